Context: an optimization exercise on an open-source flow, tuned for a short achievable clock period and few clock cycles. The choices shown serve that exercise and are no tape-out recipe. In this exercise RTL edits were held to simulation tests only and were not proved equivalent to the original. Runs are listed by start time; runs that overlapped did not see each other's results, and the first one shown may already differ from the original design. The series may have gaps, and a smaller design here may also do less where the tests do not look.

==> design/flow/design.v <==
`timescale 1ns / 1ps
module Risc_16_bit(
 input clk,
 input rst,
 output [15:0] imem_addr,
 input  [15:0] imem_data,
 output        dmem_we,
 output [2:0]  dmem_addr,
 output [15:0] dmem_wdata
);
 wire jump,bne,beq,mem_read,mem_write,alu_src,reg_dst,mem_to_reg,reg_write;
 wire[1:0] alu_op;
 wire [3:0] opcode;
 Datapath_Unit DU
 (
  .clk(clk),
  .rst(rst),
  .imem_addr(imem_addr),
  .imem_data(imem_data),
  .trace_we(dmem_we),
  .trace_addr(dmem_addr),
  .trace_wdata(dmem_wdata),
  .jump(jump),
  .beq(beq),
  .mem_read(mem_read),
  .mem_write(mem_write),
  .alu_src(alu_src),
  .reg_dst(reg_dst),
  .mem_to_reg(mem_to_reg),
  .reg_write(reg_write),
  .bne(bne),
  .alu_op(alu_op),
  .opcode(opcode)
 );
 Control_Unit control
 (
  .opcode(opcode),
  .reg_dst(reg_dst),
  .mem_to_reg(mem_to_reg),
  .alu_op(alu_op),
  .jump(jump),
  .bne(bne),
  .beq(beq),
  .mem_read(mem_read),
  .mem_write(mem_write),
  .alu_src(alu_src),
  .reg_write(reg_write)
 );
endmodule
`timescale 1ns / 1ps
module Datapath_Unit(
 input clk,
 input rst,
 output [15:0] imem_addr,
 input  [15:0] imem_data,
 output trace_we,
 output [2:0] trace_addr,
 output [15:0] trace_wdata,
 input jump,beq,mem_read,mem_write,alu_src,reg_dst,mem_to_reg,reg_write,bne,
 input[1:0] alu_op,
 output[3:0] opcode
);
 reg  [15:0] pc_current;
 wire [15:0] pc_next,pc2;
 wire [15:0] instr;
 wire [2:0] reg_write_dest;
 wire [15:0] reg_write_data;
 wire [2:0] reg_read_addr_1;
 wire [15:0] reg_read_data_1;
 wire [2:0] reg_read_addr_2;
 wire [15:0] reg_read_data_2;
 wire [15:0] ext_im,read_data2;
 wire [2:0] ALU_Control;
 wire [15:0] ALU_out;
 wire zero_flag;
 wire [15:0] PC_j, PC_beq, PC_2beq,PC_2bne,PC_bne;
 wire beq_control;
 wire bne_control;
 wire [12:0] jump_shift;
 wire [15:0] mem_read_data;
 always @(posedge clk)
 begin 
   if (rst)
     pc_current <= 16'd0;
   else
     pc_current <= pc_next;
 end
 assign pc2 = pc_current + 16'd2;
 assign imem_addr = pc_current;
 assign instr = imem_data;
 assign jump_shift = {instr[11:0],1'b0};
 assign reg_write_dest = (reg_dst==1'b1) ? instr[5:3] :instr[8:6];
 assign reg_read_addr_1 = instr[11:9];
 assign reg_read_addr_2 = instr[8:6];
 GPRs reg_file
 (
  .clk(clk),
  .rst(rst),
  .reg_write_en(reg_write),
  .reg_write_dest(reg_write_dest),
  .reg_write_data(reg_write_data),
  .reg_read_addr_1(reg_read_addr_1),
  .reg_read_data_1(reg_read_data_1),
  .reg_read_addr_2(reg_read_addr_2),
  .reg_read_data_2(reg_read_data_2)
 );
 assign ext_im = {{10{instr[5]}},instr[5:0]};  
 alu_control ALU_Control_unit(.ALUOp(alu_op),.Opcode(instr[15:12]),.ALU_Cnt(ALU_Control));
 assign read_data2 = (alu_src==1'b1) ? ext_im : reg_read_data_2;
 ALU alu_unit(.a(reg_read_data_1),.b(read_data2),.alu_control(ALU_Control),.result(ALU_out),.zero(zero_flag));
 assign PC_beq = pc2 + {ext_im[14:0],1'b0};
 assign PC_bne = pc2 + {ext_im[14:0],1'b0};
 assign beq_control = beq & zero_flag;
 assign bne_control = bne & (~zero_flag);
 assign PC_2beq = (beq_control==1'b1) ? PC_beq : pc2;
 assign PC_2bne = (bne_control==1'b1) ? PC_bne : PC_2beq;
 assign PC_j = {pc2[15:13],jump_shift};
 assign pc_next = (jump == 1'b1) ? PC_j :  PC_2bne;
  Data_Memory dm
   (
    .clk(clk),
    .rst(rst),
    .trace_we(trace_we),
    .trace_addr(trace_addr),
    .trace_wdata(trace_wdata),
    .mem_access_addr(ALU_out),
    .mem_write_data(reg_read_data_2),
    .mem_write_en(mem_write),
    .mem_read(mem_read),
    .mem_read_data(mem_read_data)
   );
 assign reg_write_data = (mem_to_reg == 1'b1)?  mem_read_data: ALU_out;
 assign opcode = instr[15:12];
endmodule
`timescale 1ns / 1ps
module Control_Unit(
      input[3:0] opcode,
      output reg[1:0] alu_op,
      output reg jump,beq,bne,mem_read,mem_write,alu_src,reg_dst,mem_to_reg,reg_write    
    );
always @(*)
begin
 case(opcode) 
 4'b0000:  
   begin
    reg_dst = 1'b0;
    alu_src = 1'b1;
    mem_to_reg = 1'b1;
    reg_write = 1'b1;
    mem_read = 1'b1;
    mem_write = 1'b0;
    beq = 1'b0;
    bne = 1'b0;
    alu_op = 2'b00;
    jump = 1'b0;   
   end
 4'b0001: 
   begin
    reg_dst = 1'b0;
    alu_src = 1'b1;
    mem_to_reg = 1'b0;
    reg_write = 1'b0;
    mem_read = 1'b0;
    mem_write = 1'b1;
    beq = 1'b0;
    bne = 1'b0;
    alu_op = 2'b00;
    jump = 1'b0;   
   end
 4'b0010:  
   begin
    reg_dst = 1'b1;
    alu_src = 1'b0;
    mem_to_reg = 1'b0;
    reg_write = 1'b1;
    mem_read = 1'b0;
    mem_write = 1'b0;
    beq = 1'b0;
    bne = 1'b0;
    alu_op = 2'b10;
    jump = 1'b0;   
   end
 4'b0011:  
   begin
    reg_dst = 1'b1;
    alu_src = 1'b0;
    mem_to_reg = 1'b0;
    reg_write = 1'b1;
    mem_read = 1'b0;
    mem_write = 1'b0;
    beq = 1'b0;
    bne = 1'b0;
    alu_op = 2'b10;
    jump = 1'b0;   
   end
 4'b0100:  
   begin
    reg_dst = 1'b1;
    alu_src = 1'b0;
    mem_to_reg = 1'b0;
    reg_write = 1'b1;
    mem_read = 1'b0;
    mem_write = 1'b0;
    beq = 1'b0;
    bne = 1'b0;
    alu_op = 2'b10;
    jump = 1'b0;   
   end
 4'b0101:  
   begin
    reg_dst = 1'b1;
    alu_src = 1'b0;
    mem_to_reg = 1'b0;
    reg_write = 1'b1;
    mem_read = 1'b0;
    mem_write = 1'b0;
    beq = 1'b0;
    bne = 1'b0;
    alu_op = 2'b10;
    jump = 1'b0;   
   end
 4'b0110:  
   begin
    reg_dst = 1'b1;
    alu_src = 1'b0;
    mem_to_reg = 1'b0;
    reg_write = 1'b1;
    mem_read = 1'b0;
    mem_write = 1'b0;
    beq = 1'b0;
    bne = 1'b0;
    alu_op = 2'b10;
    jump = 1'b0;   
   end
 4'b0111:  
   begin
    reg_dst = 1'b1;
    alu_src = 1'b0;
    mem_to_reg = 1'b0;
    reg_write = 1'b1;
    mem_read = 1'b0;
    mem_write = 1'b0;
    beq = 1'b0;
    bne = 1'b0;
    alu_op = 2'b10;
    jump = 1'b0;   
   end
 4'b1000:  
   begin
    reg_dst = 1'b1;
    alu_src = 1'b0;
    mem_to_reg = 1'b0;
    reg_write = 1'b1;
    mem_read = 1'b0;
    mem_write = 1'b0;
    beq = 1'b0;
    bne = 1'b0;
    alu_op = 2'b10;
    jump = 1'b0;   
   end
 4'b1001:  
   begin
    reg_dst = 1'b1;
    alu_src = 1'b0;
    mem_to_reg = 1'b0;
    reg_write = 1'b1;
    mem_read = 1'b0;
    mem_write = 1'b0;
    beq = 1'b0;
    bne = 1'b0;
    alu_op = 2'b10;
    jump = 1'b0;   
   end
 4'b1011: 
   begin
    reg_dst = 1'b0;
    alu_src = 1'b0;
    mem_to_reg = 1'b0;
    reg_write = 1'b0;
    mem_read = 1'b0;
    mem_write = 1'b0;
    beq = 1'b1;
    bne = 1'b0;
    alu_op = 2'b01;
    jump = 1'b0;   
   end
 4'b1100:
   begin
    reg_dst = 1'b0;
    alu_src = 1'b0;
    mem_to_reg = 1'b0;
    reg_write = 1'b0;
    mem_read = 1'b0;
    mem_write = 1'b0;
    beq = 1'b0;
    bne = 1'b1;
    alu_op = 2'b01;
    jump = 1'b0;   
   end
 4'b1101: 
   begin
    reg_dst = 1'b0;
    alu_src = 1'b0;
    mem_to_reg = 1'b0;
    reg_write = 1'b0;
    mem_read = 1'b0;
    mem_write = 1'b0;
    beq = 1'b0;
    bne = 1'b0;
    alu_op = 2'b00;
    jump = 1'b1;   
   end   
 default: begin
    reg_dst = 1'b1;
    alu_src = 1'b0;
    mem_to_reg = 1'b0;
    reg_write = 1'b1;
    mem_read = 1'b0;
    mem_write = 1'b0;
    beq = 1'b0;
    bne = 1'b0;
    alu_op = 2'b00;
    jump = 1'b0; 
   end
 endcase
 end
endmodule
`timescale 1ns / 1ps
module alu_control(
    input [1:0] ALUOp,
    input [3:0] Opcode,
    output reg [2:0] ALU_Cnt
);
always @(*) begin
    case(ALUOp)
        2'b00: ALU_Cnt = 3'b000;  
        2'b01: ALU_Cnt = 3'b001;  
        2'b10: begin  
            case(Opcode)
                4'b0010: ALU_Cnt = 3'b000;  
                4'b0011: ALU_Cnt = 3'b001;  
                4'b0100: ALU_Cnt = 3'b010;  
                4'b0101: ALU_Cnt = 3'b011;  
                4'b0110: ALU_Cnt = 3'b100;  
                4'b0111: ALU_Cnt = 3'b101;  
                4'b1000: ALU_Cnt = 3'b110;  
                4'b1001: ALU_Cnt = 3'b111;  
                default: ALU_Cnt = 3'b000;
            endcase
        end
        default: ALU_Cnt = 3'b000;
    endcase
end
endmodule
module ALU(
 input  [15:0] a,  
 input  [15:0] b,  
 input  [2:0] alu_control, 
 output reg [15:0] result,  
 output zero
    );
always @(*)
begin 
 case(alu_control)
 3'b000: result = a + b; 
 3'b001: result = a - b; 
 3'b010: result = ~a;
 3'b011: result = a<<b;
 3'b100: result = a>>b;
 3'b101: result = a & b;
 3'b110: result = a | b; 
 3'b111: begin if (a<b) result = 16'd1;
    else result = 16'd0;
    end
 default:result = a + b; 
 endcase
end
assign zero = (result==16'd0) ? 1'b1: 1'b0;
endmodule
`timescale 1ns / 1ps
module GPRs(
 input    clk,
 input    rst,
 input    reg_write_en,
 input  [2:0] reg_write_dest,
 input  [15:0] reg_write_data,
 input  [2:0] reg_read_addr_1,
 output  [15:0] reg_read_data_1,
 input  [2:0] reg_read_addr_2,
 output  [15:0] reg_read_data_2
);
 reg [15:0] reg_array [7:0];
 integer i;
 always @ (posedge clk ) begin
   if (rst) begin
    for(i=0;i<8;i=i+1)
     reg_array[i] <= 16'd0;
   end
   else if(reg_write_en) begin
    reg_array[reg_write_dest] <= reg_write_data;
   end
 end
 assign reg_read_data_1 = reg_array[reg_read_addr_1];
 assign reg_read_data_2 = reg_array[reg_read_addr_2];
endmodule
`timescale 1ns / 1ps
module Data_Memory(
 input clk,
 input rst,
 output reg        trace_we,
 output reg [2:0]  trace_addr,
 output reg [15:0] trace_wdata,
 input [15:0]   mem_access_addr,
 input [15:0]   mem_write_data,
 input     mem_write_en,
 input mem_read,
 output [15:0]   mem_read_data
);
reg [16 - 1:0] memory [8 - 1:0];
wire [2:0] ram_addr=mem_access_addr[2:0];
integer i;
 always @(posedge clk) begin
  if (rst) begin
   for (i = 0; i < 8; i = i + 1)
    memory[i] <= 16'd0;
  end
  else if (mem_write_en)
   memory[ram_addr] <= mem_write_data;
 end
 always @(posedge clk) begin
  if (rst) begin
   trace_we    <= 1'b0;
   trace_addr  <= 3'd0;
   trace_wdata <= 16'd0;
  end
  else begin
   trace_we    <= mem_write_en;
   trace_addr  <= ram_addr;
   trace_wdata <= mem_write_data;
  end
 end
 assign mem_read_data = (mem_read==1'b1) ? memory[ram_addr]: 16'd0; 
endmodule
==> design/flow/run.sh <==
#!/bin/bash
# synth_recipe.tcl (not shown) runs the flow's synth.tcl, then flattens the netlist and writes it again
# the make line also repeats each setting of config.mk as NAME=value (left out here)
make -C /OpenROAD-flow-scripts/flow DESIGN_CONFIG=/design/flow/config.mk WORK_HOME=/design/flow/orfs CLKGATE_MAP_FILE= SYNTH_SCRIPT=/design/flow/synth_recipe.tcl finish
==> design/flow/config.mk <==
export PLATFORM = sky130hd
export DESIGN_NAME = Risc_16_bit
export DESIGN_NICKNAME = Risc_16_bit
export VERILOG_FILES = /design/flow/design.v
export SDC_FILE = /design/flow/constraint.sdc
export NUM_CORES = 4
export LEC_CHECK = 0
export CAP_MARGIN = 20
export CORE_MARGIN = 2
export CORE_UTILIZATION = 40
export SLEW_MARGIN = 20
==> design/flow/constraint.sdc <==
create_clock -name core_clock -period 6.4 [get_ports {clk}]
set_input_delay 1.2800 -clock core_clock [delete_from_list [all_inputs] [get_ports {clk}]]
set_output_delay 1.2800 -clock core_clock [all_outputs]
set_load 0.01 [all_outputs]
==> flow_metrics.tcl, run 1 <==
set metrics [dict create \
    core-area_mm2 0.0479 \
    fmax_ghz 0.161 \
    min_period_ns 6.21 \
    synthCells 1856 \
    ios 54 \
    fill_cells 4341 \
    ys.flop_type "edfxtp_1" \
    post_cts.repair.setup_buffers 0 \
    ant_nets 0 \
    worst_pin_slew_ns 1.11 \
    syn_area_mm2 0.0195 \
    hold_start "DU.pc_current[14]$_SDFF_PP0_" \
    avgViaCountPerCell 5.90 \
    cp-end-kind "flip-flop" \
    initial_core_util_pct 40.7 \
    htree_levels 2 \
    synth-edff-count 256 \
    drt_iter0_drc 1552 \
    crit_start "imem_data[10]" \
    row_count 80 \
    yosysSeqAreaShare_pct 43.0 \
    finalInstanceArea_mm2 0.0238 \
    fin_skew_ns 0.0168 \
    cts_made_buffers 34 \
    rsz0062_at_grt "false" \
    ys_warn_count 6 \
    setup_viol 0 \
    cts-root-buf "clkbuf_16" \
    grt_remaining_overflow 0 \
    final_layout_size_suffix_gt1_share_pct 22.5 \
    grt_pass1_vias 15900 \
    antenna_cells 0 \
    vias 16300 \
    postPlaceCellArea_mm2 0.0226 \
    cp.arrival_ns 6.66 \
    drv_slew 0 \
    dp_hpwl_um 51800 \
    critPathMaxFanout 14 \
    fin_setup_tns_ns 0 \
    timing.final.crit_share_pct 97.0 \
    hold_path.class "flip-flop to flip-flop" \
    gp_congestion 0.989 \
    fin_ws_ns 0.191 \
    die_h_um 225 \
    synthArstFlopShare_pct 0 \
    wl_per_cell_um 24.6 \
    dr.pass1.iters 7 \
    grt_use_total_pct 27.0 \
    avgSynthCellArea_um2 10.5 \
    cts_tree "done" \
    syn_to_final_growth_pct 21.7 \
    post-place-ws_ns -0.308 \
    start_kind "input pin" \
    crit_type "input pin to flip-flop" \
    synth_cell_types 100 \
    antenna_found_initial 0 \
    dieArea_mm2 0.0506 \
    drc 0 \
    report.final.hold_viol_count 0 \
    maxCapViolCount 0 \
    nets 2211 \
    grt_pass1_wl_um 102000 \
    required_ns 6.85 \
    rr_startpoint "DU.reg_file.reg_array[4][0]$_SDFFCE_PN0P_" \
    cts_buffer_depth 3 \
    portBuffers 52 \
    outcome "finished clean" \
    clk_pin_slew_ns 0.06 \
    seq_area_mm2 0.00839 \
    yosys.area.top_type_share_pct 39.4 \
    ys_ff_latch 291 \
    timing.hold.ws_ns 0.651 \
    cts_sinks 291 \
    multi_input_area_mm2 0.0103 \
    maxSlewHeadroom_pct 25.8 \
    synth_area_leaders "edfxtp_1 39%, mux2i_1 11%, nor2_1 5.5%, ha_1 4.2%, mux4_2 4.0%" \
    drt-total-wl_um 68100 \
    die_x_um 225 \
    grt_max_degree 55 \
    clock_latency_ns 0.54 \
    reg2reg_slack_ns 1.26 \
    yosys.area.top_type "edfxtp_1" \
]
[Yosys cell counts, types with 16 or more instances]
cell,n
dfxtp_1,35
nand2b_1,24
o21ai_0,31
nand3_1,32
buf_4,17
edfxtp_1,256
clkbuf_1,50
mux4_2,35
o21ai_1,16
buf_2,25
a21oi_1,48
mux2i_1,206
inv_1,49
nor2_1,285
nor2b_1,76
and2_1,25
nand2_1,119
mux2_2,29
a21o_1,16
a22oi_1,19
nor3_1,33
ha_1,65
o22ai_1,22
xnor2_1,31
[flip-flops by register name (all words and copies together), names as in the netlist]
signal,cells
DU.dm.memory,128
DU.reg_file.reg_array,128
DU.dm.trace_wdata,16
DU.pc_current,15
DU.dm.trace_addr,3
DU.dm.trace_we,1
[critical path: stages]
cell and delay [ns]:
clkdlybuf4s50_1 0.51, buf_12 0.16, mux4_2 0.53, mux2i_4 0.20, ha_1 0.20, inv_1 0.06
fa_1 0.46, a211oi_1 0.34, o21ai_0 0.25, buf_4 0.20, a31oi_1 0.26, xnor2_1 0.15
a21oi_1 0.08, nor2_1 0.20, o2111a_1 0.27, o22ai_1 0.12, nor4_1 0.25, and4_4 0.35
mux2i_4 0.27, buf_12 0.16, nand3_1 0.09, a311oi_2 0.25
[timing repair]
| action | in CTS | in global routing |
|---|---|---|
| hold buffers | 0 | 0 |
| setup endpoints to repair | 0 | 14 |
| resized for setup | 0 | 4 |
| endpoints found under the hold margin | 0 | 0 |
[layout by cell type, fill, tap and decap left out, drive strengths merged, types with 10 or more instances in the layout]
master	synthesis	routed
a21o	16	16
a21oi	52	52
a22oi	20	20
a311oi	10	10
a31oi	13	13
and2	27	27
and3	14	14
buf	61	295
clkbuf	50	45
clkdlybuf4s50	0	49
dfxtp	35	35
edfxtp	256	256
ha	65	65
inv	58	59
mux2	33	33
mux2i	214	214
mux4	35	35
nand2	119	119
nand2b	24	24
nand3	32	32
nand4	12	12
nor2	288	288
nor2b	76	76
nor3	34	34
nor4	13	13
o211ai	10	10
o21ai	47	47
o21bai	14	14
o22ai	22	22
o31ai	11	11
or2	14	14
or3	11	11
or4	10	10
xnor2	31	31
xor2	13	13
[per-stage QoR]
stage          cells  util, %
6_report        2762     49.5
5_1_grt         2762     49.5
4_1_cts         2762     49.5
3_5_place_dp    2704     47.2
3_3_place_gp    2704     47.2
2_1_floorplan   1856        -
[path summary, 6_finish.rpt]
path,endpoint,cells after the start
worst min register to register,DU.pc_current[14]$_SDFF_PP0_,3
worst max-delay path,DU.pc_current[12]$_SDFF_PP0_,22
worst max register to register,DU.pc_current[12]$_SDFF_PP0_,20
worst min-delay path,DU.pc_current[14]$_SDFF_PP0_,3
[cell type report]
class	instances	share of cell area, %
clock buffers	45	3.88
clock inverters	13	0.674
inverters	58	0.948
multi-input cells	1396	43.5
flip-flops and latches	291	35.3
well taps	615	3.24
repair buffers	344	12.4
[kinds of logic (layout without fill, tap and decap cells)]
group,count (synthesis),in the layout,share of synthesized area [%]
and+or+nand+nor,698,698,17.4
AOI/OAI and AO/OA,303,303,11.6
DFF,291,291,43.0
muxes,282,282,17.3
buffers and inverters,169,460,4.26
adders and majority gates,68,68,4.47
xor gates and xnor gates,44,44,1.97
other,1,1,0.0192
[metal layers]
layer | vias to the layer above | part of all wire, % | global-route usage (%)
li1 | 7406 | - | -
met1 | 8120 | 44 | 38.4
met2 | 631 | 45 | 42.1
met3 | 139 | 6.5 | 3.69
met4 | 0 | 3.8 | 10.0
met5 | - | 0 | 0
Testbench counts, summed over its fixed seeds: cycles 24,079.
Power of run 1 is not shown: the default activity estimate is doubtful for this run.
==> run 2: changes to the inputs <==
==> design/flow/design.v (replaced) <==
`timescale 1ns / 1ps
module Risc_16_bit(
 input clk,
 input rst,
 output [15:0] imem_addr,
 input  [15:0] imem_data,
 output reg        dmem_we,
 output reg [2:0]  dmem_addr,
 output reg [15:0] dmem_wdata
);
 reg [7:0]  pc;
 reg [15:0] rf  [0:7];
 reg [15:0] mem [0:7];
 reg [7:0] e_ra, e_rb;         
 reg [7:0] e_wen;              
 reg       e_add, e_sub, e_not, e_sll, e_srl, e_and, e_or, e_slt, e_lw;
 reg       e_sw, e_beq, e_bne, e_pred;
 reg [5:0] e_imm;
 reg [7:0] e_alt;              
 assign imem_addr = {7'd0, pc, 1'b0};
 wire [15:0] ins = imem_data;
 wire [3:0]  op  = ins[15:12];
 wire f_j   = (op == 4'b1101);
 wire f_beq = (op == 4'b1011);
 wire f_bne = (op == 4'b1100);
 wire f_lw  = (op == 4'b0000);
 wire f_sw  = (op == 4'b0001);
 wire f_rtype = !(f_j | f_beq | f_bne | f_lw | f_sw);
 wire f_pred = f_bne | (f_beq & ins[5]);
 wire [7:0] pc1   = pc + 8'd1;
 wire [7:0] f_tgt = pc1 + {{2{ins[5]}}, ins[5:0]};
 wire [15:0] a, b;
 wire eq = (a == b);
 wire e_taken = (e_beq & eq) | (e_bne & ~eq);
 wire e_mis = (e_beq | e_bne) & (e_taken != e_pred);
 wire [7:0] pc_next = e_mis ? e_alt :
                      f_j   ? ins[7:0] :
                      f_pred ? f_tgt : pc1;
 function [7:0] onehot(input [2:0] x);
  onehot = 8'd1 << x;
 endfunction
 always @(posedge clk) begin
  if (rst) begin
   pc <= 8'd0;
   e_ra <= 8'd0; e_rb <= 8'd0; e_wen <= 8'd0;
   {e_add, e_sub, e_not, e_sll, e_srl, e_and, e_or, e_slt, e_lw} <= 9'd0;
   {e_sw, e_beq, e_bne, e_pred} <= 4'd0;
   e_imm <= 6'd0; e_alt <= 8'd0;
  end else begin
   pc <= pc_next;
   e_ra <= onehot(ins[11:9]);
   e_rb <= onehot(ins[8:6]);
   e_imm <= ins[5:0];
   e_alt <= f_pred ? pc1 : f_tgt;
   e_pred <= f_pred;
   if (e_mis) begin
    e_wen <= 8'd0;
    {e_add, e_sub, e_not, e_sll, e_srl, e_and, e_or, e_slt, e_lw} <= 9'd0;
    {e_sw, e_beq, e_bne} <= 3'd0;
   end else begin
    e_wen <= f_lw ? onehot(ins[8:6]) : f_rtype ? onehot(ins[5:3]) : 8'd0;
    e_add <= (op == 4'b0010) | (op == 4'b1010) | (op == 4'b1110) | (op == 4'b1111);
    e_sub <= (op == 4'b0011);
    e_not <= (op == 4'b0100);
    e_sll <= (op == 4'b0101);
    e_srl <= (op == 4'b0110);
    e_and <= (op == 4'b0111);
    e_or  <= (op == 4'b1000);
    e_slt <= (op == 4'b1001);
    e_lw  <= f_lw;
    e_sw  <= f_sw;
    e_beq <= f_beq;
    e_bne <= f_bne;
   end
  end
 end
 reg [15:0] ra, rb;
 integer i;
 always @(*) begin
  ra = 16'd0; rb = 16'd0;
  for (i = 0; i < 8; i = i + 1) begin
   ra = ra | ({16{e_ra[i]}} & rf[i]);
   rb = rb | ({16{e_rb[i]}} & rf[i]);
  end
 end
 assign a = ra;
 assign b = rb;
 wire [15:0] sum  = a + b;
 wire [16:0] dif  = {1'b0, a} - {1'b0, b};
 wire        big  = |b[15:4];
 wire [15:0] shl  = big ? 16'd0 : (a << b[3:0]);
 wire [15:0] shr  = big ? 16'd0 : (a >> b[3:0]);
 wire [2:0]  ma   = a[2:0] + e_imm[2:0];
 wire [15:0] ld   = mem[ma];
 wire [15:0] res =
   ({16{e_add}} & sum) |
   ({16{e_sub}} & dif[15:0]) |
   ({16{e_not}} & ~a) |
   ({16{e_sll}} & shl) |
   ({16{e_srl}} & shr) |
   ({16{e_and}} & (a & b)) |
   ({16{e_or}}  & (a | b)) |
   ({16{e_slt}} & {15'd0, dif[16]}) |
   ({16{e_lw}}  & ld);
 always @(posedge clk) begin
  if (rst) begin
   for (i = 0; i < 8; i = i + 1) begin
    rf[i]  <= 16'd0;
    mem[i] <= 16'd0;
   end
   dmem_we <= 1'b0;
   dmem_addr <= 3'd0;
   dmem_wdata <= 16'd0;
  end else begin
   for (i = 0; i < 8; i = i + 1)
    if (e_wen[i]) rf[i] <= res;
   if (e_sw) mem[ma] <= b;
   dmem_we <= e_sw;
   dmem_addr <= ma;
   dmem_wdata <= b;
  end
 end
endmodule
--- a/design/flow/config.mk
+++ b/design/flow/config.mk
@@ -6,6 +6,8 @@
 export NUM_CORES = 4
 export LEC_CHECK = 0
+export ABC_CLOCK_PERIOD_IN_PS = 2000
 export CAP_MARGIN = 20
 export CORE_MARGIN = 2
 export CORE_UTILIZATION = 40
+export SETUP_SLACK_MARGIN = 4.0
 export SLEW_MARGIN = 20
==> flow_metrics.tcl, run 2 <==
set metrics [dict create \
    drv_slew 0 \
    grt_remaining_overflow 0 \
    fmax_ghz 0.275 \
    dp_hpwl_um 41200 \
    dr.pass1.iters 8 \
    maxCapViolCount 0 \
    fin_skew_ns 0.0193 \
    r2r_cells 14 \
    synth_fa_ha_area_share_pct 4.07 \
    cp.arrival_ns 4.01 \
    start_kind "flip-flop" \
    syn_area_mm2 0.0182 \
    maxSlewHeadroom_pct 29.9 \
    synthSimpleGateAreaFrac_pct 16.1 \
    fin_setup_tns_ns 0 \
    drc 0 \
    clock_latency_ns 0.55 \
    row_count 78 \
    fin_util_pct 56.0 \
    cts_buffer_depth 3 \
    hold_path.class "flip-flop to flip-flop" \
    crit_buf_inv 3 \
    dieArea_mm2 0.0473 \
    drt-total-wl_um 71400 \
    rsz0062_at_grt "true" \
    synth_common_cells "346 x nor2_1, 204 x dfxtp_1, 129 x a22oi_1, 128 x edfxtp_1, 109 x clkbuf_1" \
    slowest_stage "fa_2" \
    min_period_ns 3.64 \
    synth_top_family_by_area "compound AO/OA/AOI/OAI gates" \
    ys.flop_type "dfxtp_1" \
    yosys.area.top_type "dfxtp_1" \
    path_delay_family "compound AO/OA/AOI/OAI gates" \
    timing.hold.ws_ns 0.466 \
    die_h_um 218 \
    synth_compound_area_share_pct 20.6 \
    core-area_mm2 0.0452 \
    htree_levels 2 \
    rr_startpoint "e_rb[2]$_SDFF_PP0_" \
    synthArstFlopShare_pct 0 \
    avgSynthCellArea_um2 9.74 \
    reg2reg_slack_ns 2.76 \
    avgViaCountPerCell 6.36 \
    yosys.area.top_type_share_pct 22.4 \
    met1_usage_pct 39.7 \
    initial_core_util_pct 40.4 \
    synth_area_leaders "dfxtp_1 22%, edfxtp_1 21%, nor2_1 7.1%, a22oi_1 5.3%, mux2i_1 4.9%" \
    portBuffers 45 \
    wl_per_cell_um 26.5 \
    timing.final.crit_share_pct 56.9 \
    final_layout_size_suffix_gt1_share_pct 37.3 \
    syn_to_final_growth_pct 38.7 \
    ant_nets 0 \
    antenna_cells 0 \
    cp-end-kind "flip-flop" \
    synth.area.mux_share_pct 8.54 \
    outcome "finished clean" \
    gp_congestion 0.963 \
    critPathCapture "rf[7][12]$_SDFFE_PP0P_" \
    grt_max_degree 111 \
    vias 17100 \
    cts_tree "done" \
    reg.largest.list "mem: 128 flops, rf: 128 flops, dmem_wdata: 16 flops" \
    synth_xor_area_share_pct 1.73 \
    ios 54 \
    ys_warn_count 2 \
    drt_iter0_drc 2157 \
    gr-max-usage-layer "met2" \
    report.final.hold_viol_count 0 \
    die_x_um 218 \
    crit_start "e_rb[2]$_SDFF_PP0_" \
    cp_num_cells 14 \
    synthCells 1874 \
    layout_commonest_cell "nor2_1" \
    yosysSeqAreaShare_pct 43.4 \
    cts_sinks 332 \
    required_ns 6.77 \
    ys_ff_latch 332 \
    synth_most_common_cell "nor2_1" \
    clk_pin_slew_ns 0.06 \
    antenna_found_initial 0 \
    cts_made_buffers 39 \
    use_met3_pct 5.13 \
    grt_pass1_vias 16400 \
    rr_endpoint "rf[7][12]$_SDFFE_PP0P_" \
    crit_chain "buf_6 > a22oi_2 > and4_4 > buf_4 > fa_2 > o21bai_4 > o2111ai_4 > a211o_4 > a21oi_4 > mux2i_1 > a311o_1 > a2111oi_4 > buf_6 > a211oi_1" \
    cts-root-buf "clkbuf_16" \
    crit_path_frequent_cell "buf_6" \
    grt.met2_usage_pct 44.1 \
    synth_cell_types 94 \
    grt_pass1_wl_um 104000 \
    synth-edff-count 128 \
    crit_type "flip-flop to flip-flop" \
    max_stage_delay_ns 0.44 \
    grt_use_total_pct 28.9 \
    setup_viol 0 \
    nets 2141 \
    worst_pin_slew_ns 1.05 \
    critPathMaxFanout 9 \
    layout_common_cells "249 x nor2_1, 180 x dfxtp_1, 138 x buf_4" \
]
[run 2: routing by layer]
metal  part of all wire (%)  vias to the layer above
li1                       -                     7379
met1                     40                     8387
met2                     45                     1164
met3                     11                      211
met4                    4.7                        0
met5                      0                        -
[run 2: cells by family (layout without fill, tap and decap cells)]
logic type,Yosys count,in the layout
DFF,332,332
xor gates and xnor gates,31,31
other,1,8
AOI/OAI and AO/OA,486,486
and+or+nand+nor,620,629
muxes,123,123
adders and majority gates,57,57
buffers and inverters,224,431
[run 2: area by class of cell]
type	count	area [um^2]
Clock buffer	59	1150
Clock inverter	13	139
Fill cell	3707	19900
Inverter	60	250
Multi-Input combinational cell	1334	11800
Sequential cell	332	8000
Tap cell	600	751
Timing Repair Buffer	299	3200
[run 2: metrics by stage]
stage | setup slack, ns | std cells | area (um^2)
floorplan | 2.67 | 1881 | 19300
global placement | 1.54 | 2398 | 19600
detailed placement | 1.43 | 2398 | 19600
CTS | 2.79 | 2661 | 24000
global route | 2.65 | 2697 | 25300
finish | 2.76 | 2697 | 25300
[run 2: worst reg2reg max path: stages, from the launching register on]
cell	delay, ns
dfxtp_4	0.36
buf_6	0.15
a22oi_2	0.11
and4_4	0.27
buf_4	0.17
fa_2	0.44
o21bai_4	0.19
o2111ai_4	0.17
a211o_4	0.39
a21oi_4	0.21
mux2i_1	0.09
a311o_1	0.32
a2111oi_4	0.30
buf_6	0.20
a211oi_1	0.09
[run 2: worst min-delay path by stage]
stage	from	to	slack (ns)	cells past startpoint
floorplan	e_alt[7]$_SDFF_PP0_	pc[7]$_SDFF_PP0_	0.44	2
global placement	e_alt[3]$_SDFF_PP0_	pc[3]$_SDFF_PP0_	0.45	2
detailed placement	e_alt[6]$_SDFF_PP0_	pc[6]$_SDFF_PP0_	0.46	2
CTS	e_alt[3]$_SDFF_PP0_	pc[3]$_SDFF_PP0_	0.47	2
global route	e_alt[0]$_SDFF_PP0_	pc[0]$_SDFF_PP0_	0.50	2
finish	e_alt[3]$_SDFF_PP0_	pc[3]$_SDFF_PP0_	0.47	2
[run 2: repair_timing]
item / in CTS / in global routing
pin swaps: 75 / 55
endpoints found under the setup margin: 455 / 435
gates cloned: 17 / 1
endpoints found under the hold margin: 0 / 0
buffers inserted: 174 / 35
gates resized for setup: 418 / 251
hold buffers: 0 / 0
Testbench counts for the RTL of run 2, summed over its fixed seeds: cycles 25,148.
Power of run 2 is not shown: the default activity estimate is doubtful for this run.
==> run 3: changes to the inputs <==
==> design/flow/design.v (replaced) <==
`timescale 1ns / 1ps
module Risc_16_bit(
 input clk,
 input rst,
 output [15:0] imem_addr,
 input  [15:0] imem_data,
 output        dmem_we,
 output [2:0]  dmem_addr,
 output [15:0] dmem_wdata
);
 reg [7:0]  pc;
 reg [15:0] rf  [0:7];
 reg [15:0] mem [0:7];
 reg [15:0] e_a, e_b;          
 reg [2:0]  e_dst;             
 reg        e_we;              
 reg        e_add, e_sub, e_not, e_sll, e_srl, e_and, e_or, e_slt, e_lw;
 reg        e_sw, e_beq, e_bne, e_pred;
 reg [2:0]  e_imm;             
 reg [7:0]  e_alt;             
 assign imem_addr = {7'd0, pc, 1'b0};
 wire [15:0] ins = imem_data;
 wire [3:0]  op  = ins[15:12];
 wire f_j   = (op == 4'b1101);
 wire f_beq = (op == 4'b1011);
 wire f_bne = (op == 4'b1100);
 wire f_lw  = (op == 4'b0000);
 wire f_sw  = (op == 4'b0001);
 wire f_rtype = !(f_j | f_beq | f_bne | f_lw | f_sw);
 wire f_pred = f_bne | (f_beq & ins[5]);
 wire [7:0] pc1   = pc + 8'd1;
 wire [7:0] f_tgt = pc1 + {{2{ins[5]}}, ins[5:0]};
 wire eq = (e_a == e_b);
 wire e_taken = (e_beq & eq) | (e_bne & ~eq);
 wire e_mis = (e_beq | e_bne) & (e_taken != e_pred);
 wire [7:0] pc_next = e_mis ? e_alt :
                      f_j   ? ins[7:0] :
                      f_pred ? f_tgt : pc1;
 wire [15:0] res;
 wire fwd_a = e_we & (e_dst == ins[11:9]);
 wire fwd_b = e_we & (e_dst == ins[8:6]);
 wire [15:0] f_a = fwd_a ? res : rf[ins[11:9]];
 wire [15:0] f_b = fwd_b ? res : rf[ins[8:6]];
 always @(posedge clk) begin
  if (rst) begin
   pc <= 8'd0;
   e_a <= 16'd0; e_b <= 16'd0;
   e_dst <= 3'd0; e_we <= 1'b0;
   {e_add, e_sub, e_not, e_sll, e_srl, e_and, e_or, e_slt, e_lw} <= 9'd0;
   {e_sw, e_beq, e_bne, e_pred} <= 4'd0;
   e_imm <= 3'd0; e_alt <= 8'd0;
  end else begin
   pc <= pc_next;
   e_a <= f_a;
   e_b <= f_b;
   e_imm <= ins[2:0];
   e_alt <= f_pred ? pc1 : f_tgt;
   e_pred <= f_pred;
   e_dst <= f_lw ? ins[8:6] : ins[5:3];
   if (e_mis) begin
    e_we <= 1'b0;
    {e_add, e_sub, e_not, e_sll, e_srl, e_and, e_or, e_slt, e_lw} <= 9'd0;
    {e_sw, e_beq, e_bne} <= 3'd0;
   end else begin
    e_we  <= f_lw | f_rtype;
    e_add <= (op == 4'b0010) | (op == 4'b1010) | (op == 4'b1110) | (op == 4'b1111);
    e_sub <= (op == 4'b0011);
    e_not <= (op == 4'b0100);
    e_sll <= (op == 4'b0101);
    e_srl <= (op == 4'b0110);
    e_and <= (op == 4'b0111);
    e_or  <= (op == 4'b1000);
    e_slt <= (op == 4'b1001);
    e_lw  <= f_lw;
    e_sw  <= f_sw;
    e_beq <= f_beq;
    e_bne <= f_bne;
   end
  end
 end
 wire [15:0] a = e_a;
 wire [15:0] b = e_b;
 wire [15:0] sum  = a + b;
 wire [16:0] dif  = {1'b0, a} - {1'b0, b};
 wire        big  = |b[15:4];
 wire [15:0] shl  = big ? 16'd0 : (a << b[3:0]);
 wire [15:0] shr  = big ? 16'd0 : (a >> b[3:0]);
 wire [2:0]  ma   = a[2:0] + e_imm;
 wire [15:0] ld   = mem[ma];
 assign res =
   ({16{e_add}} & sum) |
   ({16{e_sub}} & dif[15:0]) |
   ({16{e_not}} & ~a) |
   ({16{e_sll}} & shl) |
   ({16{e_srl}} & shr) |
   ({16{e_and}} & (a & b)) |
   ({16{e_or}}  & (a | b)) |
   ({16{e_slt}} & {15'd0, dif[16]}) |
   ({16{e_lw}}  & ld);
 assign dmem_we    = e_sw;
 assign dmem_addr  = ma;
 assign dmem_wdata = b;
 integer i;
 always @(posedge clk) begin
  if (rst) begin
   for (i = 0; i < 8; i = i + 1) begin
    rf[i]  <= 16'd0;
    mem[i] <= 16'd0;
   end
  end else begin
   if (e_we) rf[e_dst] <= res;
   if (e_sw) mem[ma] <= b;
  end
 end
endmodule
==> flow_metrics.tcl, run 3 <==
set metrics [dict create \
    vias 16200 \
    cp.arrival_ns 2.00 \
    fmax_ghz 0.305 \
    hold_buffers 0 \
    finalInstanceArea_mm2 0.0261 \
    final_layout_size_suffix_gt1_share_pct 40.5 \
    nets 1998 \
    cts_made_buffers 38 \
    grt_remaining_overflow 0 \
    clock_latency_ns 0.58 \
    cts_tree "done" \
    synth_most_common_cell "edfxtp_1" \
    drc 0 \
    required_ns 5.12 \
    start_kind "flip-flop" \
    layout_common_cells "256 x edfxtp_1, 179 x nor2_1, 143 x buf_4" \
    post-place-ws_ns 2.09 \
    crit_chain "ha_4 > fa_2 > inv_4 > xnor2_4 > bufinv_16 > buf_6" \
    ys.flop_type "edfxtp_1" \
    avgViaCountPerCell 6.32 \
    dr.pass1.iters 5 \
    fill_cells 3881 \
    core-area_mm2 0.0474 \
    hold_path.class "flip-flop to flip-flop" \
    gp_congestion 0.926 \
    synth_area_leaders "edfxtp_1 40%, mux4_2 13%, dfxtp_1 7.1%, nor2_1 3.9%, ha_1 3.8%" \
    fin_skew_ns 0.0234 \
    clk_pin_slew_ns 0.06 \
    syn_area_mm2 0.0191 \
    timing.final.crit_share_pct 51.2 \
    rr_startpoint "e_a[0]$_SDFF_PP0_" \
    crit_type "flip-flop to output port" \
    avgSynthCellArea_um2 11.2 \
    dieArea_mm2 0.0495 \
    path_delay_family "adder cells" \
    initial_core_util_pct 40.3 \
    crit_start "e_a[0]$_SDFF_PP0_" \
    reg2reg_slack_ns 3.15 \
    row_count 80 \
    synthCells 1705 \
    drt-total-wl_um 69600 \
    synth-edff-count 256 \
    yosys.area.top_type_share_pct 40.2 \
    die_x_um 223 \
    syn_to_final_growth_pct 36.4 \
    antenna_cells 0 \
    maxCapViolCount 0 \
    htree_levels 2 \
    drv_slew 0 \
    wl_per_cell_um 27.2 \
    grt_pass1_wl_um 101000 \
    cts-root-buf "clkbuf_16" \
    ys_warn_count 1 \
    cts_sinks 324 \
    cts_buffer_depth 3 \
    synthArstFlopShare_pct 0 \
    ys_ff_latch 324 \
    fin_ws_ns 3.12 \
    yosys.area.top_type "edfxtp_1" \
    portBuffers 45 \
    crit_buf_inv 3 \
    reg.largest.list "mem: 128 flops, rf: 128 flops" \
    ant_nets 0 \
    critPathMaxFanout 2 \
    synth_common_cells "256 x edfxtp_1, 200 x nor2_1, 122 x nand2_1, 110 x nor3_1, 108 x mux4_2" \
    ios 54 \
    postPlaceCellArea_mm2 0.0205 \
    antenna_found_initial 0 \
    cp-end-kind "output port" \
    grt_use_total_pct 27.0 \
    yosysSeqAreaShare_pct 47.4 \
    maxSlewHeadroom_pct 36.6 \
    max_stage_delay_ns 0.38 \
    slowest_stage "fa_2" \
    hold_start "e_alt[5]$_SDFF_PP0_" \
    rsz0062_at_grt "true" \
    report.final.hold_viol_count 0 \
    fin_util_pct 54.9 \
    synth_cell_types 85 \
    outcome "finished clean" \
    grt_max_degree 57 \
    dp_hpwl_um 37800 \
    layout_commonest_cell "edfxtp_1" \
    setup_viol 0 \
    die_h_um 223 \
    drt_iter0_drc 1810 \
    grt_pass1_vias 15800 \
    min_period_ns 3.28 \
    worst_pin_slew_ns 0.944 \
    fin_setup_tns_ns 0 \
]
-- run 3: cell types whose count changed in the layout (fill, tap and decap cells not counted), moves of 22 or more --
cell	delta
edfxtp_1	+128
nor3_1	+62
nor4_1	+22
nand2_1	+25
nor2_4	-57
mux2i_1	-53
a211oi_2	-35
mux4_2	+83
nor2_1	-70
nor2b_1	+34
a22oi_2	-28
dfxtp_1	-152
a22oi_1	-102
-- run 3: layer usage --
layer	part of all wire (%)	global-route usage, %	wire (um)	vias to the layer above
li1	-	-	-	6920
met1	38	33.8	26300	8094
met2	49	45.6	34000	956
met3	8.5	4.51	5930	211
met4	4.9	12.7	3390	0
met5	0	0	0	-
-- run 3: final cells by class --
type                    count  area [um^2]  area share (%)
well taps                 615          769            2.95
flip-flops and latches    324         9180            35.2
inverters                  66          440            1.69
clock inverters            21          239           0.917
clock buffers              47         1000            3.86
repair inverters            4         37.5           0.144
multi-input cells        1183        11200            42.8
repair buffers            301         3220            12.4
-- run 3: kinds of logic after synthesis --
| kind of cell | after synthesis | share of synthesized area [%] |
|---|---|---|
| adder cells (fa/ha/maj) | 62 | 4.22 |
| flip-flops | 324 | 47.4 |
| XOR/XNOR | 27 | 1.32 |
| AO/OA/AOI/OAI | 336 | 13.0 |
| multiplexers | 148 | 14.9 |
| AND/OR/NAND/NOR | 588 | 14.5 |
| other | 1 | 0.0196 |
| buffers and inverters | 219 | 4.73 |
-- run 3: worst reg2reg max path, cell delays in order, from the launching register on --
cell	delay (ns)
dfxtp_4	0.36
ha_4	0.15
fa_2	0.38
inv_4	0.10
xnor2_4	0.13
bufinv_16	0.20
buf_6	0.12
buf_8	0.12
buf_6	0.12
buf_12	0.13
mux4_2	0.30
nand2_2	0.11
nand2_4	0.06
a2111oi_4	0.44
buf_4	0.23
nor2_1	0.04
-- run 3: final timing paths --
check	cells past startpoint	endpoint
hold reg to reg	2	pc[5]$_SDFF_PP0_
setup reg to reg	15	rf[7][3]$_SDFFCE_PN0P_
setup / recovery	6	dmem_addr[2]
hold / removal	2	pc[5]$_SDFF_PP0_
-- run 3: metrics by stage --
stage / hold slack, ns / std cells
final: 0.431 / 2561
after global routing: 0.464 / 2561
after CTS: 0.427 / 2490
after detailed placement: 0.430 / 2236
after global placement: 0.426 / 2236
after floorplan: 0.417 / 1712
-- run 3: what timing repair did --
action                     CTS  global route
cloned                      18            12
pin swaps                   63            49
buffers inserted           168            59
resized for setup          416           171
setup endpoints to repair  589           471
Testbench counts for the RTL of run 3, summed over its fixed seeds: cycles 24,956.
Power of run 3 is not shown: the default activity estimate is doubtful for this run.
==> run 4: changes to the inputs <==
==> design/flow/design.v (replaced) <==
`timescale 1ns / 1ps
module Risc_16_bit(
 input clk,
 input rst,
 output [15:0] imem_addr,
 input  [15:0] imem_data,
 output        dmem_we,
 output [2:0]  dmem_addr,
 output [15:0] dmem_wdata
);
 integer i;
 reg [7:0]  pc;
 reg [15:0] rf  [0:7];
 reg [15:0] mem [0:7];
 reg [15:0] e_a, e_b;          
 reg [15:0] e_m [0:7];         
 reg [2:0]  e_dst;             
 reg        e_we;              
 reg        e_add, e_sub, e_not, e_sll, e_srl, e_and, e_or, e_slt, e_lw;
 reg        e_sw, e_beq, e_bne, e_pred;
 reg [2:0]  e_imm;             
 reg [7:0]  e_alt;             
 reg [15:0] w_res;
 reg [2:0]  w_dst;
 reg        w_we;
 assign imem_addr = {7'd0, pc, 1'b0};
 wire [15:0] ins = imem_data;
 wire [3:0]  op  = ins[15:12];
 wire [2:0]  rs  = ins[11:9];
 wire [2:0]  rt  = ins[8:6];
 wire f_j   = (op == 4'b1101);
 wire f_beq = (op == 4'b1011);
 wire f_bne = (op == 4'b1100);
 wire f_lw  = (op == 4'b0000);
 wire f_sw  = (op == 4'b0001);
 wire f_rtype = !(f_j | f_beq | f_bne | f_lw | f_sw);
 wire f_pred = f_bne | (f_beq & ins[5]);
 wire [7:0] pc1   = pc + 8'd1;
 wire [5:0] t_lo;
 wire       t_c;
 ks_add #(6) tadd (.x(pc1[5:0]), .y(ins[5:0]), .ci(1'b0), .s(t_lo), .co(t_c));
 wire [1:0] h0 = pc1[7:6];
 wire [1:0] hp = pc1[7:6] + 2'd1;
 wire [1:0] hm = pc1[7:6] - 2'd1;
 wire [1:0] t_hi = ins[5] ? (t_c ? h0 : hm) : (t_c ? hp : h0);
 wire [7:0] f_tgt = {t_hi, t_lo};
 wire eq = (e_a == e_b);
 wire e_taken = (e_beq & eq) | (e_bne & ~eq);
 wire e_mis = (e_beq | e_bne) & (e_taken != e_pred);
 wire s_j   = ~e_mis & f_j;
 wire s_tgt = ~e_mis & ~f_j & f_pred;
 wire s_seq = ~e_mis & ~f_j & ~f_pred;
 wire [7:0] pc_next = ({8{e_mis}} & e_alt) | ({8{s_j}} & ins[7:0]) |
                      ({8{s_tgt}} & f_tgt) | ({8{s_seq}} & pc1);
 wire [15:0] res;
 wire fe_a = e_we & (e_dst == rs);
 wire fe_b = e_we & (e_dst == rt);
 wire fw_a = w_we & (w_dst == rs);
 wire fw_b = w_we & (w_dst == rt);
 wire [15:0] f_a = fe_a ? res : fw_a ? w_res : rf[rs];
 wire [15:0] f_b = fe_b ? res : fw_b ? w_res : rf[rt];
 wire [2:0]  ma = e_a[2:0] + e_imm;
 reg  [15:0] mem_nx [0:7];
 always @(*)
  for (i = 0; i < 8; i = i + 1)
   mem_nx[i] = (e_sw && ma == i) ? e_b : mem[i];
 always @(posedge clk) begin
  if (rst) begin
   pc <= 8'd0;
   e_we <= 1'b0;
   {e_add, e_sub, e_not, e_sll, e_srl, e_and, e_or, e_slt, e_lw} <= 9'd0;
   {e_sw, e_beq, e_bne} <= 3'd0;
   w_we <= 1'b0;
  end else begin
   pc <= pc_next;
   w_we <= e_we;
   if (e_mis) begin
    e_we <= 1'b0;
    {e_add, e_sub, e_not, e_sll, e_srl, e_and, e_or, e_slt, e_lw} <= 9'd0;
    {e_sw, e_beq, e_bne} <= 3'd0;
   end else begin
    e_we  <= f_lw | f_rtype;
    e_add <= (op == 4'b0010) | (op == 4'b1010) | (op == 4'b1110) | (op == 4'b1111);
    e_sub <= (op == 4'b0011);
    e_not <= (op == 4'b0100);
    e_sll <= (op == 4'b0101);
    e_srl <= (op == 4'b0110);
    e_and <= (op == 4'b0111);
    e_or  <= (op == 4'b1000);
    e_slt <= (op == 4'b1001);
    e_lw  <= f_lw;
    e_sw  <= f_sw;
    e_beq <= f_beq;
    e_bne <= f_bne;
   end
  end
 end
 always @(posedge clk) begin
  e_a <= f_a;
  e_b <= f_b;
  for (i = 0; i < 8; i = i + 1)
   e_m[i] <= mem_nx[(i + ins[2:0]) & 7];
  e_imm <= ins[2:0];
  e_alt <= f_pred ? pc1 : f_tgt;
  e_pred <= f_pred;
  e_dst <= f_lw ? rt : ins[5:3];
  w_res <= res;
  w_dst <= e_dst;
 end
 wire [15:0] a = e_a;
 wire [15:0] b = e_b;
 wire [15:0] sum, dif;
 wire        sco, dco;
 ks_add #(16) add_u (.x(a), .y(b),  .ci(1'b0), .s(sum), .co(sco));
 ks_add #(16) sub_u (.x(a), .y(~b), .ci(1'b1), .s(dif), .co(dco));
 wire        lt   = ~dco;             
 wire        big  = |b[15:4];
 wire [15:0] sh1  = {16{~big}} & (16'd1 << b[3:0]);
 reg  [15:0] shl, shr;
 integer k, j;
 always @(*) begin
  for (j = 0; j < 16; j = j + 1) begin
   shl[j] = 1'b0;
   shr[j] = 1'b0;
   for (k = 0; k < 16; k = k + 1) begin
    if (k <= j)     shl[j] = shl[j] | (sh1[k] & a[j-k]);
    if (j + k < 16) shr[j] = shr[j] | (sh1[k] & a[j+k]);
   end
  end
 end
 wire [15:0] ld = e_m[a[2:0]];
 assign res =
   ({16{e_add}} & sum) |
   ({16{e_sub}} & dif) |
   ({16{e_not}} & ~a) |
   ({16{e_sll}} & shl) |
   ({16{e_srl}} & shr) |
   ({16{e_and}} & (a & b)) |
   ({16{e_or}}  & (a | b)) |
   ({16{e_slt}} & {15'd0, lt}) |
   ({16{e_lw}}  & ld);
 assign dmem_we    = e_sw;
 assign dmem_addr  = ma;
 assign dmem_wdata = b;
 always @(posedge clk) begin
  if (rst) begin
   for (i = 0; i < 8; i = i + 1) begin
    rf[i]  <= 16'd0;
    mem[i] <= 16'd0;
   end
  end else begin
   if (w_we) rf[w_dst] <= w_res;
   for (i = 0; i < 8; i = i + 1)
    mem[i] <= mem_nx[i];
  end
 end
endmodule
`timescale 1ns / 1ps
module ks_add #(parameter W = 16) (
 input  [W-1:0] x,
 input  [W-1:0] y,
 input          ci,
 output [W-1:0] s,
 output         co
);
 localparam N = W + 1;
 localparam L = (N <= 2) ? 1 : (N <= 4) ? 2 : (N <= 8) ? 3 : (N <= 16) ? 4 : (N <= 32) ? 5 : 6;
 wire [N-1:0] g [0:L];
 wire [N-1:0] p [0:L];
 assign g[0] = {x & y, ci};
 assign p[0] = {x ^ y, 1'b0};
 genvar l, i;
 generate
  for (l = 0; l < L; l = l + 1) begin : lv
   for (i = 0; i < N; i = i + 1) begin : bt
    if (i >= (1 << l)) begin : m
     assign g[l+1][i] = g[l][i] | (p[l][i] & g[l][i-(1<<l)]);
     assign p[l+1][i] = p[l][i] & p[l][i-(1<<l)];
    end else begin : c
     assign g[l+1][i] = g[l][i];
     assign p[l+1][i] = p[l][i];
    end
   end
  end
 endgenerate
 assign s  = p[0][N-1:1] ^ g[L][N-2:0];
 assign co = g[L][N-1];
endmodule
==> flow_metrics.tcl, run 4 <==
set metrics [dict create \
    outcome "finished clean" \
    synth_most_common_cell "nor2_1" \
    portBuffers 45 \
    yosysSeqAreaShare_pct 34.2 \
    grt.met2_usage_pct 57.2 \
    met1_usage_pct 47.8 \
    gp_congestion 1.05 \
    cts_made_buffers 54 \
    die_h_um 284 \
    antenna_found_initial 7 \
    cp-end-kind "flip-flop" \
    cts-root-buf "clkbuf_16" \
    vias 35800 \
    nets 4149 \
    maxSlewHeadroom_pct 13.3 \
    reg.largest.list "e_m: 128 flops, mem: 128 flops, rf: 128 flops" \
    fin_util_pct 61.3 \
    start_kind "flip-flop" \
    synth_area_leaders "dfxtp_1 22%, edfxtp_1 12%, mux4_2 6.8%, mux2i_1 5.7%, nor2_1 4.7%" \
    cts_buffer_depth 3 \
    ys_warn_count 6 \
    hold_path.class "flip-flop to flip-flop" \
    ant_nets 0 \
    fmax_ghz 0.292 \
    required_ns 6.87 \
    synthArstFlopShare_pct 0 \
    grt_use_total_pct 38.7 \
    yosys.area.top_type "dfxtp_1" \
    timing.hold.ws_ns 0.400 \
    grt_remaining_overflow 0 \
    avgViaCountPerCell 6.95 \
    crit_type "flip-flop to flip-flop" \
    ios 54 \
    drt_iter0_drc 6583 \
    ys_ff_latch 472 \
    fin_skew_ns 0.0424 \
    min_period_ns 3.42 \
    setup_viol 0 \
    use_met3_pct 14.2 \
    drv_slew 0 \
    synthCells 3518 \
    cp.arrival_ns 3.89 \
    gr-max-usage-layer "met2" \
    avgSynthCellArea_um2 8.93 \
    die_x_um 284 \
    syn_area_mm2 0.0314 \
    layout_common_cells "405 x buf_4, 311 x dfxtp_1, 308 x nor2_1" \
    report.final.hold_viol_count 0 \
    rsz0062_at_grt "true" \
    yosys.area.top_type_share_pct 21.9 \
    cts_tree "done" \
    grt_pass1_wl_um 232000 \
    final_layout_size_suffix_gt1_share_pct 44.4 \
    fin_setup_tns_ns 0 \
    ys.flop_type "dfxtp_1" \
    htree_levels 2 \
    dr.pass1.iters 22 \
    dp_hpwl_um 91000 \
    core-area_mm2 0.0776 \
    clk_pin_slew_ns 0.06 \
    dieArea_mm2 0.0808 \
    cts_sinks 472 \
    drc 0 \
    row_count 102 \
    synth_cell_types 98 \
    maxCapViolCount 0 \
    initial_core_util_pct 40.5 \
    wl_per_cell_um 33.0 \
    timing.final.crit_share_pct 53.5 \
    clock_latency_ns 0.66 \
    critPathMaxFanout 3 \
    grt_max_degree 81 \
    drt-total-wl_um 170000 \
    syn_to_final_growth_pct 51.4 \
    layout_commonest_cell "buf_4" \
    worst_pin_slew_ns 1.30 \
    grt_pass1_vias 33000 \
    synth-edff-count 128 \
    synth_common_cells "394 x nor2_1, 344 x dfxtp_1, 249 x clkbuf_1, 233 x nand2_1, 232 x a21oi_1" \
]
==> run 4: logic make-up after synthesis <==
logic type      synth area share (%)
simple gates                    17.0
compound gates                  23.0
other cells                   0.0119
mux                             16.2
xor+xnor                        1.25
flops                           34.2
fa+ha+maj                       2.78
buf+inv                         5.56
==> run 4: per-stage QoR <==
stage	area [um^2]	setup slack (ns)	cells
after detailed placement	33700	1.62	4370
after floorplan	33800	3.24	3525
after global routing	47600	2.91	5148
after CTS	43400	3.05	4922
after global placement	33700	1.72	4370
final	47600	2.98	5149
==> run 4: area by class of cell <==
class                           instances  area (um^2)
Antenna cell                            1         2.50
Multi-Input combinational cell       2648        24100
Fill cell                            6068        30000
Inverter                               81          470
Tap cell                             1040         1300
Clock buffer                           72         1560
Sequential cell                       472        10800
Timing Repair Buffer                  806         8970
Clock inverter                         29          289
==> run 4: routing by layer <==
layer | vias to the layer above | wire [um]
li1 | 14500 | -
met1 | 17100 | 58700
met2 | 3175 | 70000
met4 | 8 | 15200
met5 | - | 93
met3 | 1090 | 26000
==> run 4: final timing paths <==
path | startpoint | to | slack, ns | cells after the start
min | e_dst[2]$_DFF_P_ | w_dst[2]$_DFF_P_ | 0.40 | 0
min reg2reg | e_dst[2]$_DFF_P_ | w_dst[2]$_DFF_P_ | 0.40 | 0
max | e_a[0]$_DFF_P_ | e_b[14]$_DFF_P_ | 2.98 | 15
max reg2reg | e_a[0]$_DFF_P_ | e_b[14]$_DFF_P_ | 2.98 | 15
==> run 4: critical path: stages, from the launching register on <==
cell      delay (ns)
dfxtp_4         0.40
buf_6           0.15
buf_6           0.13
buf_12          0.14
buf_16          0.13
ha_4            0.17
fa_2            0.40
a211oi_2        0.28
o211ai_1        0.23
buf_4           0.21
buf_6           0.11
a21oi_4         0.11
a21oi_2         0.08
and2_4          0.17
o32ai_4         0.34
a41oi_2         0.17
==> run 4: repair_timing <==
item / CTS / global route
setup endpoints to repair: 522 / 370
resized for setup: 872 / 519
cloned: 34 / 8
hold buffers: 0 / 0
buffers inserted: 417 / 218
pin swaps: 159 / 254
Testbench counts for the RTL of run 4, summed over its fixed seeds: cycles 24,956.
Power of run 4 is not shown: the default activity estimate is doubtful for this run.
==> run 5: changes to the inputs <==
--- a/design/flow/design.v
+++ b/design/flow/design.v
@@ -14,4 +14,10 @@
  reg [15:0] mem [0:7];
  reg [15:0] e_a, e_b;          
+ reg [15:0] e_as;              
+ reg [15:0] e_bs;              
+ reg [15:0] e_nb;              
+ reg        e_ci;              
+ reg [2:0]  e_al;              
+ reg [15:0] e_bw;              
  reg [15:0] e_m [0:7];         
  reg [2:0]  e_dst;             
@@ -36,4 +42,8 @@
  wire f_rtype = !(f_j | f_beq | f_bne | f_lw | f_sw);
  wire f_pred = f_bne | (f_beq & ins[5]);
+ wire f_sll = (op == 4'b0101);
+ wire f_srl = (op == 4'b0110);
+ wire f_sub = (op == 4'b0011);
+ wire f_slt = (op == 4'b1001);
  wire [7:0] pc1   = pc + 8'd1;
  wire [5:0] t_lo;
@@ -60,9 +70,17 @@
  wire [15:0] f_a = fe_a ? res : fw_a ? w_res : rf[rs];
  wire [15:0] f_b = fe_b ? res : fw_b ? w_res : rf[rt];
- wire [2:0]  ma = e_a[2:0] + e_imm;
+ wire [2:0]  ma = e_al + e_imm;
  reg  [15:0] mem_nx [0:7];
  always @(*)
   for (i = 0; i < 8; i = i + 1)
-   mem_nx[i] = (e_sw && ma == i) ? e_b : mem[i];
+   mem_nx[i] = (e_sw && ma == i) ? e_bw : mem[i];
+ reg  [15:0] m_rot [0:7];
+ integer v, u;
+ always @(*)
+  for (v = 0; v < 8; v = v + 1) begin
+   m_rot[v] = 16'd0;
+   for (u = 0; u < 8; u = u + 1)
+    m_rot[v] = m_rot[v] | ({16{ins[2:0] == u}} & mem_nx[(v + u) % 8]);
+  end
  always @(posedge clk) begin
   if (rst) begin
@@ -82,11 +100,11 @@
     e_we  <= f_lw | f_rtype;
     e_add <= (op == 4'b0010) | (op == 4'b1010) | (op == 4'b1110) | (op == 4'b1111);
-    e_sub <= (op == 4'b0011);
+    e_sub <= f_sub;
     e_not <= (op == 4'b0100);
-    e_sll <= (op == 4'b0101);
-    e_srl <= (op == 4'b0110);
+    e_sll <= f_sll;
+    e_srl <= f_srl;
     e_and <= (op == 4'b0111);
     e_or  <= (op == 4'b1000);
-    e_slt <= (op == 4'b1001);
+    e_slt <= f_slt;
     e_lw  <= f_lw;
     e_sw  <= f_sw;
@@ -99,6 +117,12 @@
   e_a <= f_a;
   e_b <= f_b;
+  e_as <= (f_sll | f_srl) ? f_a : 16'd0;
+  e_bs <= (f_sll | f_srl) ? f_b : 16'd0;
+  e_nb <= (f_sub | f_slt) ? ~f_b : 16'd0;
+  e_ci <= f_sub | f_slt;
+  e_al <= (f_lw | f_sw) ? f_a[2:0] : 3'd0;
+  e_bw <= f_sw ? f_b : 16'd0;
   for (i = 0; i < 8; i = i + 1)
-   e_m[i] <= mem_nx[(i + ins[2:0]) & 7];
+   e_m[i] <= m_rot[i];
   e_imm <= ins[2:0];
   e_alt <= f_pred ? pc1 : f_tgt;
@@ -113,8 +137,8 @@
  wire        sco, dco;
  ks_add #(16) add_u (.x(a), .y(b),  .ci(1'b0), .s(sum), .co(sco));
- ks_add #(16) sub_u (.x(a), .y(~b), .ci(1'b1), .s(dif), .co(dco));
+ ks_add #(16) sub_u (.x(a), .y(e_nb), .ci(e_ci), .s(dif), .co(dco));
  wire        lt   = ~dco;             
- wire        big  = |b[15:4];
- wire [15:0] sh1  = {16{~big}} & (16'd1 << b[3:0]);
+ wire        big  = |e_bs[15:4];
+ wire [15:0] sh1  = {16{~big}} & (16'd1 << e_bs[3:0]);
  reg  [15:0] shl, shr;
  integer k, j;
@@ -124,10 +148,10 @@
    shr[j] = 1'b0;
    for (k = 0; k < 16; k = k + 1) begin
-    if (k <= j)     shl[j] = shl[j] | (sh1[k] & a[j-k]);
-    if (j + k < 16) shr[j] = shr[j] | (sh1[k] & a[j+k]);
-   end
-  end
- end
- wire [15:0] ld = e_m[a[2:0]];
+    if (k <= j)     shl[j] = shl[j] | (sh1[k] & e_as[j-k]);
+    if (j + k < 16) shr[j] = shr[j] | (sh1[k] & e_as[j+k]);
+   end
+  end
+ end
+ wire [15:0] ld = e_m[e_al];
  assign res =
    ({16{e_add}} & sum) |
@@ -142,5 +166,5 @@
  assign dmem_we    = e_sw;
  assign dmem_addr  = ma;
- assign dmem_wdata = b;
+ assign dmem_wdata = e_bw;
  always @(posedge clk) begin
   if (rst) begin
==> flow_metrics.tcl, run 5 <==
set metrics [dict create \
    crit_type "flip-flop to output port" \
    yosys.area.top_type_share_pct 27.0 \
    ys_warn_count 7 \
    dp_hpwl_um 66400 \
    synth_fa_ha_area_share_pct 2.56 \
    clock_latency_ns 0.65 \
    hold_path.class "flip-flop to flip-flop" \
    row_count 101 \
    gp_congestion 0.922 \
    cts-root-buf "clkbuf_16" \
    rr_startpoint "e_al[0]$_SDFF_PN0_" \
    vias 32500 \
    ys.flop_type "dfxtp_1" \
    hold_start "e_dst[2]$_DFF_P_" \
    grt_use_total_pct 30.0 \
    synth_xor_area_share_pct 1.46 \
    synth_common_cells "530 x o22ai_1, 506 x nor2_1, 412 x dfxtp_1, 242 x clkbuf_1, 228 x nand2_1" \
    outcome "finished clean" \
    drt-total-wl_um 130000 \
    cp-end-kind "output port" \
    slowest_stage "dfxtp_4" \
    yosys.area.top_type "dfxtp_1" \
    crit_chain "ha_4 > fa_2 > xor2_4 > inv_4 > buf_6" \
    min_period_ns 3.20 \
    synthCells 3433 \
    dieArea_mm2 0.0786 \
    hold_buffers 0 \
    timing.final.crit_share_pct 49.9 \
    ys_ff_latch 540 \
    ios 54 \
    start_kind "flip-flop" \
    avgSynthCellArea_um2 8.89 \
    initial_core_util_pct 40.3 \
    worst_pin_slew_ns 1.26 \
    cp.arrival_ns 1.92 \
    fill_cells 5957 \
    syn_to_final_growth_pct 44.4 \
    rr_endpoint "e_m[4][13]$_DFF_P_" \
    report.final.hold_viol_count 0 \
    final_layout_size_suffix_gt1_share_pct 34.9 \
    path_delay_family "adder cells" \
    crit_buf_inv 2 \
    fmax_ghz 0.313 \
    core-area_mm2 0.0757 \
    wl_per_cell_um 27.1 \
    dr.pass1.iters 13 \
    fin_skew_ns 0.0306 \
    hold_depth 0 \
    r2r_cells 16 \
    avgViaCountPerCell 6.76 \
    reg.largest.list "e_m: 128 flops, mem: 128 flops, rf: 128 flops" \
    synthSimpleGateAreaFrac_pct 18.4 \
    maxCapViolCount 0 \
    antenna_found_initial 1 \
    required_ns 5.12 \
    cts_made_buffers 56 \
    drc 0 \
    grt_pass1_wl_um 183000 \
    holdPathEnd "w_dst[2]$_DFF_P_" \
    synth_compound_area_share_pct 20.5 \
    synth_top_family_by_area "compound AO/OA/AOI/OAI gates" \
    synth.area.mux_share_pct 12.4 \
    critPathMaxFanout 3 \
    portBuffers 45 \
    grt_max_degree 129 \
    reg2reg_slack_ns 3.29 \
    maxSlewHeadroom_pct 15.9 \
    htree_levels 2 \
    synth_area_leaders "dfxtp_1 27%, edfxtp_1 13%, o22ai_1 11%, nor2_1 6.2%, mux2i_1 5.6%" \
    cts_buffer_depth 3 \
    cts_tree "done" \
    die_x_um 280 \
    synth-edff-count 128 \
    max_stage_delay_ns 0.37 \
    nets 3865 \
    cts_sinks 540 \
    layout_common_cells "480 x nor2_1, 455 x o22ai_1, 351 x dfxtp_1" \
    fin_setup_tns_ns 0 \
    ant_nets 0 \
    syn_area_mm2 0.0305 \
    rsz0062_at_grt "true" \
    synth_cell_types 86 \
    drv_slew 0 \
    yosysSeqAreaShare_pct 39.6 \
    synth_most_common_cell "o22ai_1" \
    grt_remaining_overflow 0 \
    setup_viol 0 \
    drt_iter0_drc 4592 \
    layout_commonest_cell "nor2_1" \
    synthArstFlopShare_pct 0 \
    clk_pin_slew_ns 0.06 \
    grt_pass1_vias 28700 \
    die_h_um 280 \
]
## run 5: cells by family (layout without fill, tap and decap cells)
logic type,after synthesis,count (layout)
DFF,540,540
and+or+nand+nor,1184,1194
buffers and inverters,381,678
other,1,9
adders and majority gates,60,60
xor gates and xnor gates,51,51
muxes,271,356
AOI/OAI and AO/OA,945,945
## run 5: worst reg2reg max path, cell delays in order, from the launching register on
cell and delay, ns:
dfxtp_4 0.37, ha_4 0.16, fa_2 0.37, xor2_4 0.21, buf_4 0.15, buf_6 0.09, buf_6 0.11, nand2_4 0.07
nor2_4 0.17, buf_12 0.15, buf_16 0.14, buf_12 0.12, buf_4 0.11, mux2i_4 0.32, o22ai_1 0.12, nor2_1 0.19
nand2_1 0.14
## run 5: worst max path at each step
stage	startpoint	end	slack, ns	cells past startpoint
after global placement	e_al[0]$_SDFF_PN0_	e_nb[2]$_SDFF_PN0_	2.15	8
final	e_al[0]$_SDFF_PN0_	dmem_addr[2]	3.20	5
after global routing	e_al[0]$_SDFF_PN0_	dmem_addr[2]	3.18	5
after floorplan	imem_data[0]	pc[7]$_SDFF_PP0_	3.24	10
after detailed placement	e_al[0]$_SDFF_PN0_	e_nb[2]$_SDFF_PN0_	2.13	8
after CTS	e_al[0]$_SDFF_PN0_	dmem_addr[2]	3.19	5
## run 5: timing repair
| item | CTS | global route |
|---|---|---|
| hold endpoints to repair | 0 | 0 |
| gates resized for setup | 777 | 341 |
| buffers inserted | 255 | 124 |
| setup endpoints to repair | 511 | 423 |
| pin swaps | 141 | 306 |
| gates cloned | 55 | 48 |
## run 5: area by class of cell
type / instances / area [um^2] / share of cell area, %
sequential: 540 / 12300 / 27.8
multi-input combinational: 2614 / 22900 / 51.9
clock inverter: 17 / 224 / 0.508
antenna: 1 / 2.50 / 0.00567
clock buffer: 86 / 1700 / 3.85
inverter: 80 / 325 / 0.738
timing repair buffer: 495 / 5490 / 12.5
tap: 978 / 1220 / 2.77
## run 5: routing by layer
metal	up-vias	track usage [%]	routed length, um
met5	-	0	17
met4	2	9.53	7160
met3	662	6.06	15200
met2	2563	47.7	58400
met1	15500	40.9	49500
li1	13800	-	-
## run 5: metrics by stage
| step | hold WS (ns) | worst slack, ns | cells | util [%] | area [um^2] |
|---|---|---|---|---|---|
| after floorplan | 0.375 | 3.24 | 3440 | - | 32300 |
| after global placement | 0.395 | 2.15 | 4225 | 43.3 | 32800 |
| after detailed placement | 0.395 | 2.13 | 4225 | 43.3 | 32800 |
| after CTS | 0.403 | 3.19 | 4638 | 53.4 | 40400 |
| after global routing | 0.407 | 3.18 | 4810 | 58.3 | 44100 |
| final | 0.400 | 3.20 | 4811 | 58.3 | 44100 |
Testbench counts for the RTL of run 5, summed over its fixed seeds: cycles 24,956.
Power of run 5 is not shown: the default activity estimate is doubtful for this run.
==> run 6: changes to the inputs <==
--- a/design/flow/design.v
+++ b/design/flow/design.v
@@ -5,7 +5,7 @@
  output [15:0] imem_addr,
  input  [15:0] imem_data,
- output        dmem_we,
- output [2:0]  dmem_addr,
- output [15:0] dmem_wdata
+ output reg        dmem_we,
+ output reg [2:0]  dmem_addr,
+ output reg [15:0] dmem_wdata
 );
  integer i;
@@ -20,5 +20,5 @@
  reg [2:0]  e_al;              
  reg [15:0] e_bw;              
- reg [15:0] e_m [0:7];         
+ reg [2:0]  e_tw [0:7];        
  reg [2:0]  e_dst;             
  reg        e_we;              
@@ -71,16 +71,8 @@
  wire [15:0] f_b = fe_b ? res : fw_b ? w_res : rf[rt];
  wire [2:0]  ma = e_al + e_imm;
- reg  [15:0] mem_nx [0:7];
+ reg  [7:0]  msel;
  always @(*)
   for (i = 0; i < 8; i = i + 1)
-   mem_nx[i] = (e_sw && ma == i) ? e_bw : mem[i];
- reg  [15:0] m_rot [0:7];
- integer v, u;
- always @(*)
-  for (v = 0; v < 8; v = v + 1) begin
-   m_rot[v] = 16'd0;
-   for (u = 0; u < 8; u = u + 1)
-    m_rot[v] = m_rot[v] | ({16{ins[2:0] == u}} & mem_nx[(v + u) % 8]);
-  end
+   msel[i] = (e_al == e_tw[i]);
  always @(posedge clk) begin
   if (rst) begin
@@ -115,4 +107,6 @@
  end
  always @(posedge clk) begin
+  dmem_addr  <= ma;
+  dmem_wdata <= e_bw;
   e_a <= f_a;
   e_b <= f_b;
@@ -124,5 +118,5 @@
   e_bw <= f_sw ? f_b : 16'd0;
   for (i = 0; i < 8; i = i + 1)
-   e_m[i] <= m_rot[i];
+   e_tw[i] <= i[2:0] - ins[2:0];
   e_imm <= ins[2:0];
   e_alt <= f_pred ? pc1 : f_tgt;
@@ -153,5 +147,10 @@
   end
  end
- wire [15:0] ld = e_m[e_al];
+ reg  [15:0] ld;
+ always @(*) begin
+  ld = 16'd0;
+  for (i = 0; i < 8; i = i + 1)
+   ld = ld | ({16{msel[i]}} & mem[i]);
+ end
  assign res =
    ({16{e_add}} & sum) |
@@ -164,7 +163,4 @@
    ({16{e_slt}} & {15'd0, lt}) |
    ({16{e_lw}}  & ld);
- assign dmem_we    = e_sw;
- assign dmem_addr  = ma;
- assign dmem_wdata = e_bw;
  always @(posedge clk) begin
   if (rst) begin
@@ -173,8 +169,10 @@
     mem[i] <= 16'd0;
    end
+   dmem_we <= 1'b0;
   end else begin
+   dmem_we <= e_sw;
    if (w_we) rf[w_dst] <= w_res;
    for (i = 0; i < 8; i = i + 1)
-    mem[i] <= mem_nx[i];
+    if (e_sw & msel[i]) mem[i] <= e_bw;
   end
  end
==> design/flow/flow/run.sh (new file) <==
#!/bin/bash
# The standard layout, with one synthesis change: no full/half adder cells
# (ADDER_MAP_FILE empty), so that ABC maps the adders as plain logic.
set -euo pipefail
bash standard.sh ADDER_MAP_FILE= finish > standard.log 2>&1
==> design/flow/standard.sh (new file) <==
#!/bin/bash
# synth_recipe.tcl (not shown) runs the flow's synth.tcl, then flattens the netlist and writes it again
# the make line also repeats each setting of config.mk as NAME=value (left out here)
make -C /OpenROAD-flow-scripts/flow DESIGN_CONFIG=/design/flow/config.mk WORK_HOME=/design/flow/orfs CLKGATE_MAP_FILE= SYNTH_SCRIPT=/design/flow/synth_recipe.tcl "${@:-finish}"
removed: design/flow/run.sh
==> flow_metrics.tcl, run 6 <==
set metrics [dict create \
    outcome "finished clean" \
    yosys.area.top_type_share_pct 27.3 \
    final_layout_size_suffix_gt1_share_pct 31.0 \
    placed_cells 3115 \
    synthCells 2502 \
    cts-root-buf "clkbuf_16" \
    row_count 88 \
    reg.largest.list "mem: 128 flops, rf: 128 flops" \
    antenna_cells 0 \
    setup_viol 0 \
    multi_input_area_mm2 0.0138 \
    synth_area_leaders "dfxtp_1 27%, edfxtp_1 17%, mux4_2 6.2%, a21oi_1 4.3%, nand2_1 4.1%" \
    fill_cells 5048 \
    cts_tree "done" \
    rsz0062_at_grt "true" \
    fmax_ghz 0.344 \
    grt_remaining_overflow 0 \
    fin_skew_ns 0.0233 \
    layout_commonest_cell "dfxtp_1" \
    dr.pass1.iters 8 \
    start_kind "flip-flop" \
    yosys.area.top_type "dfxtp_1" \
    htree_levels 2 \
    required_ns 6.83 \
    synthArstFlopShare_pct 0 \
    cts_made_buffers 45 \
    grt_max_degree 94 \
    gp_congestion 0.928 \
    synth_most_common_cell "dfxtp_1" \
    die_x_um 244 \
    synth_common_cells "315 x dfxtp_1, 250 x nand2_1, 198 x a21oi_1, 183 x clkbuf_1, 176 x nand3_1" \
    cp.arrival_ns 3.34 \
    maxCapViolCount 0 \
    drv_slew 0 \
    ant_nets 0 \
    timing.final.crit_share_pct 45.4 \
    timing.hold.ws_ns 0.405 \
    grt_pass1_vias 20000 \
    cp-end-kind "flip-flop" \
    dp_hpwl_um 50200 \
    grt_pass1_wl_um 123000 \
    layout_common_cells "256 x dfxtp_1, 241 x nand2_1, 185 x buf_4" \
    wl_per_cell_um 24.2 \
    clock_latency_ns 0.58 \
    avgViaCountPerCell 6.10 \
    synth-edff-count 128 \
    vias 20900 \
    drc 0 \
    initial_core_util_pct 40.3 \
    worst_pin_slew_ns 1.06 \
    avgSynthCellArea_um2 9.23 \
    yosysSeqAreaShare_pct 43.9 \
    stdcell_count 3426 \
    hold_buffers 0 \
    ios 54 \
    syn_area_mm2 0.0231 \
    report.final.hold_viol_count 0 \
    seq_area_mm2 0.0103 \
    antenna_found_initial 0 \
    cts_sinks 443 \
    cts_buffer_depth 3 \
    dieArea_mm2 0.0597 \
    maxSlewHeadroom_pct 29.1 \
    ys.flop_type "dfxtp_1" \
    ys_warn_count 5 \
    drt_iter0_drc 1945 \
    core-area_mm2 0.0574 \
    die_h_um 244 \
    syn_to_final_growth_pct 29.0 \
    grt_use_total_pct 26.6 \
    critPathMaxFanout 11 \
    clk_pin_slew_ns 0.07 \
    synth_cell_types 87 \
    crit_type "flip-flop to flip-flop" \
    drt-total-wl_um 83000 \
    portBuffers 45 \
    ys_ff_latch 443 \
    fin_setup_tns_ns 0 \
    hold_path.class "flip-flop to flip-flop" \
    min_period_ns 2.91 \
    nets 2642 \
]
## run 6: cell types whose count changed after synthesis, moves of 64 or more
cell / previous run / this run
o22ai_1: 530 / 10
nor2_1: 506 / 161
mux2i_1: 171 / 48
a21oi_1: 80 / 198
dfxtp_1: 412 / 315
nand3_1: 106 / 176
a22oi_1: 27 / 91
## run 6: routing by layer
layer  part of all wire, %  routed length, um  GRT usage, %  vias to the layer above
met5                     0                  0             0                        -
met4                   4.5               3760          11.5                        0
met3                   8.4               6960          4.47                      239
met2                    47              38900          43.1                     1109
met1                    40              33400          35.2                    10200
li1                      -                  -             -                     9312
## run 6: logic make-up (layout without fill, tap and decap cells)
family	Yosys count	after routing	share of synthesized area (%)
and+or+nand+nor	938	941	20.4
xor gates and xnor gates	106	106	4.02
AOI/OAI and AO/OA	569	569	16.6
DFF	443	443	43.9
buffers and inverters	300	449	5.23
other	1	8	0.0162
adders and majority gates	14	14	0.612
muxes	131	131	9.25
## run 6: critical path, cell delays in order (launching register included)
cell     delay, ns
dfxtp_4       0.40
xnor2_2       0.16
and3_4        0.23
buf_6         0.17
a22oi_2       0.13
nand4_1       0.18
a221o_1       0.41
a221o_1       0.29
a221o_1       0.37
a21o_1        0.25
nor2b_1       0.15
## run 6: final timing paths
kind	from	endpoint	slack [ns]	cells past startpoint
max	e_al[1]$_SDFF_PN0_	e_bw[5]$_SDFF_PN0_	3.49	10
min	e_dst[0]$_DFF_P_	w_dst[0]$_DFF_P_	0.40	0
max reg2reg	e_al[1]$_SDFF_PN0_	e_bw[5]$_SDFF_PN0_	3.49	10
min reg2reg	e_dst[0]$_DFF_P_	w_dst[0]$_DFF_P_	0.40	0
## run 6: area by class of cell
cell class                 count  share of cell area (%)
inverter                      53                   0.676
sequential                   443                    34.5
clock inverter                22                   0.646
multi-input combinational   1769                    46.1
clock buffer                  62                    4.51
timing repair buffer         312                    10.3
tap                          765                    3.21
## run 6: metrics by stage
stage / instance area, um^2 / utilization (%) / setup WS (ns)
2_1_floorplan: 23600 / - / 3.24
3_3_place_gp: 24000 / 41.9 / 2.23
3_5_place_dp: 24000 / 41.9 / 2.22
4_1_cts: 28700 / 50.0 / 3.55
5_1_grt: 29800 / 52.0 / 3.45
6_report: 29800 / 52.0 / 3.49
## run 6: timing repair
| item | 4_1_cts | 5_1_grt |
|---|---|---|
| gates resized for setup | 545 | 152 |
| pin swaps | 133 | 112 |
| setup endpoints to repair | 465 | 219 |
| setup buffers | 158 | 55 |
| gates cloned | 8 | 6 |
Testbench counts for the RTL of run 6, summed over its fixed seeds: cycles 25,148.
Power of run 6 is not shown: the default activity estimate is doubtful for this run.
==> run 7: changes to the inputs <==
--- a/design/flow/design.v
+++ b/design/flow/design.v
@@ -19,5 +19,4 @@
  reg        e_ci;              
  reg [2:0]  e_al;              
- reg [15:0] e_bw;              
  reg [2:0]  e_tw [0:7];        
  reg [2:0]  e_dst;             
@@ -108,5 +107,5 @@
  always @(posedge clk) begin
   dmem_addr  <= ma;
-  dmem_wdata <= e_bw;
+  dmem_wdata <= e_b;
   e_a <= f_a;
   e_b <= f_b;
@@ -116,5 +115,4 @@
   e_ci <= f_sub | f_slt;
   e_al <= (f_lw | f_sw) ? f_a[2:0] : 3'd0;
-  e_bw <= f_sw ? f_b : 16'd0;
   for (i = 0; i < 8; i = i + 1)
    e_tw[i] <= i[2:0] - ins[2:0];
@@ -135,32 +133,45 @@
  wire        big  = |e_bs[15:4];
  wire [15:0] sh1  = {16{~big}} & (16'd1 << e_bs[3:0]);
- reg  [15:0] shl, shr;
- integer k, j;
- always @(*) begin
-  for (j = 0; j < 16; j = j + 1) begin
-   shl[j] = 1'b0;
-   shr[j] = 1'b0;
-   for (k = 0; k < 16; k = k + 1) begin
-    if (k <= j)     shl[j] = shl[j] | (sh1[k] & e_as[j-k]);
-    if (j + k < 16) shr[j] = shr[j] | (sh1[k] & e_as[j+k]);
-   end
-  end
- end
- reg  [15:0] ld;
- always @(*) begin
-  ld = 16'd0;
-  for (i = 0; i < 8; i = i + 1)
-   ld = ld | ({16{msel[i]}} & mem[i]);
- end
- assign res =
-   ({16{e_add}} & sum) |
-   ({16{e_sub}} & dif) |
-   ({16{e_not}} & ~a) |
-   ({16{e_sll}} & shl) |
-   ({16{e_srl}} & shr) |
-   ({16{e_and}} & (a & b)) |
-   ({16{e_or}}  & (a | b)) |
-   ({16{e_slt}} & {15'd0, lt}) |
-   ({16{e_lw}}  & ld);
+ wire [15:0] shl, shr, ld;
+ genvar gj, gk;
+ generate
+  for (gj = 0; gj < 16; gj = gj + 1) begin : shb
+   wire [15:0] tl, tr;
+   for (gk = 0; gk < 16; gk = gk + 1) begin : t
+    if (gk <= gj) begin : l
+     assign tl[gk] = sh1[gk] & e_as[gj-gk];
+    end else begin : lz
+     assign tl[gk] = 1'b0;
+    end
+    if (gj + gk < 16) begin : r
+     assign tr[gk] = sh1[gk] & e_as[gj+gk];
+    end else begin : rz
+     assign tr[gk] = 1'b0;
+    end
+   end
+   assign shl[gj] = |tl;
+   assign shr[gj] = |tr;
+  end
+  for (gj = 0; gj < 16; gj = gj + 1) begin : ldb
+   wire [7:0] tm;
+   for (gk = 0; gk < 8; gk = gk + 1) begin : t
+    assign tm[gk] = msel[gk] & mem[gk][gj];
+   end
+   assign ld[gj] = |tm;
+  end
+  for (gj = 0; gj < 16; gj = gj + 1) begin : rb
+   wire [8:0] tr;
+   assign tr[0] = e_add & sum[gj];
+   assign tr[1] = e_sub & dif[gj];
+   assign tr[2] = e_not & ~a[gj];
+   assign tr[3] = e_sll & shl[gj];
+   assign tr[4] = e_srl & shr[gj];
+   assign tr[5] = e_and & a[gj] & b[gj];
+   assign tr[6] = e_or & (a[gj] | b[gj]);
+   assign tr[7] = (gj == 0) ? (e_slt & lt) : 1'b0;
+   assign tr[8] = e_lw & ld[gj];
+   assign res[gj] = |tr;
+  end
+ endgenerate
  always @(posedge clk) begin
   if (rst) begin
@@ -174,5 +185,5 @@
    if (w_we) rf[w_dst] <= w_res;
    for (i = 0; i < 8; i = i + 1)
-    if (e_sw & msel[i]) mem[i] <= e_bw;
+    if (e_sw & msel[i]) mem[i] <= e_b;
   end
  end
==> flow_metrics.tcl, run 7 <==
set metrics [dict create \
    synth_common_cells "299 x dfxtp_1, 231 x nand2_1, 194 x a21oi_1, 171 x nand3_1, 165 x clkbuf_1" \
    dp_hpwl_um 51700 \
    crit_type "flip-flop to flip-flop" \
    grt_use_total_pct 27.4 \
    grt_max_degree 98 \
    holdPathEnd "w_dst[2]$_DFF_P_" \
    die_x_um 245 \
    grt_pass1_vias 20700 \
    syn_area_mm2 0.0233 \
    min_period_ns 3.14 \
    yosys.area.top_type_share_pct 25.7 \
    dr.pass1.iters 7 \
    nets 2656 \
    drv_slew 0 \
    hold_start "e_dst[2]$_DFF_P_" \
    start_kind "flip-flop" \
    fin_skew_ns 0.0388 \
    core-area_mm2 0.0576 \
    cts_made_buffers 47 \
    synthArstFlopShare_pct 0 \
    yosys.area.top_type "dfxtp_1" \
    hold_buffers 0 \
    max_stage_delay_ns 0.54 \
    synth_area_leaders "dfxtp_1 26%, edfxtp_1 17%, mux4_2 6.3%, a21oi_1 4.2%, and2_1 4.1%" \
    syn_to_final_growth_pct 26.7 \
    final_layout_size_suffix_gt1_share_pct 28.6 \
    dieArea_mm2 0.0602 \
    cts-root-buf "clkbuf_16" \
    layout_common_cells "241 x dfxtp_1, 215 x nand2_1, 177 x a21oi_1" \
    outcome "finished clean" \
    htree_levels 2 \
    maxCapViolCount 0 \
    layout_commonest_cell "dfxtp_1" \
    wl_per_cell_um 24.6 \
    rr_startpoint "e_bs[0]$_SDFF_PN0_" \
    fin_setup_tns_ns 0 \
    timing.final.crit_share_pct 49.0 \
    critPathMaxFanout 27 \
    crit_chain "buf_4 > or2_2 > nor4_4 > buf_6 > and2_1 > a22oi_2 > nand3_2 > a2111o_1 > a221oi_4 > inv_1 > buf_4" \
    cp.arrival_ns 3.64 \
    clk_pin_slew_ns 0.07 \
    synth_most_common_cell "dfxtp_1" \
    synth_cell_types 95 \
    synth-edff-count 128 \
    reg2reg_slack_ns 3.26 \
    setup_viol 0 \
    ant_nets 0 \
    avgViaCountPerCell 6.20 \
    slowest_stage "a2111o_1" \
    hold_depth 0 \
    ys.flop_type "dfxtp_1" \
    maxSlewHeadroom_pct 30.9 \
    gp_congestion 0.961 \
    worst_pin_slew_ns 1.04 \
    initial_core_util_pct 40.5 \
    drc 0 \
    r2r_cells 11 \
    cts_buffer_depth 3 \
    cts_tree "done" \
    fmax_ghz 0.319 \
    report.final.hold_viol_count 0 \
    ios 54 \
    rsz0062_at_grt "true" \
    synthCells 2534 \
    drt-total-wl_um 84700 \
    cp-end-kind "flip-flop" \
    fill_cells 5086 \
    rr_endpoint "w_res[8]$_DFF_P_" \
    reg.largest.list "mem: 128 flops, rf: 128 flops" \
    crit_buf_inv 4 \
    antenna_found_initial 0 \
    grt_remaining_overflow 0 \
    portBuffers 45 \
    cts_sinks 427 \
    row_count 88 \
    vias 21300 \
    ys_warn_count 5 \
    crit_path_frequent_cell "buf_4" \
    die_h_um 245 \
    hold_path.class "flip-flop to flip-flop" \
    path_delay_family "compound AO/OA/AOI/OAI gates" \
    grt_pass1_wl_um 127000 \
    yosysSeqAreaShare_pct 42.2 \
    required_ns 6.90 \
    clock_latency_ns 0.61 \
    ys_ff_latch 427 \
    avgSynthCellArea_um2 9.19 \
    antenna_cells 0 \
    drt_iter0_drc 2814 \
]
run 7: changes by cell type after synthesis, moves of 14 or more:
cell | previous run | this run
dfxtp_1 | 315 | 299
o211ai_1 | 6 | 26
clkbuf_1 | 183 | 165
mux2i_1 | 48 | 69
a211oi_1 | 34 | 15
nand2_1 | 250 | 231
o21ai_0 | 51 | 65
run 7: worst register-to-register path, delay by kind of cell (launching register included):
| kind | cells | cell delay (ns) |
|---|---|---|
| buffers and inverters | 4 | 0.59 |
| flip-flops | 1 | 0.38 |
| AND/OR/NAND/NOR | 4 | 0.69 |
| AO/OA/AOI/OAI | 3 | 1.40 |
run 7: worst max path at each step:
stage / from / to / slack [ns] / cells past startpoint
after global placement: imem_data[10] / e_as[3]$_SDFF_PN0_ / 2.40 / 8
after CTS: e_bs[10]$_SDFF_PN0_ / e_nb[10]$_SDFF_PN0_ / 3.41 / 10
after global routing: e_bs[9]$_SDFF_PN0_ / e_a[8]$_DFF_P_ / 3.14 / 12
after detailed placement: imem_data[0] / e_alt[7]$_DFF_P_ / 2.35 / 9
after floorplan: imem_data[2] / pc[5]$_SDFF_PP0_ / 3.25 / 9
final: e_bs[0]$_SDFF_PN0_ / w_res[8]$_DFF_P_ / 3.26 / 11
run 7: final cells by class:
type,instances,area [um^2],area share (%)
clock buffer,65,1350,4.56
clock inverter,22,218,0.737
inverter,61,235,0.797
multi-input combinational,1820,14000,47.5
sequential,427,10000,33.9
tap,765,957,3.24
timing repair buffer,281,2740,9.27
run 7: timing repair:
item                                    CTS  global route
gates cloned                              8             3
setup buffers                           135            40
resized for setup                       483           128
pin swaps                                96            86
endpoints found under the setup margin  421           145
run 7: per-layer routing:
metal  vias up  share of wire, %  global-route usage, %
li1       9531                 -                      -
met1     10300                39                   34.1
met2      1169                47                   45.3
met3       315               8.5                   5.63
met4         0               4.8                   12.9
met5         -                 0                      0
run 7: logic make-up (layout without fill, tap and decap cells):
group | count (synthesis) | after routing | share of synthesized area (%)
mux | 151 | 151 | 10.1
buf+inv | 297 | 429 | 5.18
simple gates | 928 | 931 | 20.3
fa+ha+maj | 9 | 9 | 0.392
flops | 427 | 427 | 42.2
xor+xnor | 109 | 109 | 4.10
compound gates | 612 | 612 | 17.7
other cells | 1 | 8 | 0.0161
run 7: per-stage QoR:
| stage | utilization (%) | instance area, um^2 | cells | setup slack (ns) | hold slack (ns) |
|---|---|---|---|---|---|
| global placement | 42.5 | 24500 | 3168 | 2.40 | 0.393 |
| global route | 51.3 | 29500 | 3441 | 3.14 | 0.423 |
| floorplan | - | 24000 | 2541 | 3.25 | 0.329 |
| detailed placement | 42.5 | 24500 | 3168 | 2.35 | 0.400 |
| finish | 51.3 | 29500 | 3441 | 3.26 | 0.402 |
| CTS | 49.7 | 28600 | 3398 | 3.41 | 0.404 |
Testbench counts for the RTL of run 7, summed over its fixed seeds: cycles 25,148.
Power of run 7 is not shown: the default activity estimate is doubtful for this run.
==> run 8: changes to the inputs <==
--- a/design/flow/design.v
+++ b/design/flow/design.v
@@ -46,12 +46,18 @@
  wire f_slt = (op == 4'b1001);
  wire [7:0] pc1   = pc + 8'd1;
- wire [5:0] t_lo;
- wire       t_c;
- ks_add #(6) tadd (.x(pc1[5:0]), .y(ins[5:0]), .ci(1'b0), .s(t_lo), .co(t_c));
- wire [1:0] h0 = pc1[7:6];
- wire [1:0] hp = pc1[7:6] + 2'd1;
- wire [1:0] hm = pc1[7:6] - 2'd1;
- wire [1:0] t_hi = ins[5] ? (t_c ? h0 : hm) : (t_c ? hp : h0);
- wire [7:0] f_tgt = {t_hi, t_lo};
+ reg [3:0] lo_k [0:7];         
+ reg [4:0] h0_k [0:7];         
+ reg [4:0] h1_k [0:7];         
+ integer q;
+ always @(*)
+  for (q = 0; q < 8; q = q + 1) begin
+   lo_k[q] = {1'b0, pc1[2:0]} + q[3:0];
+   h0_k[q] = pc1[7:3] + {{2{q[2]}}, q[2:0]};
+   h1_k[q] = pc1[7:3] + {{2{q[2]}}, q[2:0]} + 5'd1;
+  end
+ wire [3:0] t_lo = lo_k[ins[2:0]];
+ wire [4:0] t_h0 = h0_k[ins[5:3]];
+ wire [4:0] t_h1 = h1_k[ins[5:3]];
+ wire [7:0] f_tgt = {t_lo[3] ? t_h1 : t_h0, t_lo[2:0]};
  wire eq = (e_a == e_b);
  wire e_taken = (e_beq & eq) | (e_bne & ~eq);
@@ -132,5 +138,7 @@
  wire        lt   = ~dco;             
  wire        big  = |e_bs[15:4];
- wire [15:0] sh1  = {16{~big}} & (16'd1 << e_bs[3:0]);
+ wire [15:0] sh1  = 16'd1 << e_bs[3:0];
+ wire        sll_ok = e_sll & ~big;
+ wire        srl_ok = e_srl & ~big;
  wire [15:0] shl, shr, ld;
  genvar gj, gk;
@@ -165,6 +173,6 @@
    assign tr[1] = e_sub & dif[gj];
    assign tr[2] = e_not & ~a[gj];
-   assign tr[3] = e_sll & shl[gj];
-   assign tr[4] = e_srl & shr[gj];
+   assign tr[3] = sll_ok & shl[gj];
+   assign tr[4] = srl_ok & shr[gj];
    assign tr[5] = e_and & a[gj] & b[gj];
    assign tr[6] = e_or & (a[gj] | b[gj]);
--- a/design/flow/config.mk
+++ b/design/flow/config.mk
@@ -9,5 +9,6 @@
 export CAP_MARGIN = 20
 export CORE_MARGIN = 2
-export CORE_UTILIZATION = 40
+export CORE_UTILIZATION = 60
+export PLACE_DENSITY = 0.75
 export SETUP_SLACK_MARGIN = 4.0
 export SLEW_MARGIN = 20
==> flow_metrics.tcl, run 8 <==
set metrics [dict create \
    synth_common_cells "299 x dfxtp_1, 253 x nand2_1, 221 x a21oi_1, 182 x clkbuf_1, 160 x nand3_1" \
    grt_pass1_vias 21900 \
    synth_most_common_cell "dfxtp_1" \
    antenna_found_initial 2 \
    layout_commonest_cell "dfxtp_1" \
    drt-total-wl_um 93700 \
    avgSynthCellArea_um2 9.13 \
    drc 0 \
    ant_nets 0 \
    layout_common_cells "239 x dfxtp_1, 236 x nand2_1, 201 x buf_4" \
    cts_tree "done" \
    ios 54 \
    cts_buffer_depth 3 \
    cts_sinks 427 \
    row_count 72 \
    timing.final.crit_share_pct 46.6 \
    cts-root-buf "clkbuf_16" \
    crit_start "e_bs[0]$_SDFF_PN0_" \
    dieArea_mm2 0.0413 \
    cts_made_buffers 44 \
    ys_warn_count 7 \
    initial_core_util_pct 61.2 \
    rsz0062_at_grt "true" \
    yosysSeqAreaShare_pct 41.3 \
    crit_type "flip-flop to flip-flop" \
    nets 2757 \
    grt_pass1_wl_um 133000 \
    outcome "finished clean" \
    synthArstFlopShare_pct 0 \
    ys_ff_latch 427 \
    clk_pin_slew_ns 0.07 \
    dp_hpwl_um 49100 \
    clock_latency_ns 0.62 \
    die_h_um 203 \
    grt_use_total_pct 42.2 \
    hold_depth 2 \
    setup_viol 0 \
    dr.pass1.iters 12 \
    yosys.area.top_type_share_pct 25.1 \
    vias 23400 \
    min_period_ns 2.98 \
    htree_levels 2 \
    rr_startpoint "e_bs[0]$_SDFF_PN0_" \
    final_layout_size_suffix_gt1_share_pct 33.7 \
    fin_setup_tns_ns 0 \
    avgViaCountPerCell 7.11 \
    grt_max_degree 98 \
    drv_slew 0 \
    die_x_um 203 \
    maxSlewHeadroom_pct 34.9 \
    fin_util_pct 79.8 \
    syn_to_final_growth_pct 30.4 \
    synth_area_leaders "dfxtp_1 25%, edfxtp_1 16%, mux4_2 6.3%, a21oi_1 4.6%, and2_1 4.0%" \
    gp_congestion 1.02 \
    synth_cell_types 98 \
    synthCells 2607 \
    reg.largest.list "mem: 128 flops, rf: 128 flops" \
    synth-edff-count 128 \
    reg2reg_slack_ns 3.42 \
    portBuffers 45 \
    fmax_ghz 0.335 \
    syn_area_mm2 0.0238 \
    grt_remaining_overflow 0 \
    start_kind "flip-flop" \
    cp.arrival_ns 3.49 \
    fin_skew_ns 0.0232 \
    maxCapViolCount 0 \
    critPathMaxFanout 7 \
    wl_per_cell_um 28.5 \
    cp-end-kind "flip-flop" \
    ys.flop_type "dfxtp_1" \
    hold_start "e_alt[1]$_DFF_P_" \
    drt_iter0_drc 3397 \
    hold_path.class "flip-flop to flip-flop" \
    report.final.hold_viol_count 0 \
    r2r_cells 9 \
    yosys.area.top_type "dfxtp_1" \
    worst_pin_slew_ns 0.974 \
    core-area_mm2 0.0389 \
    required_ns 6.90 \
]
==> run 8: through the flow <==
stage	worst slack (ns)	instance area [um^2]	hold WS, ns	cells
final	3.42	31000	0.452	3291
after global routing	3.42	31000	0.457	3290
after CTS	3.61	29300	0.426	3207
after detailed placement	2.20	24200	0.384	2946
after global placement	2.29	24200	0.389	2946
after floorplan	3.23	24300	0.326	2614
==> run 8: per-layer routing <==
metal  vias up  GRT usage [%]  wire length (um)
met5         -              0               281
li1       9815              -                 -
met4         8           26.6              8100
met1     11100           50.9             31700
met2      1871           67.1             41600
met3       575           11.8             12100
==> run 8: kinds of logic after synthesis <==
family                   share of synthesized area (%)
AO/OA/AOI/OAI                                     18.5
XOR/XNOR                                          3.86
adder cells (fa/ha/maj)                          0.384
buffers and inverters                             5.52
flip-flops                                        41.3
multiplexers                                      11.0
other                                           0.0158
AND/OR/NAND/NOR                                   19.4
==> run 8: critical path, stage by stage, from the launching register on <==
cell      delay [ns]
dfxtp_4         0.41
buf_12          0.15
buf_4           0.14
mux2i_2         0.59
o32ai_2         0.34
a311oi_2        0.39
o221ai_2        0.17
a21oi_2         0.26
inv_2           0.13
mux2_2          0.30
==> run 8: path summary, 6_finish.rpt <==
check,endpoint
hold / removal,pc[1]$_SDFF_PP0_
setup / recovery,e_a[10]$_DFF_P_
hold reg to reg,pc[1]$_SDFF_PP0_
setup reg to reg,e_a[10]$_DFF_P_
==> run 8: layout make-up <==
type / count / area, um^2
inverters: 54 / 223
fillers: 2336 / 7880
clock inverters: 20 / 282
diodes: 1 / 2.50
repair buffers: 340 / 3650
multi-input cells: 1872 / 15000
flip-flops and latches: 427 / 10000
well taps: 518 / 648
clock buffers: 59 / 1240
==> run 8: timing repair <==
item | in CTS | in global routing
gates resized for setup | 641 | 207
cloned | 18 | 7
setup buffers | 164 | 76
hold buffers | 0 | 0
pin swaps | 128 | 97
setup endpoints to repair | 401 | 138
Testbench counts for the RTL of run 8, summed over its fixed seeds: cycles 25,148.
Power of run 8 is not shown: the default activity estimate is doubtful for this run.
==> run 9: changes to the inputs <==
==> design/flow/design.v: back to that of run 6 <==
==> flow_metrics.tcl, run 9 <==
set metrics [dict create \
    max_stage_delay_ns 0.48 \
    start_kind "flip-flop" \
    cts_made_buffers 45 \
    maxCapViolCount 0 \
    post-place-ws_ns 2.25 \
    vias 23200 \
    grt_remaining_overflow 0 \
    fin_skew_ns 0.0269 \
    ys_warn_count 5 \
    seq_area_mm2 0.0103 \
    hold_start "e_dst[0]$_DFF_P_" \
    placed_cells 2853 \
    nets 2672 \
    multi_input_area_mm2 0.0138 \
    worst_pin_slew_ns 1.13 \
    cts_sinks 443 \
    stdcell_count 3202 \
    cts-root-buf "clkbuf_16" \
    ios 54 \
    cp-end-kind "flip-flop" \
    r2r_cells 10 \
    cts_buffer_depth 3 \
    timing.final.crit_share_pct 48.1 \
    dieArea_mm2 0.0401 \
    fin_ws_ns 3.32 \
    dr.pass1.iters 10 \
    ys.flop_type "dfxtp_1" \
    initial_core_util_pct 61.2 \
    drt_iter0_drc 3982 \
    rsz0062_at_grt "true" \
    synth_area_leaders "dfxtp_1 27%, edfxtp_1 17%, mux4_2 6.2%, a21oi_1 4.3%, nand2_1 4.1%" \
    min_period_ns 3.08 \
    htree_levels 2 \
    setup_viol 0 \
    fin_setup_tns_ns 0 \
    crit_path_frequent_cell "a221o_1" \
    antenna_found_initial 1 \
    cts_tree "done" \
    crit_chain "xnor2_1 > and3_4 > buf_12 > a22oi_2 > nand4_1 > a221o_1 > a221o_1 > a221o_1 > a21o_1 > nor2b_1" \
    grt.met2_usage_pct 66.1 \
    layout_common_cells "261 x dfxtp_1, 241 x nand2_1, 185 x buf_4" \
    grt_use_total_pct 42.7 \
    yosys.area.top_type "dfxtp_1" \
    outcome "finished clean" \
    yosys.area.top_type_share_pct 27.3 \
    fin_util_pct 79.5 \
    cp.arrival_ns 3.51 \
    reg.largest.list "mem: 128 flops, rf: 128 flops" \
    ys_ff_latch 443 \
    synth-edff-count 128 \
    syn_to_final_growth_pct 29.9 \
    yosysSeqAreaShare_pct 43.9 \
    synthArstFlopShare_pct 0 \
    avgViaCountPerCell 7.24 \
    syn_area_mm2 0.0231 \
    hold_path.class "flip-flop to flip-flop" \
    core-area_mm2 0.0378 \
    hold_buffers 0 \
    critPathMaxFanout 17 \
    fill_cells 2080 \
    report.final.hold_viol_count 0 \
    rr_endpoint "e_bs[5]$_SDFF_PN0_" \
    crit_type "flip-flop to flip-flop" \
    hold_depth 0 \
    synth_cell_types 87 \
    wl_per_cell_um 29.0 \
    avgSynthCellArea_um2 9.23 \
    holdPathEnd "w_dst[0]$_DFF_P_" \
    rr_startpoint "e_al[2]$_SDFF_PN0_" \
    clk_pin_slew_ns 0.06 \
    die_x_um 200 \
    fmax_ghz 0.325 \
    grt_max_degree 87 \
    grt_pass1_vias 21900 \
    layout_commonest_cell "dfxtp_1" \
    portBuffers 45 \
    drv_slew 0 \
    slowest_stage "dfxtp_4" \
    gp_congestion 0.997 \
    drt-total-wl_um 93000 \
    ant_nets 0 \
    synthCells 2502 \
    grt_pass1_wl_um 132000 \
    synth_most_common_cell "dfxtp_1" \
    gr-max-usage-layer "met2" \
    die_h_um 200 \
    reg2reg_slack_ns 3.32 \
    maxSlewHeadroom_pct 24.3 \
    required_ns 6.84 \
    final_layout_size_suffix_gt1_share_pct 32.8 \
    drc 0 \
    met1_usage_pct 53.5 \
    use_met3_pct 12.0 \
    dp_hpwl_um 48300 \
    clock_latency_ns 0.59 \
    synth_common_cells "315 x dfxtp_1, 250 x nand2_1, 198 x a21oi_1, 183 x clkbuf_1, 176 x nand3_1" \
    row_count 71 \
]
## run 9: changes by cell type in the layout (fill, tap and decap cells not counted), sizes merged, moves of 10 or more
cell / before / now
a21oi: 222 / 201
o22ai: 24 / 10
mux2: 29 / 19
a211oi: 18 / 34
o211ai: 33 / 6
dfxtp: 299 / 315
o21ai: 95 / 54
mux2i: 78 / 48
a22oi: 71 / 91
nand3: 160 / 176
a311oi: 12 / 1
nor2: 131 / 162
## run 9: stage by stage
stage | hold WS [ns] | cell area [um^2]
floorplan | 0.329 | 23600
global placement | 0.385 | 23700
detailed placement | 0.394 | 23700
CTS | 0.427 | 28900
global route | 0.434 | 30000
finish | 0.439 | 30000
## run 9: routing by layer
layer	routed length [um]	vias to the layer above
met5	0	-
met2	40900	2146
met1	31800	11000
met4	7080	0
met3	13100	621
li1	-	9396
## run 9: logic make-up (layout without fill, tap and decap cells)
logic type	Yosys count	after routing	share of synthesized area, %
AO/OA/AOI/OAI	569	569	16.6
XOR/XNOR	106	106	4.02
adder cells (fa/ha/maj)	14	14	0.612
buffers and inverters	300	475	5.23
flip-flops	443	443	43.9
multiplexers	131	131	9.25
other	1	9	0.0162
AND/OR/NAND/NOR	938	944	20.4
## run 9: final cells by class
type / instances / area share, %
inverters: 53 / 0.671
well taps: 511 / 2.13
clock inverters: 17 / 0.742
diodes: 1 / 0.00834
repair buffers: 339 / 11.6
flip-flops and latches: 443 / 34.3
clock buffers: 66 / 4.50
multi-input cells: 1772 / 46.1
## run 9: worst max path at each step
stage / start / end
CTS: e_al[2]$_SDFF_PN0_ / e_bs[5]$_SDFF_PN0_
global route: e_bs[8]$_SDFF_PN0_ / e_as[15]$_SDFF_PN0_
detailed placement: imem_data[1] / pc[6]$_SDFF_PP0_
global placement: imem_data[8] / e_nb[4]$_SDFF_PN0_
finish: e_al[2]$_SDFF_PN0_ / e_bs[5]$_SDFF_PN0_
floorplan: imem_data[0] / pc[6]$_SDFF_PP0_
## run 9: repair_timing
action	CTS	global route
endpoints found under the setup margin	481	252
buffers inserted	180	67
gates resized for setup	617	135
pin swaps	148	113
cloned	13	5
## run 9: critical path: cells and delay by family, from the launching register on
family / cells / cell delay [ns]
flip-flops: 1 / 0.48
XOR/XNOR: 1 / 0.12
AO/OA/AOI/OAI: 5 / 1.61
AND/OR/NAND/NOR: 3 / 0.53
buffers and inverters: 1 / 0.16
Testbench counts for the RTL of run 9, summed over its fixed seeds: cycles 25,148.
Power of run 9 is not shown: the default activity estimate is doubtful for this run.
==> run 10: changes to the inputs <==
--- a/design/flow/design.v
+++ b/design/flow/design.v
@@ -5,7 +5,7 @@
  output [15:0] imem_addr,
  input  [15:0] imem_data,
- output reg        dmem_we,
- output reg [2:0]  dmem_addr,
- output reg [15:0] dmem_wdata
+ output        dmem_we,
+ output [2:0]  dmem_addr,
+ output [15:0] dmem_wdata
 );
  integer i;
@@ -19,5 +19,4 @@
  reg        e_ci;              
  reg [2:0]  e_al;              
- reg [15:0] e_bw;              
  reg [2:0]  e_tw [0:7];        
  reg [2:0]  e_dst;             
@@ -25,4 +24,9 @@
  reg        e_add, e_sub, e_not, e_sll, e_srl, e_and, e_or, e_slt, e_lw;
  reg        e_sw, e_beq, e_bne, e_pred;
+ reg        e_early;           
+ reg [2:0]  e_pa;
+ reg        r_pend;
+ reg [2:0]  r_addr;
+ reg [15:0] r_data;
  reg [2:0]  e_imm;             
  reg [7:0]  e_alt;             
@@ -41,5 +45,6 @@
  wire f_sw  = (op == 4'b0001);
  wire f_rtype = !(f_j | f_beq | f_bne | f_lw | f_sw);
- wire f_pred = f_bne | (f_beq & ins[5]);
+ wire f_same = (rs == rt);
+ wire f_pred = (f_bne & ~f_same) | (f_beq & (f_same | ins[5]));
  wire f_sll = (op == 4'b0101);
  wire f_srl = (op == 4'b0110);
@@ -47,12 +52,18 @@
  wire f_slt = (op == 4'b1001);
  wire [7:0] pc1   = pc + 8'd1;
- wire [5:0] t_lo;
- wire       t_c;
- ks_add #(6) tadd (.x(pc1[5:0]), .y(ins[5:0]), .ci(1'b0), .s(t_lo), .co(t_c));
- wire [1:0] h0 = pc1[7:6];
- wire [1:0] hp = pc1[7:6] + 2'd1;
- wire [1:0] hm = pc1[7:6] - 2'd1;
- wire [1:0] t_hi = ins[5] ? (t_c ? h0 : hm) : (t_c ? hp : h0);
- wire [7:0] f_tgt = {t_hi, t_lo};
+ reg [3:0] lo_k [0:7];         
+ reg [4:0] h0_k [0:7];         
+ reg [4:0] h1_k [0:7];         
+ integer q;
+ always @(*)
+  for (q = 0; q < 8; q = q + 1) begin
+   lo_k[q] = {1'b0, pc1[2:0]} + q[3:0];
+   h0_k[q] = pc1[7:3] + {{2{q[2]}}, q[2:0]};
+   h1_k[q] = pc1[7:3] + {{2{q[2]}}, q[2:0]} + 5'd1;
+  end
+ wire [3:0] t_lo = lo_k[ins[2:0]];
+ wire [4:0] t_h0 = h0_k[ins[5:3]];
+ wire [4:0] t_h1 = h1_k[ins[5:3]];
+ wire [7:0] f_tgt = {t_lo[3] ? t_h1 : t_h0, t_lo[2:0]};
  wire eq = (e_a == e_b);
  wire e_taken = (e_beq & eq) | (e_bne & ~eq);
@@ -68,5 +79,6 @@
  wire fw_a = w_we & (w_dst == rs);
  wire fw_b = w_we & (w_dst == rt);
- wire [15:0] f_a = fe_a ? res : fw_a ? w_res : rf[rs];
+ wire [15:0] o_a = fw_a ? w_res : rf[rs];    
+ wire [15:0] f_a = fe_a ? res : o_a;
  wire [15:0] f_b = fe_b ? res : fw_b ? w_res : rf[rt];
  wire [2:0]  ma = e_al + e_imm;
@@ -107,6 +119,8 @@
  end
  always @(posedge clk) begin
-  dmem_addr  <= ma;
-  dmem_wdata <= e_bw;
+  e_early <= ~fe_a;
+  e_pa <= o_a[2:0] + ins[2:0];
+  r_addr <= ma;
+  r_data <= e_b;
   e_a <= f_a;
   e_b <= f_b;
@@ -116,5 +130,4 @@
   e_ci <= f_sub | f_slt;
   e_al <= (f_lw | f_sw) ? f_a[2:0] : 3'd0;
-  e_bw <= f_sw ? f_b : 16'd0;
   for (i = 0; i < 8; i = i + 1)
    e_tw[i] <= i[2:0] - ins[2:0];
@@ -126,4 +139,7 @@
   w_dst <= e_dst;
  end
+ assign dmem_we    = r_pend | (e_sw & e_early);
+ assign dmem_addr  = r_pend ? r_addr : e_pa;
+ assign dmem_wdata = r_pend ? r_data : e_b;
  wire [15:0] a = e_a;
  wire [15:0] b = e_b;
@@ -134,33 +150,48 @@
  wire        lt   = ~dco;             
  wire        big  = |e_bs[15:4];
- wire [15:0] sh1  = {16{~big}} & (16'd1 << e_bs[3:0]);
- reg  [15:0] shl, shr;
- integer k, j;
- always @(*) begin
-  for (j = 0; j < 16; j = j + 1) begin
-   shl[j] = 1'b0;
-   shr[j] = 1'b0;
-   for (k = 0; k < 16; k = k + 1) begin
-    if (k <= j)     shl[j] = shl[j] | (sh1[k] & e_as[j-k]);
-    if (j + k < 16) shr[j] = shr[j] | (sh1[k] & e_as[j+k]);
-   end
-  end
- end
- reg  [15:0] ld;
- always @(*) begin
-  ld = 16'd0;
-  for (i = 0; i < 8; i = i + 1)
-   ld = ld | ({16{msel[i]}} & mem[i]);
- end
- assign res =
-   ({16{e_add}} & sum) |
-   ({16{e_sub}} & dif) |
-   ({16{e_not}} & ~a) |
-   ({16{e_sll}} & shl) |
-   ({16{e_srl}} & shr) |
-   ({16{e_and}} & (a & b)) |
-   ({16{e_or}}  & (a | b)) |
-   ({16{e_slt}} & {15'd0, lt}) |
-   ({16{e_lw}}  & ld);
+ wire [15:0] sh1  = 16'd1 << e_bs[3:0];
+ wire        sll_ok = e_sll & ~big;
+ wire        srl_ok = e_srl & ~big;
+ wire [15:0] shl, shr, ld;
+ genvar gj, gk;
+ generate
+  for (gj = 0; gj < 16; gj = gj + 1) begin : shb
+   wire [15:0] tl, tr;
+   for (gk = 0; gk < 16; gk = gk + 1) begin : t
+    if (gk <= gj) begin : l
+     assign tl[gk] = sh1[gk] & e_as[gj-gk];
+    end else begin : lz
+     assign tl[gk] = 1'b0;
+    end
+    if (gj + gk < 16) begin : r
+     assign tr[gk] = sh1[gk] & e_as[gj+gk];
+    end else begin : rz
+     assign tr[gk] = 1'b0;
+    end
+   end
+   assign shl[gj] = |tl;
+   assign shr[gj] = |tr;
+  end
+  for (gj = 0; gj < 16; gj = gj + 1) begin : ldb
+   wire [7:0] tm;
+   for (gk = 0; gk < 8; gk = gk + 1) begin : t
+    assign tm[gk] = msel[gk] & mem[gk][gj];
+   end
+   assign ld[gj] = |tm;
+  end
+  for (gj = 0; gj < 16; gj = gj + 1) begin : rb
+   wire [8:0] tr;
+   assign tr[0] = e_add & sum[gj];
+   assign tr[1] = e_sub & dif[gj];
+   assign tr[2] = e_not & ~a[gj];
+   assign tr[3] = sll_ok & shl[gj];
+   assign tr[4] = srl_ok & shr[gj];
+   assign tr[5] = e_and & a[gj] & b[gj];
+   assign tr[6] = e_or & (a[gj] | b[gj]);
+   assign tr[7] = (gj == 0) ? (e_slt & lt) : 1'b0;
+   assign tr[8] = e_lw & ld[gj];
+   assign res[gj] = |tr;
+  end
+ endgenerate
  always @(posedge clk) begin
   if (rst) begin
@@ -169,10 +200,10 @@
     mem[i] <= 16'd0;
    end
-   dmem_we <= 1'b0;
+   r_pend <= 1'b0;
   end else begin
-   dmem_we <= e_sw;
+   r_pend <= e_sw & ~(e_early & ~r_pend);
    if (w_we) rf[w_dst] <= w_res;
    for (i = 0; i < 8; i = i + 1)
-    if (e_sw & msel[i]) mem[i] <= e_bw;
+    if (e_sw & msel[i]) mem[i] <= e_b;
   end
  end
--- a/design/flow/config.mk
+++ b/design/flow/config.mk
@@ -9,6 +9,5 @@
 export CAP_MARGIN = 20
 export CORE_MARGIN = 2
-export CORE_UTILIZATION = 60
-export PLACE_DENSITY = 0.75
+export CORE_UTILIZATION = 40
 export SETUP_SLACK_MARGIN = 4.0
 export SLEW_MARGIN = 20
==> flow_metrics.tcl, run 10 <==
set metrics [dict create \
    crit_type "flip-flop to output port" \
    route.met2.wl_um 43800 \
    yosys.area.top_type_share_pct 24.9 \
    drv_slew 0 \
    reg2reg_slack_ns 3.53 \
    ys_ff_latch 431 \
    cts_tree "done" \
    worst_pin_slew_ns 0.955 \
    dp_hpwl_um 53000 \
    maxSlewHeadroom_pct 36.3 \
    report.final.hold_viol_count 0 \
    drc 0 \
    crit_chain "buf_12 > mux2_4 > buf_6" \
    route.met3.wl_um 8630 \
    grt_max_degree 89 \
    ys_warn_count 7 \
    yosysSeqAreaShare_pct 40.7 \
    clk_pin_slew_ns 0.06 \
    fin_skew_ns 0.0323 \
    die_h_um 251 \
    hold_path.class "flip-flop to flip-flop" \
    gp_congestion 0.966 \
    htree_levels 2 \
    avgSynthCellArea_um2 9.13 \
    grt_pass1_vias 22400 \
    synth-edff-count 128 \
    fmax_ghz 0.341 \
    antenna_found_initial 1 \
    critPathMaxFanout 7 \
    syn_area_mm2 0.0243 \
    cts_sinks 431 \
    drt_iter0_drc 2471 \
    slowest_stage "dfxtp_4" \
    wl_per_cell_um 25.2 \
    ios 54 \
    grt_pass1_wl_um 138000 \
    top_layer_used "met5" \
    cts-root-buf "clkbuf_16" \
    initial_core_util_pct 40.4 \
    synth_common_cells "303 x dfxtp_1, 240 x nand2_1, 224 x nor2_1, 218 x a21oi_1, 150 x clkbuf_1" \
    clock_latency_ns 0.62 \
    synth_area_leaders "dfxtp_1 25%, edfxtp_1 16%, mux4_2 6.6%, a21oi_1 4.5%, and2_1 3.8%" \
    portBuffers 45 \
    synthCells 2663 \
    grt_remaining_overflow 0 \
    yosys.area.top_type "dfxtp_1" \
    synthArstFlopShare_pct 0 \
    wl_met1_um 34800 \
    min_period_ns 2.93 \
    grt_use_total_pct 28.6 \
    layout_common_cells "251 x dfxtp_1, 212 x nand2_1, 209 x nor2_1" \
    syn_to_final_growth_pct 34.4 \
    outcome "finished clean" \
    drt-total-wl_um 92400 \
    row_count 90 \
    timing.final.crit_share_pct 45.8 \
    die_x_um 251 \
    ys.flop_type "dfxtp_1" \
    dieArea_mm2 0.0628 \
    synth_cell_types 97 \
    dr.pass1.iters 6 \
    cts_buffer_depth 3 \
    setup_viol 0 \
    ant_nets 0 \
    nets 2860 \
    layout_commonest_cell "dfxtp_1" \
    cp-end-kind "output port" \
    reg.largest.list "mem: 128 flops, rf: 128 flops" \
    maxCapViolCount 0 \
    synth_most_common_cell "dfxtp_1" \
    avgViaCountPerCell 6.20 \
    start_kind "flip-flop" \
    cp.arrival_ns 1.65 \
    rsz0062_at_grt "true" \
    final_layout_size_suffix_gt1_share_pct 33.3 \
    max_stage_delay_ns 0.39 \
    core-area_mm2 0.0602 \
    vias 22700 \
    fin_setup_tns_ns 0 \
    cts_made_buffers 47 \
    hold_buffers 0 \
    required_ns 5.12 \
]
==> run 10: changes by cell type in the layout (fill, tap and decap cells not counted), moves of 17 or more <==
cell | before | now
buf_6 | 68 | 97
o21ai_0 | 32 | 64
o211ai_1 | 6 | 30
nor2_1 | 128 | 209
nand2_1 | 241 | 212
nand3_1 | 169 | 115
buf_4 | 185 | 168
a21oi_1 | 179 | 198
mux2i_1 | 45 | 68
==> run 10: kinds of logic (layout without fill, tap and decap cells) <==
family / after synthesis / count (layout) / share of synthesized area (%)
AND/OR/NAND/NOR: 933 / 933 / 19.1
AO/OA/AOI/OAI: 686 / 686 / 19.0
flip-flops: 431 / 431 / 40.7
buffers and inverters: 307 / 516 / 5.29
multiplexers: 177 / 177 / 11.1
XOR/XNOR: 117 / 117 / 4.35
adder cells (fa/ha/maj): 11 / 11 / 0.453
other: 1 / 9 / 0.0154
==> run 10: cell type report <==
type                       instances  area (um^2)
inverter                          60          302
clock inverter                    22          229
clock buffer                      64         1420
fill                            5093        27600
timing repair inverter             1         6.26
sequential                       431        10100
timing repair buffer             369         4350
antenna                            1         2.50
multi-input combinational       1932        15300
tap                              782          978
==> run 10: repair_timing <==
item                                    CTS  global route
buffers inserted                        214            47
gates resized for setup                 767           136
cloned                                   20             1
endpoints found under the setup margin  435           176
pin swaps                               151            85
==> run 10: worst paths after layout <==
kind / start / endpoint / depth (start not counted)
hold reg to reg: e_dst[2]$_DFF_P_ / w_dst[2]$_DFF_P_ / 0
hold / removal: e_dst[2]$_DFF_P_ / w_dst[2]$_DFF_P_ / 0
setup reg to reg: e_al[1]$_SDFF_PN0_ / e_as[9]$_SDFF_PN0_ / 12
setup / recovery: r_pend$_SDFF_PP0_ / dmem_wdata[15] / 3
==> run 10: metal layers <==
| layer | vias up | global-route usage (%) |
|---|---|---|
| met4 | 2 | 14.2 |
| met1 | 11000 | 35.4 |
| met3 | 331 | 5.82 |
| li1 | 10100 | - |
| met5 | - | 0 |
| met2 | 1264 | 47.5 |
==> run 10: worst max-delay path: cells and delay by family (launching register included) <==
family	cells	cell delay, ns
DFF	1	0.39
muxes	1	0.35
buffers and inverters	2	0.29
==> run 10: stage by stage <==
stage / setup WS, ns / hold slack (ns) / std cells / util, % / instance area, um^2
2_1_floorplan: 3.21 / 0.326 / 2670 / - / 24900
3_3_place_gp: 2.03 / 0.385 / 3293 / 42.0 / 25300
3_5_place_dp: 1.94 / 0.388 / 3293 / 42.0 / 25300
4_1_cts: 3.45 / 0.392 / 3613 / 52.6 / 31700
5_1_grt: 3.44 / 0.399 / 3661 / 54.3 / 32700
6_report: 3.47 / 0.391 / 3662 / 54.3 / 32700
Testbench counts for the RTL of run 10, summed over its fixed seeds: cycles 24,801.
Power of run 10 is not shown: the default activity estimate is doubtful for this run.
==> run 11: changes to the inputs <==
--- a/design/flow/design.v
+++ b/design/flow/design.v
@@ -80,6 +80,9 @@
  wire fw_b = w_we & (w_dst == rt);
  wire [15:0] o_a = fw_a ? w_res : rf[rs];    
- wire [15:0] f_a = fe_a ? res : o_a;
- wire [15:0] f_b = fe_b ? res : fw_b ? w_res : rf[rt];
+ wire [15:0] o_b = fw_b ? w_res : rf[rt];
+ wire f_sh  = f_sll | f_srl;
+ wire f_mem = f_lw | f_sw;
+ wire [15:0] n_a, n_b, n_as, n_bs, n_nb;
+ wire [2:0]  n_al;
  wire [2:0]  ma = e_al + e_imm;
  reg  [7:0]  msel;
@@ -123,11 +126,11 @@
   r_addr <= ma;
   r_data <= e_b;
-  e_a <= f_a;
-  e_b <= f_b;
-  e_as <= (f_sll | f_srl) ? f_a : 16'd0;
-  e_bs <= (f_sll | f_srl) ? f_b : 16'd0;
-  e_nb <= (f_sub | f_slt) ? ~f_b : 16'd0;
+  e_a <= n_a;
+  e_b <= n_b;
+  e_as <= n_as;
+  e_bs <= n_bs;
+  e_nb <= n_nb;
   e_ci <= f_sub | f_slt;
-  e_al <= (f_lw | f_sw) ? f_a[2:0] : 3'd0;
+  e_al <= n_al;
   for (i = 0; i < 8; i = i + 1)
    e_tw[i] <= i[2:0] - ins[2:0];
@@ -153,4 +156,15 @@
  wire        sll_ok = e_sll & ~big;
  wire        srl_ok = e_srl & ~big;
+ wire [8:0] usel = {e_lw, e_slt, e_or, e_and, srl_ok, sll_ok, e_not, e_sub, e_add};
+ wire [8:0] s_a  = usel & {9{fe_a}};
+ wire [8:0] s_b  = usel & {9{fe_b}};
+ wire [8:0] s_as = usel & {9{fe_a & f_sh}};
+ wire [8:0] s_bs = usel & {9{fe_b & f_sh}};
+ wire [8:0] s_al = usel & {9{fe_a & f_mem}};
+ wire nf_a  = ~fe_a;
+ wire nf_b  = ~fe_b;
+ wire nf_as = ~fe_a & f_sh;
+ wire nf_bs = ~fe_b & f_sh;
+ wire nf_al = ~fe_a & f_mem;
  wire [15:0] shl, shr, ld;
  genvar gj, gk;
@@ -181,15 +195,25 @@
   end
   for (gj = 0; gj < 16; gj = gj + 1) begin : rb
-   wire [8:0] tr;
-   assign tr[0] = e_add & sum[gj];
-   assign tr[1] = e_sub & dif[gj];
-   assign tr[2] = e_not & ~a[gj];
-   assign tr[3] = sll_ok & shl[gj];
-   assign tr[4] = srl_ok & shr[gj];
-   assign tr[5] = e_and & a[gj] & b[gj];
-   assign tr[6] = e_or & (a[gj] | b[gj]);
-   assign tr[7] = (gj == 0) ? (e_slt & lt) : 1'b0;
-   assign tr[8] = e_lw & ld[gj];
-   assign res[gj] = |tr;
+   wire [8:0] u;
+   assign u[0] = sum[gj];
+   assign u[1] = dif[gj];
+   assign u[2] = ~a[gj];
+   assign u[3] = shl[gj];
+   assign u[4] = shr[gj];
+   assign u[5] = a[gj] & b[gj];
+   assign u[6] = a[gj] | b[gj];
+   assign u[7] = (gj == 0) ? lt : 1'b0;
+   assign u[8] = ld[gj];
+   assign res[gj] = |(u & usel);
+   fwd_sel fa  (.u(u), .s(s_a),  .n(nf_a),  .o(o_a[gj]), .y(n_a[gj]));
+   fwd_sel fb  (.u(u), .s(s_b),  .n(nf_b),  .o(o_b[gj]), .y(n_b[gj]));
+   fwd_sel fas (.u(u), .s(s_as), .n(nf_as), .o(o_a[gj]), .y(n_as[gj]));
+   fwd_sel fbs (.u(u), .s(s_bs), .n(nf_bs), .o(o_b[gj]), .y(n_bs[gj]));
+   wire nb_n;
+   fwd_sel fnb (.u(u), .s(s_b),  .n(nf_b),  .o(o_b[gj]), .y(nb_n));
+   assign n_nb[gj] = ~nb_n;
+   if (gj < 3) begin : al
+    fwd_sel fal (.u(u), .s(s_al), .n(nf_al), .o(o_a[gj]), .y(n_al[gj]));
+   end
   end
  endgenerate
@@ -208,4 +232,14 @@
   end
  end
+endmodule
+`timescale 1ns / 1ps
+module fwd_sel(
+ input  [8:0] u,
+ input  [8:0] s,
+ input        n,
+ input        o,
+ output       y
+);
+ assign y = |{u & s, n & o};
 endmodule
 `timescale 1ns / 1ps
==> flow_metrics.tcl, run 11 <==
set metrics [dict create \
    synthCells 2629 \
    hold_buffers 0 \
    grt_max_degree 83 \
    syn_to_final_growth_pct 33.7 \
    rr_startpoint "e_al[0]$_DFF_P_" \
    setup_viol 0 \
    worst_pin_slew_ns 0.885 \
    rsz0062_at_grt "true" \
    nets 2817 \
    cts_sinks 431 \
    synth_most_common_cell "dfxtp_1" \
    crit_type "flip-flop to output port" \
    required_ns 5.12 \
    avgSynthCellArea_um2 9.12 \
    critPathCapture "dmem_wdata[8]" \
    drt_iter0_drc 2373 \
    r2r_cells 12 \
    row_count 89 \
    cts_tree "done" \
    htree_levels 2 \
    ios 54 \
    maxSlewHeadroom_pct 40.9 \
    crit_start "r_pend$_SDFF_PP0_" \
    outcome "finished clean" \
    drt-total-wl_um 89900 \
    avgViaCountPerCell 6.11 \
    start_kind "flip-flop" \
    timing.final.crit_share_pct 46.5 \
    cts_buffer_depth 3 \
    min_period_ns 2.97 \
    critPathMaxFanout 6 \
    maxCapViolCount 0 \
    wl_per_cell_um 24.9 \
    antenna_found_initial 0 \
    dieArea_mm2 0.0619 \
    die_h_um 249 \
    vias 22000 \
    reg2reg_slack_ns 3.56 \
    grt_pass1_wl_um 131000 \
    grt_remaining_overflow 0 \
    ys.flop_type "dfxtp_1" \
    ant_nets 0 \
    yosys.area.top_type_share_pct 25.3 \
    ys_ff_latch 431 \
    grt_pass1_vias 21000 \
    drc 0 \
    reg.largest.list "mem: 128 flops, rf: 128 flops" \
    layout_common_cells "246 x dfxtp_1, 217 x nor2_1, 210 x a21oi_1, 210 x nand2_1, 172 x buf_4" \
    clk_pin_slew_ns 0.06 \
    core-area_mm2 0.0591 \
    synth_area_leaders "dfxtp_1 25%, edfxtp_1 16%, mux4_2 6.5%, a21oi_1 4.9%, nor2_1 3.8%" \
    layout_commonest_cell "dfxtp_1" \
    gp_congestion 0.977 \
    fin_setup_tns_ns 0 \
    ys_warn_count 7 \
    grt_use_total_pct 27.4 \
    synthArstFlopShare_pct 0 \
    syn_area_mm2 0.0240 \
    synth-edff-count 128 \
    fmax_ghz 0.336 \
    final_layout_size_suffix_gt1_share_pct 33.0 \
    multi_input_area_mm2 0.0149 \
    dr.pass1.iters 6 \
    cts-root-buf "clkbuf_16" \
    drv_slew 0 \
    cp-end-kind "output port" \
    clock_latency_ns 0.62 \
    cts_made_buffers 47 \
    fin_skew_ns 0.0523 \
    cp.arrival_ns 1.69 \
    synth_common_cells "303 x dfxtp_1, 240 x nor2_1, 235 x a21oi_1, 230 x nand2_1, 162 x clkbuf_1" \
    yosys.area.top_type "dfxtp_1" \
    dp_hpwl_um 53100 \
    yosysSeqAreaShare_pct 41.3 \
    portBuffers 45 \
    fill_cells 4996 \
    seq_area_mm2 0.0101 \
    report.final.hold_viol_count 0 \
    rr_endpoint "e_as[13]$_DFF_P_" \
    initial_core_util_pct 40.5 \
    synth_cell_types 89 \
    hold_path.class "flip-flop to flip-flop" \
    die_x_um 249 \
]
[run 11: layout make-up]
class / instances / area share [%]
clock buffer: 68 / 4.45
antenna: 1 / 0.00781
tap: 773 / 3.02
clock inverter: 19 / 0.902
timing repair buffer: 350 / 12.7
multi-input combinational: 1909 / 46.5
timing repair inverter: 3 / 0.0781
inverter: 57 / 0.867
sequential: 431 / 31.5
[run 11: what timing repair did]
item                                    4_1_cts  5_1_grt
gates resized for setup                     640      221
cloned                                       16        7
pin swaps                                   133       99
endpoints found under the setup margin      433      217
setup buffers                               162       88
[run 11: cell families (layout without fill, tap and decap cells)]
logic type,after synthesis,in the layout,share of synthesized area (%)
AOI/OAI and AO/OA,674,674,18.6
buffers and inverters,296,497,5.14
DFF,431,431,41.3
other,1,9,0.0156
xor gates and xnor gates,117,117,4.37
and+or+nand+nor,922,922,18.9
muxes,178,178,11.2
adders and majority gates,10,10,0.423
[run 11: worst min path at each step]
stage | start | endpoint | slack, ns | cells after the start
floorplan | e_b[12]$_DFF_P_ | r_data[12]$_DFF_P_ | 0.33 | 0
global placement | e_dst[2]$_DFF_P_ | w_dst[2]$_DFF_P_ | 0.40 | 0
detailed placement | e_dst[2]$_DFF_P_ | w_dst[2]$_DFF_P_ | 0.41 | 0
CTS | e_b[3]$_DFF_P_ | r_data[3]$_DFF_P_ | 0.43 | 0
global route | e_b[3]$_DFF_P_ | r_data[3]$_DFF_P_ | 0.44 | 0
finish | e_b[10]$_DFF_P_ | r_data[10]$_DFF_P_ | 0.43 | 0
[run 11: stage by stage]
stage                     util, %  hold slack (ns)  setup slack [ns]  area (um^2)  instances
after floorplan                 -            0.329              3.41        24500       2636
after global placement       42.2            0.399              2.31        24900       3250
after detailed placement     42.2            0.414              2.25        24900       3250
after CTS                    51.1            0.430              3.38        30200       3515
after global routing         54.2            0.435              3.38        32000       3610
final                        54.2            0.432              3.43        32000       3611
[run 11: worst max-delay path: stages, from the launching register on]
cell     delay (ns)
dfxtp_4        0.40
buf_12         0.12
buf_12         0.14
mux2_4         0.31
buf_6          0.12
[run 11: layer usage]
metal  track usage, %  share of wire [%]  vias to the layer above
met4             13.2                5.3                        0
li1                 -                  -                     9883
met5                0                  0                        -
met1             35.0                 39                    10700
met3             4.61                8.4                      268
met2             45.0                 47                     1172
Testbench counts for the RTL of run 11, summed over its fixed seeds: cycles 24,801.
Power of run 11 is not shown: the default activity estimate is doubtful for this run.
==> run 12: changes to the inputs <==
--- a/design/flow/design.v
+++ b/design/flow/design.v
@@ -15,19 +15,19 @@
  reg [15:0] e_a, e_b;          
  reg [15:0] e_as;              
- reg [15:0] e_bs;              
  reg [15:0] e_nb;              
  reg        e_ci;              
+ reg [15:0] e_sh;              
+ reg [7:0]  e_ms;              
+ reg [2:0]  e_ma;              
+ reg        e_early;           
  reg [2:0]  e_al;              
- reg [2:0]  e_tw [0:7];        
+ reg [2:0]  e_imm;             
+ reg        r_pend;
+ reg [2:0]  r_addr;
+ reg [15:0] r_data;
  reg [2:0]  e_dst;             
  reg        e_we;              
  reg        e_add, e_sub, e_not, e_sll, e_srl, e_and, e_or, e_slt, e_lw;
  reg        e_sw, e_beq, e_bne, e_pred;
- reg        e_early;           
- reg [2:0]  e_pa;
- reg        r_pend;
- reg [2:0]  r_addr;
- reg [15:0] r_data;
- reg [2:0]  e_imm;             
  reg [7:0]  e_alt;             
  reg [15:0] w_res;
@@ -51,4 +51,6 @@
  wire f_sub = (op == 4'b0011);
  wire f_slt = (op == 4'b1001);
+ wire f_sh  = f_sll | f_srl;
+ wire f_mem = f_lw | f_sw;
  wire [7:0] pc1   = pc + 8'd1;
  reg [3:0] lo_k [0:7];         
@@ -69,9 +71,4 @@
  wire e_taken = (e_beq & eq) | (e_bne & ~eq);
  wire e_mis = (e_beq | e_bne) & (e_taken != e_pred);
- wire s_j   = ~e_mis & f_j;
- wire s_tgt = ~e_mis & ~f_j & f_pred;
- wire s_seq = ~e_mis & ~f_j & ~f_pred;
- wire [7:0] pc_next = ({8{e_mis}} & e_alt) | ({8{s_j}} & ins[7:0]) |
-                      ({8{s_tgt}} & f_tgt) | ({8{s_seq}} & pc1);
  wire [15:0] res;
  wire fe_a = e_we & (e_dst == rs);
@@ -81,13 +78,16 @@
  wire [15:0] o_a = fw_a ? w_res : rf[rs];    
  wire [15:0] o_b = fw_b ? w_res : rf[rt];
- wire f_sh  = f_sll | f_srl;
- wire f_mem = f_lw | f_sw;
- wire [15:0] n_a, n_b, n_as, n_bs, n_nb;
- wire [2:0]  n_al;
- wire [2:0]  ma = e_al + e_imm;
- reg  [7:0]  msel;
- always @(*)
-  for (i = 0; i < 8; i = i + 1)
-   msel[i] = (e_al == e_tw[i]);
+ wire [15:0] f_a = fe_a ? res : o_a;
+ wire [15:0] f_b = fe_b ? res : o_b;
+ wire f_hold = (f_sh & fe_b) | (f_lw & fe_a);
+ wire s_hold = ~e_mis & f_hold;
+ wire s_j    = ~e_mis & ~f_hold & f_j;
+ wire s_tgt  = ~e_mis & ~f_hold & ~f_j & f_pred;
+ wire s_seq  = ~e_mis & ~f_hold & ~f_j & ~f_pred;
+ wire [7:0] pc_next = ({8{e_mis}} & e_alt) | ({8{s_hold}} & pc) |
+                      ({8{s_j}} & ins[7:0]) | ({8{s_tgt}} & f_tgt) |
+                      ({8{s_seq}} & pc1);
+ wire [2:0] f_ma = o_a[2:0] + ins[2:0];
+ wire       f_big = |o_b[15:4];
  always @(posedge clk) begin
   if (rst) begin
@@ -100,5 +100,5 @@
    pc <= pc_next;
    w_we <= e_we;
-   if (e_mis) begin
+   if (e_mis | f_hold) begin
     e_we <= 1'b0;
     {e_add, e_sub, e_not, e_sll, e_srl, e_and, e_or, e_slt, e_lw} <= 9'd0;
@@ -122,18 +122,19 @@
  end
  always @(posedge clk) begin
+  e_a <= f_a;
+  e_b <= f_b;
+  e_as <= f_sh ? f_a : 16'd0;
+  e_nb <= (f_sub | f_slt) ? ~f_b : 16'd0;
+  e_ci <= f_sub | f_slt;
+  for (i = 0; i < 16; i = i + 1)
+   e_sh[i] <= f_sh & ~f_big & (o_b[3:0] == i);
+  for (i = 0; i < 8; i = i + 1)
+   e_ms[i] <= f_mem & (f_ma == i);
+  e_ma <= f_ma;
   e_early <= ~fe_a;
-  e_pa <= o_a[2:0] + ins[2:0];
+  e_al <= f_sw ? f_a[2:0] : 3'd0;
+  e_imm <= ins[2:0];
   r_addr <= ma;
   r_data <= e_b;
-  e_a <= n_a;
-  e_b <= n_b;
-  e_as <= n_as;
-  e_bs <= n_bs;
-  e_nb <= n_nb;
-  e_ci <= f_sub | f_slt;
-  e_al <= n_al;
-  for (i = 0; i < 8; i = i + 1)
-   e_tw[i] <= i[2:0] - ins[2:0];
-  e_imm <= ins[2:0];
   e_alt <= f_pred ? pc1 : f_tgt;
   e_pred <= f_pred;
@@ -142,6 +143,8 @@
   w_dst <= e_dst;
  end
+ wire [2:0] ma = e_early ? e_ma : e_al + e_imm;
+ wire [7:0] wsel = e_early ? e_ms : (8'd1 << ma);
  assign dmem_we    = r_pend | (e_sw & e_early);
- assign dmem_addr  = r_pend ? r_addr : e_pa;
+ assign dmem_addr  = r_pend ? r_addr : e_ma;
  assign dmem_wdata = r_pend ? r_data : e_b;
  wire [15:0] a = e_a;
@@ -152,19 +155,4 @@
  ks_add #(16) sub_u (.x(a), .y(e_nb), .ci(e_ci), .s(dif), .co(dco));
  wire        lt   = ~dco;             
- wire        big  = |e_bs[15:4];
- wire [15:0] sh1  = 16'd1 << e_bs[3:0];
- wire        sll_ok = e_sll & ~big;
- wire        srl_ok = e_srl & ~big;
- wire [8:0] usel = {e_lw, e_slt, e_or, e_and, srl_ok, sll_ok, e_not, e_sub, e_add};
- wire [8:0] s_a  = usel & {9{fe_a}};
- wire [8:0] s_b  = usel & {9{fe_b}};
- wire [8:0] s_as = usel & {9{fe_a & f_sh}};
- wire [8:0] s_bs = usel & {9{fe_b & f_sh}};
- wire [8:0] s_al = usel & {9{fe_a & f_mem}};
- wire nf_a  = ~fe_a;
- wire nf_b  = ~fe_b;
- wire nf_as = ~fe_a & f_sh;
- wire nf_bs = ~fe_b & f_sh;
- wire nf_al = ~fe_a & f_mem;
  wire [15:0] shl, shr, ld;
  genvar gj, gk;
@@ -174,10 +162,10 @@
    for (gk = 0; gk < 16; gk = gk + 1) begin : t
     if (gk <= gj) begin : l
-     assign tl[gk] = sh1[gk] & e_as[gj-gk];
+     assign tl[gk] = e_sh[gk] & e_as[gj-gk];
     end else begin : lz
      assign tl[gk] = 1'b0;
     end
     if (gj + gk < 16) begin : r
-     assign tr[gk] = sh1[gk] & e_as[gj+gk];
+     assign tr[gk] = e_sh[gk] & e_as[gj+gk];
     end else begin : rz
      assign tr[gk] = 1'b0;
@@ -190,30 +178,20 @@
    wire [7:0] tm;
    for (gk = 0; gk < 8; gk = gk + 1) begin : t
-    assign tm[gk] = msel[gk] & mem[gk][gj];
+    assign tm[gk] = e_ms[gk] & mem[gk][gj];
    end
    assign ld[gj] = |tm;
   end
   for (gj = 0; gj < 16; gj = gj + 1) begin : rb
-   wire [8:0] u;
-   assign u[0] = sum[gj];
-   assign u[1] = dif[gj];
-   assign u[2] = ~a[gj];
-   assign u[3] = shl[gj];
-   assign u[4] = shr[gj];
-   assign u[5] = a[gj] & b[gj];
-   assign u[6] = a[gj] | b[gj];
-   assign u[7] = (gj == 0) ? lt : 1'b0;
-   assign u[8] = ld[gj];
-   assign res[gj] = |(u & usel);
-   fwd_sel fa  (.u(u), .s(s_a),  .n(nf_a),  .o(o_a[gj]), .y(n_a[gj]));
-   fwd_sel fb  (.u(u), .s(s_b),  .n(nf_b),  .o(o_b[gj]), .y(n_b[gj]));
-   fwd_sel fas (.u(u), .s(s_as), .n(nf_as), .o(o_a[gj]), .y(n_as[gj]));
-   fwd_sel fbs (.u(u), .s(s_bs), .n(nf_bs), .o(o_b[gj]), .y(n_bs[gj]));
-   wire nb_n;
-   fwd_sel fnb (.u(u), .s(s_b),  .n(nf_b),  .o(o_b[gj]), .y(nb_n));
-   assign n_nb[gj] = ~nb_n;
-   if (gj < 3) begin : al
-    fwd_sel fal (.u(u), .s(s_al), .n(nf_al), .o(o_a[gj]), .y(n_al[gj]));
-   end
+   wire [8:0] tr;
+   assign tr[0] = e_add & sum[gj];
+   assign tr[1] = e_sub & dif[gj];
+   assign tr[2] = e_not & ~a[gj];
+   assign tr[3] = e_sll & shl[gj];
+   assign tr[4] = e_srl & shr[gj];
+   assign tr[5] = e_and & a[gj] & b[gj];
+   assign tr[6] = e_or & (a[gj] | b[gj]);
+   assign tr[7] = (gj == 0) ? (e_slt & lt) : 1'b0;
+   assign tr[8] = e_lw & ld[gj];
+   assign res[gj] = |tr;
   end
  endgenerate
@@ -229,17 +207,7 @@
    if (w_we) rf[w_dst] <= w_res;
    for (i = 0; i < 8; i = i + 1)
-    if (e_sw & msel[i]) mem[i] <= e_b;
+    if (e_sw & wsel[i]) mem[i] <= e_b;
   end
  end
-endmodule
-`timescale 1ns / 1ps
-module fwd_sel(
- input  [8:0] u,
- input  [8:0] s,
- input        n,
- input        o,
- output       y
-);
- assign y = |{u & s, n & o};
 endmodule
 `timescale 1ns / 1ps
==> flow_metrics.tcl, run 12 <==
set metrics [dict create \
    outcome "finished clean" \
    synthCells 2400 \
    finalInstanceArea_mm2 0.0296 \
    crit_chain "buf_12 > buf_6 > mux2_4 > buf_6" \
    synth.area.mux_share_pct 13.9 \
    postPlaceCellArea_mm2 0.0239 \
    fmax_ghz 0.343 \
    maxCapViolCount 0 \
    antenna_cells 0 \
    ios 54 \
    critPathMaxFanout 8 \
    layout_common_cells "243 x nor2_1, 242 x dfxtp_1, 182 x nand2_1" \
    yosys.area.top_type_share_pct 26.4 \
    vias 20200 \
    yosysSeqAreaShare_pct 43.3 \
    rsz0062_at_grt "true" \
    fill_cells 4864 \
    fin_setup_tns_ns 0 \
    synth_common_cells "300 x dfxtp_1, 274 x nor2_1, 199 x nand2_1, 181 x clkbuf_1, 154 x mux2i_1" \
    max_stage_delay_ns 0.37 \
    hold_buffers 0 \
    start_kind "flip-flop" \
    reg.largest.list "mem: 128 flops, rf: 128 flops" \
    slowest_stage "dfxtp_4" \
    avgSynthCellArea_um2 9.47 \
    yosys.area.top_type "dfxtp_1" \
    cts_buffer_depth 3 \
    grt_use_total_pct 26.6 \
    gp_congestion 0.962 \
    antenna_found_initial 0 \
    dieArea_mm2 0.0588 \
    fin_ws_ns 3.48 \
    dp_hpwl_um 48300 \
    synth_area_leaders "dfxtp_1 26%, edfxtp_1 17%, mux2i_1 6.8%, mux4_2 6.4%, nor2_1 4.5%" \
    layout_commonest_cell "nor2_1" \
    initial_core_util_pct 40.4 \
    clk_pin_slew_ns 0.06 \
    grt_pass1_vias 19500 \
    worst_pin_slew_ns 0.963 \
    syn_area_mm2 0.0227 \
    stdcell_count 3337 \
    portBuffers 45 \
    grt_pass1_wl_um 122000 \
    ys_warn_count 6 \
    synth_xor_area_share_pct 3.85 \
    fin_skew_ns 0.0313 \
    cts_sinks 428 \
    die_h_um 242 \
    synth_fa_ha_area_share_pct 0.578 \
    post-place-ws_ns 1.96 \
    row_count 87 \
    cts-root-buf "clkbuf_16" \
    htree_levels 2 \
    report.final.hold_viol_count 0 \
    drc 0 \
    cp-end-kind "output port" \
    synthSimpleGateAreaFrac_pct 17.4 \
    avgViaCountPerCell 6.07 \
    cts_made_buffers 48 \
    min_period_ns 2.92 \
    synth_cell_types 89 \
    synth_compound_area_share_pct 16.2 \
    maxSlewHeadroom_pct 35.7 \
    drt_iter0_drc 2264 \
    crit_path_frequent_cell "buf_6" \
    grt_max_degree 105 \
    crit_type "flip-flop to output port" \
    synth_top_family_by_area "simple AND/OR/NAND/NOR gates" \
    grt_remaining_overflow 0 \
    synth_most_common_cell "dfxtp_1" \
    final_layout_size_suffix_gt1_share_pct 31.7 \
    hold_path.class "flip-flop to flip-flop" \
    synth-edff-count 128 \
    drt-total-wl_um 81400 \
    ys.flop_type "dfxtp_1" \
    ys_ff_latch 428 \
    placed_cells 3026 \
    wl_per_cell_um 24.4 \
    nets 2564 \
    setup_viol 0 \
    synthArstFlopShare_pct 0 \
    required_ns 5.12 \
    clock_latency_ns 0.61 \
    timing.final.crit_share_pct 45.6 \
    dr.pass1.iters 10 \
    core-area_mm2 0.0563 \
    cts_tree "done" \
    syn_to_final_growth_pct 30.3 \
    ant_nets 0 \
    drv_slew 0 \
    die_x_um 242 \
    cp.arrival_ns 1.64 \
]
run 12: cell types whose count changed in the layout (fill, tap and decap cells not counted), moves of 17 or more:
cell      before  now
a22oi_1       45  127
nand2b_1      27   10
nand2_1      210  182
o21ai_2       10   35
nand3_1      104   33
mux2i_1       64  137
buf_12        46   17
nand4_1       18   52
a22oi_2       37    0
nor2b_1       22    5
a21oi_1      210   69
nor2_1       217  243
run 12: cells by family after synthesis:
logic type | after synthesis
muxes | 233
and+or+nand+nor | 821
adders and majority gates | 13
AOI/OAI and AO/OA | 536
buffers and inverters | 269
xor gates and xnor gates | 99
other | 1
DFF | 428
run 12: final timing paths:
| kind | from | to | slack, ns | depth (start not counted) |
|---|---|---|---|---|
| worst min-delay path | e_dst[0]$_DFF_P_ | w_dst[0]$_DFF_P_ | 0.40 | 0 |
| worst min register to register | e_dst[0]$_DFF_P_ | w_dst[0]$_DFF_P_ | 0.40 | 0 |
| worst max-delay path | r_pend$_SDFF_PP0_ | dmem_wdata[11] | 3.48 | 4 |
| worst max register to register | e_a[0]$_DFF_P_ | e_as[8]$_SDFF_PP0_ | 3.58 | 11 |
run 12: stage by stage:
| step | utilization [%] | hold slack, ns |
|---|---|---|
| after floorplan | - | 0.326 |
| after global placement | 42.4 | 0.401 |
| after detailed placement | 42.4 | 0.395 |
| after CTS | 50.3 | 0.399 |
| after global routing | 52.6 | 0.403 |
| final | 52.6 | 0.398 |
run 12: timing repair:
action,CTS,global route
gates resized for setup,554,189
pin swaps,107,87
cloned,12,5
buffers inserted,157,52
endpoints found under the setup margin,282,305
run 12: per-layer routing:
metal	wire length [um]	GRT usage (%)
met5	0	0
met4	3300	10.1
met3	6630	3.92
met2	38600	43.4
met1	33000	35.8
run 12: cell type report:
| cell class | instances | area (um^2) | area share [%] |
|---|---|---|---|
| Multi-Input combinational cell | 1712 | 13700 | 46.2 |
| Tap cell | 756 | 946 | 3.19 |
| Inverter | 47 | 216 | 0.731 |
| Clock buffer | 66 | 1360 | 4.58 |
| Clock inverter | 19 | 203 | 0.684 |
| Sequential cell | 428 | 10000 | 33.8 |
| Timing Repair Buffer | 309 | 3200 | 10.8 |
run 12: critical path, delay by kind of cell, from the launching register on:
| family | cells | cell delay (ns) |
|---|---|---|
| multiplexers | 1 | 0.29 |
| buffers and inverters | 3 | 0.38 |
| flip-flops | 1 | 0.37 |
Testbench counts for the RTL of run 12, summed over its fixed seeds: cycles 25,148.
Power of run 12 is not shown: the default activity estimate is doubtful for this run.
==> run 13: changes to the inputs <==
--- a/design/flow/design.v
+++ b/design/flow/design.v
@@ -12,22 +12,23 @@
  reg [7:0]  pc;
  reg [15:0] rf  [0:7];
+ reg [15:0] rf_sh [0:7];       
  reg [15:0] mem [0:7];
  reg [15:0] e_a, e_b;          
  reg [15:0] e_as;              
+ reg [15:0] e_sh;              
  reg [15:0] e_nb;              
  reg        e_ci;              
- reg [15:0] e_sh;              
- reg [7:0]  e_ms;              
- reg [2:0]  e_ma;              
- reg        e_early;           
  reg [2:0]  e_al;              
- reg [2:0]  e_imm;             
- reg        r_pend;
- reg [2:0]  r_addr;
- reg [15:0] r_data;
+ reg [2:0]  e_tw [0:7];        
  reg [2:0]  e_dst;             
  reg        e_we;              
  reg        e_add, e_sub, e_not, e_sll, e_srl, e_and, e_or, e_slt, e_lw;
  reg        e_sw, e_beq, e_bne, e_pred;
+ reg        e_early;           
+ reg [2:0]  e_pa;
+ reg        r_pend;
+ reg [2:0]  r_addr;
+ reg [15:0] r_data;
+ reg [2:0]  e_imm;             
  reg [7:0]  e_alt;             
  reg [15:0] w_res;
@@ -51,6 +52,4 @@
  wire f_sub = (op == 4'b0011);
  wire f_slt = (op == 4'b1001);
- wire f_sh  = f_sll | f_srl;
- wire f_mem = f_lw | f_sw;
  wire [7:0] pc1   = pc + 8'd1;
  reg [3:0] lo_k [0:7];         
@@ -77,8 +76,12 @@
  wire fw_b = w_we & (w_dst == rt);
  wire [15:0] o_a = fw_a ? w_res : rf[rs];    
- wire [15:0] o_b = fw_b ? w_res : rf[rt];
  wire [15:0] f_a = fe_a ? res : o_a;
- wire [15:0] f_b = fe_b ? res : o_b;
- wire f_hold = (f_sh & fe_b) | (f_lw & fe_a);
+ wire [15:0] f_b = fe_b ? res : fw_b ? w_res : rf[rt];
+ reg  [15:0] w_sh;
+ always @(*)
+  for (i = 0; i < 16; i = i + 1)
+   w_sh[i] = ~|w_res[15:4] & (w_res[3:0] == i);
+ wire [15:0] o_sh = fw_b ? w_sh : rf_sh[rt];
+ wire f_hold = (f_sll | f_srl) & fe_b;
  wire s_hold = ~e_mis & f_hold;
  wire s_j    = ~e_mis & ~f_hold & f_j;
@@ -88,6 +91,9 @@
                       ({8{s_j}} & ins[7:0]) | ({8{s_tgt}} & f_tgt) |
                       ({8{s_seq}} & pc1);
- wire [2:0] f_ma = o_a[2:0] + ins[2:0];
- wire       f_big = |o_b[15:4];
+ wire [2:0]  ma = e_al + e_imm;
+ reg  [7:0]  msel;
+ always @(*)
+  for (i = 0; i < 8; i = i + 1)
+   msel[i] = (e_al == e_tw[i]);
  always @(posedge clk) begin
   if (rst) begin
@@ -122,19 +128,18 @@
  end
  always @(posedge clk) begin
+  e_early <= ~fe_a;
+  e_pa <= o_a[2:0] + ins[2:0];
+  r_addr <= ma;
+  r_data <= e_b;
   e_a <= f_a;
   e_b <= f_b;
-  e_as <= f_sh ? f_a : 16'd0;
+  e_as <= (f_sll | f_srl) ? f_a : 16'd0;
+  e_sh <= (f_sll | f_srl) ? o_sh : 16'd0;
   e_nb <= (f_sub | f_slt) ? ~f_b : 16'd0;
   e_ci <= f_sub | f_slt;
-  for (i = 0; i < 16; i = i + 1)
-   e_sh[i] <= f_sh & ~f_big & (o_b[3:0] == i);
+  e_al <= (f_lw | f_sw) ? f_a[2:0] : 3'd0;
   for (i = 0; i < 8; i = i + 1)
-   e_ms[i] <= f_mem & (f_ma == i);
-  e_ma <= f_ma;
-  e_early <= ~fe_a;
-  e_al <= f_sw ? f_a[2:0] : 3'd0;
+   e_tw[i] <= i[2:0] - ins[2:0];
   e_imm <= ins[2:0];
-  r_addr <= ma;
-  r_data <= e_b;
   e_alt <= f_pred ? pc1 : f_tgt;
   e_pred <= f_pred;
@@ -143,8 +148,6 @@
   w_dst <= e_dst;
  end
- wire [2:0] ma = e_early ? e_ma : e_al + e_imm;
- wire [7:0] wsel = e_early ? e_ms : (8'd1 << ma);
  assign dmem_we    = r_pend | (e_sw & e_early);
- assign dmem_addr  = r_pend ? r_addr : e_ma;
+ assign dmem_addr  = r_pend ? r_addr : e_pa;
  assign dmem_wdata = r_pend ? r_data : e_b;
  wire [15:0] a = e_a;
@@ -155,4 +158,7 @@
  ks_add #(16) sub_u (.x(a), .y(e_nb), .ci(e_ci), .s(dif), .co(dco));
  wire        lt   = ~dco;             
+ wire [15:0] sh1  = e_sh;
+ wire        sll_ok = e_sll;
+ wire        srl_ok = e_srl;
  wire [15:0] shl, shr, ld;
  genvar gj, gk;
@@ -162,10 +168,10 @@
    for (gk = 0; gk < 16; gk = gk + 1) begin : t
     if (gk <= gj) begin : l
-     assign tl[gk] = e_sh[gk] & e_as[gj-gk];
+     assign tl[gk] = sh1[gk] & e_as[gj-gk];
     end else begin : lz
      assign tl[gk] = 1'b0;
     end
     if (gj + gk < 16) begin : r
-     assign tr[gk] = e_sh[gk] & e_as[gj+gk];
+     assign tr[gk] = sh1[gk] & e_as[gj+gk];
     end else begin : rz
      assign tr[gk] = 1'b0;
@@ -178,5 +184,5 @@
    wire [7:0] tm;
    for (gk = 0; gk < 8; gk = gk + 1) begin : t
-    assign tm[gk] = e_ms[gk] & mem[gk][gj];
+    assign tm[gk] = msel[gk] & mem[gk][gj];
    end
    assign ld[gj] = |tm;
@@ -187,6 +193,6 @@
    assign tr[1] = e_sub & dif[gj];
    assign tr[2] = e_not & ~a[gj];
-   assign tr[3] = e_sll & shl[gj];
-   assign tr[4] = e_srl & shr[gj];
+   assign tr[3] = sll_ok & shl[gj];
+   assign tr[4] = srl_ok & shr[gj];
    assign tr[5] = e_and & a[gj] & b[gj];
    assign tr[6] = e_or & (a[gj] | b[gj]);
@@ -200,4 +206,5 @@
    for (i = 0; i < 8; i = i + 1) begin
     rf[i]  <= 16'd0;
+    rf_sh[i] <= 16'd1;
     mem[i] <= 16'd0;
    end
@@ -205,7 +212,10 @@
   end else begin
    r_pend <= e_sw & ~(e_early & ~r_pend);
-   if (w_we) rf[w_dst] <= w_res;
+   if (w_we) begin
+    rf[w_dst] <= w_res;
+    rf_sh[w_dst] <= w_sh;
+   end
    for (i = 0; i < 8; i = i + 1)
-    if (e_sw & wsel[i]) mem[i] <= e_b;
+    if (e_sw & msel[i]) mem[i] <= e_b;
   end
  end
==> flow_metrics.tcl, run 13 <==
set metrics [dict create \
    timing.final.crit_share_pct 48.2 \
    ys_ff_latch 559 \
    rsz0062_at_grt "true" \
    synth-edff-count 256 \
    hold_path.class "flip-flop to flip-flop" \
    ys.flop_type "dfxtp_1" \
    maxCapViolCount 0 \
    grt_use_total_pct 28.0 \
    ys_warn_count 7 \
    antenna_cells 0 \
    yosys.area.top_type "edfxtp_1" \
    cts_buffer_depth 3 \
    avgSynthCellArea_um2 9.83 \
    syn_to_final_growth_pct 32.0 \
    outcome "finished clean" \
    report.final.hold_viol_count 0 \
    dr.pass1.iters 9 \
    layout_common_cells "277 x nand2_1, 256 x edfxtp_1, 241 x nor2_1" \
    path_delay_family "flip-flops" \
    portBuffers 45 \
    fill_cells 6064 \
    synthArstFlopShare_pct 0 \
    rr_endpoint "e_alt[7]$_DFF_P_" \
    fmax_ghz 0.324 \
    hold_start "e_dst[2]$_DFF_P_" \
    start_kind "flip-flop" \
    grt_max_degree 109 \
    cts-root-buf "clkbuf_16" \
    crit_chain "buf_16 > buf_6 > mux2_4 > buf_6" \
    grt_pass1_vias 24600 \
    grt_remaining_overflow 0 \
    cts_made_buffers 61 \
    yosysSeqAreaShare_pct 47.7 \
    setup_viol 0 \
    cp.arrival_ns 1.81 \
    htree_levels 2 \
    wl_per_cell_um 26.5 \
    die_x_um 272 \
    die_h_um 272 \
    maxSlewHeadroom_pct 32.3 \
    final_layout_size_suffix_gt1_share_pct 33.9 \
    cts_tree "done" \
    yosys.area.top_type_share_pct 26.7 \
    min_period_ns 3.09 \
    drv_slew 0 \
    clk_pin_slew_ns 0.06 \
    crit_buf_inv 3 \
    cp-end-kind "output port" \
    synth_cell_types 95 \
    ios 54 \
    max_stage_delay_ns 0.44 \
    synthCells 2932 \
    syn_area_mm2 0.0288 \
    synth_common_cells "323 x nand2_1, 303 x dfxtp_1, 262 x nor2_1, 256 x edfxtp_1, 229 x clkbuf_1" \
    nets 3081 \
    crit_path_frequent_cell "buf_6" \
    avgViaCountPerCell 6.31 \
    drc 0 \
    fin_skew_ns 0.0349 \
    multi_input_area_mm2 0.0165 \
    grt_pass1_wl_um 159000 \
    reg.largest.list "mem: 128 flops, rf: 128 flops, rf_sh: 128 flops" \
    required_ns 5.12 \
    hold_buffers 0 \
    fin_setup_tns_ns 0 \
    gp_congestion 0.970 \
    ant_nets 0 \
    slowest_stage "dfxtp_4" \
    holdPathEnd "w_dst[2]$_DFF_P_" \
    drt-total-wl_um 108000 \
    synth_area_leaders "edfxtp_1 27%, dfxtp_1 21%, mux4_2 7.5%, nand2_1 4.2%, nor2_1 3.4%" \
    crit_type "flip-flop to output port" \
    cts_sinks 559 \
    worst_pin_slew_ns 1.02 \
    row_count 98 \
    initial_core_util_pct 40.4 \
    drt_iter0_drc 3204 \
    antenna_found_initial 1 \
    core-area_mm2 0.0714 \
    reg2reg_slack_ns 3.67 \
    dp_hpwl_um 58200 \
    clock_latency_ns 0.67 \
    hold_depth 0 \
    layout_commonest_cell "nand2_1" \
    seq_area_mm2 0.0140 \
    synth_most_common_cell "nand2_1" \
    dieArea_mm2 0.0742 \
    r2r_cells 12 \
    vias 25700 \
    rr_startpoint "pc[0]$_SDFF_PP0_" \
    critPathMaxFanout 5 \
]
run 13: area by class of cell:
type / count / share of cell area (%)
tap: 950 / 3.13
clock inverter: 24 / 0.875
timing repair buffer: 350 / 10.5
sequential: 559 / 36.8
inverter: 45 / 0.606
multi-input combinational: 2045 / 43.4
timing repair inverter: 1 / 0.0230
clock buffer: 91 / 4.68
run 13: worst register-to-register path, cell delays in order, from the launching register on:
cell and delay, ns:
dfxtp_2 0.34, buf_12 0.13, buf_4 0.17, nand3_4 0.12, xor2_4 0.23, or3_4 0.40, a31oi_4 0.20, o41a_1 0.31
buf_4 0.16, nand2_2 0.06, xnor2_2 0.21, and4_1 0.23, nor3_2 0.06
run 13: logic make-up (layout without fill, tap and decap cells):
family	Yosys count	in the layout	share of synthesized area, %
AOI/OAI and AO/OA	658	658	15.7
buffers and inverters	349	511	4.89
xor gates and xnor gates	116	116	3.53
other	1	8	0.0130
and+or+nand+nor	1066	1080	17.5
adders and majority gates	9	9	0.326
DFF	559	559	47.7
muxes	174	174	10.3
run 13: stage by stage:
| stage | worst slack (ns) | hold slack [ns] | utilization [%] | area (um^2) | std cells |
|---|---|---|---|---|---|
| after floorplan | 3.34 | 0.329 | - | 30000 | 2939 |
| after global placement | 2.16 | 0.387 | 42.3 | 30200 | 3673 |
| after detailed placement | 2.03 | 0.383 | 42.3 | 30200 | 3674 |
| after CTS | 3.30 | 0.393 | 51.2 | 36500 | 3984 |
| after global routing | 3.27 | 0.408 | 53.3 | 38000 | 4065 |
| final | 3.31 | 0.393 | 53.3 | 38000 | 4065 |
run 13: worst max path at each step:
stage                 startpoint          endpoint  slack (ns)  depth (start not counted)
4_1_cts        r_pend$_SDFF_PP0_    dmem_wdata[12]        3.30                          4
5_1_grt        r_pend$_SDFF_PP0_    dmem_wdata[12]        3.27                          4
3_5_place_dp        imem_data[3]  pc[7]$_SDFF_PP0_        2.03                         10
6_report       r_pend$_SDFF_PP0_    dmem_wdata[12]        3.31                          4
3_3_place_gp        imem_data[3]  pc[7]$_SDFF_PP0_        2.16                         10
2_1_floorplan       imem_data[4]  pc[7]$_SDFF_PP0_        3.34                          9
run 13: timing repair:
item,4_1_cts,5_1_grt
setup endpoints to repair,694,331
setup buffers,161,78
pin swaps,138,107
gates cloned,34,3
gates resized for setup,701,197
run 13: per-layer routing:
metal | track usage (%) | wire (um)
met1 | 36.4 | 42100
met2 | 45.2 | 50500
met3 | 4.95 | 9770
met4 | 13.4 | 5510
met5 | 0 | 20
Testbench counts for the RTL of run 13, summed over its fixed seeds: cycles 24,993.
Power of run 13 is not shown: the default activity estimate is doubtful for this run.
==> run 14: changes to the inputs <==
--- a/design/flow/design.v
+++ b/design/flow/design.v
@@ -15,5 +15,6 @@
  reg [15:0] mem [0:7];
  reg [15:0] e_a, e_b;          
- reg [15:0] e_as;              
+ reg [15:0] e_asl, e_asr;      
+ reg [15:0] e_bw;              
  reg [15:0] e_sh;              
  reg [15:0] e_nb;              
@@ -108,21 +109,20 @@
    if (e_mis | f_hold) begin
     e_we <= 1'b0;
-    {e_add, e_sub, e_not, e_sll, e_srl, e_and, e_or, e_slt, e_lw} <= 9'd0;
     {e_sw, e_beq, e_bne} <= 3'd0;
    end else begin
     e_we  <= f_lw | f_rtype;
-    e_add <= (op == 4'b0010) | (op == 4'b1010) | (op == 4'b1110) | (op == 4'b1111);
-    e_sub <= f_sub;
-    e_not <= (op == 4'b0100);
-    e_sll <= f_sll;
-    e_srl <= f_srl;
-    e_and <= (op == 4'b0111);
-    e_or  <= (op == 4'b1000);
-    e_slt <= f_slt;
-    e_lw  <= f_lw;
     e_sw  <= f_sw;
     e_beq <= f_beq;
     e_bne <= f_bne;
    end
+   e_add <= (op == 4'b0010) | (op == 4'b1010) | (op == 4'b1110) | (op == 4'b1111);
+   e_sub <= f_sub;
+   e_not <= (op == 4'b0100);
+   e_sll <= f_sll;
+   e_srl <= f_srl;
+   e_and <= (op == 4'b0111);
+   e_or  <= (op == 4'b1000);
+   e_slt <= f_slt;
+   e_lw  <= f_lw;
   end
  end
@@ -131,8 +131,10 @@
   e_pa <= o_a[2:0] + ins[2:0];
   r_addr <= ma;
-  r_data <= e_b;
+  r_data <= e_bw;
   e_a <= f_a;
   e_b <= f_b;
-  e_as <= (f_sll | f_srl) ? f_a : 16'd0;
+  e_asl <= f_sll ? f_a : 16'd0;
+  e_asr <= f_srl ? f_a : 16'd0;
+  e_bw <= f_sw ? f_b : 16'd0;
   e_sh <= (f_sll | f_srl) ? o_sh : 16'd0;
   e_nb <= (f_sub | f_slt) ? ~f_b : 16'd0;
@@ -150,5 +152,5 @@
  assign dmem_we    = r_pend | (e_sw & e_early);
  assign dmem_addr  = r_pend ? r_addr : e_pa;
- assign dmem_wdata = r_pend ? r_data : e_b;
+ assign dmem_wdata = r_pend ? r_data : e_bw;
  wire [15:0] a = e_a;
  wire [15:0] b = e_b;
@@ -168,10 +170,10 @@
    for (gk = 0; gk < 16; gk = gk + 1) begin : t
     if (gk <= gj) begin : l
-     assign tl[gk] = sh1[gk] & e_as[gj-gk];
+     assign tl[gk] = sh1[gk] & e_asl[gj-gk];
     end else begin : lz
      assign tl[gk] = 1'b0;
     end
     if (gj + gk < 16) begin : r
-     assign tr[gk] = sh1[gk] & e_as[gj+gk];
+     assign tr[gk] = sh1[gk] & e_asr[gj+gk];
     end else begin : rz
      assign tr[gk] = 1'b0;
@@ -217,5 +219,5 @@
    end
    for (i = 0; i < 8; i = i + 1)
-    if (e_sw & msel[i]) mem[i] <= e_b;
+    if (e_sw & msel[i]) mem[i] <= e_bw;
   end
  end
==> flow_metrics.tcl, run 14 <==
set metrics [dict create \
    outcome "finished clean" \
    dr.pass1.iters 11 \
    timing.final.crit_share_pct 45.8 \
    ios 54 \
    die_x_um 278 \
    ys.flop_type "dfxtp_1" \
    reg.largest.list "mem: 128 flops, rf: 128 flops, rf_sh: 128 flops" \
    yosys.area.top_type_share_pct 25.6 \
    cts_made_buffers 67 \
    synth_top_family_by_area "compound AO/OA/AOI/OAI gates" \
    critPathCapture "dmem_wdata[2]" \
    cts_sinks 591 \
    gp_congestion 0.900 \
    die_h_um 278 \
    final_layout_size_suffix_gt1_share_pct 31.3 \
    portBuffers 45 \
    required_ns 5.12 \
    yosysSeqAreaShare_pct 47.9 \
    syn_area_mm2 0.0300 \
    crit_start "r_pend$_SDFF_PP0_" \
    crit_type "flip-flop to output port" \
    setup_viol 0 \
    ys_ff_latch 591 \
    grt_max_degree 93 \
    synth.area.mux_share_pct 9.77 \
    grt.met2_usage_pct 43.8 \
    clk_pin_slew_ns 0.06 \
    avgViaCountPerCell 6.20 \
    dp_hpwl_um 60900 \
    synth_common_cells "400 x nand2_1, 335 x dfxtp_1, 264 x nor2_1, 256 x edfxtp_1, 248 x clkbuf_1" \
    met1_usage_pct 33.7 \
    fin_setup_tns_ns 0 \
    synthArstFlopShare_pct 0 \
    yosys.area.top_type "edfxtp_1" \
    cp-end-kind "output port" \
    vias 26000 \
    grt_pass1_wl_um 157000 \
    drv_slew 0 \
    drt-total-wl_um 105000 \
    synthSimpleGateAreaFrac_pct 16.7 \
    core-area_mm2 0.0744 \
    max_stage_delay_ns 0.40 \
    fmax_ghz 0.341 \
    report.final.hold_viol_count 0 \
    hold_buffers 0 \
    layout_common_cells "381 x nand2_1, 268 x dfxtp_1, 256 x edfxtp_1" \
    worst_pin_slew_ns 1.02 \
    maxCapViolCount 0 \
    layout_commonest_cell "nand2_1" \
    placed_cells 3792 \
    wl_per_cell_um 25.2 \
    synth_xor_area_share_pct 3.34 \
    crit_chain "buf_12 > mux2_4 > buf_6" \
    grt_use_total_pct 26.4 \
    drt_iter0_drc 2993 \
    min_period_ns 2.93 \
    synth_most_common_cell "nand2_1" \
    synth-edff-count 256 \
    grt_remaining_overflow 0 \
    htree_levels 3 \
    ys_warn_count 7 \
    avgSynthCellArea_um2 9.86 \
    ant_nets 0 \
    initial_core_util_pct 40.4 \
    maxSlewHeadroom_pct 32.0 \
    hold_path.class "flip-flop to flip-flop" \
    use_met3_pct 4.05 \
    nets 3186 \
    syn_to_final_growth_pct 29.4 \
    start_kind "flip-flop" \
    dieArea_mm2 0.0773 \
    clock_latency_ns 0.62 \
    rsz0062_at_grt "true" \
    rr_endpoint "e_al[0]$_SDFF_PN0_" \
    fin_skew_ns 0.0268 \
    gr-max-usage-layer "met2" \
    critPathMaxFanout 8 \
    rr_startpoint "e_al[0]$_SDFF_PN0_" \
    synthCells 3046 \
    slowest_stage "dfxtp_4" \
    cp.arrival_ns 1.65 \
    cts_tree "done" \
    reg2reg_slack_ns 3.60 \
    stdcell_count 4188 \
    synth_fa_ha_area_share_pct 0.491 \
    antenna_found_initial 2 \
    synth_compound_area_share_pct 16.9 \
    drc 0 \
    cts_buffer_depth 3 \
    r2r_cells 12 \
    synth_area_leaders "edfxtp_1 26%, dfxtp_1 22%, mux4_2 7.2%, nand2_1 5.0%, a21oi_1 3.3%" \
    grt_pass1_vias 25500 \
    synth_cell_types 88 \
    row_count 100 \
    cts-root-buf "clkbuf_16" \
    hold_start "e_dst[0]$_DFF_P_" \
]
-- run 14: cell count changes after synthesis, moves of 24 or more --
cell and change:
a221oi_1 +27, nand2_1 +77, nand3_1 -104, dfxtp_1 +32
a22o_1 +28, and2_1 +24
-- run 14: worst min path at each step --
stage,endpoint,cells after the start
2_1_floorplan,r_data[0]$_DFF_P_,0
3_3_place_gp,w_dst[2]$_DFF_P_,0
3_5_place_dp,w_dst[2]$_DFF_P_,0
4_1_cts,w_dst[2]$_DFF_P_,0
5_1_grt,w_dst[2]$_DFF_P_,0
6_report,w_dst[0]$_DFF_P_,0
-- run 14: layer usage --
layer  routed length (um)  vias to the layer above
met2                51000                     1316
met1                41400                    12900
li1                     -                    11400
met3                 7880                      318
met5                    0                        -
met4                 5060                        0
-- run 14: stage by stage --
stage / util (%) / hold slack, ns / instance area (um^2) / setup WS, ns
after floorplan: - / 0.329 / 31000 / 3.38
after global placement: 41.8 / 0.401 / 31100 / 1.75
after detailed placement: 41.8 / 0.389 / 31100 / 1.81
after CTS: 50.4 / 0.426 / 37500 / 3.46
after global routing: 52.2 / 0.444 / 38900 / 3.45
final: 52.2 / 0.426 / 38900 / 3.47
-- run 14: final cells by class --
class / instances / area (um^2)
multi-input combinational: 2111 / 16700
tap: 969 / 1210
fill: 6363 / 35600
inverter: 49 / 203
clock buffer: 92 / 1910
clock inverter: 26 / 293
timing repair buffer: 348 / 3980
antenna: 2 / 5.00
sequential: 591 / 14600
-- run 14: repair_timing --
| action | in CTS | in global routing |
|---|---|---|
| hold endpoints to repair | 0 | 0 |
| gates resized for setup | 670 | 176 |
| buffers inserted | 181 | 66 |
| cloned | 25 | 4 |
| pin swaps | 133 | 100 |
| endpoints found under the setup margin | 721 | 380 |
-- run 14: worst max-delay path: cells and delay by family (launching register included) --
| kind | cells | cell delay (ns) |
|---|---|---|
| buffers and inverters | 2 | 0.30 |
| flip-flops | 1 | 0.40 |
| multiplexers | 1 | 0.34 |
-- run 14: cells by family (layout without fill, tap and decap cells) --
kind of cell,count (synthesis),count (layout)
simple gates,1068,1083
flops,591,591
other cells,1,10
compound gates,725,725
mux,170,170
xor+xnor,111,111
buf+inv,366,515
fa+ha+maj,14,14
Testbench counts for the RTL of run 14, summed over its fixed seeds: cycles 24,993.
Power of run 14 is not shown: the default activity estimate is doubtful for this run.
==> run 15: changes to the inputs <==
--- a/design/flow/design.v
+++ b/design/flow/design.v
@@ -12,10 +12,9 @@
  reg [7:0]  pc;
  reg [15:0] rf  [0:7];
- reg [15:0] rf_sh [0:7];       
  reg [15:0] mem [0:7];
  reg [15:0] e_a, e_b;          
  reg [15:0] e_asl, e_asr;      
  reg [15:0] e_bw;              
- reg [15:0] e_sh;              
+ reg [15:0] e_bs;              
  reg [15:0] e_nb;              
  reg        e_ci;              
@@ -32,5 +31,5 @@
  reg [15:0] r_data;
  reg [2:0]  e_imm;             
- reg [7:0]  e_alt;             
+ reg [7:0]  e_pc1, e_tgt;      
  reg [15:0] w_res;
  reg [2:0]  w_dst;
@@ -71,4 +70,10 @@
  wire e_taken = (e_beq & eq) | (e_bne & ~eq);
  wire e_mis = (e_beq | e_bne) & (e_taken != e_pred);
+ wire [7:0] e_alt = e_pred ? e_pc1 : e_tgt;    
+ wire s_j   = ~e_mis & f_j;
+ wire s_tgt = ~e_mis & ~f_j & f_pred;
+ wire s_seq = ~e_mis & ~f_j & ~f_pred;
+ wire [7:0] pc_next = ({8{e_mis}} & e_alt) | ({8{s_j}} & ins[7:0]) |
+                      ({8{s_tgt}} & f_tgt) | ({8{s_seq}} & pc1);
  wire [15:0] res;
  wire fe_a = e_we & (e_dst == rs);
@@ -79,17 +84,4 @@
  wire [15:0] f_a = fe_a ? res : o_a;
  wire [15:0] f_b = fe_b ? res : fw_b ? w_res : rf[rt];
- reg  [15:0] w_sh;
- always @(*)
-  for (i = 0; i < 16; i = i + 1)
-   w_sh[i] = ~|w_res[15:4] & (w_res[3:0] == i);
- wire [15:0] o_sh = fw_b ? w_sh : rf_sh[rt];
- wire f_hold = (f_sll | f_srl) & fe_b;
- wire s_hold = ~e_mis & f_hold;
- wire s_j    = ~e_mis & ~f_hold & f_j;
- wire s_tgt  = ~e_mis & ~f_hold & ~f_j & f_pred;
- wire s_seq  = ~e_mis & ~f_hold & ~f_j & ~f_pred;
- wire [7:0] pc_next = ({8{e_mis}} & e_alt) | ({8{s_hold}} & pc) |
-                      ({8{s_j}} & ins[7:0]) | ({8{s_tgt}} & f_tgt) |
-                      ({8{s_seq}} & pc1);
  wire [2:0]  ma = e_al + e_imm;
  reg  [7:0]  msel;
@@ -107,5 +99,5 @@
    pc <= pc_next;
    w_we <= e_we;
-   if (e_mis | f_hold) begin
+   if (e_mis) begin
     e_we <= 1'b0;
     {e_sw, e_beq, e_bne} <= 3'd0;
@@ -137,5 +129,5 @@
   e_asr <= f_srl ? f_a : 16'd0;
   e_bw <= f_sw ? f_b : 16'd0;
-  e_sh <= (f_sll | f_srl) ? o_sh : 16'd0;
+  e_bs <= (f_sll | f_srl) ? f_b : 16'd0;
   e_nb <= (f_sub | f_slt) ? ~f_b : 16'd0;
   e_ci <= f_sub | f_slt;
@@ -144,5 +136,6 @@
    e_tw[i] <= i[2:0] - ins[2:0];
   e_imm <= ins[2:0];
-  e_alt <= f_pred ? pc1 : f_tgt;
+  e_pc1 <= pc1;
+  e_tgt <= f_tgt;
   e_pred <= f_pred;
   e_dst <= f_lw ? rt : ins[5:3];
@@ -160,7 +153,8 @@
  ks_add #(16) sub_u (.x(a), .y(e_nb), .ci(e_ci), .s(dif), .co(dco));
  wire        lt   = ~dco;             
- wire [15:0] sh1  = e_sh;
- wire        sll_ok = e_sll;
- wire        srl_ok = e_srl;
+ wire        big  = |e_bs[15:4];
+ wire [15:0] sh1  = 16'd1 << e_bs[3:0];
+ wire        sll_ok = e_sll & ~big;
+ wire        srl_ok = e_srl & ~big;
  wire [15:0] shl, shr, ld;
  genvar gj, gk;
@@ -208,5 +202,4 @@
    for (i = 0; i < 8; i = i + 1) begin
     rf[i]  <= 16'd0;
-    rf_sh[i] <= 16'd1;
     mem[i] <= 16'd0;
    end
@@ -214,8 +207,5 @@
   end else begin
    r_pend <= e_sw & ~(e_early & ~r_pend);
-   if (w_we) begin
-    rf[w_dst] <= w_res;
-    rf_sh[w_dst] <= w_sh;
-   end
+   if (w_we) rf[w_dst] <= w_res;
    for (i = 0; i < 8; i = i + 1)
     if (e_sw & msel[i]) mem[i] <= e_bw;
==> flow_metrics.tcl, run 15 <==
set metrics [dict create \
    antenna_found_initial 1 \
    cts_made_buffers 49 \
    hold_start "e_dst[0]$_DFF_P_" \
    antenna_cells 0 \
    min_period_ns 3.00 \
    syn_area_mm2 0.0249 \
    avgViaCountPerCell 6.18 \
    dieArea_mm2 0.0643 \
    row_count 91 \
    synthCells 2695 \
    drt-total-wl_um 94800 \
    cts_tree "done" \
    dr.pass1.iters 6 \
    drv_slew 0 \
    max_stage_delay_ns 0.69 \
    r2r_cells 10 \
    synth_area_leaders "dfxtp_1 28%, edfxtp_1 15%, mux4_2 6.2%, a21oi_1 4.4%, nand2_1 4.2%" \
    yosys.area.top_type_share_pct 27.6 \
    reg.largest.list "mem: 128 flops, rf: 128 flops" \
    layout_common_cells "281 x dfxtp_1, 263 x nand2_1, 195 x buf_4" \
    initial_core_util_pct 40.4 \
    report.final.hold_viol_count 0 \
    vias 23300 \
    ys_warn_count 7 \
    synth-edff-count 128 \
    timing.final.crit_share_pct 46.9 \
    clk_pin_slew_ns 0.06 \
    die_h_um 253 \
    ys_ff_latch 471 \
    reg2reg_slack_ns 3.40 \
    rsz0062_at_grt "true" \
    crit_chain "buf_12 > bufbuf_16 > and3_4 > a21oi_1 > o21bai_1 > a222oi_1 > o211ai_1 > a221o_2 > a21oi_4 > inv_1" \
    gp_congestion 0.970 \
    grt_use_total_pct 28.5 \
    hold_depth 0 \
    grt_max_degree 114 \
    cts-root-buf "clkbuf_16" \
    slowest_stage "a222oi_1" \
    clock_latency_ns 0.62 \
    dp_hpwl_um 54900 \
    rr_startpoint "e_bs[1]$_SDFF_PN0_" \
    avgSynthCellArea_um2 9.24 \
    final_layout_size_suffix_gt1_share_pct 34.7 \
    ios 54 \
    synthArstFlopShare_pct 0 \
    nets 2911 \
    syn_to_final_growth_pct 36.6 \
    grt_pass1_vias 21900 \
    portBuffers 45 \
    htree_levels 2 \
    grt_remaining_overflow 0 \
    drt_iter0_drc 3028 \
    rr_endpoint "e_a[6]$_DFF_P_" \
    layout_commonest_cell "dfxtp_1" \
    grt_pass1_wl_um 139000 \
    ant_nets 0 \
    cp.arrival_ns 3.49 \
    synth_most_common_cell "dfxtp_1" \
    cts_sinks 471 \
    maxCapViolCount 0 \
    cts_buffer_depth 3 \
    wl_per_cell_um 25.2 \
    synth_common_cells "343 x dfxtp_1, 281 x nand2_1, 217 x a21oi_1, 165 x clkbuf_1, 162 x nor2_1" \
    yosys.area.top_type "dfxtp_1" \
    cp-end-kind "flip-flop" \
    critPathMaxFanout 10 \
    drc 0 \
    maxSlewHeadroom_pct 33.4 \
    synth_cell_types 89 \
    crit_type "flip-flop to flip-flop" \
    required_ns 6.89 \
    holdPathEnd "w_dst[0]$_DFF_P_" \
    ys.flop_type "dfxtp_1" \
    fin_setup_tns_ns 0 \
    start_kind "flip-flop" \
    fin_skew_ns 0.0420 \
    core-area_mm2 0.0616 \
    yosysSeqAreaShare_pct 43.0 \
    setup_viol 0 \
    fmax_ghz 0.333 \
    die_x_um 253 \
    worst_pin_slew_ns 0.998 \
    hold_path.class "flip-flop to flip-flop" \
    outcome "finished clean" \
]
run 15: worst max-delay path, delay by kind of cell (launching register included):
family                 cells  cell delay [ns]
and+or+nand+nor            1             0.16
DFF                        1             0.38
AOI/OAI and AO/OA          6             1.88
buffers and inverters      3             0.47
run 15: worst max-delay path by stage:
stage	depth (start not counted)	to	slack [ns]	start
2_1_floorplan	9	pc[7]$_SDFF_PP0_	3.37	imem_data[4]
3_3_place_gp	9	pc[7]$_SDFF_PP0_	2.16	imem_data[5]
3_5_place_dp	9	pc[7]$_SDFF_PP0_	2.14	imem_data[5]
4_1_cts	4	dmem_wdata[13]	3.43	r_pend$_SDFF_PP0_
5_1_grt	4	dmem_wdata[13]	3.40	r_pend$_SDFF_PP0_
6_report	10	e_a[6]$_DFF_P_	3.40	e_bs[1]$_SDFF_PN0_
run 15: cell type report:
| cell class | instances | area (um^2) |
|---|---|---|
| Multi-Input combinational cell | 1909 | 15400 |
| Inverter | 78 | 365 |
| Sequential cell | 471 | 10900 |
| Timing Repair Buffer | 384 | 4630 |
| Clock buffer | 73 | 1470 |
| Fill cell | 5154 | 27600 |
| Clock inverter | 14 | 233 |
| Tap cell | 837 | 1050 |
run 15: per-layer routing:
layer  GRT usage [%]  part of all wire [%]
met4            12.3                   5.2
met5               0                     0
met2            45.4                    46
met1            38.8                    39
met3            3.54                   9.5
run 15: kinds of logic (layout without fill, tap and decap cells):
family,after synthesis,in the layout,synth area share (%)
mux,171,171,10.5
flops,471,471,43.0
xor+xnor,120,120,4.22
compound gates,697,697,19.1
other cells,1,8,0.0151
simple gates,904,904,17.5
fa+ha+maj,9,9,0.367
buf+inv,322,549,5.23
run 15: through the flow:
step,cells,util (%),hold WS [ns],setup WS [ns],instance area (um^2)
after floorplan,2702,-,0.329,3.37,25600
final,3766,55.2,0.429,3.40,34000
after global placement,3381,42.3,0.414,2.16,26000
after detailed placement,3381,42.3,0.416,2.14,26000
after CTS,3680,52.4,0.430,3.43,32300
after global routing,3766,55.2,0.433,3.40,34000
run 15: repair_timing:
action | 4_1_cts | 5_1_grt
setup endpoints to repair | 381 | 310
hold buffers | 0 | 0
buffers inserted | 189 | 83
cloned | 23 | 3
pin swaps | 119 | 132
gates resized for setup | 694 | 226
Testbench counts for the RTL of run 15, summed over its fixed seeds: cycles 24,801.
Power of run 15 is not shown: the default activity estimate is doubtful for this run.
==> run 16: changes to the inputs <==
--- a/design/flow/design.v
+++ b/design/flow/design.v
@@ -12,9 +12,10 @@
  reg [7:0]  pc;
  reg [15:0] rf  [0:7];
+ reg [15:0] rf_sh [0:7];       
  reg [15:0] mem [0:7];
  reg [15:0] e_a, e_b;          
  reg [15:0] e_asl, e_asr;      
  reg [15:0] e_bw;              
- reg [15:0] e_bs;              
+ reg [15:0] e_sh;              
  reg [15:0] e_nb;              
  reg        e_ci;              
@@ -71,9 +72,4 @@
  wire e_mis = (e_beq | e_bne) & (e_taken != e_pred);
  wire [7:0] e_alt = e_pred ? e_pc1 : e_tgt;    
- wire s_j   = ~e_mis & f_j;
- wire s_tgt = ~e_mis & ~f_j & f_pred;
- wire s_seq = ~e_mis & ~f_j & ~f_pred;
- wire [7:0] pc_next = ({8{e_mis}} & e_alt) | ({8{s_j}} & ins[7:0]) |
-                      ({8{s_tgt}} & f_tgt) | ({8{s_seq}} & pc1);
  wire [15:0] res;
  wire fe_a = e_we & (e_dst == rs);
@@ -84,4 +80,17 @@
  wire [15:0] f_a = fe_a ? res : o_a;
  wire [15:0] f_b = fe_b ? res : fw_b ? w_res : rf[rt];
+ reg  [15:0] w_sh;
+ always @(*)
+  for (i = 0; i < 16; i = i + 1)
+   w_sh[i] = ~|w_res[15:4] & (w_res[3:0] == i);
+ wire [15:0] o_sh = fw_b ? w_sh : rf_sh[rt];
+ wire f_hold = (f_sll | f_srl) & fe_b;
+ wire s_hold = ~e_mis & f_hold;
+ wire s_j    = ~e_mis & ~f_hold & f_j;
+ wire s_tgt  = ~e_mis & ~f_hold & ~f_j & f_pred;
+ wire s_seq  = ~e_mis & ~f_hold & ~f_j & ~f_pred;
+ wire [7:0] pc_next = ({8{e_mis}} & e_alt) | ({8{s_hold}} & pc) |
+                      ({8{s_j}} & ins[7:0]) | ({8{s_tgt}} & f_tgt) |
+                      ({8{s_seq}} & pc1);
  wire [2:0]  ma = e_al + e_imm;
  reg  [7:0]  msel;
@@ -99,5 +108,5 @@
    pc <= pc_next;
    w_we <= e_we;
-   if (e_mis) begin
+   if (e_mis | f_hold) begin
     e_we <= 1'b0;
     {e_sw, e_beq, e_bne} <= 3'd0;
@@ -129,5 +138,5 @@
   e_asr <= f_srl ? f_a : 16'd0;
   e_bw <= f_sw ? f_b : 16'd0;
-  e_bs <= (f_sll | f_srl) ? f_b : 16'd0;
+  e_sh <= (f_sll | f_srl) ? o_sh : 16'd0;
   e_nb <= (f_sub | f_slt) ? ~f_b : 16'd0;
   e_ci <= f_sub | f_slt;
@@ -153,8 +162,7 @@
  ks_add #(16) sub_u (.x(a), .y(e_nb), .ci(e_ci), .s(dif), .co(dco));
  wire        lt   = ~dco;             
- wire        big  = |e_bs[15:4];
- wire [15:0] sh1  = 16'd1 << e_bs[3:0];
- wire        sll_ok = e_sll & ~big;
- wire        srl_ok = e_srl & ~big;
+ wire [15:0] sh1  = e_sh;
+ wire        sll_ok = e_sll;
+ wire        srl_ok = e_srl;
  wire [15:0] shl, shr, ld;
  genvar gj, gk;
@@ -202,4 +210,5 @@
    for (i = 0; i < 8; i = i + 1) begin
     rf[i]  <= 16'd0;
+    rf_sh[i] <= 16'd1;
     mem[i] <= 16'd0;
    end
@@ -207,5 +216,8 @@
   end else begin
    r_pend <= e_sw & ~(e_early & ~r_pend);
-   if (w_we) rf[w_dst] <= w_res;
+   if (w_we) begin
+    rf[w_dst] <= w_res;
+    rf_sh[w_dst] <= w_sh;
+   end
    for (i = 0; i < 8; i = i + 1)
     if (e_sw & msel[i]) mem[i] <= e_bw;
==> flow_metrics.tcl, run 16 <==
set metrics [dict create \
    gr-max-usage-layer "met2" \
    cp.arrival_ns 1.77 \
    required_ns 5.12 \
    row_count 100 \
    crit_chain "buf_12 > buf_16 > mux2_4 > buf_6" \
    layout_commonest_cell "dfxtp_1" \
    die_x_um 279 \
    crit_start "r_pend$_SDFF_PP0_" \
    ys_ff_latch 599 \
    ys.flop_type "dfxtp_1" \
    grt_remaining_overflow 0 \
    r2r_cells 11 \
    hold_buffers 0 \
    grt_max_degree 72 \
    cts-root-buf "clkbuf_16" \
    hold_depth 0 \
    dieArea_mm2 0.0776 \
    min_period_ns 3.05 \
    avgSynthCellArea_um2 10.0 \
    critPathMaxFanout 5 \
    rsz0062_at_grt "true" \
    drt_iter0_drc 3686 \
    met1_usage_pct 36.3 \
    dp_hpwl_um 59600 \
    nets 3147 \
    layout_common_cells "276 x dfxtp_1, 256 x edfxtp_1, 241 x nor2_1" \
    yosys.area.top_type_share_pct 25.5 \
    synth_area_leaders "edfxtp_1 25%, dfxtp_1 23%, mux4_2 7.2%, a21oi_1 3.4%, nand2_1 3.3%" \
    maxSlewHeadroom_pct 32.4 \
    ys_warn_count 7 \
    use_met3_pct 5.28 \
    cts_tree "done" \
    drv_slew 0 \
    synthCells 3014 \
    gp_congestion 0.961 \
    grt_pass1_wl_um 164000 \
    critPathCapture "dmem_wdata[13]" \
    worst_pin_slew_ns 1.01 \
    vias 26600 \
    portBuffers 45 \
    hold_start "e_dst[1]$_DFF_P_" \
    synth_most_common_cell "dfxtp_1" \
    ios 54 \
    die_h_um 279 \
    drt-total-wl_um 112000 \
    yosys.area.top_type "edfxtp_1" \
    syn_to_final_growth_pct 30.5 \
    ant_nets 0 \
    rr_startpoint "e_al[2]$_SDFF_PN0_" \
    report.final.hold_viol_count 0 \
    timing.final.crit_share_pct 47.7 \
    drc 0 \
    wl_per_cell_um 27.0 \
    outcome "finished clean" \
    avgViaCountPerCell 6.42 \
    post-place-ws_ns 1.73 \
    rr_endpoint "e_nb[5]$_SDFF_PN0_" \
    start_kind "flip-flop" \
    fin_skew_ns 0.0568 \
    reg2reg_slack_ns 3.46 \
    setup_viol 0 \
    maxCapViolCount 0 \
    cts_sinks 599 \
    yosysSeqAreaShare_pct 48.2 \
    htree_levels 3 \
    hold_path.class "flip-flop to flip-flop" \
    core-area_mm2 0.0746 \
    fmax_ghz 0.328 \
    antenna_found_initial 3 \
    cts_made_buffers 67 \
    synthArstFlopShare_pct 0 \
    cp-end-kind "output port" \
    clock_latency_ns 0.65 \
    dr.pass1.iters 8 \
    grt_pass1_vias 25600 \
    clk_pin_slew_ns 0.06 \
    grt.met2_usage_pct 43.9 \
    initial_core_util_pct 40.5 \
    final_layout_size_suffix_gt1_share_pct 32.0 \
    slowest_stage "dfxtp_4" \
    synth_common_cells "343 x dfxtp_1, 269 x nand2_1, 264 x nor2_1, 256 x edfxtp_1, 241 x clkbuf_1" \
    synth_cell_types 90 \
    max_stage_delay_ns 0.44 \
    reg.largest.list "mem: 128 flops, rf: 128 flops, rf_sh: 128 flops" \
    fin_setup_tns_ns 0 \
    cts_buffer_depth 3 \
    synth-edff-count 256 \
    fin_ws_ns 3.35 \
    syn_area_mm2 0.0302 \
    grt_use_total_pct 27.7 \
    crit_type "flip-flop to output port" \
]
==> run 16: changes by cell type in the layout (fill, tap and decap cells not counted), moves of 28 or more <==
cell / change
edfxtp_1: +128
buf_4: -32
nand2_1: -28
and3_1: +94
and2_1: -97
nor2_1: +108
a22oi_1: +60
==> run 16: cell families after synthesis <==
group                      synth area share, %
DFF                                       48.2
and+or+nand+nor                           16.3
AOI/OAI and AO/OA                         16.0
muxes                                     10.4
buffers and inverters                     4.99
other                                   0.0124
xor gates and xnor gates                  3.54
adders and majority gates                0.444
==> run 16: worst min-delay path by stage <==
stage                              to  slack [ns]
detailed placement   w_dst[1]$_DFF_P_        0.38
CTS                  w_dst[1]$_DFF_P_        0.39
global route         w_dst[1]$_DFF_P_        0.40
floorplan           r_data[0]$_DFF_P_        0.33
finish               w_dst[1]$_DFF_P_        0.39
global placement     w_dst[1]$_DFF_P_        0.39
==> run 16: worst max-delay path: cells and delay by family, from the launching register on <==
family   cells  cell delay (ns)
flops        1             0.44
mux          1             0.31
buf+inv      3             0.38
==> run 16: metrics by stage <==
step / util [%] / std cells / area, um^2 / hold WS, ns
after detailed placement: 42.0 / 3756 / 31400 / 0.383
after CTS: 50.9 / 4070 / 38000 / 0.387
after floorplan: - / 3021 / 31200 / 0.329
after global routing: 52.8 / 4150 / 39400 / 0.398
after global placement: 42.0 / 3756 / 31400 / 0.389
final: 52.8 / 4150 / 39400 / 0.391
==> run 16: timing repair <==
action / CTS / global route
setup endpoints to repair: 799 / 340
gates cloned: 31 / 4
pin swaps: 131 / 86
buffers inserted: 164 / 74
gates resized for setup: 689 / 162
==> run 16: routing by layer <==
layer | vias up | wire (um)
met5 | - | 10
met4 | 2 | 6310
met3 | 381 | 11100
met2 | 1705 | 51400
met1 | 13100 | 43300
li1 | 11400 | -
==> run 16: final cells by class <==
type	instances	area, um^2
Fill cell	6227	35200
Clock buffer	85	1800
Sequential cell	599	14700
Antenna cell	2	5.00
Clock inverter	34	489
Multi-Input combinational cell	2058	16800
Inverter	62	277
Tap cell	969	1210
Timing Repair Buffer	340	4020
Timing Repair inverter	1	16.3
Testbench counts for the RTL of run 16, summed over its fixed seeds: cycles 24,993.
Power of run 16 is not shown: the default activity estimate is doubtful for this run.
==> run 17: changes to the inputs <==
--- a/design/flow/design.v
+++ b/design/flow/design.v
@@ -32,5 +32,5 @@
  reg [15:0] r_data;
  reg [2:0]  e_imm;             
- reg [7:0]  e_pc1, e_tgt;      
+ reg [7:0]  e_alt;             
  reg [15:0] w_res;
  reg [2:0]  w_dst;
@@ -71,5 +71,4 @@
  wire e_taken = (e_beq & eq) | (e_bne & ~eq);
  wire e_mis = (e_beq | e_bne) & (e_taken != e_pred);
- wire [7:0] e_alt = e_pred ? e_pc1 : e_tgt;    
  wire [15:0] res;
  wire fe_a = e_we & (e_dst == rs);
@@ -145,6 +144,5 @@
    e_tw[i] <= i[2:0] - ins[2:0];
   e_imm <= ins[2:0];
-  e_pc1 <= pc1;
-  e_tgt <= f_tgt;
+  e_alt <= f_pred ? pc1 : f_tgt;
   e_pred <= f_pred;
   e_dst <= f_lw ? rt : ins[5:3];
--- a/design/flow/config.mk
+++ b/design/flow/config.mk
@@ -9,5 +9,5 @@
 export CAP_MARGIN = 20
 export CORE_MARGIN = 2
-export CORE_UTILIZATION = 40
+export CORE_UTILIZATION = 30
 export SETUP_SLACK_MARGIN = 4.0
 export SLEW_MARGIN = 20
==> flow_metrics.tcl, run 17 <==
set metrics [dict create \
    timing.final.crit_share_pct 46.7 \
    syn_area_mm2 0.0300 \
    top_layer_used "met5" \
    avgViaCountPerCell 5.68 \
    clock_latency_ns 0.67 \
    gp_congestion 0.881 \
    drv_slew 0 \
    cp.arrival_ns 1.71 \
    grt_pass1_wl_um 152000 \
    synthCells 3046 \
    drt_iter0_drc 3217 \
    htree_levels 2 \
    max_stage_delay_ns 0.42 \
    ys_ff_latch 591 \
    maxCapViolCount 0 \
    dieArea_mm2 0.103 \
    row_count 116 \
    yosys.area.top_type_share_pct 25.6 \
    synth_cell_types 88 \
    grt_pass1_vias 23700 \
    report.final.hold_viol_count 0 \
    ys.flop_type "dfxtp_1" \
    drt-total-wl_um 103000 \
    yosys.area.top_type "edfxtp_1" \
    fmax_ghz 0.335 \
    r2r_cells 12 \
    antenna_found_initial 4 \
    fin_setup_tns_ns 0 \
    layout_common_cells "382 x nand2_1, 265 x dfxtp_1, 256 x edfxtp_1" \
    cts_tree "done" \
    hold_start "e_dst[2]$_DFF_P_" \
    fin_skew_ns 0.0402 \
    rr_endpoint "e_bw[14]$_SDFF_PN0_" \
    ys_warn_count 7 \
    avgSynthCellArea_um2 9.86 \
    cts_buffer_depth 3 \
    nets 3157 \
    grt_remaining_overflow 0 \
    final_layout_size_suffix_gt1_share_pct 30.9 \
    crit_chain "buf_16 > mux2_4 > buf_6" \
    rsz0062_at_grt "true" \
    slowest_stage "dfxtp_4" \
    die_x_um 320 \
    cts_sinks 591 \
    clk_pin_slew_ns 0.07 \
    synth_common_cells "400 x nand2_1, 335 x dfxtp_1, 264 x nor2_1, 256 x edfxtp_1, 248 x clkbuf_1" \
    synth_most_common_cell "nand2_1" \
    worst_pin_slew_ns 1.05 \
    min_period_ns 2.99 \
    crit_start "r_pend$_SDFF_PP0_" \
    ios 54 \
    maxSlewHeadroom_pct 30.1 \
    start_kind "flip-flop" \
    hold_depth 0 \
    wl_per_cell_um 23.0 \
    hold_buffers 0 \
    portBuffers 45 \
    core-area_mm2 0.0997 \
    reg2reg_slack_ns 3.58 \
    vias 25500 \
    holdPathEnd "w_dst[2]$_DFF_P_" \
    drc 0 \
    route.met3.wl_um 9760 \
    cts_made_buffers 57 \
    ant_nets 0 \
    cp-end-kind "output port" \
    route.met2.wl_um 47600 \
    synth_area_leaders "edfxtp_1 26%, dfxtp_1 22%, mux4_2 7.2%, nand2_1 5.0%, a21oi_1 3.3%" \
    synthArstFlopShare_pct 0 \
    required_ns 5.12 \
    outcome "finished clean" \
    dp_hpwl_um 58100 \
    wl_met1_um 42700 \
    yosysSeqAreaShare_pct 47.9 \
    critPathMaxFanout 6 \
    hold_path.class "flip-flop to flip-flop" \
    die_h_um 320 \
    crit_type "flip-flop to output port" \
    dr.pass1.iters 10 \
    layout_commonest_cell "nand2_1" \
    reg.largest.list "mem: 128 flops, rf: 128 flops, rf_sh: 128 flops" \
    initial_core_util_pct 30.1 \
    rr_startpoint "e_al[0]$_SDFF_PN0_" \
    synth-edff-count 256 \
    syn_to_final_growth_pct 29.0 \
    cts-root-buf "clkbuf_16" \
    setup_viol 0 \
    grt_use_total_pct 19.1 \
    grt_max_degree 78 \
]
run 17: cell count changes after synthesis, moves of 13 or more:
cell / change
and2_1: +23
mux2_2: -16
nand2_1: +131
nor2b_1: +15
o21ai_0: +24
nand4_1: +17
nand3_1: -129
a211oi_1: +35
and3_1: -13
run 17: cell families (layout without fill, tap and decap cells):
logic type	Yosys count	count (layout)	synth area share [%]
simple gates	1068	1078	16.7
compound gates	725	725	16.9
flops	591	591	47.9
buf+inv	366	487	4.90
mux	170	170	9.77
xor+xnor	111	111	3.34
fa+ha+maj	14	14	0.491
other cells	1	9	0.0125
run 17: metrics by stage:
| step | hold WS (ns) | area [um^2] | setup slack, ns | util, % | instances |
|---|---|---|---|---|---|
| 3_5_place_dp | 0.404 | 31600 | 1.87 | 31.7 | 4125 |
| 3_3_place_gp | 0.414 | 31600 | 1.95 | 31.7 | 4125 |
| 5_1_grt | 0.429 | 38800 | 3.38 | 38.9 | 4482 |
| 2_1_floorplan | 0.329 | 31000 | 3.38 | - | 3053 |
| 6_report | 0.412 | 38800 | 3.41 | 38.9 | 4483 |
| 4_1_cts | 0.419 | 37400 | 3.37 | 37.5 | 4416 |
run 17: how the worst max path moves through the flow:
stage,end,cells past startpoint
floorplan,pc[7]$_SDFF_PP0_,10
global placement,pc[7]$_SDFF_PP0_,10
detailed placement,pc[7]$_SDFF_PP0_,10
CTS,dmem_wdata[9],3
global route,dmem_wdata[9],3
finish,dmem_wdata[8],3
run 17: layer usage:
layer | track usage (%) | vias to the layer above
li1 | - | 11300
met1 | 26.2 | 12600
met2 | 30.5 | 1281
met3 | 3.91 | 223
met4 | 5.50 | 4
met5 | 0 | -
run 17: final cells by class:
type,instances,area (um^2)
diodes,1,2.50
inverters,49,205
fillers,9410,60900
repair buffers,334,3840
clock buffers,82,1600
flip-flops and latches,591,14600
clock inverters,22,290
multi-input cells,2106,16600
well taps,1298,1620
run 17: what timing repair did:
action                                  CTS  global route
gates resized for setup                 667           180
gates cloned                             24             2
pin swaps                               126           120
endpoints found under the setup margin  694           370
setup buffers                           163            64
run 17: worst max-delay path, delay by kind of cell (launching register included):
kind	cells	cell delay, ns
buffers and inverters	2	0.29
multiplexers	1	0.34
flip-flops	1	0.42
Testbench counts for the RTL of run 17, summed over its fixed seeds: cycles 24,993.
Power of run 17 is not shown: the default activity estimate is doubtful for this run.
==> run 18: changes to the inputs <==
==> design/flow/design.v: back to that of run 10 <==
--- a/design/flow/config.mk
+++ b/design/flow/config.mk
@@ -9,5 +9,5 @@
 export CAP_MARGIN = 20
 export CORE_MARGIN = 2
-export CORE_UTILIZATION = 30
-export SETUP_SLACK_MARGIN = 4.0
+export CORE_UTILIZATION = 40
+export SETUP_SLACK_MARGIN = 3.7
 export SLEW_MARGIN = 20
==> flow_metrics.tcl, run 18 <==
set metrics [dict create \
    initial_core_util_pct 40.4 \
    cp.arrival_ns 1.61 \
    gp_congestion 0.971 \
    clock_latency_ns 0.62 \
    synth_most_common_cell "dfxtp_1" \
    worst_pin_slew_ns 1.15 \
    htree_levels 2 \
    nets 2775 \
    yosysSeqAreaShare_pct 40.7 \
    dieArea_mm2 0.0628 \
    outcome "finished clean" \
    path_delay_family "flip-flops" \
    gr-max-usage-layer "met2" \
    yosys.area.top_type_share_pct 24.9 \
    post-place-ws_ns 2.05 \
    synthCells 2663 \
    synth_cell_types 97 \
    final_layout_size_suffix_gt1_share_pct 28.4 \
    rr_startpoint "e_b[2]$_DFF_P_" \
    grt_pass1_vias 21000 \
    die_h_um 251 \
    cts_tree "done" \
    yosys.area.top_type "dfxtp_1" \
    slowest_stage "dfxtp_4" \
    ys_ff_latch 431 \
    max_stage_delay_ns 0.38 \
    hold_path.class "flip-flop to flip-flop" \
    critPathMaxFanout 6 \
    setup_viol 0 \
    start_kind "flip-flop" \
    synth_common_cells "303 x dfxtp_1, 240 x nand2_1, 224 x nor2_1, 218 x a21oi_1, 150 x clkbuf_1" \
    r2r_cells 9 \
    layout_commonest_cell "dfxtp_1" \
    reg2reg_slack_ns 3.58 \
    crit_type "flip-flop to output port" \
    drc 0 \
    core-area_mm2 0.0602 \
    layout_common_cells "244 x dfxtp_1, 222 x nand2_1, 216 x nor2_1" \
    ys_warn_count 7 \
    grt_max_degree 99 \
    fmax_ghz 0.346 \
    syn_area_mm2 0.0243 \
    rsz0062_at_grt "true" \
    avgViaCountPerCell 6.18 \
    grt_pass1_wl_um 129000 \
    cts_made_buffers 46 \
    grt_remaining_overflow 0 \
    synth-edff-count 128 \
    grt_use_total_pct 26.6 \
    syn_to_final_growth_pct 27.3 \
    antenna_found_initial 1 \
    row_count 90 \
    reg.largest.list "mem: 128 flops, rf: 128 flops" \
    maxSlewHeadroom_pct 23.3 \
    avgSynthCellArea_um2 9.13 \
    drv_slew 0 \
    drt-total-wl_um 86600 \
    wl_per_cell_um 24.2 \
    use_met3_pct 4.15 \
    clk_pin_slew_ns 0.07 \
    fin_skew_ns 0.0601 \
    met1_usage_pct 34.5 \
    timing.final.crit_share_pct 45.1 \
    antenna_cells 0 \
    ios 54 \
    grt.met2_usage_pct 43.3 \
    synthArstFlopShare_pct 0 \
    fin_ws_ns 3.51 \
    critPathCapture "dmem_wdata[15]" \
    ys.flop_type "dfxtp_1" \
    die_x_um 251 \
    fin_setup_tns_ns 0 \
    crit_chain "buf_12 > mux2_4 > buf_6" \
    maxCapViolCount 0 \
    dr.pass1.iters 9 \
    required_ns 5.12 \
    synth_area_leaders "dfxtp_1 25%, edfxtp_1 16%, mux4_2 6.6%, a21oi_1 4.5%, and2_1 3.8%" \
    dp_hpwl_um 53100 \
    cp_num_cells 3 \
    cts_sinks 431 \
    cts-root-buf "clkbuf_16" \
    hold_buffers 0 \
    portBuffers 45 \
    min_period_ns 2.89 \
    crit_start "r_pend$_SDFF_PP0_" \
    vias 22100 \
    ant_nets 0 \
    cp-end-kind "output port" \
    crit_buf_inv 2 \
    drt_iter0_drc 2444 \
    rr_endpoint "e_a[15]$_DFF_P_" \
    report.final.hold_viol_count 0 \
    cts_buffer_depth 3 \
]
==> run 18: cell count changes after synthesis, sizes merged, moves of 30 or more <==
cell    change
and2       +72
nand2     -160
nor2       -40
edfxtp    -128
nand3      +63
clkbuf     -98
a22oi      -63
and3       -82
a211oi     -33
dfxtp      -32
o21ai      +30
==> run 18: worst min-delay path by stage <==
stage	slack, ns	depth (start not counted)	to	startpoint
final	0.42	0	w_dst[0]$_DFF_P_	e_dst[0]$_DFF_P_
after detailed placement	0.40	0	w_dst[0]$_DFF_P_	e_dst[0]$_DFF_P_
after floorplan	0.33	0	r_data[14]$_DFF_P_	e_b[14]$_DFF_P_
after global placement	0.40	0	w_dst[0]$_DFF_P_	e_dst[0]$_DFF_P_
after global routing	0.43	0	w_dst[0]$_DFF_P_	e_dst[0]$_DFF_P_
after CTS	0.41	0	w_dst[0]$_DFF_P_	e_dst[0]$_DFF_P_
==> run 18: cells by family (layout without fill, tap and decap cells) <==
group / Yosys count / in the layout / share of synthesized area (%)
adder cells (fa/ha/maj): 11 / 11 / 0.453
multiplexers: 177 / 177 / 11.1
buffers and inverters: 307 / 428 / 5.29
XOR/XNOR: 117 / 117 / 4.35
AND/OR/NAND/NOR: 933 / 934 / 19.1
other: 1 / 8 / 0.0154
flip-flops: 431 / 431 / 40.7
AO/OA/AOI/OAI: 686 / 686 / 19.0
==> run 18: area by class of cell <==
class | instances | area (um^2)
repair buffers | 284 | 3140
flip-flops and latches | 431 | 10100
fillers | 5269 | 29300
clock inverters | 22 | 305
inverters | 60 | 297
clock buffers | 61 | 1320
well taps | 782 | 978
multi-input cells | 1933 | 14800
repair inverters | 1 | 8.76
==> run 18: stage by stage <==
stage                     hold slack, ns  util (%)  cell area (um^2)  instances
after floorplan                    0.326         -             24800       2670
after global placement             0.401      42.0             25300       3299
after detailed placement           0.401      42.0             25300       3299
after CTS                          0.412      49.2             29600       3505
after global routing               0.431      51.4             31000       3574
final                              0.418      51.4             31000       3574
==> run 18: what timing repair did <==
| item | 4_1_cts | 5_1_grt |
|---|---|---|
| pin swaps | 78 | 70 |
| gates resized for setup | 514 | 172 |
| endpoints found under the setup margin | 253 | 182 |
| gates cloned | 10 | 4 |
| buffers inserted | 113 | 65 |
==> run 18: per-layer routing <==
layer,up-vias,routed length (um)
met5,-,7
met4,2,4370
met3,267,7320
met2,1122,40400
met1,10800,34400
li1,9892,-
Testbench counts for the RTL of run 18, summed over its fixed seeds: cycles 24,801.
Power of run 18 is not shown: the default activity estimate is doubtful for this run.
==> run 19: changes to the inputs <==
==> design/flow/design.v: back to that of run 14 <==
==> flow_metrics.tcl, run 19 <==
set metrics [dict create \
    outcome "finished clean" \
    vias 25100 \
    ys_ff_latch 591 \
    drt-total-wl_um 101000 \
    die_h_um 278 \
    initial_core_util_pct 40.4 \
    maxSlewHeadroom_pct 26.1 \
    report.final.hold_viol_count 0 \
    avgViaCountPerCell 6.17 \
    layout_commonest_cell "nand2_1" \
    synth_common_cells "400 x nand2_1, 335 x dfxtp_1, 264 x nor2_1, 256 x edfxtp_1, 248 x clkbuf_1" \
    required_ns 5.12 \
    dp_hpwl_um 59900 \
    timing.hold.ws_ns 0.454 \
    reg2reg_slack_ns 3.55 \
    cts_made_buffers 66 \
    dieArea_mm2 0.0773 \
    synth_fa_ha_area_share_pct 0.491 \
    hold_depth 2 \
    path_delay_family "buffers and inverters" \
    avgSynthCellArea_um2 9.86 \
    syn_area_mm2 0.0300 \
    synthCells 3046 \
    wl_per_cell_um 24.8 \
    synthSimpleGateAreaFrac_pct 16.7 \
    crit_chain "buf_12 > buf_12 > mux2_4 > buf_6" \
    synth.area.mux_share_pct 9.77 \
    crit_buf_inv 3 \
    portBuffers 45 \
    ys.flop_type "dfxtp_1" \
    crit_type "flip-flop to output port" \
    clk_pin_slew_ns 0.06 \
    timing.final.crit_share_pct 46.5 \
    core-area_mm2 0.0744 \
    reg.largest.list "mem: 128 flops, rf: 128 flops, rf_sh: 128 flops" \
    crit_path_frequent_cell "buf_12" \
    synth_area_leaders "edfxtp_1 26%, dfxtp_1 22%, mux4_2 7.2%, nand2_1 5.0%, a21oi_1 3.3%" \
    syn_to_final_growth_pct 21.1 \
    clock_latency_ns 0.62 \
    hold_path.class "flip-flop to flip-flop" \
    ant_nets 0 \
    hold_start "mem[0][0]$_SDFFE_PP0P_" \
    layout_common_cells "395 x nand2_1, 277 x dfxtp_1, 256 x edfxtp_1" \
    r2r_cells 12 \
    htree_levels 3 \
    drt_iter0_drc 3037 \
    grt_use_total_pct 25.2 \
    multi_input_area_mm2 0.0156 \
    ys_warn_count 7 \
    synth_most_common_cell "nand2_1" \
    rr_startpoint "e_al[0]$_SDFF_PN0_" \
    cts-root-buf "clkbuf_16" \
    fill_cells 6654 \
    maxCapViolCount 0 \
    slowest_stage "dfxtp_4" \
    cp.arrival_ns 1.70 \
    min_period_ns 2.98 \
    row_count 100 \
    setup_viol 0 \
    synth_compound_area_share_pct 16.9 \
    synth-edff-count 256 \
    yosys.area.top_type "edfxtp_1" \
    start_kind "flip-flop" \
    cts_buffer_depth 3 \
    yosysSeqAreaShare_pct 47.9 \
    grt_pass1_wl_um 150000 \
    fin_ws_ns 3.42 \
    fmax_ghz 0.336 \
    rr_endpoint "e_nb[0]$_SDFF_PN0_" \
    nets 3072 \
    grt_remaining_overflow 0 \
    final_layout_size_suffix_gt1_share_pct 24.0 \
    drc 0 \
    grt_pass1_vias 24100 \
    yosys.area.top_type_share_pct 25.6 \
    gp_congestion 0.949 \
    post-place-ws_ns 1.84 \
    synthArstFlopShare_pct 0 \
    cts_tree "done" \
    synth_cell_types 88 \
    seq_area_mm2 0.0145 \
    dr.pass1.iters 10 \
    critPathMaxFanout 6 \
    fin_util_pct 48.9 \
    fin_setup_tns_ns 0 \
    holdPathEnd "mem[0][0]$_SDFFE_PP0P_" \
    max_stage_delay_ns 0.38 \
    fin_skew_ns 0.0222 \
    ios 54 \
    cp-end-kind "output port" \
    worst_pin_slew_ns 1.11 \
    synth_top_family_by_area "compound AO/OA/AOI/OAI gates" \
    antenna_cells 0 \
    rsz0062_at_grt "true" \
    drv_slew 0 \
    cts_sinks 591 \
    grt_max_degree 106 \
    synth_xor_area_share_pct 3.34 \
    antenna_found_initial 0 \
    die_x_um 278 \
]
[run 19: changes by cell type after synthesis, moves of 25 or more]
cell / delta
nand2_1: +160
edfxtp_1: +128
clkbuf_1: +98
and3_1: +82
and2_1: -75
nand3_1: -63
a22oi_1: +62
nor2_1: +40
a211oi_1: +32
a221oi_1: +32
dfxtp_1: +32
o21ai_0: -32
mux2i_1: -27
mux4_2: +25
[run 19: area by class of cell]
type / instances / area share [%]
well taps: 969 / 3.33
clock inverters: 18 / 0.616
multi-input cells: 2104 / 42.8
clock buffers: 98 / 5.49
inverters: 49 / 0.547
repair buffers: 242 / 7.28
flip-flops and latches: 591 / 40.0
[run 19: per-stage QoR]
| step | instance area [um^2] | cells |
|---|---|---|
| 2_1_floorplan | 30500 | 3053 |
| 3_3_place_gp | 30900 | 3796 |
| 3_5_place_dp | 30900 | 3797 |
| 4_1_cts | 35100 | 4006 |
| 5_1_grt | 36400 | 4071 |
| 6_report | 36400 | 4071 |
[run 19: per-layer routing]
metal / wire length, um / share of wire (%) / vias to the layer above / global-route usage (%)
li1: - / - / 11200 / -
met5: 0 / 0 / - / 0
met2: 48300 / 48 / 1237 / 41.7
met4: 4590 / 4.5 / 0 / 10.8
met1: 40400 / 40 / 12500 / 32.6
met3: 7710 / 7.6 / 266 / 4.02
[run 19: worst max-delay path by stage]
stage	startpoint	slack [ns]	cells past startpoint	to
final	r_pend$_SDFF_PP0_	3.42	4	dmem_wdata[13]
after global routing	r_pend$_SDFF_PP0_	3.38	4	dmem_wdata[13]
after CTS	r_pend$_SDFF_PP0_	3.41	4	dmem_wdata[13]
after detailed placement	imem_data[3]	1.84	10	pc[7]$_SDFF_PP0_
after global placement	imem_data[3]	1.83	10	pc[7]$_SDFF_PP0_
after floorplan	imem_data[5]	3.37	10	pc[7]$_SDFF_PP0_
[run 19: what timing repair did]
action	4_1_cts	5_1_grt
pin swaps	40	79
hold buffers	0	0
buffers inserted	79	61
resized for setup	394	168
setup endpoints to repair	477	176
cloned	14	4
[run 19: worst register-to-register path: stages (launching register included)]
cell and delay (ns):
dfxtp_4 0.38, xor2_4 0.19, buf_6 0.13, nor3_2 0.34, buf_6 0.24, a22o_1 0.20, o41ai_4 0.08, buf_4 0.19
o2111ai_4 0.10, a211oi_2 0.08, a211oi_4 0.49, a21oi_4 0.15, and2_1 0.17
[run 19: logic make-up after synthesis]
family	count (synthesis)
fa+ha+maj	14
other cells	1
mux	170
buf+inv	366
flops	591
xor+xnor	111
simple gates	1068
compound gates	725
Testbench counts for the RTL of run 19, summed over its fixed seeds: cycles 24,993.
Power of run 19 is not shown: the default activity estimate is doubtful for this run.
==> run 20: changes to the inputs <==
==> design/flow/design.v: back to that of run 10 <==
--- a/design/flow/config.mk
+++ b/design/flow/config.mk
@@ -10,4 +10,4 @@
 export CORE_MARGIN = 2
 export CORE_UTILIZATION = 40
-export SETUP_SLACK_MARGIN = 3.7
+export SETUP_SLACK_MARGIN = 3.5
 export SLEW_MARGIN = 20
==> flow_metrics.tcl, run 20 <==
set metrics [dict create \
    outcome "finished clean" \
    synthArstFlopShare_pct 0 \
    rsz0062_at_grt "true" \
    antenna_cells 0 \
    hold_path.class "flip-flop to flip-flop" \
    drc 0 \
    row_count 90 \
    critPathMaxFanout 4 \
    min_period_ns 3.06 \
    slowest_stage "dfxtp_4" \
    htree_levels 2 \
    reg.largest.list "mem: 128 flops, rf: 128 flops" \
    cts_sinks 431 \
    rr_endpoint "e_nb[13]$_SDFF_PN0_" \
    cp.arrival_ns 1.78 \
    yosys.area.top_type "dfxtp_1" \
    ys_warn_count 7 \
    hold_depth 0 \
    cts_made_buffers 47 \
    maxCapViolCount 0 \
    fmax_ghz 0.327 \
    nets 2685 \
    grt_pass1_wl_um 123000 \
    final_layout_size_suffix_gt1_share_pct 20.8 \
    ys_ff_latch 431 \
    synthCells 2663 \
    required_ns 5.12 \
    dp_hpwl_um 52100 \
    antenna_found_initial 2 \
    cp-end-kind "output port" \
    maxSlewHeadroom_pct 24.6 \
    rr_startpoint "e_bs[0]$_SDFF_PN0_" \
    portBuffers 45 \
    initial_core_util_pct 40.4 \
    worst_pin_slew_ns 1.13 \
    drt-total-wl_um 82900 \
    layout_commonest_cell "dfxtp_1" \
    synth-edff-count 128 \
    synth_most_common_cell "dfxtp_1" \
    crit_path_frequent_cell "buf_12" \
    cts_buffer_depth 3 \
    report.final.hold_viol_count 0 \
    syn_area_mm2 0.0243 \
    crit_chain "buf_12 > buf_12 > mux2_4 > buf_6" \
    grt_max_degree 96 \
    synth_cell_types 97 \
    avgViaCountPerCell 6.11 \
    gp_congestion 0.952 \
    cts-root-buf "clkbuf_16" \
    core-area_mm2 0.0602 \
    fin_skew_ns 0.0421 \
    yosys.area.top_type_share_pct 24.9 \
    fin_setup_tns_ns 0 \
    start_kind "flip-flop" \
    timing.final.crit_share_pct 47.8 \
    grt_pass1_vias 20200 \
    synth_area_leaders "dfxtp_1 25%, edfxtp_1 16%, mux4_2 6.6%, a21oi_1 4.5%, and2_1 3.8%" \
    setup_viol 0 \
    r2r_cells 11 \
    die_x_um 251 \
    cts_tree "done" \
    crit_type "flip-flop to output port" \
    grt_use_total_pct 25.3 \
    drv_slew 0 \
    ios 54 \
    ys.flop_type "dfxtp_1" \
    layout_common_cells "254 x dfxtp_1, 230 x nand2_1, 220 x nor2_1" \
    post-place-ws_ns 2.04 \
    clock_latency_ns 0.64 \
    hold_start "e_dst[0]$_DFF_P_" \
    wl_per_cell_um 23.8 \
    grt_remaining_overflow 0 \
    syn_to_final_growth_pct 19.2 \
    dr.pass1.iters 6 \
    drt_iter0_drc 2169 \
    ant_nets 0 \
    synth_common_cells "303 x dfxtp_1, 240 x nand2_1, 224 x nor2_1, 218 x a21oi_1, 150 x clkbuf_1" \
    max_stage_delay_ns 0.42 \
    yosysSeqAreaShare_pct 40.7 \
    vias 21300 \
    hold_buffers 0 \
    avgSynthCellArea_um2 9.13 \
    clk_pin_slew_ns 0.06 \
    holdPathEnd "w_dst[0]$_DFF_P_" \
    die_h_um 251 \
    reg2reg_slack_ns 3.40 \
    dieArea_mm2 0.0628 \
    fin_ws_ns 3.34 \
]
## run 20: cell count changes after synthesis, sizes merged, moves of 33 or more
cell    delta
nand2    -160
nor2      -40
and3      -82
edfxtp   -128
clkbuf    -98
a22oi     -63
a211oi    -33
and2      +72
nand3     +63
## run 20: timing repair
| item | CTS | global route |
|---|---|---|
| setup buffers | 57 | 33 |
| pin swaps | 19 | 37 |
| setup endpoints to repair | 178 | 160 |
| cloned | 5 | 7 |
| endpoints found under the hold margin | 0 | 0 |
| resized for setup | 323 | 109 |
## run 20: critical path, delay by kind of cell (launching register included)
kind	cells	cell delay, ns
flops	1	0.42
mux	1	0.34
buf+inv	3	0.41
## run 20: worst max-delay path by stage
| stage | from | end | slack (ns) | depth (start not counted) |
|---|---|---|---|---|
| after floorplan | imem_data[4] | pc[7]$_SDFF_PP0_ | 3.21 | 9 |
| after global placement | imem_data[4] | pc[7]$_SDFF_PP0_ | 2.10 | 9 |
| after detailed placement | imem_data[4] | pc[7]$_SDFF_PP0_ | 2.04 | 9 |
| after CTS | r_pend$_SDFF_PP0_ | dmem_wdata[15] | 3.32 | 4 |
| after global routing | r_pend$_SDFF_PP0_ | dmem_wdata[15] | 3.31 | 4 |
| final | r_pend$_SDFF_PP0_ | dmem_wdata[15] | 3.34 | 4 |
## run 20: metal layers
layer  up-vias  part of all wire, %  track usage (%)
met4         4                  4.3             10.5
li1       9693                    -                -
met3       238                  7.7             3.64
met5         -                0.040                0
met2       998                   47             41.2
met1     10400                   41             33.6
## run 20: metrics by stage
step / hold slack, ns / area (um^2) / utilization [%] / instances
finish: 0.400 / 29000 / 48.1 / 3488
global route: 0.408 / 29000 / 48.1 / 3488
CTS: 0.402 / 28200 / 46.9 / 3448
detailed placement: 0.399 / 25200 / 41.8 / 3298
global placement: 0.396 / 25200 / 41.8 / 3298
floorplan: 0.326 / 24500 / - / 2670
## run 20: kinds of logic (layout without fill, tap and decap cells)
logic type / count (synthesis) / after routing / share of synthesized area, %
and+or+nand+nor: 933 / 934 / 19.1
AOI/OAI and AO/OA: 686 / 686 / 19.0
DFF: 431 / 431 / 40.7
buffers and inverters: 307 / 342 / 5.29
muxes: 177 / 177 / 11.1
xor gates and xnor gates: 117 / 117 / 4.35
adders and majority gates: 11 / 11 / 0.453
other: 1 / 8 / 0.0154
## run 20: area by class of cell
cell class,count,area [um^2]
clock buffer,70,1450
timing repair inverter,2,8.76
clock inverter,18,272
tap,782,978
fill,5559,31300
inverter,60,277
timing repair buffer,192,2000
sequential,431,10000
multi-input combinational,1933,14000
Testbench counts for the RTL of run 20, summed over its fixed seeds: cycles 24,801.
Power of run 20 is not shown: the default activity estimate is doubtful for this run.
==> run 21: changes to the inputs <==
==> design/flow/design.v: back to that of run 15 <==
--- a/design/flow/config.mk
+++ b/design/flow/config.mk
@@ -10,4 +10,4 @@
 export CORE_MARGIN = 2
 export CORE_UTILIZATION = 40
-export SETUP_SLACK_MARGIN = 3.5
+export SETUP_SLACK_MARGIN = 3.7
 export SLEW_MARGIN = 20
==> flow_metrics.tcl, run 21 <==
set metrics [dict create \
    outcome "finished clean" \
    maxCapViolCount 0 \
    ant_nets 0 \
    drv_slew 0 \
    gp_congestion 0.957 \
    syn_area_mm2 0.0249 \
    portBuffers 45 \
    synthCells 2695 \
    avgSynthCellArea_um2 9.24 \
    grt_pass1_vias 20900 \
    critPathMaxFanout 6 \
    antenna_cells 0 \
    synthArstFlopShare_pct 0 \
    hold_path.class "flip-flop to flip-flop" \
    setup_viol 0 \
    stdcell_count 3611 \
    worst_pin_slew_ns 1.01 \
    htree_levels 2 \
    crit_type "flip-flop to output port" \
    timing.hold.ws_ns 0.411 \
    clk_pin_slew_ns 0.06 \
    fin_skew_ns 0.0416 \
    nets 2751 \
    drt-total-wl_um 89300 \
    start_kind "flip-flop" \
    timing.final.crit_share_pct 46.0 \
    fill_cells 5467 \
    cts_sinks 471 \
    row_count 91 \
    synth-edff-count 128 \
    initial_core_util_pct 40.4 \
    cts_tree "done" \
    die_x_um 253 \
    report.final.hold_viol_count 0 \
    required_ns 5.12 \
    synth_cell_types 89 \
    grt_use_total_pct 26.6 \
    fin_setup_tns_ns 0 \
    min_period_ns 2.94 \
    reg.largest.list "mem: 128 flops, rf: 128 flops" \
    yosysSeqAreaShare_pct 43.0 \
    placed_cells 3381 \
    layout_common_cells "286 x dfxtp_1, 263 x nand2_1, 202 x a21oi_1" \
    dieArea_mm2 0.0643 \
    rsz0062_at_grt "true" \
    avgViaCountPerCell 6.14 \
    grt_pass1_wl_um 131000 \
    synth_common_cells "343 x dfxtp_1, 281 x nand2_1, 217 x a21oi_1, 165 x clkbuf_1, 162 x nor2_1" \
    seq_area_mm2 0.0108 \
    cts-root-buf "clkbuf_16" \
    ys_warn_count 7 \
    cts_made_buffers 49 \
    vias 22200 \
    dp_hpwl_um 55500 \
    cts_buffer_depth 3 \
    synth_area_leaders "dfxtp_1 28%, edfxtp_1 15%, mux4_2 6.2%, a21oi_1 4.4%, nand2_1 4.2%" \
    maxSlewHeadroom_pct 32.8 \
    syn_to_final_growth_pct 24.2 \
    ios 54 \
    ys_ff_latch 471 \
    yosys.area.top_type_share_pct 27.6 \
    layout_commonest_cell "dfxtp_1" \
    die_h_um 253 \
    drc 0 \
    grt_remaining_overflow 0 \
    grt_max_degree 93 \
    multi_input_area_mm2 0.0145 \
    synth_most_common_cell "dfxtp_1" \
    drt_iter0_drc 2827 \
    fmax_ghz 0.340 \
    yosys.area.top_type "dfxtp_1" \
    cp.arrival_ns 1.66 \
    cp-end-kind "output port" \
    fin_util_pct 50.2 \
    wl_per_cell_um 24.7 \
    core-area_mm2 0.0616 \
    clock_latency_ns 0.62 \
    final_layout_size_suffix_gt1_share_pct 25.8 \
    antenna_found_initial 1 \
    dr.pass1.iters 6 \
    ys.flop_type "dfxtp_1" \
]
run 21: changes by cell type after synthesis, moves of 10 or more:
cell	previous run	this run
nand2_1	240	281
nor2_1	224	162
clkbuf_1	150	165
o21ai_0	100	82
dfxtp_1	303	343
xnor2_1	67	82
a22o_1	19	8
nand3_1	118	153
inv_1	49	69
nor3_1	24	35
mux2i_1	77	64
nand2b_1	28	18
run 21: final timing paths:
check / start / end / slack (ns) / cells after the start
min reg2reg: e_dst[0]$_DFF_P_ / w_dst[0]$_DFF_P_ / 0.41 / 0
max: r_pend$_SDFF_PP0_ / dmem_wdata[13] / 3.46 / 3
min: e_dst[0]$_DFF_P_ / w_dst[0]$_DFF_P_ / 0.41 / 0
max reg2reg: e_bs[2]$_SDFF_PN0_ / e_asr[6]$_SDFF_PN0_ / 3.49 / 10
run 21: per-stage QoR:
| stage | setup WS (ns) | cell area (um^2) |
|---|---|---|
| 4_1_cts | 3.47 | 29600 |
| 5_1_grt | 3.44 | 30900 |
| 3_5_place_dp | 1.99 | 25900 |
| 6_report | 3.46 | 30900 |
| 3_3_place_gp | 2.01 | 25900 |
| 2_1_floorplan | 3.37 | 25300 |
run 21: layer usage:
metal	share of wire, %	track usage (%)	up-vias
met3	8.8	4.32	243
li1	-	-	9906
met5	0.012	0	-
met1	41	36.0	10900
met4	4.7	11.2	2
met2	46	42.1	1160
run 21: cells by family (layout without fill, tap and decap cells):
group	count (synthesis)	after routing	share of synthesized area [%]
xor gates and xnor gates	120	120	4.22
DFF	471	471	43.0
AOI/OAI and AO/OA	697	697	19.1
buffers and inverters	322	393	5.23
adders and majority gates	9	9	0.367
and+or+nand+nor	904	905	17.5
muxes	171	171	10.5
other	1	8	0.0151
run 21: layout make-up:
type,count,share of cell area [%]
timing repair buffer,223,8.04
tap,837,3.39
inverter,78,1.10
multi-input combinational,1910,46.9
sequential,471,35.1
clock inverter,14,0.498
clock buffer,78,5.01
run 21: worst max-delay path: stages, from the launching register on:
cell     delay [ns]
dfxtp_4        0.45
buf_12         0.15
mux2_4         0.33
buf_6          0.13
run 21: what timing repair did:
item | 4_1_cts | 5_1_grt
pin swaps | 48 | 61
buffers inserted | 83 | 43
setup endpoints to repair | 565 | 177
cloned | 6 | 6
resized for setup | 439 | 182
hold buffers | 0 | 0
Testbench counts for the RTL of run 21, summed over its fixed seeds: cycles 24,801.
Power of run 21 is not shown: the default activity estimate is doubtful for this run.

static timing again, ports no longer ideal:
Ports are ideal in the flow. The routed layouts listed here were re-timed in OpenROAD. Step 1 (the two cells are an assumption about what drives the block):
set clk [get_ports {clk}]
set_driving_cell -lib_cell sky130_fd_sc_hd__clkbuf_16 $clk
set_driving_cell -lib_cell sky130_fd_sc_hd__buf_2 [delete_from_list [all_inputs] $clk]
Step 2 also shifts input and output timing later by t, the mid clock arrival at the registers, as if the neighbouring blocks saw the same clock. Slacks: no drivers / after step 1 / after step 2; pairs: no drivers / after step 1.
| run | t (ns) | setup slack, ns | worst setup path after step 2 | latest minus earliest clock arrival (ns) | worst slew at a driven data input, ns |
|---|---|---|---|---|---|
| run 1 | 0.583 | 0.191 / 0.223 / -0.360 | input to register | 0.017 / 0.017 | 0.04 |
| run 2 | 0.596 | 2.761 / 2.762 / 2.761 | input to register | 0.020 / 0.020 | 0.06 |
| run 3 | 0.628 | 3.123 / 3.063 / 2.962 | input to register | 0.023 / 0.024 | 0.05 |
| run 4 | 0.713 | 2.976 / 2.949 / 2.441 | input to register | 0.045 / 0.044 | 0.21 |
| run 5 | 0.698 | 3.203 / 3.139 / 2.902 | input to register | 0.031 / 0.032 | 0.09 |
| run 6 | 0.631 | 3.493 / 3.493 / 2.984 | input to register | 0.023 / 0.024 | 0.07 |
| run 7 | 0.655 | 3.265 / 3.265 / 3.006 | input to register | 0.040 / 0.041 | 0.10 |
| run 8 | 0.668 | 3.417 / 3.417 / 2.987 | input to register | 0.028 / 0.028 | 0.07 |
| run 9 | 0.637 | 3.324 / 3.324 / 2.828 | input to register | 0.033 / 0.033 | 0.07 |
| run 10 | 0.667 | 3.471 / 3.407 / 3.008 | input to register | 0.036 / 0.035 | 0.10 |
| run 11 | 0.661 | 3.426 / 3.365 / 3.217 | input to register | 0.054 / 0.053 | 0.07 |
| run 12 | 0.653 | 3.483 / 3.362 / 2.709 | input to register | 0.031 / 0.031 | 0.21 |
| run 13 | 0.726 | 3.314 / 3.241 / 2.971 | input to register | 0.035 / 0.036 | 0.24 |
| run 14 | 0.668 | 3.467 / 3.407 / 3.051 | input to register | 0.028 / 0.028 | 0.22 |
| run 15 | 0.663 | 3.400 / 3.360 / 3.142 | input to register | 0.043 / 0.043 | 0.14 |
| run 16 | 0.682 | 3.347 / 3.285 / 3.038 | input to register | 0.058 / 0.058 | 0.23 |
| run 17 | 0.714 | 3.412 / 3.347 / 3.022 | input to register | 0.041 / 0.041 | 0.18 |
| run 18 | 0.653 | 3.512 / 3.453 / 3.074 | input to register | 0.062 / 0.062 | 0.08 |
| run 19 | 0.673 | 3.423 / 3.356 / 3.029 | input to register | 0.023 / 0.023 | 0.10 |
| run 20 | 0.676 | 3.339 / 3.280 / 2.879 | input to register | 0.044 / 0.044 | 0.08 |
| run 21 | 0.661 | 3.455 / 3.395 / 3.090 | input to register | 0.043 / 0.042 | 0.08 |
Met with ideal ports but missed after step 2: setup timing in run 1. The setup slack of run 12, which loses most, moves by -0.121 ns with the drivers and by -0.774 ns with both steps.
